Context: an optimization exercise on an open-source flow, tuned for small area. The choices shown serve that exercise and are no tape-out recipe. RTL that was checked went through simulation tests only; none was proved equivalent to the original. Order is by start time. A run may have started before the one above it ended, and the first run may already hold edits. The series may have gaps, and a smaller design here may also do less where the tests do not look. Function not checked in runs 3 to 5, 8 and 9: the RTL went through the layout flow alone. Power is estimated from default activity; no workload was simulated.

File: flow/design.v
module SimpleFIFO16(
	input clk,
	input rst_n,
	input read,
	input write,
	input [15:0] d_in,
	output [15:0] d_out,
	output full,  
	output empty,  
	output reg wr_ack,  
	output reg wr_err,  
	output reg rd_ack,  
	output reg rd_err,  
	output reg [4:0] data_count  
);
	localparam [2:0] INIT = 3'b000; 
	localparam [2:0] NO_OP = 3'b001;
	localparam [2:0] READ = 3'b010;
	localparam [2:0] RD_ERROR = 3'b011;
	localparam [2:0] WRITE = 3'b100;
	localparam [2:0] WR_ERROR = 3'b101;
	reg [2:0] state;
	reg [2:0] next_state;
	reg [4:0] next_data_count;
	reg [3:0] head, tail;
	reg [3:0] next_head, next_tail;
	reg [15:0] BUFFER[0:15]; 
	reg [15:0] next_data;
	assign full = (data_count == 5'd16)?1'b1:1'b0;
	assign empty = (data_count == 5'd0)?1'b1:1'b0;
	assign d_out = BUFFER[head];
	always @(posedge clk, negedge rst_n) begin
		if(~rst_n) {state, data_count, head, tail} <= 13'b000; 
		else begin 
			state <= next_state;
			data_count <= next_data_count;
			head <= next_head;
			tail <= next_tail;
			BUFFER[tail] <= next_data;
		end
	end
	always @(read, write, data_count, state) begin
		case ({read, write})
			2'b00: 
				next_state <= NO_OP;
			2'b10: 
				if(data_count > 0) next_state <= READ;
				else next_state <= RD_ERROR;
			2'b01: 
				if(data_count < 16) next_state <= WRITE;
				else next_state <= WR_ERROR;
			2'b11: 
				next_state <= NO_OP;
			default:
				next_state <= 3'bxxx;
		endcase
	end
	always @(read, write, data_count, head, tail, d_in) begin
		if({write, read} == 2'b00 || {write, read} == 2'b11) begin 
				next_head <= head;
				next_tail <= tail;
				next_data_count <= data_count;
				next_data <= BUFFER[tail];
		end
		else if(write == 1'b1) begin 
			if(data_count == 16) begin 
				next_head <= head;
				next_tail <= tail;
				next_data_count <= data_count;
				next_data <= BUFFER[tail];
			end
			else begin 
				next_head <= head;
				next_tail <= tail + 1'b1;
				next_data_count <= data_count + 1'b1;
				next_data <= d_in;
			end
		end
		else if(read == 1'b1) begin
			if(data_count == 0) begin 
				next_head <= head;
				next_tail <= tail;
				next_data_count <= data_count;
				next_data <= BUFFER[tail];
			end
			else begin 
				next_head <= head + 1'b1;
				next_tail <= tail;
				next_data_count <= data_count - 1'b1;
				next_data <= BUFFER[tail];
			end
		end
		else begin 
			{next_head, next_tail, next_data_count} = 13'bxxxx_xxxx_xxxx;
			next_data <= 16'dx;
		end
	end	
	always @(state) begin
		case(state)
			INIT:
				{wr_ack, wr_err, rd_ack, rd_err} = 4'b0000;
			NO_OP:
				{wr_ack, wr_err, rd_ack, rd_err} = 4'b0000;
			READ:
				{wr_ack, wr_err, rd_ack, rd_err} = 4'b0010;
			RD_ERROR: 
				{wr_ack, wr_err, rd_ack, rd_err} = 4'b0001;
			WRITE:
				{wr_ack, wr_err, rd_ack, rd_err} = 4'b1000;
			WR_ERROR:
				{wr_ack, wr_err, rd_ack, rd_err} = 4'b0100;
			default: 
				{wr_ack, wr_err, rd_ack, rd_err} <= 4'bx;
		endcase
	end
endmodule
module SimpleFIFO32to16(
	input clk,
	input rst_n,
	input read,
	input write,
	input [31:0] d_in,
	output [15:0] d_out,
	output full,  
	output empty,  
	output reg wr_ack,  
	output reg wr_err,  
	output reg rd_ack,  
	output reg rd_err,  
	output reg [4:0] data_count  
);
	localparam [2:0] INIT = 3'b000; 
	localparam [2:0] NO_OP = 3'b001;
	localparam [2:0] READ = 3'b010;
	localparam [2:0] RD_ERROR = 3'b011;
	localparam [2:0] WRITE = 3'b100;
	localparam [2:0] WR_ERROR = 3'b101;
	reg [2:0] state;
	reg [2:0] next_state;
	reg [4:0] next_data_count;
	reg [3:0] head, tail;
	reg [3:0] next_head, next_tail;
	reg [15:0] BUFFER[0:15]; 
	reg [31:0] next_data;
	assign full = (data_count == 5'd16)?1'b1:1'b0;
	assign empty = (data_count == 5'd0)?1'b1:1'b0;
	assign d_out = BUFFER[head];
	always @(posedge clk, negedge rst_n) begin
		if(~rst_n) {state, data_count, head, tail} <= 13'b000; 
		else begin 
			state <= next_state;
			data_count <= next_data_count;
			head <= next_head;
			tail <= next_tail;
			{BUFFER[tail], BUFFER[tail+1]} <= next_data;
		end
	end
	always @(read, write, data_count, state) begin
		case ({read, write})
			2'b00: 
				next_state <= NO_OP;
			2'b10: 
				if(data_count > 0) next_state <= READ;
				else next_state <= RD_ERROR;
			2'b01: 
				if(data_count < 16) next_state <= WRITE;
				else next_state <= WR_ERROR;
			2'b11: 
				next_state <= NO_OP;
			default:
				next_state <= 3'bxxx;
		endcase
	end
	always @(read, write, data_count, head, tail, d_in) begin
		if({write, read} == 2'b00 || {write, read} == 2'b11) begin 
				next_head <= head;
				next_tail <= tail;
				next_data_count <= data_count;
				next_data <= {BUFFER[tail], BUFFER[tail+1]};
		end
		else if(write == 1'b1) begin 
			if(data_count > 15) begin 
				next_head <= head;
				next_tail <= tail;
				next_data_count <= data_count;
				next_data <= {BUFFER[tail], BUFFER[tail+1]};
			end
			else begin 
				next_head <= head;
				next_tail <= tail + 2'd2;
				next_data_count <= data_count + 2'd2;
				next_data <= d_in;
			end
		end
		else if(read == 1'b1) begin
			if(data_count == 0) begin 
				next_head <= head;
				next_tail <= tail;
				next_data_count <= data_count;
				next_data <= {BUFFER[tail], BUFFER[tail+1]};
			end
			else begin 
				next_head <= head + 1'b1;
				next_tail <= tail;
				next_data_count <= data_count - 1'b1;
				next_data <= {BUFFER[tail], BUFFER[tail+1]};
			end
		end
		else begin 
			{next_head, next_tail, next_data_count} = 15'bxxxx_xxxx_xxxx;
			next_data <= 32'dx;
		end
	end	
	always @(state) begin
		case(state)
			INIT:
				{wr_ack, wr_err, rd_ack, rd_err} = 4'b0000;
			NO_OP:
				{wr_ack, wr_err, rd_ack, rd_err} = 4'b0000;
			READ:
				{wr_ack, wr_err, rd_ack, rd_err} = 4'b0010;
			RD_ERROR: 
				{wr_ack, wr_err, rd_ack, rd_err} = 4'b0001;
			WRITE:
				{wr_ack, wr_err, rd_ack, rd_err} = 4'b1000;
			WR_ERROR:
				{wr_ack, wr_err, rd_ack, rd_err} = 4'b0100;
			default: 
				{wr_ack, wr_err, rd_ack, rd_err} <= 4'bx;
		endcase
	end
endmodule
module HammingWeight(
    input clk,
    input rst_n,
    input op_start,
    input [15:0] din,
    output hw_vld,
    output [4:0] hamW 
);
    reg [2:0] state, next_state;
    reg [15:0] t0, next_t0;
    localparam STA_IDLE = 3'd0;
    localparam STA_C1 = 3'd1;
    localparam STA_C2 = 3'd2;
    localparam STA_C3 = 3'd3;
    localparam STA_C4 = 3'd4;
    localparam M1 = 16'h5555;
    localparam M2 = 16'h3333;
    localparam M4 = 16'h0f0f;
    localparam M8 = 16'h00ff;
    assign hw_vld = (state == STA_IDLE); 
    assign hamW = t0[4:0]; 
    always @(posedge clk, negedge rst_n) begin
        if(~rst_n) begin
            state <= 3'd0;
            t0 <= 16'd0;
        end
        else begin
            state <= next_state;
            t0 <= next_t0;
        end
    end
    always @(state, op_start, t0, M1, M2, M4, M8, din) begin
        case(state)
            STA_IDLE: begin
                next_t0 <= t0;
                if(op_start) next_state <= STA_C1;
                else next_state <= STA_IDLE;
            end
            STA_C1: begin
                next_t0 <= (din & M1) + ((din >> 1) & M1);
                next_state <= STA_C2;
            end
            STA_C2: begin
                next_t0 <= (t0 & M2) + ((t0 >> 2) & M2);
                next_state <= STA_C3;
            end
            STA_C3: begin
                next_t0 <= (t0 & M4) + ((t0 >> 4) & M4);
                next_state <= STA_C4;
            end
            STA_C4: begin
                next_t0 <= (t0 & M8) + ((t0 >> 8) & M8);
                next_state <= STA_IDLE;
            end
            default: begin
                next_t0 <= 16'dx;
                next_state <= 3'dx;
            end
        endcase
    end
endmodule
module IDPManager(
	input clk,
	input rst_n,
	output reg MEM_REQ,
	output [31:0]MEM_ADDR,
	output reg   [3:0]MEM_CMD,
	input      [31:0]MEM_DIN,
	input      MEM_VLD,
    input      MEM_FIN,
	input      MEM_IDP_SEL,
	input pxMem_WR_RDY,
    output pxMem_WR_VLD,
	input pxMem_GRANT,
	output reg pxMem_WR_REQ,
	output [19:0] pxMem_Addr,
	output [3:0] pxMem_burst, 
	output [15:0] pxMem_out,
    output [19:0] track_din,
	output reg track_write,
    input IDP_START,
    output IDP_STATUS,
    input [31:0] CFG_READ_START_ADDR, 
    input [8:0] CFG_WIDTH,
	input [8:0] CFG_HEIGHT,
    input [9:0] CFG_NUM_FMAP
);
    localparam STA_IDLE = 5'd0;
    localparam STA_LOAD_CFG = 5'd1; 
    localparam STA_LD_SM_GRANT_REQ = 5'd2;
    localparam STA_LD_SM_CMD = 5'd3;
    localparam STA_LD_SM_WAIT = 5'd4;
    localparam STA_LD_SM_WRT_BUFFER = 5'd5;
    localparam STA_REQ_HAM_WEIGHT = 5'd6; 
    localparam STA_WAIT_HAM_WEIGHT = 5'd7; 
    localparam STA_LD_PX_DETERM_READ = 5'd8; 
    localparam STA_LD_PX_GRANT_REQ = 5'd9;
    localparam STA_LD_PX_CMD = 5'd10;
    localparam STA_LD_PX_WAIT = 5'd11;
    localparam STA_LD_PX_WRT_BUFFER = 5'd12; 
    localparam STA_MOVE_EMPTY = 5'd13;
    localparam STA_DEC_NONEMPTY = 5'd14; 
    localparam STA_CPY_PX_GRANT_REQ = 5'd15; 
    localparam STA_CPY_PX_CMD = 5'd16; 
    localparam STA_CPY_PX_BURST = 5'd17; 
    localparam STA_PX_CALC_COLUMN_POSITION = 5'd18; 
    localparam STA_PX_CHECK_ROW_FINISH = 5'd19;
    localparam STA_SET_ROW_TRACK_ADDR = 5'd20; 
    localparam STA_CHECK_NEXT_ITERATION = 5'd21; 
    localparam STA_FINISH = 5'd22; 
    reg [4:0] state, next_state;
    reg [9:0] cur_idx, next_idx;
    reg [8:0] cur_col, next_col;
    reg [8:0] cur_row, next_row;
    reg [20:0] cur_pxm_addr, next_pxm_addr;
    reg [31:0] cur_ext_mem_read_addr, next_ext_mem_read_addr;
    reg [3:0] cur_burst, next_burst;
    reg [15:0] cur_SM, next_SM;
    reg [4:0] px_cnt, next_px_cnt;
    reg memBufRead, memBufWrite;
    wire [15:0] memBufout; wire [4:0] memBufcnt;
    SimpleFIFO32to16 memRdBuffer(clk, rst_n, memBufRead, memBufWrite, MEM_DIN, memBufout, , , , , , , memBufcnt);
	reg decBufread, decBwrite;
    wire [15:0] decBufin;
	wire [15:0] decBufout; wire [4:0] decBufcnt;
    assign decBufin = (state == STA_MOVE_EMPTY)?16'd0:memBufout;
	SimpleFIFO16 decodeBuf(clk, rst_n, decBufread, decBwrite, decBufin, decBufout, , , , , , , decBufcnt); 
    wire [4:0] hamW;
    wire ham_vld;
    wire ham_start;
    assign ham_start = (state == STA_REQ_HAM_WEIGHT);
    HammingWeight hamCalc(clk, rst_n, ham_start, cur_SM, ham_vld, hamW);
    assign MEM_ADDR = cur_ext_mem_read_addr;
    assign IDP_STATUS = (state != STA_IDLE);
    assign pxMem_burst = 4'd15;
    assign pxMem_out = decBufout;
    assign track_din = cur_pxm_addr - CFG_NUM_FMAP * 16 * (((CFG_WIDTH - 1) / 16) + 1);
    assign pxMem_WR_VLD = (state == STA_CPY_PX_BURST);
    assign pxMem_Addr = cur_pxm_addr;
    always @(posedge clk, negedge rst_n) begin
        if(~rst_n) begin
            state <= 5'd0;
            cur_idx <= 10'd0;
            cur_col <= 9'd0;
            cur_row <= 9'd0;
            cur_pxm_addr <= 20'd0;
            cur_ext_mem_read_addr <= 32'd0;
            cur_burst <= 4'd0;
            cur_SM <= 16'd0;
            px_cnt <= 5'd0;
        end
        else begin
            state <= next_state;
            cur_idx <= next_idx;
            cur_col <= next_col;
            cur_row <= next_row;
            cur_pxm_addr <= next_pxm_addr;
            cur_ext_mem_read_addr <= next_ext_mem_read_addr;
            cur_burst <= next_burst;
            cur_SM <= next_SM;
            px_cnt <= next_px_cnt;
        end
    end
    always @(*) begin
        case(state)
            STA_IDLE: begin
                if(IDP_START) next_state <= STA_LOAD_CFG;
                else next_state <= STA_IDLE;
            end
            STA_LOAD_CFG: next_state <= STA_LD_SM_GRANT_REQ;
            STA_LD_SM_GRANT_REQ: begin
                if(MEM_IDP_SEL) next_state <= STA_LD_SM_CMD;
                else next_state <= STA_LD_SM_GRANT_REQ;
            end
            STA_LD_SM_CMD: next_state <= STA_LD_SM_WAIT;
            STA_LD_SM_WAIT: begin
                if(MEM_VLD) next_state <= STA_LD_SM_WRT_BUFFER;
                else next_state <= STA_LD_SM_WAIT;
            end
            STA_LD_SM_WRT_BUFFER: begin
                if(MEM_FIN) next_state <= STA_REQ_HAM_WEIGHT;
                else next_state <= STA_LD_SM_WRT_BUFFER;
            end
            STA_REQ_HAM_WEIGHT: next_state <= STA_WAIT_HAM_WEIGHT;
            STA_WAIT_HAM_WEIGHT: begin
                if(ham_vld) next_state <= STA_LD_PX_DETERM_READ;
                else next_state <= STA_WAIT_HAM_WEIGHT;
            end
            STA_LD_PX_DETERM_READ: begin
                if(hamW == 5'd0) next_state <= STA_MOVE_EMPTY;
                next_state <= STA_LD_PX_GRANT_REQ;
            end
            STA_LD_PX_GRANT_REQ: begin
                if(MEM_IDP_SEL) next_state <= STA_LD_PX_CMD;
                else next_state <= STA_LD_PX_GRANT_REQ;
            end
            STA_LD_PX_CMD: next_state <= STA_LD_PX_WAIT;
            STA_LD_PX_WAIT: begin
                if(MEM_VLD) next_state <= STA_LD_PX_WRT_BUFFER;
                else next_state <= STA_LD_PX_WAIT;
            end
            STA_LD_PX_WRT_BUFFER: begin
                if(MEM_FIN) begin
                    if(cur_SM[15]) next_state <= STA_DEC_NONEMPTY;
                    else next_state <= STA_MOVE_EMPTY;
                end
                else next_state <= STA_LD_PX_WRT_BUFFER;
            end
            STA_MOVE_EMPTY: begin
                if(cur_SM[15]) next_state <= STA_DEC_NONEMPTY;
                else if(px_cnt == 5'd1) next_state <= STA_CPY_PX_GRANT_REQ;
				else next_state <= STA_MOVE_EMPTY;
            end
            STA_DEC_NONEMPTY: begin
				if(px_cnt == 5'd1) next_state <= STA_CPY_PX_GRANT_REQ;
				else if(~cur_SM[14]) next_state <= STA_MOVE_EMPTY; 
				else next_state <= STA_DEC_NONEMPTY;
            end
            STA_CPY_PX_GRANT_REQ: begin
                if(pxMem_GRANT) next_state <= STA_CPY_PX_CMD;
                else next_state <= STA_CPY_PX_GRANT_REQ;
            end
            STA_CPY_PX_CMD: next_state <= STA_CPY_PX_BURST;
            STA_CPY_PX_BURST: begin
                if(decBufcnt == 4'd1) next_state <= STA_PX_CALC_COLUMN_POSITION;
                else next_state <= STA_CPY_PX_BURST;
            end
            STA_PX_CALC_COLUMN_POSITION: next_state <= STA_PX_CHECK_ROW_FINISH;
            STA_PX_CHECK_ROW_FINISH: begin
                if(CFG_NUM_FMAP == cur_idx) next_state <= STA_SET_ROW_TRACK_ADDR;
                else next_state <= STA_CHECK_NEXT_ITERATION;
            end
            STA_SET_ROW_TRACK_ADDR: next_state <= STA_CHECK_NEXT_ITERATION;
            STA_CHECK_NEXT_ITERATION: begin
                if(CFG_HEIGHT == cur_row) next_state <= STA_FINISH;
                else begin
                    if(memBufcnt) next_state <= STA_REQ_HAM_WEIGHT;
                    else next_state <= STA_LD_SM_GRANT_REQ;
                end
            end
            STA_FINISH: next_state <= STA_IDLE;
            default: next_state <= 4'dx;
        endcase
    end
    wire [4:0]aab = hamW;
    always @(*) begin
        case(state)
            STA_IDLE: begin
                next_idx <= cur_idx;
                next_col <= cur_col;
                next_row <= cur_row;
                next_pxm_addr <= cur_pxm_addr;
                next_ext_mem_read_addr <= cur_ext_mem_read_addr;
                next_burst <= cur_burst;
                next_SM <= cur_SM;
                next_px_cnt <= px_cnt;
                MEM_REQ <= 1'd0;
                MEM_CMD <= 4'd0;
                pxMem_WR_REQ <= 1'd0;
                track_write <= 1'd0;
                memBufRead <= 1'd0;
                memBufWrite <= 1'd0;
                decBufread <= 1'd0;
                decBwrite <= 1'd0;
            end
            STA_LOAD_CFG: begin
                next_idx <= 10'd0;
                next_col <= 9'd0;
                next_row <= 9'd0;
                next_pxm_addr <= 20'd0;
                next_ext_mem_read_addr <= CFG_READ_START_ADDR;
                next_burst <= cur_burst;
                next_SM <= cur_SM;
                next_px_cnt <= px_cnt;
                MEM_REQ <= 1'd0;
                MEM_CMD <= 4'd0;
                pxMem_WR_REQ <= 1'd0;
                track_write <= 1'd0;
                memBufRead <= 1'd0;
                memBufWrite <= 1'd0;
                decBufread <= 1'd0;
                decBwrite <= 1'd0;
            end
            STA_LD_SM_GRANT_REQ: begin
                next_idx <= cur_idx;
                next_col <= cur_col;
                next_row <= cur_row;
                next_pxm_addr <= cur_pxm_addr;
                next_ext_mem_read_addr <= cur_ext_mem_read_addr;
                next_burst <= cur_burst;
                next_SM <= cur_SM;
                next_px_cnt <= px_cnt;
                MEM_REQ <= 1'd1;
                MEM_CMD <= 4'd0;
                pxMem_WR_REQ <= 1'd0;
                track_write <= 1'd0;
                memBufRead <= 1'd0;
                memBufWrite <= 1'd0;
                decBufread <= 1'd0;
                decBwrite <= 1'd0;
            end
            STA_LD_SM_CMD: begin
                next_idx <= cur_idx;
                next_col <= cur_col;
                next_row <= cur_row;
                next_pxm_addr <= cur_pxm_addr;
                next_ext_mem_read_addr <= cur_ext_mem_read_addr;
                next_burst <= cur_burst;
                next_SM <= cur_SM;
                next_px_cnt <= px_cnt;
                MEM_REQ <= 1'd1;
                MEM_CMD <= 4'd0;
                pxMem_WR_REQ <= 1'd0;
                track_write <= 1'd0;
                memBufRead <= 1'd0;
                memBufWrite <= 1'd0;
                decBufread <= 1'd0;
                decBwrite <= 1'd0;
            end
            STA_LD_SM_WAIT: begin
                next_idx <= cur_idx;
                next_col <= cur_col;
                next_row <= cur_row;
                next_pxm_addr <= cur_pxm_addr;
                next_ext_mem_read_addr <= cur_ext_mem_read_addr;
                next_burst <= cur_burst;
                next_SM <= cur_SM;
                next_px_cnt <= px_cnt;
                MEM_REQ <= 1'd0;
                MEM_CMD <= 4'd0;
                pxMem_WR_REQ <= 1'd0;
                track_write <= 1'd0;
                memBufRead <= 1'd0;
                memBufWrite <= 1'd0;
                decBufread <= 1'd0;
                decBwrite <= 1'd0;
            end
            STA_LD_SM_WRT_BUFFER: begin
                next_idx <= cur_idx;
                next_col <= cur_col;
                next_row <= cur_row;
                next_pxm_addr <= cur_pxm_addr;
                next_ext_mem_read_addr <= cur_ext_mem_read_addr + 2;
                next_burst <= cur_burst;
                next_SM <= MEM_DIN[31:16];
                next_px_cnt <= px_cnt;
                MEM_REQ <= 1'd0;
                MEM_CMD <= 4'd0;
                pxMem_WR_REQ <= 1'd0;
                track_write <= 1'd0;
                memBufRead <= 1'd0;
                memBufWrite <= 1'd0;
                decBufread <= 1'd0;
                decBwrite <= 1'd0;
            end
            STA_REQ_HAM_WEIGHT: begin
                next_idx <= cur_idx;
                next_col <= cur_col;
                next_row <= cur_row;
                next_pxm_addr <= cur_pxm_addr;
                next_ext_mem_read_addr <= cur_ext_mem_read_addr;
                next_burst <= cur_burst;
                next_SM <= cur_SM;
                next_px_cnt <= px_cnt;
                MEM_REQ <= 1'd0;
                MEM_CMD <= 4'd0;
                pxMem_WR_REQ <= 1'd0;
                track_write <= 1'd0;
                memBufRead <= 1'd0;
                memBufWrite <= 1'd0;
                decBufread <= 1'd0;
                decBwrite <= 1'd0;
            end
            STA_WAIT_HAM_WEIGHT: begin
                next_idx <= cur_idx;
                next_col <= cur_col;
                next_row <= cur_row;
                next_pxm_addr <= cur_pxm_addr;
                next_ext_mem_read_addr <= cur_ext_mem_read_addr;
                next_burst <= cur_burst;
                next_SM <= cur_SM;
                next_px_cnt <= px_cnt;
                MEM_REQ <= 1'd0;
                MEM_CMD <= 4'd0;
                pxMem_WR_REQ <= 1'd0;
                track_write <= 1'd0;
                memBufRead <= 1'd0;
                memBufWrite <= 1'd0;
                decBufread <= 1'd0;
                decBwrite <= 1'd0;
            end
            STA_LD_PX_DETERM_READ: begin
                next_idx <= cur_idx;
                next_col <= cur_col;
                next_row <= cur_row;
                next_pxm_addr <= cur_pxm_addr;
                next_ext_mem_read_addr <= cur_ext_mem_read_addr;
                next_burst <= cur_burst;
                next_SM <= cur_SM;
                next_px_cnt <= 5'd16;
                MEM_REQ <= 1'd0;
                MEM_CMD <= 4'd0;
                pxMem_WR_REQ <= 1'd0;
                track_write <= 1'd0;
                memBufRead <= 1'd0;
                memBufWrite <= 1'd0;
                decBufread <= 1'd0;
                decBwrite <= 1'd0;
            end
            STA_LD_PX_GRANT_REQ: begin
                next_idx <= cur_idx;
                next_col <= cur_col;
                next_row <= cur_row;
                next_pxm_addr <= cur_pxm_addr;
                next_ext_mem_read_addr <= cur_ext_mem_read_addr;
                next_burst <= cur_burst;
                next_SM <= cur_SM;
                next_px_cnt <= px_cnt;
                MEM_REQ <= 1'd1;
                MEM_CMD <= {1'd0, aab[3:1]}; 
                pxMem_WR_REQ <= 1'd0;
                track_write <= 1'd0;
                memBufRead <= 1'd0;
                memBufWrite <= 1'd0;
                decBufread <= 1'd0;
                decBwrite <= 1'd0;
            end
            STA_LD_PX_CMD: begin
                next_idx <= cur_idx;
                next_col <= cur_col;
                next_row <= cur_row;
                next_pxm_addr <= cur_pxm_addr;
                next_ext_mem_read_addr <= cur_ext_mem_read_addr + aab[3:1] * 4 + 4;
                next_burst <= cur_burst;
                next_SM <= cur_SM;
                next_px_cnt <= px_cnt;
                MEM_REQ <= 1'd1;
                MEM_CMD <= {1'd0, aab[3:1]}; 
                pxMem_WR_REQ <= 1'd0;
                track_write <= 1'd0;
                memBufRead <= 1'd0;
                memBufWrite <= 1'd0;
                decBufread <= 1'd0;
                decBwrite <= 1'd0;
            end
            STA_LD_PX_WAIT: begin
                next_idx <= cur_idx;
                next_col <= cur_col;
                next_row <= cur_row;
                next_pxm_addr <= cur_pxm_addr;
                next_ext_mem_read_addr <= cur_ext_mem_read_addr;
                next_burst <= cur_burst;
                next_SM <= cur_SM;
                next_px_cnt <= px_cnt;
                MEM_REQ <= 1'd1;
                MEM_CMD <= 4'd0;
                pxMem_WR_REQ <= 1'd0;
                track_write <= 1'd0;
                memBufRead <= 1'd0;
                memBufWrite <= 1'd0;
                decBufread <= 1'd0;
                decBwrite <= 1'd0;
            end
            STA_LD_PX_WRT_BUFFER: begin
                next_idx <= cur_idx;
                next_col <= cur_col;
                next_row <= cur_row;
                next_pxm_addr <= cur_pxm_addr;
                next_ext_mem_read_addr <= cur_ext_mem_read_addr;
                next_burst <= cur_burst;
                next_SM <= cur_SM;
                next_px_cnt <= px_cnt;
                MEM_REQ <= 1'd0;
                MEM_CMD <= 4'd0;
                pxMem_WR_REQ <= 1'd0;
                track_write <= 1'd0;
                memBufRead <= 1'd0;
                memBufWrite <= 1'd1;
                decBufread <= 1'd0;
                decBwrite <= 1'd0;
            end
            STA_MOVE_EMPTY: begin
                next_idx <= cur_idx;
                next_col <= cur_col;
                next_row <= cur_row;
                next_pxm_addr <= cur_pxm_addr;
                next_ext_mem_read_addr <= cur_ext_mem_read_addr;
                next_burst <= cur_burst;
                MEM_REQ <= 1'd0;
                MEM_CMD <= 4'd0;
                pxMem_WR_REQ <= 1'd0;
                track_write <= 1'd0;
                memBufRead <= 1'd0;
                memBufWrite <= 1'd0;
                decBufread <= 1'd0;
                if(cur_SM[15]) begin
                    next_SM <= cur_SM;
                    next_px_cnt <= px_cnt;
                    decBwrite <= 1'd0;
                end
                else begin
                    next_SM <= {cur_SM[14:0], 1'd0};
                    next_px_cnt <= px_cnt - 1'd1;
                    decBwrite <= 1'd1;
                end
            end
            STA_DEC_NONEMPTY: begin
                next_idx <= cur_idx;
                next_col <= cur_col;
                next_row <= cur_row;
                next_pxm_addr <= cur_pxm_addr;
                next_ext_mem_read_addr <= cur_ext_mem_read_addr;
                next_burst <= cur_burst;
                next_SM <= {cur_SM[14:0], 1'd0};
                MEM_REQ <= 1'd0;
                MEM_CMD <= 4'd0;
                pxMem_WR_REQ <= 1'd0;
                track_write <= 1'd0;
                memBufRead <= 1'd1;
                memBufWrite <= 1'd0;
                decBufread <= 1'd0;
                next_px_cnt <= px_cnt - 1'd1;
                decBwrite <= 1'd1;
            end
            STA_CPY_PX_GRANT_REQ: begin
                next_idx <= cur_idx;
                next_col <= cur_col;
                next_row <= cur_row;
                next_pxm_addr <= cur_pxm_addr;
                next_ext_mem_read_addr <= cur_ext_mem_read_addr;
                next_burst <= 4'd15;
                next_SM <= cur_SM;
                next_px_cnt <= px_cnt;
                MEM_REQ <= 1'd0;
                MEM_CMD <= 4'd0;
                pxMem_WR_REQ <= 1'd1;
                track_write <= 1'd0;
                memBufRead <= 1'd0;
                memBufWrite <= 1'd0;
                decBufread <= 1'd0;
                decBwrite <= 1'd0;
            end
            STA_CPY_PX_CMD: begin
                next_idx <= cur_idx;
                next_col <= cur_col;
                next_row <= cur_row;
                next_pxm_addr <= cur_pxm_addr;
                next_ext_mem_read_addr <= cur_ext_mem_read_addr;
                next_burst <= cur_burst;
                next_SM <= cur_SM;
                next_px_cnt <= px_cnt;
                MEM_REQ <= 1'd0;
                MEM_CMD <= 4'd0;
                pxMem_WR_REQ <= 1'd1;
                track_write <= 1'd0;
                memBufRead <= 1'd0;
                memBufWrite <= 1'd0;
                decBufread <= 1'd0;
                decBwrite <= 1'd0;
            end
            STA_CPY_PX_BURST: begin
                next_idx <= cur_idx;
                next_col <= cur_col;
                next_row <= cur_row;
                next_pxm_addr <= cur_pxm_addr + 1;
                next_ext_mem_read_addr <= cur_ext_mem_read_addr;
                next_burst <= cur_burst;
                next_SM <= cur_SM;
                next_px_cnt <= px_cnt;
                MEM_REQ <= 1'd0;
                MEM_CMD <= 4'd0;
                pxMem_WR_REQ <= 1'd1;
                track_write <= 1'd0;
                memBufRead <= 1'd0;
                memBufWrite <= 1'd0;
                decBufread <= 1'd1;
                decBwrite <= 1'd0;
            end
            STA_PX_CALC_COLUMN_POSITION: begin
                if(cur_col + 16 >= CFG_WIDTH) begin
                    next_idx <= cur_idx + 1;
                    next_col <= 0;
                end
                else begin
                    next_idx <= cur_idx;
                    next_col <= cur_col + 16;
                end
                next_row <= cur_row;
                next_pxm_addr <= cur_pxm_addr;
                next_ext_mem_read_addr <= cur_ext_mem_read_addr;
                next_burst <= cur_burst;
                next_SM <= cur_SM;
                next_px_cnt <= px_cnt;
                MEM_REQ <= 1'd0;
                MEM_CMD <= 4'd0;
                pxMem_WR_REQ <= 1'd0;
                track_write <= 1'd0;
                memBufRead <= 1'd0;
                memBufWrite <= 1'd0;
                decBufread <= 1'd0;
                decBwrite <= 1'd0;
            end
            STA_PX_CHECK_ROW_FINISH: begin
                next_idx <= cur_idx;
                next_col <= cur_col;
                next_row <= cur_row;
                next_pxm_addr <= cur_pxm_addr;
                next_ext_mem_read_addr <= cur_ext_mem_read_addr;
                next_burst <= cur_burst;
                next_SM <= cur_SM;
                next_px_cnt <= px_cnt;
                MEM_REQ <= 1'd0;
                MEM_CMD <= 4'd0;
                pxMem_WR_REQ <= 1'd0;
                track_write <= 1'd0;
                memBufRead <= 1'd0;
                memBufWrite <= 1'd0;
                decBufread <= 1'd0;
                decBwrite <= 1'd0;
            end
            STA_SET_ROW_TRACK_ADDR: begin
                next_idx <= 10'd0;
                next_col <= cur_col;
                next_row <= cur_row + 1;
                next_pxm_addr <= cur_pxm_addr;
                next_ext_mem_read_addr <= cur_ext_mem_read_addr;
                next_burst <= cur_burst;
                next_SM <= cur_SM;
                next_px_cnt <= px_cnt;
                MEM_REQ <= 1'd0;
                MEM_CMD <= 4'd0;
                pxMem_WR_REQ <= 1'd0;
                track_write <= 1'd1;
                memBufRead <= 1'd0;
                memBufWrite <= 1'd0;
                decBufread <= 1'd0;
                decBwrite <= 1'd0;
            end
            STA_CHECK_NEXT_ITERATION: begin
                next_idx <= cur_idx;
                next_col <= cur_col;
                next_row <= cur_row;
                next_pxm_addr <= cur_pxm_addr;
                next_ext_mem_read_addr <= cur_ext_mem_read_addr;
                next_burst <= cur_burst;
                next_px_cnt <= px_cnt;
                MEM_REQ <= 1'd0;
                MEM_CMD <= 4'd0;
                pxMem_WR_REQ <= 1'd0;
                track_write <= 1'd0;
                memBufWrite <= 1'd0;
                decBufread <= 1'd0;
                decBwrite <= 1'd0;
                if(memBufcnt) begin
                    memBufRead <= 1'd1;
                    next_SM <= memBufout;
                end
                else begin
                    memBufRead <= 1'd0;
                    next_SM <= cur_SM;
                end
            end
            STA_FINISH: begin
                next_idx <= cur_idx;
                next_col <= cur_col;
                next_row <= cur_row;
                next_pxm_addr <= cur_pxm_addr;
                next_ext_mem_read_addr <= cur_ext_mem_read_addr;
                next_burst <= cur_burst;
                next_SM <= cur_SM;
                next_px_cnt <= px_cnt;
                MEM_REQ <= 1'd0;
                MEM_CMD <= 4'd0;
                pxMem_WR_REQ <= 1'd0;
                track_write <= 1'd0;
                memBufRead <= 1'd0;
                memBufWrite <= 1'd0;
                decBufread <= 1'd0;
                decBwrite <= 1'd0;
            end
            default: begin
                next_idx <= 10'dx;
                next_col <= 9'dx;
                next_row <= 9'dx;
                next_pxm_addr <= 20'dx;
                next_ext_mem_read_addr <= 32'dx;
                next_burst <= 32'dx;
                next_SM <= 32'dx;
                next_px_cnt <= 32'dx;
                MEM_REQ <= 1'dx;
                MEM_CMD <= 1'dx;
                pxMem_WR_REQ <= 1'dx;
                track_write <= 1'dx;
                memBufRead <= 1'dx;
                memBufWrite <= 1'dx;
                decBufread <= 1'dx;
                decBwrite <= 1'dx;
            end
        endcase
    end
endmodule
File: flow/run.sh
#!/bin/bash
# synth_recipe.tcl (not shown) runs the flow's synth.tcl, then flattens the netlist and writes it again
# the make line also repeats each setting of config.mk as NAME=value (left out here)
make -C /OpenROAD-flow-scripts/flow DESIGN_CONFIG=/design/flow/config.mk WORK_HOME=/design/flow/orfs CLKGATE_MAP_FILE= SYNTH_SCRIPT=/design/flow/synth_recipe.tcl finish
File: flow/config.mk
export PLATFORM = sky130hd
export DESIGN_NAME = IDPManager
export DESIGN_NICKNAME = IDPManager
export VERILOG_FILES = /design/flow/design.v
export SDC_FILE = /design/flow/constraint.sdc
export NUM_CORES = 4
export LEC_CHECK = 0
export CAP_MARGIN = 20
export CORE_MARGIN = 2
export CORE_UTILIZATION = 40
export SLEW_MARGIN = 20
File: flow/constraint.sdc
create_clock -name core_clock -period 16.0 [get_ports {clk}]
set_input_delay 3.2000 -clock core_clock [delete_from_list [all_inputs] [get_ports {clk}]]
set_output_delay 3.2000 -clock core_clock [all_outputs]
set_load 0.01 [all_outputs]
==> flow_summary.json, run 1 <==
{
  "synth.top_cells.by_area": "sky130_fd_sc_hd__edfxtp_1, sky130_fd_sc_hd__dfrtp_1, sky130_fd_sc_hd__a22oi_1, sky130_fd_sc_hd__fa_1, sky130_fd_sc_hd__ha_1",
  "final_min_period_over_clock_period": 0.947,
  "synth_sequential_area_ratio": 0.500,
  "port_buffers": 194,
  "r2r_start": "state[4]$_DFF_PN0_",
  "post_synth_num_cell_types": 78,
  "worst_ep_arrival_time_ps": 11950,
  "net-switching-power_uw": 3960,
  "cts_sinks": 658,
  "layout.cells.most_common": "sky130_fd_sc_hd__edfxtp_1",
  "asyncSetResetFlopFracSynth": 0.222,
  "grt_first_pass_wirelength_um": 193000,
  "final-seq-area_mm2": 0.0190,
  "power_frac_comb": 0.482,
  "slowest_delay_ps": 680,
  "synth-edff-count": 512,
  "hold_fix_buffers_at_cts": 0,
  "clock_tree_from_tritoncts": "yes",
  "grt.total_usage": 0.262,
  "power.share.sequential": 0.333,
  "drt_drc_violations_left": 0,
  "fp.dieW_um": 312,
  "mostFrequentLayoutCells": "sky130_fd_sc_hd__edfxtp_1, sky130_fd_sc_hd__nand2_1, sky130_fd_sc_hd__nor2_1",
  "dpl.cell_count": 4874,
  "vdd_drop_max_v": 0.000116,
  "max_freq_mhz": 66.0,
  "vias": 31319,
  "routabilityCongestion": 0.885,
  "post_layout_instance_area_mm2": 0.0440,
  "synth.avg_cell_area_um2": 10.7,
  "cell_type_group_with_the_largest_total_delay_on_the_critical_path": "adder cells",
  "worst_hold_path.endpoint": "cur_ext_mem_read_addr[0]$_DFFE_PN0P_",
  "relative_contribution_of_the_clock_network_to_total_power": 0.184,
  "timing_hold_violations_final": 0,
  "finish.cell_count_without_fillers": 5017,
  "clockBufferDepth": 3,
  "cellPowerDensity_mw_per_mm2": 212,
  "clk_root_buffer_cell": "sky130_fd_sc_hd__clkbuf_16",
  "num_rows": 113,
  "drive_gt1_frac": 0.0766,
  "endpoint_kind": "output pin",
  "rr_endpoint": "memRdBuffer.BUFFER[3][7]$_DFFE_PP_",
  "synth.ff_latch_count": 658,
  "max-cap-violations": 0,
  "fin_hold_ws_ps": 508,
  "run_status": "timing/DRC/antenna clean",
  "timing.setup.critical_path_class": "primary input to output pin",
  "grt_max_degree": 78,
  "total_leakage_power_uw": 0.0161,
  "worst_clk_skew_ps": 47.8,
  "grt_pass1_vias": 30110,
  "yosys_warnings": 6,
  "critPathSlowestCell": "sky130_fd_sc_hd__xnor2_1",
  "crit_path_max_fo": 10,
  "reg2regPathDepth": 11,
  "dominantRegCellSynth": "sky130_fd_sc_hd__edfxtp_1",
  "area_growth_pct": 15.6,
  "rrSetupSlack_ps": 10790,
  "detail_route.iter0.violations": 4723,
  "place_worst_setup_slack_ps": 797,
  "routed_via_density": 6.24,
  "clock_insertion_delay_worst_skew_ps": 660,
  "fillCellCount": 8738,
  "worst_hold_path_type": "register to register",
  "number_of_antenna_violations_at_the_first_check_in_global_routing": 2,
  "grt_overflow_total": 0,
  "total_of_endpoints_with_negative_setup_slack_in_the_final_report": 0,
  "critical_path_required_ps": 12800,
  "cp_num_buf_inv": 5,
  "cts.clk_slew.worst_paths_ps": 50,
  "finalWirelength_um": 131000,
  "final.min_clock_period_ps": 15150,
  "totalNegativeSetupSlack_ps": 0,
  "dp_hpwl_um": 80100,
  "swShare": 0.424,
  "relSlewSlack": 0.134,
  "multi_input_area_mm2": 0.0175,
  "ant_nets": 0,
  "route.detailed.wl_per_inst_um": 26.2,
  "die_h_um": 312,
  "final.setup.worst_slack_ps": 852,
  "drt-pass1-iter-count": 10,
  "timing.hold.worst_path_depth": 1,
  "postSynthCellCount": 3561,
  "die-area_mm2": 0.0976,
  "synth_largest_area_cell": "sky130_fd_sc_hd__edfxtp_1",
  "floorplan.initialDensity": 0.402,
  "floorplan.core_area_mm2": 0.0946,
  "post_cts_setup_buffer_count": 0,
  "min-delay-start": "cur_ext_mem_read_addr[0]$_DFFE_PN0P_",
  "cp_common_cell": "sky130_fd_sc_hd__ha_1",
  "io_pins": 201,
  "p_int_uw": 5380,
  "cts_htree_levels": 3,
  "cts_repair_resize_count": 0,
  "fin_nets": 3994,
  "cts_buffers": 76,
  "timing_max_transition_violations_final": 0,
  "rsz0062_at_grt": "no",
  "synth_top_area_frac": 0.404,
  "post_synth_instance_area_mm2": 0.0381,
  "critical_path.startpoint_type": "primary input",
  "instance_area_after_placement_mm2": 0.0415,
  "tightestPinTransition_ps": 1300
}
## per-layer routing
layer / track usage / vias up / wire (um)
met2: 0.389 / 2001 / 56400
met5: 0 / - / 0
met3: 0.0636 / 368 / 16300
li1: - / 13755 / -
met1: 0.367 / 15195 / 53200
met4: 0.106 / 0 / 5480
## power by group through the flow
stage | clock network, uW | registers [uW] | logic [uW]
after floorplan | 0 | 3020 | 2850
final | 1720 | 3110 | 4510
after global placement | 0 | 3130 | 4350
after global routing | 1810 | 3160 | 4900
after CTS | 1740 | 3100 | 4420
after detailed placement | 0 | 3140 | 4410
## Yosys cell counts, types with 86 or more instances
master,instances
sky130_fd_sc_hd__a22oi_1,216
sky130_fd_sc_hd__edfxtp_1,512
sky130_fd_sc_hd__o21ai_0,177
sky130_fd_sc_hd__inv_1,163
sky130_fd_sc_hd__nand3_1,86
sky130_fd_sc_hd__a221oi_1,88
sky130_fd_sc_hd__nor2_1,262
sky130_fd_sc_hd__clkbuf_1,229
sky130_fd_sc_hd__a222oi_1,96
sky130_fd_sc_hd__a21oi_1,201
sky130_fd_sc_hd__ha_1,125
sky130_fd_sc_hd__nand2_1,303
sky130_fd_sc_hd__dfrtp_1,146
## stage by stage
stage,power [uW],util
finish,9340,0.465
global route,9870,0.465
CTS,9270,0.464
detailed placement,7540,0.438
global placement,7480,0.438
floorplan,5870,-
## flip-flops by register name, summed over array words and instances, names as in the netlist, 9 cells and up
signal / cells
cur_idx: 10
hamCalc.t0: 16
decodeBuf.BUFFER: 256
cur_row: 9
cur_pxm_addr: 20
memRdBuffer.BUFFER: 256
cur_ext_mem_read_addr: 32
cur_SM: 16
## worst reg2reg max path, delay by kind of cell (launching register included)
family | cells | cell delay, ps
DFF | 1 | 600
AOI/OAI and AO/OA | 2 | 890
and+or+nand+nor | 2 | 480
adders and majority gates | 1 | 410
buffers and inverters | 6 | 2530
## worst max path at each step
stage                       from  slack [ps]            end  depth (start not counted)
floorplan           CFG_WIDTH[3]        2510  track_din[18]                         31
global placement    CFG_WIDTH[3]         830  track_din[18]                         32
detailed placement  CFG_WIDTH[3]         800  track_din[18]                         31
CTS                 CFG_WIDTH[3]         780  track_din[18]                         31
global route        CFG_WIDTH[3]         400  track_din[18]                         31
finish              CFG_WIDTH[3]         850  track_din[18]                         31
## area by class of cell
cell class,count,area share
clock buffers,101,0.0463
multi-input cells,2486,0.398
repair buffers,302,0.0635
inverters,166,0.0142
flip-flops and latches,658,0.433
diodes,3,0.000171
well taps,1265,0.0360
clock inverters,36,0.00939
## cells by family (layout without fill, tap and decap cells)
group | after synthesis | in the layout | share of synthesized area
compound gates | 1038 | 1038 | 0.193
xor+xnor | 125 | 125 | 0.0288
fa+ha+maj | 204 | 204 | 0.0827
buf+inv | 426 | 605 | 0.0432
flops | 658 | 658 | 0.500
mux | 79 | 79 | 0.0217
other cells | 2 | 14 | 0.000197
simple gates | 1029 | 1029 | 0.131
==> run 2, diff against run 1 <==
==> flow/design.v (replaced) <==
module rca #(parameter W = 8) (
    input  [W-1:0] a,
    input  [W-1:0] b,
    input          ci,
    output [W-1:0] s
);
    wire [W:0] c;
    assign c[0] = ci;
    genvar i;
    generate
        for (i = 0; i < W; i = i + 1) begin : g
            assign s[i]   = a[i] ^ b[i] ^ c[i];
            assign c[i+1] = (a[i] & b[i]) | (c[i] & (a[i] ^ b[i]));
        end
    endgenerate
endmodule
module inc #(parameter W = 8) (
    input  [W-1:0] a,
    input          ci,
    output [W-1:0] s
);
    wire [W:0] c;
    assign c[0] = ci;
    genvar i;
    generate
        for (i = 0; i < W; i = i + 1) begin : g
            assign s[i]   = a[i] ^ c[i];
            assign c[i+1] = a[i] & c[i];
        end
    endgenerate
endmodule
module csa #(parameter W = 8) (
    input  [W-1:0] a,
    input  [W-1:0] b,
    input  [W-1:0] c,
    output [W-1:0] s,
    output [W-1:0] y
);
    wire [W-1:0] m = (a & b) | (a & c) | (b & c);
    assign s = a ^ b ^ c;
    assign y = {m[W-2:0], 1'b0};
endmodule
module pop16half (
    input  [15:0] x,
    output [2:0]  h
);
    wire [4:0] s1, c1;
    genvar i;
    generate
        for (i = 0; i < 5; i = i + 1) begin : g
            assign s1[i] = x[3*i] ^ x[3*i+1] ^ x[3*i+2];
            assign c1[i] = (x[3*i] & x[3*i+1]) | (x[3*i] & x[3*i+2]) | (x[3*i+1] & x[3*i+2]);
        end
    endgenerate
    wire a0 = s1[0] ^ s1[1] ^ s1[2];
    wire a1 = (s1[0] & s1[1]) | (s1[0] & s1[2]) | (s1[1] & s1[2]);
    wire b0 = s1[3] ^ s1[4] ^ x[15];
    wire b1 = (s1[3] & s1[4]) | (s1[3] & x[15]) | (s1[4] & x[15]);
    wire w1c = a0 & b0;                  
    wire d0 = c1[0] ^ c1[1] ^ c1[2];
    wire d1 = (c1[0] & c1[1]) | (c1[0] & c1[2]) | (c1[1] & c1[2]);
    wire e0 = c1[3] ^ c1[4] ^ a1;
    wire e1 = (c1[3] & c1[4]) | (c1[3] & a1) | (c1[4] & a1);
    wire f0 = b1 ^ w1c ^ d0;
    wire f1 = (b1 & w1c) | (b1 & d0) | (w1c & d0);
    wire g0 = e0 ^ f0;
    wire g1 = e0 & f0;
    wire k0 = d1 ^ e1 ^ f1;
    wire k1 = (d1 & e1) | (d1 & f1) | (e1 & f1);
    assign h[0] = g0;
    assign h[1] = k0 ^ g1;
    assign h[2] = k1 ^ (k0 & g1);
endmodule
module IDPManager(
    input clk,
    input rst_n,
    output MEM_REQ,
    output [31:0] MEM_ADDR,
    output [3:0] MEM_CMD,
    input  [31:0] MEM_DIN,
    input  MEM_VLD,
    input  MEM_FIN,
    input  MEM_IDP_SEL,
    input  pxMem_WR_RDY,
    output pxMem_WR_VLD,
    input  pxMem_GRANT,
    output pxMem_WR_REQ,
    output [19:0] pxMem_Addr,
    output [3:0] pxMem_burst,
    output [15:0] pxMem_out,
    output [19:0] track_din,
    output track_write,
    input  IDP_START,
    output IDP_STATUS,
    input  [31:0] CFG_READ_START_ADDR,
    input  [8:0] CFG_WIDTH,
    input  [8:0] CFG_HEIGHT,
    input  [9:0] CFG_NUM_FMAP
);
    localparam S_IDLE      = 5'd0;
    localparam S_LOAD_CFG  = 5'd1;
    localparam S_SM_GNT    = 5'd2;
    localparam S_SM_CMD    = 5'd3;
    localparam S_SM_WAIT   = 5'd4;
    localparam S_SM_WRT    = 5'd5;
    localparam S_HAM       = 5'd6;    
    localparam S_PX_GNT    = 5'd9;
    localparam S_PX_CMD    = 5'd10;
    localparam S_PX_WAIT   = 5'd11;
    localparam S_PX_WRT    = 5'd12;
    localparam S_MOVE      = 5'd13;
    localparam S_DEC       = 5'd14;
    localparam S_CPY_GNT   = 5'd15;
    localparam S_CPY_CMD   = 5'd16;
    localparam S_BURST     = 5'd17;
    localparam S_CALC_COL  = 5'd18;
    localparam S_CHK_ROW   = 5'd19;
    localparam S_SET_ROW   = 5'd20;
    localparam S_CHK_NEXT  = 5'd21;
    localparam S_FINISH    = 5'd22;
    reg [4:0] state, next_state;
    reg [31:0] ext_addr;
    reg [19:0] pxm_addr;
    reg [9:0]  cur_idx;
    reg [4:0]  cur_col;     
    reg [8:0]  cur_row;
    reg [15:0] cur_SM;
    reg [3:0]  cnt;
    reg [15:0] BUFFER [0:15];
    reg [3:0]  head;
    reg [2:0]  tail;        
    reg [4:0]  bcnt;
    wire [15:0] bout = BUFFER[head];
    wire bempty = (bcnt == 5'd0);
    wire bfull  = (bcnt[4] == 1'b1);      
    wire st_burst = (state == S_BURST);
    wire bwrite = (state == S_PX_WRT) & ~bfull;
    wire bread  = ((st_burst & cur_SM[15]) | (state == S_CHK_NEXT)) & ~bempty;
    always @(posedge clk) begin
        if (bwrite) begin
            BUFFER[{tail, 1'b0}] <= MEM_DIN[31:16];
            BUFFER[{tail, 1'b1}] <= MEM_DIN[15:0];
        end
    end
    always @(posedge clk, negedge rst_n) begin
        if (~rst_n) begin
            head <= 4'd0;
            tail <= 3'd0;
            bcnt <= 5'd0;
        end else begin
            if (bwrite) begin
                tail <= tail + 1'b1;
                bcnt <= bcnt + 5'd2;
            end else if (bread) begin
                head <= head + 1'b1;
                bcnt <= bcnt - 1'b1;
            end
        end
    end
    wire [2:0] half;
    pop16half u_pop (.x(cur_SM), .h(half));
    assign IDP_STATUS   = (state != S_IDLE);
    assign MEM_REQ      = (state == S_SM_GNT) | (state == S_SM_CMD) | (state == S_PX_GNT) |
                          (state == S_PX_CMD) | (state == S_PX_WAIT);
    assign MEM_CMD      = {1'b0, ((state == S_PX_GNT) | (state == S_PX_CMD)) ? half : 3'd0};
    assign MEM_ADDR     = ext_addr;
    assign pxMem_WR_REQ = (state == S_CPY_GNT) | (state == S_CPY_CMD) | st_burst;
    assign pxMem_WR_VLD = st_burst;
    assign pxMem_Addr   = pxm_addr;
    assign pxMem_burst  = 4'd15;
    assign pxMem_out    = cur_SM[15] ? bout : 16'd0;
    assign track_write  = (state == S_SET_ROW);
    wire [5:0]  nseg;
    inc #(6) u_nseg (.a({1'b0, CFG_WIDTH[8:4]}), .ci(CFG_WIDTH[3:0] != 4'd0), .s(nseg));
    wire [15:0] N16 = {6'd0, CFG_NUM_FMAP};
    wire [15:0] r0 = ~pxm_addr[19:4];
    wire [15:0] r1 = N16 & {16{nseg[0]}};
    wire [15:0] r2 = (N16 << 1) & {16{nseg[1]}};
    wire [15:0] r3 = (N16 << 2) & {16{nseg[2]}};
    wire [15:0] r4 = (N16 << 3) & {16{nseg[3]}};
    wire [15:0] r5 = ((N16 << 4) & {16{nseg[4]}}) | ((N16 << 5) & {16{nseg[5]}});
    wire [15:0] s1a, y1a, s1b, y1b, s2, y2, s3, y3, tsum;
    csa #(16) u_c1a (.a(r0), .b(r1), .c(r2), .s(s1a), .y(y1a));
    csa #(16) u_c1b (.a(r3), .b(r4), .c(r5), .s(s1b), .y(y1b));
    csa #(16) u_c2  (.a(s1a), .b(y1a), .c(s1b), .s(s2), .y(y2));
    csa #(16) u_c3  (.a(s2), .b(y2), .c(y1b), .s(s3), .y(y3));
    rca #(16) u_tr  (.a(s3), .b(y3), .ci(1'b0), .s(tsum));
    assign track_din = {~tsum, pxm_addr[3:0]};
    wire [4:0] col_inc;
    inc #(5) u_col (.a(cur_col), .ci(1'b1), .s(col_inc));
    wire col_wrap = ({(cur_col == 5'd31), col_inc} >= nseg);
    always @(*) begin
        next_state = state;
        case (state)
            S_IDLE:     if (IDP_START) next_state = S_LOAD_CFG;
            S_LOAD_CFG: next_state = S_SM_GNT;
            S_SM_GNT:   if (MEM_IDP_SEL) next_state = S_SM_CMD;
            S_SM_CMD:   next_state = S_SM_WAIT;
            S_SM_WAIT:  if (MEM_VLD) next_state = S_SM_WRT;
            S_SM_WRT:   if (MEM_FIN) next_state = S_HAM;
            S_HAM:      if (cnt == 4'd15) next_state = S_PX_GNT;
            S_PX_GNT:   if (MEM_IDP_SEL) next_state = S_PX_CMD;
            S_PX_CMD:   next_state = S_PX_WAIT;
            S_PX_WAIT:  if (MEM_VLD) next_state = S_PX_WRT;
            S_PX_WRT:   if (MEM_FIN) next_state = cur_SM[15] ? S_DEC : S_MOVE;
            S_MOVE: begin
                if (cur_SM[15]) next_state = S_DEC;
                else if (cnt == 4'd15) next_state = S_CPY_GNT;
            end
            S_DEC: begin
                if (cnt == 4'd15) next_state = S_CPY_GNT;
                else if (~cur_SM[14]) next_state = S_MOVE;
            end
            S_CPY_GNT:  if (pxMem_GRANT) next_state = S_CPY_CMD;
            S_CPY_CMD:  next_state = S_BURST;
            S_BURST:    if (pxm_addr[3:0] == 4'd15) next_state = S_CALC_COL;
            S_CALC_COL: next_state = S_CHK_ROW;
            S_CHK_ROW:  next_state = (CFG_NUM_FMAP == cur_idx) ? S_SET_ROW : S_CHK_NEXT;
            S_SET_ROW:  next_state = S_CHK_NEXT;
            S_CHK_NEXT: begin
                if (CFG_HEIGHT == cur_row) next_state = S_FINISH;
                else if (~bempty) next_state = S_HAM;
                else next_state = S_SM_GNT;
            end
            S_FINISH:   next_state = S_IDLE;
            default:    next_state = 5'bxxxxx;
        endcase
    end
    wire st_smwrt = (state == S_SM_WRT);
    wire st_pxcmd = (state == S_PX_CMD);
    wire [31:0] ext_next;
    assign ext_next[0] = ext_addr[0];
    assign ext_next[1] = ext_addr[1] ^ st_smwrt;
    wire c2 = (st_smwrt & ext_addr[1]) | st_pxcmd;
    wire [2:0] f = half & {3{st_pxcmd}};
    wire [3:0] lo_sum;
    rca #(3) u_elo (.a(ext_addr[4:2]), .b(f), .ci(c2), .s(lo_sum[2:0]));
    assign lo_sum[3] = (ext_addr[4] & f[2]) | ((ext_addr[4] ^ f[2]) &
                       ((ext_addr[3] & f[1]) | ((ext_addr[3] ^ f[1]) &
                       ((ext_addr[2] & f[0]) | ((ext_addr[2] ^ f[0]) & c2)))));
    assign ext_next[4:2] = lo_sum[2:0];
    inc #(27) u_ehi (.a(ext_addr[31:5]), .ci(lo_sum[3]), .s(ext_next[31:5]));
    wire [19:0] pxm_next;
    inc #(20) u_pxm (.a(pxm_addr), .ci(st_burst), .s(pxm_next));
    wire rot = st_burst | (state == S_DEC) | ((state == S_MOVE) & ~cur_SM[15]);
    always @(posedge clk, negedge rst_n) begin
        if (~rst_n) begin
            state    <= S_IDLE;
            ext_addr <= 32'd0;
            pxm_addr <= 20'd0;
        end else begin
            state <= next_state;
            ext_addr <= (state == S_LOAD_CFG) ? CFG_READ_START_ADDR : ext_next;
            pxm_addr <= (state == S_LOAD_CFG) ? 20'd0 : pxm_next;
        end
    end
    wire [9:0] idx_inc;
    wire [8:0] row_inc;
    wire [3:0] cnt_inc;
    inc #(10) u_idx (.a(cur_idx), .ci(1'b1), .s(idx_inc));
    inc #(9)  u_row (.a(cur_row), .ci(1'b1), .s(row_inc));
    inc #(4)  u_cnt (.a(cnt), .ci(1'b1), .s(cnt_inc));
    always @(posedge clk) begin
        if (state == S_LOAD_CFG) begin
            cur_idx <= 10'd0;
            cur_col <= 5'd0;
            cur_row <= 9'd0;
        end else if (state == S_CALC_COL) begin
            if (col_wrap) begin
                cur_idx <= idx_inc;
                cur_col <= 5'd0;
            end else
                cur_col <= col_inc;
        end else if (state == S_SET_ROW) begin
            cur_idx <= 10'd0;
            cur_row <= row_inc;
        end
        if (state == S_SM_WRT) cur_SM <= MEM_DIN[31:16];
        else if ((state == S_CHK_NEXT) & ~bempty) cur_SM <= bout;
        else if (rot) cur_SM <= {cur_SM[14:0], cur_SM[15]};
        if ((state == S_SM_WRT) | (state == S_CHK_NEXT)) cnt <= 4'd9;
        else if ((state == S_HAM) | (state == S_DEC) | ((state == S_MOVE) & ~cur_SM[15]))
            cnt <= cnt_inc;
    end
endmodule
==> flow_summary.json, run 2 <==
{
  "grt_pass1_vias": 11471,
  "multi_input_area_mm2": 0.00738,
  "asyncSetResetFlopFracSynth": 0.187,
  "dominantRegCellSynth": "sky130_fd_sc_hd__edfxtp_1",
  "ant_nets": 0,
  "routed_via_density": 5.19,
  "post_cts_setup_buffer_count": 0,
  "timing_max_transition_violations_final": 0,
  "mostFrequentLayoutCells": "sky130_fd_sc_hd__edfxtp_1, sky130_fd_sc_hd__nand2_1, sky130_fd_sc_hd__clkdlybuf4s50_1",
  "regMostFlops": "BUFFER",
  "dp_hpwl_um": 27500,
  "drive_gt1_frac": 0.131,
  "yosys_warnings": 1,
  "die_h_um": 219,
  "worst_clk_skew_ps": 30.3,
  "crit_path_cells": "clkdlybuf4s50_1 -> or4_1 -> ha_1 -> ha_1 -> ha_1 -> ha_1 -> ha_1 -> and2_1 -> fa_1 -> fa_1 -> fa_1 -> fa_1 -> fa_1 -> fa_1 -> fa_1 -> fa_1 -> fa_1 -> fa_1 -> fa_1 -> fa_1 -> fa_1 -> inv_1 -> fa_1 -> clkdlybuf4s50_1",
  "die-area_mm2": 0.0481,
  "port_buffers": 194,
  "max_freq_mhz": 64.1,
  "cp_common_cell": "sky130_fd_sc_hd__fa_1",
  "critical_path.startpoint_type": "primary input",
  "clockBufferDepth": 3,
  "grt_first_pass_wirelength_um": 66200,
  "cts_htree_levels": 2,
  "worst_ep_arrival_time_ps": 12410,
  "cts.clk_slew.worst_paths_ps": 50,
  "endpoint_kind": "output pin",
  "route.detailed.wl_per_inst_um": 19.9,
  "number_of_flip_flops_in_the_largest_register": 256,
  "grt_overflow_total": 0,
  "synth.cells.most_frequent": "sky130_fd_sc_hd__edfxtp_1, sky130_fd_sc_hd__nand2_1, sky130_fd_sc_hd__ha_1, sky130_fd_sc_hd__inv_1, sky130_fd_sc_hd__dfrtp_1",
  "tightestPinTransition_ps": 1030,
  "clk_root_buffer_cell": "sky130_fd_sc_hd__clkbuf_16",
  "io_pins": 201,
  "synth.ff_latch_count": 369,
  "slowest_delay_ps": 570,
  "synth_top_area_frac": 0.441,
  "totalNegativeSetupSlack_ps": 0,
  "timing.setup.critical_path_class": "primary input to output pin",
  "relSlewSlack": 0.315,
  "postSynthCellCount": 1348,
  "timing_hold_violations_final": 0,
  "fp.dieW_um": 219,
  "fillCellCount": 4019,
  "rsz0062_at_grt": "no",
  "floorplan.core_area_mm2": 0.0456,
  "synth_sequential_area_ratio": 0.564,
  "post-synth-top-count-cell": "sky130_fd_sc_hd__edfxtp_1",
  "grt.total_usage": 0.182,
  "clock_tree_from_tritoncts": "yes",
  "synth.top_cells.by_area": "sky130_fd_sc_hd__edfxtp_1, sky130_fd_sc_hd__dfrtp_1, sky130_fd_sc_hd__mux4_2, sky130_fd_sc_hd__fa_1, sky130_fd_sc_hd__ha_1",
  "vdd_drop_max_v": 0.0000957,
  "synth.avg_cell_area_um2": 13.8,
  "worst_hold_path_type": "register to register",
  "floorplan.initialDensity": 0.407,
  "critPathSlowestCell": "sky130_fd_sc_hd__fa_1",
  "post_synth_instance_area_mm2": 0.0185,
  "regs_by_ff_count": "BUFFER: 256 flops, ext_addr: 32 flops, pxm_addr: 20 flops",
  "cts_sinks": 369,
  "critical_path_required_ps": 12800,
  "cellPowerDensity_mw_per_mm2": 138,
  "layout.cells.most_common": "sky130_fd_sc_hd__edfxtp_1",
  "routabilityCongestion": 0.794,
  "post_synth_num_cell_types": 74,
  "final.min_clock_period_ps": 15610,
  "drt-pass1-iter-count": 5,
  "total_leakage_power_uw": 0.00870,
  "number_of_antenna_violations_at_the_first_check_in_global_routing": 1,
  "cts_repair_resize_count": 0,
  "crit_path_max_fo": 2,
  "detail_route.iter0.violations": 671,
  "max-cap-violations": 0,
  "clock_insertion_delay_worst_skew_ps": 570,
  "final-seq-area_mm2": 0.0105,
  "total_of_endpoints_with_negative_setup_slack_in_the_final_report": 0,
  "synth-edff-count": 272,
  "drt_drc_violations_left": 0,
  "synth_largest_area_cell": "sky130_fd_sc_hd__edfxtp_1",
  "finalWirelength_um": 42900,
  "area_growth_pct": 20.7,
  "run_status": "timing/DRC/antenna clean",
  "grt_max_degree": 70,
  "fin_hold_ws_ps": 468,
  "vias": 11227,
  "hold_fix_buffers_at_cts": 0,
  "final_min_period_over_clock_period": 0.976,
  "num_rows": 78,
  "cts_buffers": 42,
  "layout.core_utilization": 0.491,
  "fin_nets": 1787
}
## run 2: logic make-up after synthesis
family	synth area share
buf+inv	0.0422
other cells	0.000405
xor+xnor	0.0175
flops	0.564
fa+ha+maj	0.132
compound gates	0.0533
simple gates	0.0899
mux	0.100
## run 2: final cells by class
type                            instances  area share
Sequential cell                       369       0.467
Clock inverter                         29      0.0120
Timing Repair Buffer                  214      0.0935
Inverter                               90      0.0151
Clock buffer                           47      0.0487
Antenna cell                            2    0.000224
Tap cell                              600      0.0335
Multi-Input combinational cell        811       0.330
## run 2: final timing paths
check                                         from                      end  slack (ps)  cells after the start
setup / recovery                      CFG_WIDTH[3]            track_din[18]         390                     24
hold / removal             cur_col[1]$_SDFFE_PP0P_  cur_col[1]$_SDFFE_PP0P_         470                      2
setup reg to reg              state[3]$_DFFE_PN0P_   ext_addr[31]$_DFF_PN0_        7010                     38
hold reg to reg            cur_col[1]$_SDFFE_PP0P_  cur_col[1]$_SDFFE_PP0P_         470                      2
max in group asynchronous                    rst_n      head[2]$_DFFE_PN0P_       12490                      1
min in group asynchronous                    rst_n   ext_addr[30]$_DFF_PN0_        2790                      1
## run 2: worst max-delay path, delay by kind of cell
| family | cells | cell delay, ps |
|---|---|---|
| buffers and inverters | 3 | 960 |
| adder cells (fa/ha/maj) | 19 | 7530 |
| AND/OR/NAND/NOR | 2 | 710 |
## run 2: stage by stage
stage / setup slack (ps) / cell area, um^2 / total power (uW) / cells
2_1_floorplan: 1230 / 18500 / 1760 / 1351
3_3_place_gp: 202 / 21000 / 2150 / 2084
3_5_place_dp: 161 / 21000 / 2160 / 2084
4_1_cts: 159 / 22400 / 3130 / 2160
5_1_grt: 68.4 / 22400 / 3280 / 2161
6_report: 392 / 22400 / 3090 / 2162
## run 2: layer usage
metal,GRT usage,routed length [um],vias up
li1,-,-,5193
met1,0.249,19100,5674
met2,0.296,20800,301
met3,0.0261,2090,59
met4,0.0637,996,0
met5,0,0,-
## run 2: report_power, final
part	switching (uW)	leakage, uW	internal [uW]	total [uW]
combinational	485	0.00447	456	941
clock	384	0.000667	570	955
sequential	80.9	0.00357	1110	1190
==> run 3, diff against run 2 <==
--- a/flow/design.v
+++ b/flow/design.v
@@ -127,10 +127,15 @@
     reg [15:0] cur_SM;
     reg [3:0]  cnt;
     reg [15:0] BUFFER [0:15];
-    reg [3:0]  head;
     reg [2:0]  tail;        
     reg [4:0]  bcnt;
-    wire [15:0] bout = BUFFER[head];
+    reg [15:0] hoh;         
+    reg [15:0] bout;
+    integer k;
+    always @(*) begin
+        bout = 16'd0;
+        for (k = 0; k < 16; k = k + 1) bout = bout | (BUFFER[k] & {16{hoh[k]}});
+    end
     wire bempty = (bcnt == 5'd0);
     wire bfull  = (bcnt[4] == 1'b1);      
     wire st_burst = (state == S_BURST);
@@ -144,7 +149,7 @@
     end
     always @(posedge clk, negedge rst_n) begin
         if (~rst_n) begin
-            head <= 4'd0;
+            hoh <= 16'd1;
             tail <= 3'd0;
             bcnt <= 5'd0;
         end else begin
@@ -152,7 +157,7 @@
                 tail <= tail + 1'b1;
                 bcnt <= bcnt + 5'd2;
             end else if (bread) begin
-                head <= head + 1'b1;
+                hoh <= {hoh[14:0], hoh[15]};
                 bcnt <= bcnt - 1'b1;
             end
         end
==> flow/flow/run.sh (new file) <==
#!/bin/bash
# The standard layout (standard synthesis, floorplan, power grid, placement,
# CTS, routing), with two changes: port buffers use the smallest buffer cell,
# and CTS uses small clock buffers without dummy loads.
set -euo pipefail
bash standard.sh \
  "BUFFER_PORTS_ARGS=-buffer_cell sky130_fd_sc_hd__buf_1" \
  "CTS_ARGS=-sink_clustering_enable -repair_clock_nets -buf_list {sky130_fd_sc_hd__clkbuf_4} -dont_use_dummy_load" \
  finish > flow_make.log 2>&1
==> flow/standard.sh (new file) <==
#!/bin/bash
# synth_recipe.tcl (not shown) runs the flow's synth.tcl, then flattens the netlist and writes it again
# the make line also repeats each setting of config.mk as NAME=value (left out here)
make -C /OpenROAD-flow-scripts/flow DESIGN_CONFIG=/design/flow/config.mk WORK_HOME=/design/flow/orfs CLKGATE_MAP_FILE= SYNTH_SCRIPT=/design/flow/synth_recipe.tcl "${@:-finish}"
removed: flow/run.sh
==> flow_summary.json, run 3 <==
{
  "timing.setup.critical_path_class": "primary input to output pin",
  "crit_path_max_fo": 11,
  "final.setup.worst_slack_ps": 820,
  "critPathSlowestCell": "sky130_fd_sc_hd__fa_1",
  "clock_insertion_delay_worst_skew_ps": 840,
  "ant_nets": 0,
  "port_buffers": 194,
  "power.share.sequential": 0.467,
  "die_h_um": 217,
  "floorplan.core_area_mm2": 0.0444,
  "layout.cells.most_common": "sky130_fd_sc_hd__edfxtp_1",
  "met2WireLength_um": 21900,
  "area_growth_pct": 11.2,
  "asyncSetResetFlopFracSynth": 0.213,
  "number_of_antenna_violations_at_the_first_check_in_global_routing": 5,
  "synth.avg_cell_area_um2": 13.1,
  "total_of_endpoints_with_negative_setup_slack_in_the_final_report": 0,
  "slowest_delay_ps": 570,
  "synth.ff_latch_count": 381,
  "cts_htree_levels": 3,
  "die-area_mm2": 0.0470,
  "cts_sinks": 381,
  "synth.top_cells.by_area": "sky130_fd_sc_hd__edfxtp_1, sky130_fd_sc_hd__dfrtp_1, sky130_fd_sc_hd__fa_1, sky130_fd_sc_hd__ha_1, sky130_fd_sc_hd__nand2_1",
  "tightestPinTransition_ps": 1190,
  "route.detailed.wl_per_inst_um": 20.9,
  "post_synth_instance_area_mm2": 0.0181,
  "synth-edff-count": 272,
  "worst_hold_path_type": "register to register",
  "dominantRegCellSynth": "sky130_fd_sc_hd__edfxtp_1",
  "final_min_period_over_clock_period": 0.949,
  "cell_type_group_with_the_largest_total_delay_on_the_critical_path": "adder cells",
  "timing_hold_violations_final": 0,
  "detail_route.iter0.violations": 893,
  "routed_via_density": 5.41,
  "uppermost_layer_routed": "met5",
  "critical_path_required_ps": 12800,
  "max_freq_mhz": 65.9,
  "grt_pass1_vias": 12097,
  "endpoint_kind": "output pin",
  "drt-pass1-iter-count": 5,
  "grt_first_pass_wirelength_um": 70200,
  "clock_tree_from_tritoncts": "yes",
  "final.min_clock_period_ps": 15180,
  "power_frac_comb": 0.288,
  "cellPowerDensity_mw_per_mm2": 125,
  "post_synth_num_cell_types": 64,
  "rsz0062_at_grt": "no",
  "p_int_uw": 1670,
  "synth_largest_area_cell": "sky130_fd_sc_hd__edfxtp_1",
  "synth_top_area_frac": 0.451,
  "relSlewSlack": 0.205,
  "relative_contribution_of_the_clock_network_to_total_power": 0.245,
  "drt_drc_violations_left": 0,
  "grt_max_degree": 70,
  "number_of_flip_flops_in_the_largest_register": 256,
  "hold_fix_buffers_at_cts": 0,
  "routabilityCongestion": 0.810,
  "swShare": 0.338,
  "timing_max_transition_violations_final": 0,
  "postSynthCellCount": 1384,
  "cp_common_cell": "sky130_fd_sc_hd__fa_1",
  "finalWirelength_um": 45900,
  "drive_gt1_frac": 0.0978,
  "fp.dieW_um": 217,
  "clockBufferDepth": 3,
  "num_rows": 77,
  "cts.clk_slew.worst_paths_ps": 60,
  "dp_hpwl_um": 28400,
  "grt_overflow_total": 0,
  "vdd_drop_max_v": 0.000121,
  "regMostFlops": "BUFFER",
  "totalNegativeSetupSlack_ps": 0,
  "run_status": "timing/DRC/antenna clean",
  "total_leakage_power_uw": 0.00779,
  "place_worst_setup_slack_ps": 762,
  "mostFrequentLayoutCells": "sky130_fd_sc_hd__edfxtp_1, sky130_fd_sc_hd__buf_1, sky130_fd_sc_hd__nand2_1",
  "io_pins": 201,
  "worst_ep_arrival_time_ps": 11980,
  "clk_root_buffer_cell": "sky130_fd_sc_hd__clkbuf_4",
  "net-switching-power_uw": 854,
  "yosys_warnings": 1,
  "cts_repair_resize_count": 0,
  "synth_sequential_area_ratio": 0.594,
  "fillCellCount": 4099,
  "critical_path.startpoint_type": "primary input",
  "met3_wirelength_um": 3160,
  "post_cts_setup_buffer_count": 0,
  "met1_length_um": 19900,
  "worst_clk_skew_ps": 144,
  "post-synth-top-count-cell": "sky130_fd_sc_hd__edfxtp_1",
  "grt.total_usage": 0.197,
  "cts_buffers": 98,
  "fin_nets": 1866,
  "vias": 11916,
  "regs_by_ff_count": "BUFFER: 256 flops, ext_addr: 32 flops, pxm_addr: 20 flops",
  "cp_num_buf_inv": 3,
  "finalPower_uw": 2520,
  "synth.cells.most_frequent": "sky130_fd_sc_hd__edfxtp_1, sky130_fd_sc_hd__nand2_1, sky130_fd_sc_hd__ha_1, sky130_fd_sc_hd__inv_1, sky130_fd_sc_hd__dfrtp_1",
  "max-cap-violations": 0,
  "floorplan.initialDensity": 0.408
}
run 3: metrics by stage:
stage,utilization,instances,hold slack [ps],area [um^2]
final,0.453,2202,480,20100
after CTS,0.453,2198,482,20100
after detailed placement,0.436,2100,468,19400
after global routing,0.453,2201,498,20100
after floorplan,-,1387,446,18100
after global placement,0.436,2099,461,19400
run 3: logic make-up (layout without fill, tap and decap cells):
family | Yosys count | count (layout) | share of synthesized area
flops | 381 | 381 | 0.594
simple gates | 364 | 364 | 0.0974
compound gates | 242 | 242 | 0.101
buf+inv | 182 | 401 | 0.0428
fa+ha+maj | 158 | 158 | 0.135
xor+xnor | 35 | 35 | 0.0169
mux | 20 | 20 | 0.0122
other cells | 2 | 9 | 0.000415
run 3: area by class of cell:
class                           count  area (um^2)  share of cell area
Timing Repair Buffer              212          887              0.0441
Clock buffer                       98          736              0.0365
Tap cell                          592          741              0.0368
Multi-Input combinational cell    824         6660               0.331
Inverter                           91          344              0.0171
Antenna cell                        4         10.0            0.000497
Sequential cell                   381        10800               0.534
run 3: power by group through the flow:
stage                     clock network, uW  logic (uW)  registers [uW]
after floorplan                           0         476            1200
after global placement                    0         720            1200
after detailed placement                  0         735            1200
after CTS                               643         739            1180
after global routing                    690         830            1190
final                                   619         726            1180
run 3: path summary, 6_finish.rpt:
path | start | to | slack, ps | cells past startpoint
worst max-delay path | CFG_WIDTH[3] | track_din[19] | 820 | 26
worst min-delay path | cur_col[1]$_SDFFE_PP0P_ | cur_col[1]$_SDFFE_PP0P_ | 480 | 1
worst max register to register | cur_SM[12]$_DFFE_PP_ | ext_addr[31]$_DFF_PN0_ | 6740 | 39
worst min register to register | cur_col[1]$_SDFFE_PP0P_ | cur_col[1]$_SDFFE_PP0P_ | 480 | 1
max in group asynchronous | rst_n | ext_addr[4]$_DFF_PN0_ | 12460 | 2
min in group asynchronous | rst_n | pxm_addr[16]$_DFF_PN0_ | 2300 | 1
run 3: per-layer routing:
metal / vias up / GRT usage
met4: 4 / 0.0603
met3: 78 / 0.0482
li1: 5462 / -
met2: 406 / 0.321
met5: - / 0
met1: 5966 / 0.261
==> run 4, diff against run 3 <==
--- a/flow/flow/run.sh
+++ b/flow/flow/run.sh
@@ -5,5 +5,5 @@
 set -euo pipefail
 bash standard.sh \
   "BUFFER_PORTS_ARGS=-buffer_cell sky130_fd_sc_hd__buf_1" \
-  "CTS_ARGS=-sink_clustering_enable -repair_clock_nets -buf_list {sky130_fd_sc_hd__clkbuf_4} -dont_use_dummy_load" \
+  "CTS_ARGS=-sink_clustering_enable -repair_clock_nets -buf_list {sky130_fd_sc_hd__clkbuf_8} -sink_clustering_size 16 -sink_clustering_max_diameter 50 -dont_use_dummy_load" \
   finish > flow_make.log 2>&1
==> flow_summary.json, run 4 <==
{
  "run_status": "timing/DRC/antenna clean",
  "synth.ff_latch_count": 381,
  "cts_sinks": 381,
  "synth.avg_cell_area_um2": 13.1,
  "synth_top_area_frac": 0.451,
  "post_synth_instance_area_mm2": 0.0181,
  "drt-pass1-iter-count": 5,
  "ant_nets": 0,
  "io_pins": 201,
  "floorplan.core_area_mm2": 0.0444,
  "number_of_antenna_violations_at_the_first_check_in_global_routing": 3,
  "timing_hold_violations_final": 0,
  "cts_htree_levels": 2,
  "synth.cells.most_frequent": "sky130_fd_sc_hd__edfxtp_1, sky130_fd_sc_hd__nand2_1, sky130_fd_sc_hd__ha_1, sky130_fd_sc_hd__inv_1, sky130_fd_sc_hd__dfrtp_1",
  "floorplan.initialDensity": 0.408,
  "relSlewSlack": 0.225,
  "grt_max_degree": 70,
  "clock_insertion_delay_worst_skew_ps": 660,
  "crit_path_max_fo": 11,
  "final_min_period_over_clock_period": 0.949,
  "postSynthCellCount": 1384,
  "regs_by_ff_count": "BUFFER: 256 flops, ext_addr: 32 flops, pxm_addr: 20 flops",
  "dp_hpwl_um": 28400,
  "totalNegativeSetupSlack_ps": 0,
  "asyncSetResetFlopFracSynth": 0.213,
  "grt_first_pass_wirelength_um": 68800,
  "synth.top_cells.by_area": "sky130_fd_sc_hd__edfxtp_1, sky130_fd_sc_hd__dfrtp_1, sky130_fd_sc_hd__fa_1, sky130_fd_sc_hd__ha_1, sky130_fd_sc_hd__nand2_1",
  "timing.setup.critical_path_class": "primary input to output pin",
  "timing_max_transition_violations_final": 0,
  "detail_route.iter0.violations": 975,
  "grt.total_usage": 0.193,
  "max_freq_mhz": 65.9,
  "post_cts_setup_buffer_count": 0,
  "grt_overflow_total": 0,
  "fin_nets": 1809,
  "fin_hold_ws_ps": 482,
  "mostFrequentLayoutCells": "sky130_fd_sc_hd__edfxtp_1, sky130_fd_sc_hd__buf_1, sky130_fd_sc_hd__nand2_1",
  "drt_drc_violations_left": 0,
  "clock_tree_from_tritoncts": "yes",
  "yosys_warnings": 1,
  "cts_repair_resize_count": 0,
  "synth-edff-count": 272,
  "finalWirelength_um": 45500,
  "synth_sequential_area_ratio": 0.594,
  "layout.cells.most_common": "sky130_fd_sc_hd__edfxtp_1",
  "vias": 11546,
  "regMostFlops": "BUFFER",
  "synth_largest_area_cell": "sky130_fd_sc_hd__edfxtp_1",
  "cts.clk_slew.worst_paths_ps": 70,
  "rsz0062_at_grt": "no",
  "num_rows": 77,
  "die-area_mm2": 0.0470,
  "route.detailed.wl_per_inst_um": 21.2,
  "clk_root_buffer_cell": "sky130_fd_sc_hd__clkbuf_8",
  "worst_clk_skew_ps": 138,
  "clockBufferDepth": 3,
  "post_synth_num_cell_types": 64,
  "max-cap-violations": 0,
  "layout.core_utilization": 0.449,
  "port_buffers": 194,
  "grt_pass1_vias": 11559,
  "dominantRegCellSynth": "sky130_fd_sc_hd__edfxtp_1",
  "vdd_drop_max_v": 0.000121,
  "post-synth-top-count-cell": "sky130_fd_sc_hd__edfxtp_1",
  "total_of_endpoints_with_negative_setup_slack_in_the_final_report": 0,
  "area_growth_pct": 10.2,
  "critical_path.startpoint_type": "primary input",
  "fp.dieW_um": 217,
  "tightestPinTransition_ps": 1160,
  "hold_fix_buffers_at_cts": 0,
  "worst_ep_arrival_time_ps": 11980,
  "worst_hold_path_type": "register to register",
  "cellPowerDensity_mw_per_mm2": 123,
  "total_leakage_power_uw": 0.00763,
  "drive_gt1_frac": 0.0646,
  "critical_path_required_ps": 12800,
  "cts_buffers": 41,
  "final.min_clock_period_ps": 15180,
  "number_of_flip_flops_in_the_largest_register": 256,
  "endpoint_kind": "output pin",
  "routabilityCongestion": 0.810,
  "routed_via_density": 5.39,
  "die_h_um": 217
}
==> run 4: cell counts after synthesis <==
Identical to the previous run, type by type.
==> run 4: through the flow <==
| step | worst slack, ps | cell area, um^2 | power (uW) | cells |
|---|---|---|---|---|
| 6_report | 821 | 20000 | 2450 | 2142 |
| 4_1_cts | 760 | 19900 | 2480 | 2141 |
| 3_5_place_dp | 762 | 19400 | 1930 | 2100 |
| 5_1_grt | 444 | 20000 | 2610 | 2141 |
| 2_1_floorplan | 1230 | 18100 | 1680 | 1387 |
| 3_3_place_gp | 825 | 19400 | 1920 | 2099 |
==> run 4: cell families after synthesis <==
family | synth area share
flops | 0.594
buf+inv | 0.0428
other cells | 0.000415
mux | 0.0122
simple gates | 0.0974
compound gates | 0.101
xor+xnor | 0.0169
fa+ha+maj | 0.135
==> run 4: layer usage <==
layer  part of all wire  track usage
met2               0.47        0.317
met1               0.44        0.260
met4              0.022       0.0514
met5            0.00059            0
met3              0.068       0.0405
==> run 4: critical path: stages <==
cell,delay [ps]
sky130_fd_sc_hd__buf_1,70
sky130_fd_sc_hd__or4_1,540
sky130_fd_sc_hd__ha_1,210
sky130_fd_sc_hd__ha_1,180
sky130_fd_sc_hd__ha_1,180
sky130_fd_sc_hd__ha_1,190
sky130_fd_sc_hd__ha_1,430
sky130_fd_sc_hd__and2_1,240
sky130_fd_sc_hd__fa_1,510
sky130_fd_sc_hd__fa_1,570
sky130_fd_sc_hd__fa_1,430
sky130_fd_sc_hd__fa_1,410
sky130_fd_sc_hd__fa_1,470
sky130_fd_sc_hd__fa_1,480
sky130_fd_sc_hd__fa_1,460
sky130_fd_sc_hd__fa_1,460
sky130_fd_sc_hd__fa_1,460
sky130_fd_sc_hd__fa_1,460
sky130_fd_sc_hd__fa_1,460
sky130_fd_sc_hd__fa_1,460
sky130_fd_sc_hd__fa_1,420
sky130_fd_sc_hd__inv_1,90
sky130_fd_sc_hd__fa_1,180
sky130_fd_sc_hd__xnor2_1,130
sky130_fd_sc_hd__xnor2_1,140
sky130_fd_sc_hd__buf_1,160
==> run 4: area by class of cell <==
class                           instances  area (um^2)
Antenna cell                            1         2.50
Clock buffer                           41          564
Fill cell                            4071        24500
Inverter                               91          344
Multi-Input combinational cell        824         6660
Sequential cell                       381        10800
Tap cell                              592          741
Timing Repair Buffer                  212          887
==> run 4: power by group <==
group	total, uW	switching, uW	internal [uW]
clock	545	318	227
sequential	1180	49.1	1130
combinational	723	459	264
==> run 4: final timing paths <==
path / start / end / slack (ps) / cells after the start
worst max-delay path: CFG_WIDTH[3] / track_din[19] / 820 / 26
worst min-delay path: cur_col[1]$_SDFFE_PP0P_ / cur_col[1]$_SDFFE_PP0P_ / 480 / 1
worst max register to register: cur_SM[14]$_DFFE_PP_ / ext_addr[31]$_DFF_PN0_ / 6820 / 39
worst min register to register: cur_col[1]$_SDFFE_PP0P_ / cur_col[1]$_SDFFE_PP0P_ / 480 / 1
max in group asynchronous: rst_n / ext_addr[6]$_DFF_PN0_ / 12320 / 2
min in group asynchronous: rst_n / pxm_addr[16]$_DFF_PN0_ / 2500 / 1
==> run 5, diff against run 4 <==
==> flow/flow/run.sh (replaced) <==
#!/bin/bash
# The standard layout (standard synthesis, floorplan, power grid, placement,
# CTS, routing), with two changes: port buffers use the smallest buffer cell,
# and CTS uses small clock buffers without dummy loads.
set -euo pipefail
bash standard.sh \
  "BUFFER_PORTS_ARGS=-buffer_cell sky130_fd_sc_hd__buf_1" \
  "CTS_ARGS=-sink_clustering_enable -repair_clock_nets -buf_list {sky130_fd_sc_hd__clkbuf_4} -sink_clustering_size 10 -sink_clustering_max_diameter 40 -dont_use_dummy_load" \
  finish > flow_make.log 2>&1
==> flow_summary.json, run 5 <==
{
  "run_status": "timing/DRC/antenna clean",
  "floorplan.initialDensity": 0.408,
  "dp_hpwl_um": 28400,
  "max_freq_mhz": 65.9,
  "io_pins": 201,
  "total_of_endpoints_with_negative_setup_slack_in_the_final_report": 0,
  "port_buffers": 194,
  "die_h_um": 217,
  "synth.top_cells.by_area": "sky130_fd_sc_hd__edfxtp_1, sky130_fd_sc_hd__dfrtp_1, sky130_fd_sc_hd__fa_1, sky130_fd_sc_hd__ha_1, sky130_fd_sc_hd__nand2_1",
  "critical_path.startpoint_type": "primary input",
  "finalWirelength_um": 45500,
  "yosys_warnings": 1,
  "detail_route.iter0.violations": 955,
  "hold_fix_buffers_at_cts": 0,
  "cts_sinks": 381,
  "cts_htree_levels": 2,
  "cp_common_cell": "sky130_fd_sc_hd__fa_1",
  "cts.clk_slew.worst_paths_ps": 50,
  "number_of_flip_flops_in_the_largest_register": 256,
  "rsz0062_at_grt": "no",
  "clk_root_buffer_cell": "sky130_fd_sc_hd__clkbuf_4",
  "slowest_delay_ps": 570,
  "synth_sequential_area_ratio": 0.594,
  "post-synth-top-count-cell": "sky130_fd_sc_hd__edfxtp_1",
  "tightestPinTransition_ps": 1200,
  "synth_largest_area_cell": "sky130_fd_sc_hd__edfxtp_1",
  "worst_hold_path_type": "register to register",
  "post_synth_instance_area_mm2": 0.0181,
  "clock_tree_from_tritoncts": "yes",
  "synth_top_area_frac": 0.451,
  "mostFrequentLayoutCells": "sky130_fd_sc_hd__edfxtp_1, sky130_fd_sc_hd__buf_1, sky130_fd_sc_hd__nand2_1",
  "timing_max_transition_violations_final": 0,
  "final.min_clock_period_ps": 15180,
  "grt_first_pass_wirelength_um": 69200,
  "total_leakage_power_uw": 0.00760,
  "synth.cells.most_frequent": "sky130_fd_sc_hd__edfxtp_1, sky130_fd_sc_hd__nand2_1, sky130_fd_sc_hd__ha_1, sky130_fd_sc_hd__inv_1, sky130_fd_sc_hd__dfrtp_1",
  "clockBufferDepth": 3,
  "vdd_drop_max_v": 0.000120,
  "area_growth_pct": 9.49,
  "routed_via_density": 5.40,
  "route.detailed.wl_per_inst_um": 21.0,
  "synth.ff_latch_count": 381,
  "die-area_mm2": 0.0470,
  "totalNegativeSetupSlack_ps": 0,
  "clock_insertion_delay_worst_skew_ps": 850,
  "dominantRegCellSynth": "sky130_fd_sc_hd__edfxtp_1",
  "ant_nets": 0,
  "floorplan.core_area_mm2": 0.0444,
  "cts_buffers": 57,
  "fin_nets": 1825,
  "final_min_period_over_clock_period": 0.949,
  "worst_ep_arrival_time_ps": 11980,
  "routabilityCongestion": 0.810,
  "regs_by_ff_count": "BUFFER: 256 flops, ext_addr: 32 flops, pxm_addr: 20 flops",
  "critPathSlowestCell": "sky130_fd_sc_hd__fa_1",
  "grt_pass1_vias": 11721,
  "regMostFlops": "BUFFER",
  "relSlewSlack": 0.199,
  "grt_max_degree": 70,
  "postSynthCellCount": 1384,
  "grt_overflow_total": 0,
  "layout.cells.most_common": "sky130_fd_sc_hd__edfxtp_1",
  "max-cap-violations": 0,
  "timing_hold_violations_final": 0,
  "fp.dieW_um": 217,
  "vias": 11683,
  "drt_drc_violations_left": 0,
  "endpoint_kind": "output pin",
  "grt.total_usage": 0.194,
  "cellPowerDensity_mw_per_mm2": 120,
  "num_rows": 77,
  "number_of_antenna_violations_at_the_first_check_in_global_routing": 5,
  "finalPower_uw": 2380,
  "worst_clk_skew_ps": 139,
  "fillCellCount": 4102,
  "cell_type_group_with_the_largest_total_delay_on_the_critical_path": "adder cells",
  "critical_path_required_ps": 12800,
  "drt-pass1-iter-count": 5,
  "timing.setup.critical_path_class": "primary input to output pin",
  "drive_gt1_frac": 0.0741,
  "asyncSetResetFlopFracSynth": 0.213,
  "cts_repair_resize_count": 0,
  "synth.avg_cell_area_um2": 13.1,
  "crit_path_max_fo": 11,
  "synth-edff-count": 272,
  "cp_num_buf_inv": 3,
  "post_synth_num_cell_types": 64,
  "post_cts_setup_buffer_count": 0
}
-- run 5: cell counts after synthesis --
Identical to the previous run, type by type.
-- run 5: routing by layer --
metal  track usage  vias to the layer above  wire, um
li1              -                     5351         -
met1         0.262                     5823     19700
met2         0.318                      416     21500
met3        0.0393                       89      3190
met4        0.0527                        4      1060
met5             0                        -        27
-- run 5: final cells by class --
cell class	instances	area, um^2	share of cell area
sequential	381	10800	0.543
tap	592	741	0.0374
inverter	91	344	0.0174
multi-input combinational	824	6660	0.336
clock buffer	57	428	0.0216
antenna	5	12.5	0.000631
timing repair buffer	212	887	0.0447
-- run 5: metrics by stage --
step | setup WS (ps) | hold WS, ps | instance area [um^2] | utilization | std cells
5_1_grt | 444 | 494 | 19800 | 0.446 | 2161
2_1_floorplan | 1230 | 446 | 18100 | - | 1387
3_3_place_gp | 825 | 461 | 19400 | 0.436 | 2099
6_report | 820 | 477 | 19800 | 0.446 | 2162
4_1_cts | 760 | 480 | 19800 | 0.446 | 2157
3_5_place_dp | 762 | 468 | 19400 | 0.436 | 2100
-- run 5: power breakdown --
part | switching (uW) | internal [uW] | leakage, uW
clock | 315 | 162 | 0.000262
sequential | 49.1 | 1130 | 0.00374
combinational | 457 | 264 | 0.00359
-- run 5: kinds of logic (layout without fill, tap and decap cells) --
family	Yosys count	after routing	synth area share
and+or+nand+nor	364	364	0.0974
buffers and inverters	182	360	0.0428
muxes	20	20	0.0122
other	2	10	0.000415
xor gates and xnor gates	35	35	0.0169
DFF	381	381	0.594
AOI/OAI and AO/OA	242	242	0.101
adders and majority gates	158	158	0.135
-- run 5: path summary, 6_finish.rpt --
kind	start	to	slack [ps]	depth (start not counted)
setup / recovery	CFG_WIDTH[3]	track_din[19]	820	26
hold reg to reg	cur_col[1]$_SDFFE_PP0P_	cur_col[1]$_SDFFE_PP0P_	480	1
max in group asynchronous	rst_n	tail[0]$_DFFE_PN0P_	12480	2
min in group asynchronous	rst_n	pxm_addr[15]$_DFF_PN0_	2290	1
hold / removal	cur_col[1]$_SDFFE_PP0P_	cur_col[1]$_SDFFE_PP0P_	480	1
setup reg to reg	cur_SM[14]$_DFFE_PP_	ext_addr[31]$_DFF_PN0_	6850	39
==> run 6, diff against run 5 <==
--- a/flow/design.v
+++ b/flow/design.v
@@ -71,6 +71,36 @@
     assign h[1] = k0 ^ g1;
     assign h[2] = k1 ^ (k0 & g1);
 endmodule
+module dec #(parameter W = 8) (
+    input  [W-1:0] a,
+    input          bi,
+    output [W-1:0] s
+);
+    wire [W:0] b;
+    assign b[0] = bi;
+    genvar i;
+    generate
+        for (i = 0; i < W; i = i + 1) begin : g
+            assign s[i]   = a[i] ^ b[i];
+            assign b[i+1] = ~a[i] & b[i];
+        end
+    endgenerate
+endmodule
+module geq #(parameter W = 8) (
+    input  [W-1:0] a,
+    input  [W-1:0] b,
+    output         ge
+);
+    wire [W:0] c;
+    assign c[0] = 1'b1;
+    genvar i;
+    generate
+        for (i = 0; i < W; i = i + 1) begin : g
+            assign c[i+1] = (a[i] & ~b[i]) | (c[i] & (a[i] | ~b[i]));
+        end
+    endgenerate
+    assign ge = c[W];
+endmodule
 module IDPManager(
     input clk,
     input rst_n,
@@ -121,9 +151,9 @@
     reg [4:0] state, next_state;
     reg [31:0] ext_addr;
     reg [19:0] pxm_addr;
-    reg [9:0]  cur_idx;
+    reg [9:0]  cur_idx;     
     reg [4:0]  cur_col;     
-    reg [8:0]  cur_row;
+    reg [8:0]  cur_row;     
     reg [15:0] cur_SM;
     reg [3:0]  cnt;
     reg [15:0] BUFFER [0:15];
@@ -141,6 +171,12 @@
     wire st_burst = (state == S_BURST);
     wire bwrite = (state == S_PX_WRT) & ~bfull;
     wire bread  = ((st_burst & cur_SM[15]) | (state == S_CHK_NEXT)) & ~bempty;
+    wire [2:0] tail_inc;
+    wire [3:0] bcnt_up;
+    wire [4:0] bcnt_dn;
+    inc #(3) u_tail (.a(tail), .ci(1'b1), .s(tail_inc));
+    inc #(4) u_bup (.a(bcnt[4:1]), .ci(1'b1), .s(bcnt_up));
+    dec #(5) u_bdn (.a(bcnt), .bi(1'b1), .s(bcnt_dn));
     always @(posedge clk) begin
         if (bwrite) begin
             BUFFER[{tail, 1'b0}] <= MEM_DIN[31:16];
@@ -154,11 +190,11 @@
             bcnt <= 5'd0;
         end else begin
             if (bwrite) begin
-                tail <= tail + 1'b1;
-                bcnt <= bcnt + 5'd2;
+                tail <= tail_inc;
+                bcnt <= {bcnt_up, bcnt[0]};
             end else if (bread) begin
                 hoh <= {hoh[14:0], hoh[15]};
-                bcnt <= bcnt - 1'b1;
+                bcnt <= bcnt_dn;
             end
         end
     end
@@ -193,7 +229,9 @@
     assign track_din = {~tsum, pxm_addr[3:0]};
     wire [4:0] col_inc;
     inc #(5) u_col (.a(cur_col), .ci(1'b1), .s(col_inc));
-    wire col_wrap = ({(cur_col == 5'd31), col_inc} >= nseg);
+    wire col_ge;
+    geq #(5) u_colge (.a(cur_col), .b(CFG_WIDTH[8:4]), .ge(col_ge));
+    wire col_wrap = col_ge | ((col_inc == CFG_WIDTH[8:4]) & (CFG_WIDTH[3:0] == 4'd0));
     always @(*) begin
         next_state = state;
         case (state)
@@ -220,10 +258,10 @@
             S_CPY_CMD:  next_state = S_BURST;
             S_BURST:    if (pxm_addr[3:0] == 4'd15) next_state = S_CALC_COL;
             S_CALC_COL: next_state = S_CHK_ROW;
-            S_CHK_ROW:  next_state = (CFG_NUM_FMAP == cur_idx) ? S_SET_ROW : S_CHK_NEXT;
+            S_CHK_ROW:  next_state = (&cur_idx) ? S_SET_ROW : S_CHK_NEXT;
             S_SET_ROW:  next_state = S_CHK_NEXT;
             S_CHK_NEXT: begin
-                if (CFG_HEIGHT == cur_row) next_state = S_FINISH;
+                if (&cur_row) next_state = S_FINISH;
                 else if (~bempty) next_state = S_HAM;
                 else next_state = S_SM_GNT;
             end
@@ -267,9 +305,9 @@
     inc #(4)  u_cnt (.a(cnt), .ci(1'b1), .s(cnt_inc));
     always @(posedge clk) begin
         if (state == S_LOAD_CFG) begin
-            cur_idx <= 10'd0;
+            cur_idx <= ~CFG_NUM_FMAP;
             cur_col <= 5'd0;
-            cur_row <= 9'd0;
+            cur_row <= ~CFG_HEIGHT;
         end else if (state == S_CALC_COL) begin
             if (col_wrap) begin
                 cur_idx <= idx_inc;
@@ -277,7 +315,7 @@
             end else
                 cur_col <= col_inc;
         end else if (state == S_SET_ROW) begin
-            cur_idx <= 10'd0;
+            cur_idx <= ~CFG_NUM_FMAP;
             cur_row <= row_inc;
         end
         if (state == S_SM_WRT) cur_SM <= MEM_DIN[31:16];
==> flow_summary.json, run 6 <==
{
  "number_of_flip_flops_in_the_largest_register": 256,
  "yosys_warnings": 1,
  "critical_path.startpoint_type": "primary input",
  "route.detailed.wl_per_inst_um": 21.9,
  "synth_sequential_area_ratio": 0.606,
  "grt_max_degree": 75,
  "finish.cell_count_without_fillers": 2055,
  "worst_clk_skew_ps": 138,
  "cts_htree_levels": 2,
  "net-switching-power_uw": 1010,
  "postSynthCellCount": 1261,
  "synth.avg_cell_area_um2": 14.3,
  "vias": 11292,
  "critical_path_required_ps": 12800,
  "final_min_period_over_clock_period": 0.940,
  "die-area_mm2": 0.0469,
  "fp.dieW_um": 216,
  "asyncSetResetFlopFracSynth": 0.213,
  "synth.cells.most_frequent": "sky130_fd_sc_hd__edfxtp_1, sky130_fd_sc_hd__ha_1, sky130_fd_sc_hd__inv_1, sky130_fd_sc_hd__dfrtp_1, sky130_fd_sc_hd__a22o_1",
  "worst_ep_arrival_time_ps": 11850,
  "cts_sinks": 381,
  "crit_path_max_fo": 10,
  "total_of_endpoints_with_negative_setup_slack_in_the_final_report": 0,
  "tightestPinTransition_ps": 1170,
  "grt_pass1_vias": 11473,
  "drt-pass1-iter-count": 5,
  "synth.ff_latch_count": 381,
  "vdd_drop_max_v": 0.000154,
  "number_of_antenna_violations_at_the_first_check_in_global_routing": 2,
  "num_rows": 77,
  "relSlewSlack": 0.221,
  "synth.top_cells.by_area": "sky130_fd_sc_hd__edfxtp_1, sky130_fd_sc_hd__dfrtp_1, sky130_fd_sc_hd__fa_1, sky130_fd_sc_hd__ha_1, sky130_fd_sc_hd__a22o_1",
  "floorplan.initialDensity": 0.407,
  "detail_route.iter0.violations": 781,
  "synth_largest_area_cell": "sky130_fd_sc_hd__edfxtp_1",
  "p_int_uw": 1790,
  "clock_insertion_delay_worst_skew_ps": 850,
  "routabilityCongestion": 0.801,
  "post_synth_instance_area_mm2": 0.0181,
  "floorplan.core_area_mm2": 0.0444,
  "fillCellCount": 4083,
  "timing_max_transition_violations_final": 0,
  "worst_hold_path_type": "register to register",
  "post_synth_num_cell_types": 71,
  "io_pins": 201,
  "final.min_clock_period_ps": 15050,
  "dominantRegCellSynth": "sky130_fd_sc_hd__edfxtp_1",
  "cts.clk_slew.worst_paths_ps": 80,
  "fin_nets": 1718,
  "timing.setup.critical_path_class": "primary input to output pin",
  "regMostFlops": "BUFFER",
  "run_status": "timing/DRC/antenna clean",
  "post-synth-top-count-cell": "sky130_fd_sc_hd__edfxtp_1",
  "power_frac_comb": 0.370,
  "grt_overflow_total": 0,
  "total_leakage_power_uw": 0.00749,
  "die_h_um": 216,
  "grt.total_usage": 0.192,
  "clockBufferDepth": 3,
  "dp_hpwl_um": 27700,
  "drt_drc_violations_left": 0,
  "port_buffers": 194,
  "post_cts_setup_buffer_count": 0,
  "max_freq_mhz": 66.5,
  "dpl.cell_count": 1993,
  "cellPowerDensity_mw_per_mm2": 141,
  "regs_by_ff_count": "BUFFER: 256 flops, ext_addr: 32 flops, pxm_addr: 20 flops",
  "synth_top_area_frac": 0.484,
  "layout.cells.most_common": "sky130_fd_sc_hd__edfxtp_1",
  "hold_fix_buffers_at_cts": 0,
  "timing_hold_violations_final": 0,
  "power.share.sequential": 0.456,
  "mostFrequentLayoutCells": "sky130_fd_sc_hd__edfxtp_1, sky130_fd_sc_hd__buf_1, sky130_fd_sc_hd__ha_1",
  "cts_buffers": 61,
  "rrSetupSlack_ps": 6890,
  "totalNegativeSetupSlack_ps": 0,
  "area_growth_pct": 10.0,
  "cts_repair_resize_count": 0,
  "clock_tree_from_tritoncts": "yes",
  "rsz0062_at_grt": "no",
  "relative_contribution_of_the_clock_network_to_total_power": 0.174,
  "finalWirelength_um": 44900,
  "drive_gt1_frac": 0.102,
  "ant_nets": 0,
  "max-cap-violations": 0,
  "grt_first_pass_wirelength_um": 68400,
  "clk_root_buffer_cell": "sky130_fd_sc_hd__clkbuf_4",
  "endpoint_kind": "output pin",
  "synth-edff-count": 291,
  "routed_via_density": 5.49,
  "swShare": 0.362
}
-- run 6: changes by cell type after synthesis, sizes merged, moves of 11 or more --
cell	before	now
a211oi	0	17
a21o	0	18
a21oi	41	23
clkbuf	57	46
dfxtp	28	9
edfxtp	272	291
mux2	17	47
nand2	189	59
nand3	19	7
o21ai	37	13
-- run 6: path summary, 6_finish.rpt --
| path | from | to | cells past startpoint |
|---|---|---|---|
| max | CFG_WIDTH[3] | track_din[19] | 27 |
| min | cnt[0]$_SDFFE_PP1P_ | cnt[0]$_SDFFE_PP1P_ | 2 |
| max reg2reg | cur_SM[3]$_DFFE_PP_ | ext_addr[30]$_DFF_PN0_ | 40 |
| min reg2reg | cnt[0]$_SDFFE_PP1P_ | cnt[0]$_SDFFE_PP1P_ | 2 |
| max in group asynchronous | rst_n | bcnt[0]$_DFFE_PN0P_ | 2 |
| min in group asynchronous | rst_n | pxm_addr[6]$_DFF_PN0_ | 1 |
-- run 6: cell type report --
| cell class | instances | area (um^2) | share of cell area |
|---|---|---|---|
| inverters | 91 | 342 | 0.0172 |
| flip-flops and latches | 381 | 10900 | 0.551 |
| clock buffers | 61 | 458 | 0.0231 |
| well taps | 592 | 741 | 0.0373 |
| repair buffers | 215 | 890 | 0.0448 |
| multi-input cells | 714 | 6490 | 0.326 |
| diodes | 1 | 2.50 | 0.000126 |
-- run 6: logic make-up after synthesis --
group	synth area share
flip-flops	0.606
AO/OA/AOI/OAI	0.107
AND/OR/NAND/NOR	0.0734
buffers and inverters	0.0391
adder cells (fa/ha/maj)	0.132
multiplexers	0.0326
XOR/XNOR	0.00873
other	0.000416
-- run 6: metrics by stage --
step                      setup WS, ps   util  hold WS, ps  area (um^2)  total power (uW)
final                              953  0.447          503        19900              2810
after global routing               492  0.447          533        19900              3010
after CTS                          854  0.447          509        19900              2850
after detailed placement           870  0.437          489        19400              2360
after global placement             964  0.437          481        19400              2320
after floorplan                   1400      -          466        18100              1980
-- run 6: routing by layer --
metal  global-route usage  up-vias  share of wire
met4               0.0605        2          0.023
met5                    0        -        0.00029
met1                0.262     5681           0.44
met2                0.313      421           0.48
li1                     -     5114              -
met3               0.0347       74          0.063
-- run 6: power groups by stage --
stage	clock, uW	combinational [uW]	sequential (uW)
after floorplan	0	679	1300
after global placement	0	1030	1300
after detailed placement	0	1050	1300
after CTS	511	1060	1280
after global routing	547	1160	1300
final	488	1040	1280
-- run 6: critical path, stage by stage --
cell and delay (ps):
sky130_fd_sc_hd__buf_1 70, sky130_fd_sc_hd__nor4_1 370, sky130_fd_sc_hd__inv_1 90, sky130_fd_sc_hd__ha_1 190, sky130_fd_sc_hd__ha_1 180, sky130_fd_sc_hd__ha_1 180
sky130_fd_sc_hd__ha_1 190, sky130_fd_sc_hd__ha_1 400, sky130_fd_sc_hd__and2_1 230, sky130_fd_sc_hd__fa_1 500, sky130_fd_sc_hd__fa_1 560, sky130_fd_sc_hd__fa_1 430
sky130_fd_sc_hd__fa_1 420, sky130_fd_sc_hd__fa_1 480, sky130_fd_sc_hd__fa_1 460, sky130_fd_sc_hd__fa_1 470, sky130_fd_sc_hd__fa_1 460, sky130_fd_sc_hd__fa_1 460
sky130_fd_sc_hd__fa_1 460, sky130_fd_sc_hd__fa_1 460, sky130_fd_sc_hd__fa_1 460, sky130_fd_sc_hd__fa_1 420, sky130_fd_sc_hd__inv_1 90, sky130_fd_sc_hd__fa_1 190
sky130_fd_sc_hd__xnor2_1 130, sky130_fd_sc_hd__xnor2_1 140, sky130_fd_sc_hd__buf_1 170
==> run 7, diff against run 6 <==
==> flow/flow/run.sh (replaced) <==
#!/bin/bash
# The standard layout (standard synthesis, floorplan, power grid, placement,
# CTS, routing), with two changes: port buffers use the smallest buffer cell,
# and CTS uses small clock buffers without dummy loads.
set -euo pipefail
bash standard.sh \
  "BUFFER_PORTS_ARGS=-buffer_cell sky130_fd_sc_hd__buf_1" \
  "CTS_ARGS=-sink_clustering_enable -repair_clock_nets -buf_list {sky130_fd_sc_hd__clkbuf_2 sky130_fd_sc_hd__clkbuf_4} -sink_clustering_size 12 -sink_clustering_max_diameter 45 -dont_use_dummy_load" \
  finish > flow_make.log 2>&1
==> flow_summary.json, run 7 <==
{
  "synth_area_in_simple_gates": 0.0734,
  "grt_overflow_total": 0,
  "post-synth-top-count-cell": "sky130_fd_sc_hd__edfxtp_1",
  "cp_common_cell": "sky130_fd_sc_hd__fa_1",
  "synth-edff-count": 291,
  "fillCellCount": 4089,
  "finalPower_uw": 2780,
  "swShare": 0.364,
  "drt-pass1-iter-count": 7,
  "net-switching-power_uw": 1010,
  "xor_and_xnor_area_share_after_synthesis": 0.00873,
  "area_growth_pct": 9.62,
  "rsz0062_at_grt": "no",
  "port_buffers": 194,
  "totalNegativeSetupSlack_ps": 0,
  "synth_top_area_frac": 0.484,
  "clock_insertion_delay_worst_skew_ps": 860,
  "post_synth_instance_area_mm2": 0.0181,
  "timing.setup.critical_path_class": "primary input to output pin",
  "synth_largest_area_cell": "sky130_fd_sc_hd__edfxtp_1",
  "timing_max_transition_violations_final": 0,
  "critPathSlowestCell": "sky130_fd_sc_hd__fa_1",
  "synth_compound_gate_area_share": 0.107,
  "slowest_delay_ps": 560,
  "clockBufferDepth": 3,
  "adder_and_majority_cell_fraction_of_the_synthesized_area": 0.132,
  "tightestPinTransition_ps": 1150,
  "final-seq-area_mm2": 0.0109,
  "postSynthCellCount": 1261,
  "synth_sequential_area_ratio": 0.606,
  "cts.clk_slew.worst_paths_ps": 80,
  "synth_top_family_by_area": "adder cells",
  "vdd_drop_max_v": 0.000155,
  "dp_hpwl_um": 27700,
  "regs_by_ff_count": "BUFFER: 256 flops, ext_addr: 32 flops, pxm_addr: 20 flops",
  "grt_pass1_vias": 11423,
  "final.min_clock_period_ps": 15050,
  "cts_sinks": 381,
  "final_min_period_over_clock_period": 0.941,
  "finish.cell_count_without_fillers": 2047,
  "number_of_antenna_violations_at_the_first_check_in_global_routing": 3,
  "routed_via_density": 5.50,
  "grt_first_pass_wirelength_um": 68400,
  "grt.total_usage": 0.192,
  "relative_contribution_of_the_clock_network_to_total_power": 0.164,
  "cts_repair_resize_count": 0,
  "number_of_flip_flops_in_the_largest_register": 256,
  "worst_clk_skew_ps": 204,
  "p_int_uw": 1770,
  "floorplan.initialDensity": 0.407,
  "endpoint_kind": "output pin",
  "timing_hold_violations_final": 0,
  "fp.dieW_um": 216,
  "run_status": "timing/DRC/antenna clean",
  "worst_ep_arrival_time_ps": 11850,
  "grt_max_degree": 75,
  "crit_path_max_fo": 10,
  "route.detailed.wl_per_inst_um": 21.9,
  "synth.area.mux_share": 0.0326,
  "regMostFlops": "BUFFER",
  "die-area_mm2": 0.0469,
  "drive_gt1_frac": 0.0957,
  "floorplan.core_area_mm2": 0.0444,
  "multi_input_area_mm2": 0.00649,
  "fin_nets": 1708,
  "critical_path.startpoint_type": "primary input",
  "power_frac_comb": 0.375,
  "yosys_warnings": 1,
  "clock_tree_from_tritoncts": "yes",
  "clk_root_buffer_cell": "sky130_fd_sc_hd__clkbuf_4",
  "max_freq_mhz": 66.4,
  "cellPowerDensity_mw_per_mm2": 140,
  "synth.top_cells.by_area": "sky130_fd_sc_hd__edfxtp_1, sky130_fd_sc_hd__dfrtp_1, sky130_fd_sc_hd__fa_1, sky130_fd_sc_hd__ha_1, sky130_fd_sc_hd__a22o_1",
  "post_synth_num_cell_types": 71,
  "cts_buffers": 51,
  "num_rows": 77,
  "max-cap-violations": 0,
  "cts_htree_levels": 2,
  "vias": 11261,
  "layout.cells.most_common": "sky130_fd_sc_hd__edfxtp_1",
  "critical_path_required_ps": 12800,
  "routabilityCongestion": 0.801,
  "total_of_endpoints_with_negative_setup_slack_in_the_final_report": 0,
  "asyncSetResetFlopFracSynth": 0.213,
  "dpl.cell_count": 1993,
  "finalWirelength_um": 44800,
  "worst_hold_path_type": "register to register",
  "mostFrequentLayoutCells": "sky130_fd_sc_hd__edfxtp_1, sky130_fd_sc_hd__buf_1, sky130_fd_sc_hd__ha_1",
  "detail_route.iter0.violations": 726,
  "die_h_um": 216,
  "io_pins": 201,
  "synth.avg_cell_area_um2": 14.3,
  "layout.core_utilization": 0.446,
  "cp_num_buf_inv": 4,
  "power.share.sequential": 0.461,
  "ant_nets": 0,
  "cell_type_group_with_the_largest_total_delay_on_the_critical_path": "adder cells",
  "drt_drc_violations_left": 0,
  "synth.cells.most_frequent": "sky130_fd_sc_hd__edfxtp_1, sky130_fd_sc_hd__ha_1, sky130_fd_sc_hd__inv_1, sky130_fd_sc_hd__dfrtp_1, sky130_fd_sc_hd__a22o_1",
  "total_leakage_power_uw": 0.00745,
  "post_cts_setup_buffer_count": 0,
  "hold_fix_buffers_at_cts": 0,
  "synth.ff_latch_count": 381,
  "dominantRegCellSynth": "sky130_fd_sc_hd__edfxtp_1",
  "relSlewSlack": 0.232
}
## run 7: cell count changes in the layout (fill, tap and decap cells not counted), sizes merged
| cell | before | now |
|---|---|---|
| diode | 1 | 3 |
| clkbuf | 62 | 52 |
## run 7: final timing paths
kind | startpoint | end | slack [ps] | depth (start not counted)
min | cnt[0]$_SDFFE_PP1P_ | cnt[0]$_SDFFE_PP1P_ | 500 | 2
max in group asynchronous | rst_n | tail[0]$_DFFE_PN0P_ | 12410 | 2
min in group asynchronous | rst_n | pxm_addr[5]$_DFF_PN0_ | 2340 | 1
min reg2reg | cnt[0]$_SDFFE_PP1P_ | cnt[0]$_SDFFE_PP1P_ | 500 | 2
max reg2reg | cur_SM[3]$_DFFE_PP_ | ext_addr[30]$_DFF_PN0_ | 6870 | 40
max | CFG_WIDTH[3] | track_din[19] | 950 | 27
## run 7: area by class of cell
class | instances | area share
flip-flops and latches | 381 | 0.553
multi-input cells | 714 | 0.328
repair buffers | 215 | 0.0449
well taps | 592 | 0.0374
clock buffers | 51 | 0.0193
inverters | 91 | 0.0173
diodes | 3 | 0.000379
## run 7: worst register-to-register path, delay by kind of cell (launching register included)
kind          cells  cell delay (ps)
buf+inv           4              280
mux               1              260
fa+ha+maj        33             7700
simple gates      2              310
flops             1              390
## run 7: power by group through the flow
stage	clock, uW	combinational (uW)	sequential [uW]
finish	456	1040	1280
detailed placement	0	1050	1300
CTS	478	1060	1280
global placement	0	1030	1300
floorplan	0	679	1300
global route	514	1160	1300
## run 7: cell families after synthesis
| logic type | count (synthesis) |
|---|---|
| flip-flops | 381 |
| other | 2 |
| buffers and inverters | 169 |
| multiplexers | 53 |
| XOR/XNOR | 18 |
| AO/OA/AOI/OAI | 242 |
| adder cells (fa/ha/maj) | 154 |
| AND/OR/NAND/NOR | 242 |
## run 7: per-stage QoR
step                setup slack, ps  hold slack, ps  area, um^2
finish                          946             500       19800
global route                    492             537       19800
CTS                             854             509       19800
detailed placement              870             489       19400
global placement                964             481       19400
floorplan                      1400             466       18100
## run 7: per-layer routing
| layer | up-vias | global-route usage | part of all wire |
|---|---|---|---|
| met1 | 5668 | 0.262 | 0.43 |
| met2 | 414 | 0.313 | 0.48 |
| met5 | - | 0 | 0.00029 |
| li1 | 5084 | - | - |
| met4 | 2 | 0.0564 | 0.025 |
| met3 | 93 | 0.0378 | 0.067 |
==> run 8, diff against run 7 <==
--- a/flow/design.v
+++ b/flow/design.v
@@ -127,27 +127,27 @@
     input  [8:0] CFG_HEIGHT,
     input  [9:0] CFG_NUM_FMAP
 );
-    localparam S_IDLE      = 5'd0;
-    localparam S_LOAD_CFG  = 5'd1;
-    localparam S_SM_GNT    = 5'd2;
-    localparam S_SM_CMD    = 5'd3;
-    localparam S_SM_WAIT   = 5'd4;
-    localparam S_SM_WRT    = 5'd5;
-    localparam S_HAM       = 5'd6;    
-    localparam S_PX_GNT    = 5'd9;
-    localparam S_PX_CMD    = 5'd10;
-    localparam S_PX_WAIT   = 5'd11;
-    localparam S_PX_WRT    = 5'd12;
-    localparam S_MOVE      = 5'd13;
-    localparam S_DEC       = 5'd14;
-    localparam S_CPY_GNT   = 5'd15;
-    localparam S_CPY_CMD   = 5'd16;
-    localparam S_BURST     = 5'd17;
-    localparam S_CALC_COL  = 5'd18;
-    localparam S_CHK_ROW   = 5'd19;
-    localparam S_SET_ROW   = 5'd20;
-    localparam S_CHK_NEXT  = 5'd21;
-    localparam S_FINISH    = 5'd22;
+    localparam S_IDLE = 5'd0;
+    localparam S_LOAD_CFG = 5'd1;
+    localparam S_SM_GNT = 5'd4;
+    localparam S_SM_CMD = 5'd5;
+    localparam S_SM_WAIT = 5'd6;
+    localparam S_SM_WRT = 5'd7;
+    localparam S_HAM = 5'd3;    
+    localparam S_PX_GNT = 5'd8;
+    localparam S_PX_CMD = 5'd9;
+    localparam S_PX_WAIT = 5'd10;
+    localparam S_PX_WRT = 5'd11;
+    localparam S_MOVE = 5'd12;
+    localparam S_DEC = 5'd13;
+    localparam S_CPY_GNT = 5'd16;
+    localparam S_CPY_CMD = 5'd17;
+    localparam S_BURST = 5'd18;
+    localparam S_CALC_COL = 5'd20;
+    localparam S_CHK_ROW = 5'd21;
+    localparam S_SET_ROW = 5'd22;
+    localparam S_CHK_NEXT = 5'd23;
+    localparam S_FINISH = 5'd2;
     reg [4:0] state, next_state;
     reg [31:0] ext_addr;
     reg [19:0] pxm_addr;
@@ -285,7 +285,9 @@
     inc #(27) u_ehi (.a(ext_addr[31:5]), .ci(lo_sum[3]), .s(ext_next[31:5]));
     wire [19:0] pxm_next;
     inc #(20) u_pxm (.a(pxm_addr), .ci(st_burst), .s(pxm_next));
-    wire rot = st_burst | (state == S_DEC) | ((state == S_MOVE) & ~cur_SM[15]);
+    wire rot = st_burst | (state == S_DEC) | ((state == S_MOVE) & ~cur_SM[15]) |
+               (state == S_CALC_COL) | (state == S_CHK_ROW) | (state == S_SET_ROW) |
+               (state == S_IDLE) | (state == S_LOAD_CFG) | (state == S_FINISH);
     always @(posedge clk, negedge rst_n) begin
         if (~rst_n) begin
             state    <= S_IDLE;
@@ -318,10 +320,10 @@
             cur_idx <= ~CFG_NUM_FMAP;
             cur_row <= row_inc;
         end
-        if (state == S_SM_WRT) cur_SM <= MEM_DIN[31:16];
-        else if ((state == S_CHK_NEXT) & ~bempty) cur_SM <= bout;
+        if (state[4:2] == 3'b001) cur_SM <= MEM_DIN[31:16];
+        else if (state == S_CHK_NEXT) cur_SM <= bout;
         else if (rot) cur_SM <= {cur_SM[14:0], cur_SM[15]};
-        if ((state == S_SM_WRT) | (state == S_CHK_NEXT)) cnt <= 4'd9;
+        if ((state[4:2] == 3'b001) | (state == S_CHK_NEXT)) cnt <= 4'd9;
         else if ((state == S_HAM) | (state == S_DEC) | ((state == S_MOVE) & ~cur_SM[15]))
             cnt <= cnt_inc;
     end
==> flow/flow/run.sh (replaced) <==
#!/bin/bash
# The standard layout (standard synthesis, floorplan, power grid, placement,
# CTS, routing), with two changes: port buffers use the smallest buffer cell,
# and CTS uses small clock buffers without dummy loads.
set -euo pipefail
bash standard.sh \
  "BUFFER_PORTS_ARGS=-buffer_cell sky130_fd_sc_hd__buf_1" \
  "CTS_ARGS=-sink_clustering_enable -repair_clock_nets -buf_list {sky130_fd_sc_hd__clkbuf_4} -sink_clustering_size 10 -sink_clustering_max_diameter 40 -dont_use_dummy_load" \
  finish > flow_make.log 2>&1
==> flow_summary.json, run 8 <==
{
  "run_status": "timing/DRC/antenna clean",
  "post_layout_instance_area_mm2": 0.0197,
  "cts_repair_resize_count": 0,
  "floorplan.initialDensity": 0.406,
  "grt_pass1_vias": 11541,
  "cts.clk_slew.worst_paths_ps": 60,
  "synth.top_cells.by_area": "sky130_fd_sc_hd__edfxtp_1, sky130_fd_sc_hd__dfrtp_1, sky130_fd_sc_hd__fa_1, sky130_fd_sc_hd__ha_1, sky130_fd_sc_hd__a22oi_1",
  "power_frac_comb": 0.375,
  "die-area_mm2": 0.0467,
  "asyncSetResetFlopFracSynth": 0.213,
  "slowest_delay_ps": 570,
  "dominantRegCellSynth": "sky130_fd_sc_hd__edfxtp_1",
  "fp.dieW_um": 216,
  "port_buffers": 194,
  "number_of_flip_flops_in_the_largest_register": 256,
  "relative_contribution_of_the_clock_network_to_total_power": 0.163,
  "synth.cells.most_frequent": "sky130_fd_sc_hd__edfxtp_1, sky130_fd_sc_hd__nand2_1, sky130_fd_sc_hd__ha_1, sky130_fd_sc_hd__inv_1, sky130_fd_sc_hd__a22oi_1",
  "timing.setup.critical_path_class": "primary input to output pin",
  "max-cap-violations": 0,
  "synth.ff_latch_count": 381,
  "relSlewSlack": 0.208,
  "clock_insertion_delay_worst_skew_ps": 780,
  "rsz0062_at_grt": "no",
  "detail_route.iter0.violations": 912,
  "tightestPinTransition_ps": 1190,
  "finalPower_uw": 2710,
  "totalNegativeSetupSlack_ps": 0,
  "clk_root_buffer_cell": "sky130_fd_sc_hd__clkbuf_4",
  "vdd_drop_max_v": 0.000194,
  "layout.cells.most_common": "sky130_fd_sc_hd__edfxtp_1",
  "post_cts_setup_buffer_count": 0,
  "critical_path.startpoint_type": "primary input",
  "synth.avg_cell_area_um2": 13.4,
  "synth-edff-count": 291,
  "grt.total_usage": 0.197,
  "crit_path_max_fo": 10,
  "grt_first_pass_wirelength_um": 69900,
  "critPathSlowestCell": "sky130_fd_sc_hd__fa_1",
  "io_pins": 201,
  "finalWirelength_um": 45900,
  "post_synth_instance_area_mm2": 0.0180,
  "grt_overflow_total": 0,
  "die_h_um": 216,
  "dp_hpwl_um": 28600,
  "cts_buffers": 49,
  "net-switching-power_uw": 1010,
  "cp_common_cell": "sky130_fd_sc_hd__fa_1",
  "endpoint_kind": "output pin",
  "route.detailed.wl_per_inst_um": 21.7,
  "routabilityCongestion": 0.810,
  "hold_fix_buffers_at_cts": 0,
  "regMostFlops": "BUFFER",
  "regs_by_ff_count": "BUFFER: 256 flops, ext_addr: 32 flops, pxm_addr: 20 flops",
  "grt_max_degree": 82,
  "final_min_period_over_clock_period": 0.950,
  "critical_path_required_ps": 12800,
  "synth_sequential_area_ratio": 0.609,
  "post_synth_num_cell_types": 73,
  "worst_hold_path_type": "register to register",
  "floorplan.core_area_mm2": 0.0443,
  "final.min_clock_period_ps": 15210,
  "swShare": 0.372,
  "routed_via_density": 5.42,
  "number_of_antenna_violations_at_the_first_check_in_global_routing": 1,
  "cts_sinks": 381,
  "timing_max_transition_violations_final": 0,
  "clockBufferDepth": 3,
  "post-synth-top-count-cell": "sky130_fd_sc_hd__edfxtp_1",
  "cp_num_buf_inv": 3,
  "clock_tree_from_tritoncts": "yes",
  "cell_type_group_with_the_largest_total_delay_on_the_critical_path": "adder cells",
  "worst_clk_skew_ps": 143,
  "drt-pass1-iter-count": 5,
  "ant_nets": 0,
  "synth_top_area_frac": 0.486,
  "area_growth_pct": 9.40,
  "cellPowerDensity_mw_per_mm2": 138,
  "p_int_uw": 1710,
  "cts_htree_levels": 2,
  "worst_ep_arrival_time_ps": 12010,
  "synth_largest_area_cell": "sky130_fd_sc_hd__edfxtp_1",
  "mostFrequentLayoutCells": "sky130_fd_sc_hd__edfxtp_1, sky130_fd_sc_hd__buf_1, sky130_fd_sc_hd__nand2_1",
  "instance_area_after_placement_mm2": 0.0193,
  "postSynthCellCount": 1341,
  "total_leakage_power_uw": 0.00762,
  "fillCellCount": 4083,
  "drt_drc_violations_left": 0,
  "max_freq_mhz": 65.8,
  "total_of_endpoints_with_negative_setup_slack_in_the_final_report": 0,
  "yosys_warnings": 1,
  "timing_hold_violations_final": 0,
  "fin_nets": 1781,
  "num_rows": 77,
  "drive_gt1_frac": 0.0754,
  "power.share.sequential": 0.462,
  "vias": 11472
}
==> run 8: changes by cell type after synthesis, moves of 17 or more <==
cell,previous run,this run
sky130_fd_sc_hd__a22oi_1,7,87
sky130_fd_sc_hd__nand2_1,59,151
sky130_fd_sc_hd__a221oi_1,65,32
sky130_fd_sc_hd__a22o_1,69,38
sky130_fd_sc_hd__nand3_1,7,39
sky130_fd_sc_hd__mux2_2,44,17
sky130_fd_sc_hd__a21o_1,18,1
==> run 8: final timing paths <==
check / from / to / slack, ps / depth (start not counted)
max in group asynchronous: rst_n / hoh[3]$_DFFE_PN0P_ / 12720 / 2
worst min register to register: ext_addr[0]$_DFFE_PN0P_ / ext_addr[0]$_DFFE_PN0P_ / 470 / 2
worst min-delay path: ext_addr[0]$_DFFE_PN0P_ / ext_addr[0]$_DFFE_PN0P_ / 470 / 2
worst max register to register: cur_SM[6]$_DFFE_PP_ / ext_addr[31]$_DFF_PN0_ / 7090 / 40
min in group asynchronous: rst_n / pxm_addr[18]$_DFF_PN0_ / 2620 / 2
worst max-delay path: CFG_WIDTH[3] / track_din[19] / 790 / 26
==> run 8: worst reg2reg max path: cells and delay by family, from the launching register on <==
family / cells / cell delay, ps
adders and majority gates: 33 / 7620
buffers and inverters: 3 / 230
AOI/OAI and AO/OA: 1 / 80
and+or+nand+nor: 2 / 220
xor gates and xnor gates: 1 / 150
DFF: 1 / 440
==> run 8: power by group through the flow <==
stage               Combinational (uW)  Clock, uW  Sequential, uW
finish                            1020        442            1250
global route                      1170        496            1270
CTS                               1050        462            1250
detailed placement                1050          0            1280
global placement                  1030          0            1270
floorplan                          686          0            1270
==> run 8: cell families after synthesis <==
logic type / synth area share
flops: 0.609
simple gates: 0.0911
compound gates: 0.104
buf+inv: 0.0393
fa+ha+maj: 0.133
mux: 0.0141
xor+xnor: 0.00877
other cells: 0.000418
==> run 8: area by class of cell <==
class | count | area [um^2] | area share
multi-input cells | 793 | 6400 | 0.325
well taps | 592 | 741 | 0.0377
flip-flops and latches | 381 | 11000 | 0.557
inverters | 90 | 338 | 0.0172
diodes | 1 | 2.50 | 0.000127
clock buffers | 49 | 368 | 0.0187
repair buffers | 212 | 871 | 0.0443
==> run 8: metal layers <==
layer,track usage,vias up,share of wire
met1,0.265,5772,0.42
met2,0.329,380,0.49
met3,0.0319,77,0.063
met4,0.0603,0,0.027
met5,0,-,0
li1,-,5243,-
==> run 8: stage by stage <==
stage,hold slack [ps],setup slack [ps],utilization,cells
2_1_floorplan,452,1240,-,1344
3_3_place_gp,456,818,0.435,2068
3_5_place_dp,461,736,0.435,2068
4_1_cts,477,743,0.444,2117
5_1_grt,528,425,0.444,2118
6_report,473,795,0.444,2118
==> run 9, diff against run 8 <==
==> flow/design.v (replaced) <==
module fa (
    input  a,
    input  b,
    input  c,
    output s,
    output co
);
    assign s  = a ^ b ^ c;
    assign co = (a & b) | (a & c) | (b & c);
endmodule
module IDPManager(
    input clk,
    input rst_n,
    output MEM_REQ,
    output [31:0] MEM_ADDR,
    output [3:0] MEM_CMD,
    input  [31:0] MEM_DIN,
    input  MEM_VLD,
    input  MEM_FIN,
    input  MEM_IDP_SEL,
    input  pxMem_WR_RDY,
    output pxMem_WR_VLD,
    input  pxMem_GRANT,
    output pxMem_WR_REQ,
    output [19:0] pxMem_Addr,
    output [3:0] pxMem_burst,
    output [15:0] pxMem_out,
    output [19:0] track_din,
    output track_write,
    input  IDP_START,
    output IDP_STATUS,
    input  [31:0] CFG_READ_START_ADDR,
    input  [8:0] CFG_WIDTH,
    input  [8:0] CFG_HEIGHT,
    input  [9:0] CFG_NUM_FMAP
);
    localparam S_IDLE      = 5'd0;
    localparam S_LOAD_CFG  = 5'd1;
    localparam S_SM_GNT    = 5'd2;
    localparam S_SM_CMD    = 5'd3;
    localparam S_SM_WAIT   = 5'd4;
    localparam S_SM_WRT    = 5'd5;
    localparam S_HAM       = 5'd6;    
    localparam S_PX_GNT    = 5'd9;
    localparam S_PX_CMD    = 5'd10;
    localparam S_PX_WAIT   = 5'd11;
    localparam S_PX_WRT    = 5'd12;
    localparam S_MOVE      = 5'd13;
    localparam S_DEC       = 5'd14;
    localparam S_CPY_GNT   = 5'd15;
    localparam S_CPY_CMD   = 5'd16;
    localparam S_BURST     = 5'd17;
    localparam S_CALC_COL  = 5'd18;
    localparam S_CHK_ROW   = 5'd19;
    localparam S_SET_ROW   = 5'd20;
    localparam S_CHK_NEXT  = 5'd21;
    localparam S_FINISH    = 5'd22;
    reg [4:0] state, next_state;
    function [31:0] f_inc;             
        input [31:0] a;
        input        ci;
        integer j;
        reg c;
        begin
            c = ci;
            for (j = 0; j < 32; j = j + 1) begin
                f_inc[j] = a[j] ^ c;
                c = a[j] & c;
            end
        end
    endfunction
    function [31:0] f_dec;             
        input [31:0] a;
        input        bi;
        integer j;
        reg b;
        begin
            b = bi;
            for (j = 0; j < 32; j = j + 1) begin
                f_dec[j] = a[j] ^ b;
                b = ~a[j] & b;
            end
        end
    endfunction
    reg [31:0] ext_addr;
    reg [19:0] pxm_addr;
    reg [9:0]  cur_idx;     
    reg [4:0]  cur_col;     
    reg [8:0]  cur_row;     
    reg [15:0] cur_SM;
    reg [3:0]  cnt;
    reg [15:0] BUFFER [0:15];
    reg [2:0]  tail;        
    reg [4:0]  bcnt;
    reg [15:0] hoh;         
    reg [15:0] bout;
    integer k;
    always @(*) begin
        bout = 16'd0;
        for (k = 0; k < 16; k = k + 1) bout = bout | (BUFFER[k] & {16{hoh[k]}});
    end
    wire bempty = (bcnt == 5'd0);
    wire bfull  = (bcnt[4] == 1'b1);      
    wire st_burst = (state == S_BURST);
    wire bwrite = (state == S_PX_WRT) & ~bfull;
    wire bread  = ((st_burst & cur_SM[15]) | (state == S_CHK_NEXT)) & ~bempty;
    wire [2:0] tail_inc;
    wire [3:0] bcnt_up;
    wire [4:0] bcnt_dn;
    assign tail_inc = f_inc(tail, 1'b1);
    assign bcnt_up = f_inc(bcnt[4:1], 1'b1);
    assign bcnt_dn = f_dec(bcnt, 1'b1);
    always @(posedge clk) begin
        if (bwrite) begin
            BUFFER[{tail, 1'b0}] <= MEM_DIN[31:16];
            BUFFER[{tail, 1'b1}] <= MEM_DIN[15:0];
        end
    end
    always @(posedge clk, negedge rst_n) begin
        if (~rst_n) begin
            hoh <= 16'd1;
            tail <= 3'd0;
            bcnt <= 5'd0;
        end else begin
            if (bwrite) begin
                tail <= tail_inc;
                bcnt <= {bcnt_up, bcnt[0]};
            end else if (bread) begin
                hoh <= {hoh[14:0], hoh[15]};
                bcnt <= bcnt_dn;
            end
        end
    end
    wire [2:0] half;
    wire [4:0] ps1, pc1;
    genvar gi;
    generate
        for (gi = 0; gi < 5; gi = gi + 1) begin : g_pop
            fa u_p (.a(cur_SM[3*gi]), .b(cur_SM[3*gi+1]), .c(cur_SM[3*gi+2]), .s(ps1[gi]), .co(pc1[gi]));
        end
    endgenerate
    wire pa0, pa1, pb0, pb1, pd0, pd1, pe0, pe1, pf0, pf1, pk0, pk1;
    fa u_pa (.a(ps1[0]), .b(ps1[1]), .c(ps1[2]), .s(pa0), .co(pa1));
    fa u_pb (.a(ps1[3]), .b(ps1[4]), .c(cur_SM[15]), .s(pb0), .co(pb1));
    wire pw1c = pa0 & pb0;
    fa u_pd (.a(pc1[0]), .b(pc1[1]), .c(pc1[2]), .s(pd0), .co(pd1));
    fa u_pe (.a(pc1[3]), .b(pc1[4]), .c(pa1), .s(pe0), .co(pe1));
    fa u_pf (.a(pb1), .b(pw1c), .c(pd0), .s(pf0), .co(pf1));
    wire pg1 = pe0 & pf0;
    fa u_pk (.a(pd1), .b(pe1), .c(pf1), .s(pk0), .co(pk1));
    assign half[0] = pe0 ^ pf0;
    assign half[1] = pk0 ^ pg1;
    assign half[2] = pk1 ^ (pk0 & pg1);
    assign IDP_STATUS   = (state != S_IDLE);
    assign MEM_REQ      = (state == S_SM_GNT) | (state == S_SM_CMD) | (state == S_PX_GNT) |
                          (state == S_PX_CMD) | (state == S_PX_WAIT);
    assign MEM_CMD      = {1'b0, ((state == S_PX_GNT) | (state == S_PX_CMD)) ? half : 3'd0};
    assign MEM_ADDR     = ext_addr;
    assign pxMem_WR_REQ = (state == S_CPY_GNT) | (state == S_CPY_CMD) | st_burst;
    assign pxMem_WR_VLD = st_burst;
    assign pxMem_Addr   = pxm_addr;
    assign pxMem_burst  = 4'd15;
    assign pxMem_out    = cur_SM[15] ? bout : 16'd0;
    assign track_write  = (state == S_SET_ROW);
    wire [5:0]  nseg;
    assign nseg = f_inc({1'b0, CFG_WIDTH[8:4]}, CFG_WIDTH[3:0] != 4'd0);
    wire [15:0] npx = ~pxm_addr[19:4];
    wire [9:0]  pp0 = CFG_NUM_FMAP & {10{nseg[0]}};
    wire [9:0]  pp1 = CFG_NUM_FMAP & {10{nseg[1]}};
    wire [9:0]  pp2 = CFG_NUM_FMAP & {10{nseg[2]}};
    wire [9:0]  pp3 = CFG_NUM_FMAP & {10{nseg[3]}};
    wire [10:0] pp4 = ({1'b0, CFG_NUM_FMAP} & {11{nseg[4]}}) | ({CFG_NUM_FMAP, 1'b0} & {11{nseg[5]}});
    wire [15:0] tsum;
    wire tk_1 = npx[3] ^ pp0[3];
    wire tk_2 = npx[3] & pp0[3];
    wire tk_3, tk_4;
    fa u_tk_3 (.a(npx[4]), .b(pp0[4]), .c(pp1[3]), .s(tk_3), .co(tk_4));
    wire tk_5 = pp2[2] ^ pp3[1];
    wire tk_6 = pp2[2] & pp3[1];
    wire tk_7, tk_8;
    fa u_tk_7 (.a(npx[5]), .b(pp0[5]), .c(pp1[4]), .s(tk_7), .co(tk_8));
    wire tk_9, tk_10;
    fa u_tk_9 (.a(pp2[3]), .b(pp3[2]), .c(pp4[1]), .s(tk_9), .co(tk_10));
    wire tk_11, tk_12;
    fa u_tk_11 (.a(npx[6]), .b(pp0[6]), .c(pp1[5]), .s(tk_11), .co(tk_12));
    wire tk_13, tk_14;
    fa u_tk_13 (.a(pp2[4]), .b(pp3[3]), .c(pp4[2]), .s(tk_13), .co(tk_14));
    wire tk_15, tk_16;
    fa u_tk_15 (.a(npx[7]), .b(pp0[7]), .c(pp1[6]), .s(tk_15), .co(tk_16));
    wire tk_17, tk_18;
    fa u_tk_17 (.a(pp2[5]), .b(pp3[4]), .c(pp4[3]), .s(tk_17), .co(tk_18));
    wire tk_19, tk_20;
    fa u_tk_19 (.a(npx[8]), .b(pp0[8]), .c(pp1[7]), .s(tk_19), .co(tk_20));
    wire tk_21, tk_22;
    fa u_tk_21 (.a(pp2[6]), .b(pp3[5]), .c(pp4[4]), .s(tk_21), .co(tk_22));
    wire tk_23, tk_24;
    fa u_tk_23 (.a(npx[9]), .b(pp0[9]), .c(pp1[8]), .s(tk_23), .co(tk_24));
    wire tk_25, tk_26;
    fa u_tk_25 (.a(pp2[7]), .b(pp3[6]), .c(pp4[5]), .s(tk_25), .co(tk_26));
    wire tk_27, tk_28;
    fa u_tk_27 (.a(npx[10]), .b(pp1[9]), .c(pp2[8]), .s(tk_27), .co(tk_28));
    wire tk_29 = pp3[7] ^ pp4[6];
    wire tk_30 = pp3[7] & pp4[6];
    wire tk_31, tk_32;
    fa u_tk_31 (.a(npx[11]), .b(pp2[9]), .c(pp3[8]), .s(tk_31), .co(tk_32));
    wire tk_33 = npx[2] ^ pp0[2];
    wire tk_34 = npx[2] & pp0[2];
    wire tk_35, tk_36;
    fa u_tk_35 (.a(pp1[2]), .b(pp2[1]), .c(pp3[0]), .s(tk_35), .co(tk_36));
    wire tk_37, tk_38;
    fa u_tk_37 (.a(pp4[0]), .b(tk_3), .c(tk_5), .s(tk_37), .co(tk_38));
    wire tk_39, tk_40;
    fa u_tk_39 (.a(tk_7), .b(tk_9), .c(tk_4), .s(tk_39), .co(tk_40));
    wire tk_41, tk_42;
    fa u_tk_41 (.a(tk_11), .b(tk_13), .c(tk_8), .s(tk_41), .co(tk_42));
    wire tk_43, tk_44;
    fa u_tk_43 (.a(tk_15), .b(tk_17), .c(tk_12), .s(tk_43), .co(tk_44));
    wire tk_45, tk_46;
    fa u_tk_45 (.a(tk_19), .b(tk_21), .c(tk_16), .s(tk_45), .co(tk_46));
    wire tk_47, tk_48;
    fa u_tk_47 (.a(tk_23), .b(tk_25), .c(tk_20), .s(tk_47), .co(tk_48));
    wire tk_49, tk_50;
    fa u_tk_49 (.a(tk_27), .b(tk_29), .c(tk_24), .s(tk_49), .co(tk_50));
    wire tk_51, tk_52;
    fa u_tk_51 (.a(pp4[7]), .b(tk_31), .c(tk_28), .s(tk_51), .co(tk_52));
    wire tk_53, tk_54;
    fa u_tk_53 (.a(npx[12]), .b(pp3[9]), .c(pp4[8]), .s(tk_53), .co(tk_54));
    wire tk_55 = npx[1] ^ pp0[1];
    wire tk_56 = npx[1] & pp0[1];
    wire tk_57, tk_58;
    fa u_tk_57 (.a(pp1[1]), .b(pp2[0]), .c(tk_33), .s(tk_57), .co(tk_58));
    wire tk_59, tk_60;
    fa u_tk_59 (.a(tk_1), .b(tk_35), .c(tk_34), .s(tk_59), .co(tk_60));
    wire tk_61, tk_62;
    fa u_tk_61 (.a(tk_2), .b(tk_37), .c(tk_36), .s(tk_61), .co(tk_62));
    wire tk_63, tk_64;
    fa u_tk_63 (.a(tk_6), .b(tk_39), .c(tk_38), .s(tk_63), .co(tk_64));
    wire tk_65, tk_66;
    fa u_tk_65 (.a(tk_10), .b(tk_41), .c(tk_40), .s(tk_65), .co(tk_66));
    wire tk_67, tk_68;
    fa u_tk_67 (.a(tk_14), .b(tk_43), .c(tk_42), .s(tk_67), .co(tk_68));
    wire tk_69, tk_70;
    fa u_tk_69 (.a(tk_18), .b(tk_45), .c(tk_44), .s(tk_69), .co(tk_70));
    wire tk_71, tk_72;
    fa u_tk_71 (.a(tk_22), .b(tk_47), .c(tk_46), .s(tk_71), .co(tk_72));
    wire tk_73, tk_74;
    fa u_tk_73 (.a(tk_26), .b(tk_49), .c(tk_48), .s(tk_73), .co(tk_74));
    wire tk_75, tk_76;
    fa u_tk_75 (.a(tk_30), .b(tk_51), .c(tk_50), .s(tk_75), .co(tk_76));
    wire tk_77, tk_78;
    fa u_tk_77 (.a(tk_32), .b(tk_53), .c(tk_52), .s(tk_77), .co(tk_78));
    wire tk_79, tk_80;
    fa u_tk_79 (.a(npx[13]), .b(pp4[9]), .c(tk_54), .s(tk_79), .co(tk_80));
    wire tk_81 = npx[14] ^ pp4[10];
    wire tk_82 = npx[14] & pp4[10];
    wire tk_83 = npx[0] ^ pp0[0];
    wire tk_84 = npx[0] & pp0[0];
    wire tk_85, tk_86;
    fa u_tk_85 (.a(pp1[0]), .b(tk_55), .c(tk_84), .s(tk_85), .co(tk_86));
    wire tk_87, tk_88;
    fa u_tk_87 (.a(tk_57), .b(tk_56), .c(tk_86), .s(tk_87), .co(tk_88));
    wire tk_89, tk_90;
    fa u_tk_89 (.a(tk_59), .b(tk_58), .c(tk_88), .s(tk_89), .co(tk_90));
    wire tk_91, tk_92;
    fa u_tk_91 (.a(tk_61), .b(tk_60), .c(tk_90), .s(tk_91), .co(tk_92));
    wire tk_93, tk_94;
    fa u_tk_93 (.a(tk_63), .b(tk_62), .c(tk_92), .s(tk_93), .co(tk_94));
    wire tk_95, tk_96;
    fa u_tk_95 (.a(tk_65), .b(tk_64), .c(tk_94), .s(tk_95), .co(tk_96));
    wire tk_97, tk_98;
    fa u_tk_97 (.a(tk_67), .b(tk_66), .c(tk_96), .s(tk_97), .co(tk_98));
    wire tk_99, tk_100;
    fa u_tk_99 (.a(tk_69), .b(tk_68), .c(tk_98), .s(tk_99), .co(tk_100));
    wire tk_101, tk_102;
    fa u_tk_101 (.a(tk_71), .b(tk_70), .c(tk_100), .s(tk_101), .co(tk_102));
    wire tk_103, tk_104;
    fa u_tk_103 (.a(tk_73), .b(tk_72), .c(tk_102), .s(tk_103), .co(tk_104));
    wire tk_105, tk_106;
    fa u_tk_105 (.a(tk_75), .b(tk_74), .c(tk_104), .s(tk_105), .co(tk_106));
    wire tk_107, tk_108;
    fa u_tk_107 (.a(tk_77), .b(tk_76), .c(tk_106), .s(tk_107), .co(tk_108));
    wire tk_109, tk_110;
    fa u_tk_109 (.a(tk_79), .b(tk_78), .c(tk_108), .s(tk_109), .co(tk_110));
    wire tk_111, tk_112;
    fa u_tk_111 (.a(tk_81), .b(tk_80), .c(tk_110), .s(tk_111), .co(tk_112));
    wire tk_113, tk_114;
    fa u_tk_113 (.a(npx[15]), .b(tk_82), .c(tk_112), .s(tk_113), .co(tk_114));
    assign tsum = {tk_113, tk_111, tk_109, tk_107, tk_105, tk_103, tk_101, tk_99, tk_97, tk_95, tk_93, tk_91, tk_89, tk_87, tk_85, tk_83};
    assign track_din = {~tsum, pxm_addr[3:0]};
    wire [4:0] col_inc;
    assign col_inc = f_inc(cur_col, 1'b1);
    wire col_ge;
    reg cge;
    integer gj;
    always @(*) begin
        cge = 1'b1;
        for (gj = 0; gj < 5; gj = gj + 1)
            cge = (cur_col[gj] & ~CFG_WIDTH[4+gj]) | (cge & (cur_col[gj] | ~CFG_WIDTH[4+gj]));
    end
    assign col_ge = cge;
    wire col_wrap = col_ge | ((col_inc == CFG_WIDTH[8:4]) & (CFG_WIDTH[3:0] == 4'd0));
    always @(*) begin
        next_state = state;
        case (state)
            S_IDLE:     if (IDP_START) next_state = S_LOAD_CFG;
            S_LOAD_CFG: next_state = S_SM_GNT;
            S_SM_GNT:   if (MEM_IDP_SEL) next_state = S_SM_CMD;
            S_SM_CMD:   next_state = S_SM_WAIT;
            S_SM_WAIT:  if (MEM_VLD) next_state = S_SM_WRT;
            S_SM_WRT:   if (MEM_FIN) next_state = S_HAM;
            S_HAM:      if (cnt == 4'd15) next_state = S_PX_GNT;
            S_PX_GNT:   if (MEM_IDP_SEL) next_state = S_PX_CMD;
            S_PX_CMD:   next_state = S_PX_WAIT;
            S_PX_WAIT:  if (MEM_VLD) next_state = S_PX_WRT;
            S_PX_WRT:   if (MEM_FIN) next_state = cur_SM[15] ? S_DEC : S_MOVE;
            S_MOVE: begin
                if (cur_SM[15]) next_state = S_DEC;
                else if (cnt == 4'd15) next_state = S_CPY_GNT;
            end
            S_DEC: begin
                if (cnt == 4'd15) next_state = S_CPY_GNT;
                else if (~cur_SM[14]) next_state = S_MOVE;
            end
            S_CPY_GNT:  if (pxMem_GRANT) next_state = S_CPY_CMD;
            S_CPY_CMD:  next_state = S_BURST;
            S_BURST:    if (pxm_addr[3:0] == 4'd15) next_state = S_CALC_COL;
            S_CALC_COL: next_state = S_CHK_ROW;
            S_CHK_ROW:  next_state = (&cur_idx) ? S_SET_ROW : S_CHK_NEXT;
            S_SET_ROW:  next_state = S_CHK_NEXT;
            S_CHK_NEXT: begin
                if (&cur_row) next_state = S_FINISH;
                else if (~bempty) next_state = S_HAM;
                else next_state = S_SM_GNT;
            end
            S_FINISH:   next_state = S_IDLE;
            default:    next_state = 5'bxxxxx;
        endcase
    end
    wire st_smwrt = (state == S_SM_WRT);
    wire st_pxcmd = (state == S_PX_CMD);
    wire [31:0] ext_next;
    assign ext_next[0] = ext_addr[0];
    assign ext_next[1] = ext_addr[1] ^ st_smwrt;
    wire c2 = (st_smwrt & ext_addr[1]) | st_pxcmd;
    wire [2:0] f = half & {3{st_pxcmd}};
    wire [3:0] lo_sum;
    wire ec3, ec4;
    fa u_e2 (.a(ext_addr[2]), .b(f[0]), .c(c2),  .s(lo_sum[0]), .co(ec3));
    fa u_e3 (.a(ext_addr[3]), .b(f[1]), .c(ec3), .s(lo_sum[1]), .co(ec4));
    fa u_e4 (.a(ext_addr[4]), .b(f[2]), .c(ec4), .s(lo_sum[2]), .co(lo_sum[3]));
    assign ext_next[4:2] = lo_sum[2:0];
    assign ext_next[31:5] = f_inc(ext_addr[31:5], lo_sum[3]);
    wire [19:0] pxm_next;
    assign pxm_next = f_inc(pxm_addr, st_burst);
    wire rot = st_burst | (state == S_DEC) | ((state == S_MOVE) & ~cur_SM[15]);
    always @(posedge clk, negedge rst_n) begin
        if (~rst_n) begin
            state    <= S_IDLE;
            ext_addr <= 32'd0;
            pxm_addr <= 20'd0;
        end else begin
            state <= next_state;
            ext_addr <= (state == S_LOAD_CFG) ? CFG_READ_START_ADDR : ext_next;
            pxm_addr <= (state == S_LOAD_CFG) ? 20'd0 : pxm_next;
        end
    end
    wire [9:0] idx_inc;
    wire [8:0] row_inc;
    wire [3:0] cnt_inc;
    assign idx_inc = f_inc(cur_idx, 1'b1);
    assign row_inc = f_inc(cur_row, 1'b1);
    assign cnt_inc = f_inc(cnt, 1'b1);
    always @(posedge clk) begin
        if (state == S_LOAD_CFG) begin
            cur_idx <= ~CFG_NUM_FMAP;
            cur_col <= 5'd0;
            cur_row <= ~CFG_HEIGHT;
        end else if (state == S_CALC_COL) begin
            if (col_wrap) begin
                cur_idx <= idx_inc;
                cur_col <= 5'd0;
            end else
                cur_col <= col_inc;
        end else if (state == S_SET_ROW) begin
            cur_idx <= ~CFG_NUM_FMAP;
            cur_row <= row_inc;
        end
        if (state == S_SM_WRT) cur_SM <= MEM_DIN[31:16];
        else if ((state == S_CHK_NEXT) & ~bempty) cur_SM <= bout;
        else if (rot) cur_SM <= {cur_SM[14:0], cur_SM[15]};
        if ((state == S_SM_WRT) | (state == S_CHK_NEXT)) cnt <= 4'd9;
        else if ((state == S_HAM) | (state == S_DEC) | ((state == S_MOVE) & ~cur_SM[15]))
            cnt <= cnt_inc;
    end
endmodule
==> flow_summary.json, run 9 <==
{
  "routed_via_density": 5.49,
  "final.min_clock_period_ps": 14540,
  "grt.total_usage": 0.197,
  "num_rows": 77,
  "fillCellCount": 4075,
  "clock_insertion_delay_worst_skew_ps": 840,
  "synth.avg_cell_area_um2": 13.3,
  "detail_route.iter0.violations": 1011,
  "final.setup.worst_slack_ps": 1460,
  "timing.setup.critical_path_class": "primary input to output pin",
  "critical_path_required_ps": 12800,
  "rsz0062_at_grt": "no",
  "area_growth_pct": 9.75,
  "max-cap-violations": 0,
  "number_of_flip_flops_in_the_largest_register": 256,
  "place_worst_setup_slack_ps": 1460,
  "clk_root_buffer_cell": "sky130_fd_sc_hd__clkbuf_4",
  "crit_path_max_fo": 10,
  "timing_hold_violations_final": 0,
  "endpoint_kind": "output pin",
  "run_status": "timing/DRC/antenna clean",
  "critical_path.startpoint_type": "primary input",
  "total_of_endpoints_with_negative_setup_slack_in_the_final_report": 0,
  "synth-edff-count": 291,
  "grt_max_degree": 77,
  "cp_common_cell": "sky130_fd_sc_hd__fa_1",
  "post-synth-top-count-cell": "sky130_fd_sc_hd__edfxtp_1",
  "post_cts_setup_buffer_count": 0,
  "fp.dieW_um": 217,
  "relSlewSlack": 0.208,
  "worst_hold_path_type": "register to register",
  "hold_fix_buffers_at_cts": 0,
  "die-area_mm2": 0.0469,
  "finalWirelength_um": 46000,
  "critPathSlowestCell": "sky130_fd_sc_hd__or4_4",
  "dominantRegCellSynth": "sky130_fd_sc_hd__edfxtp_1",
  "synth.cells.most_frequent": "sky130_fd_sc_hd__edfxtp_1, sky130_fd_sc_hd__nand2_1, sky130_fd_sc_hd__inv_1, sky130_fd_sc_hd__ha_1, sky130_fd_sc_hd__dfrtp_1",
  "regMostFlops": "BUFFER",
  "finish.cell_count_without_fillers": 2138,
  "floorplan.initialDensity": 0.407,
  "multi_input_area_mm2": 0.00649,
  "synth.ff_latch_count": 381,
  "dpl.cell_count": 2076,
  "asyncSetResetFlopFracSynth": 0.213,
  "grt_pass1_vias": 11645,
  "cellPowerDensity_mw_per_mm2": 139,
  "synth.top_cells.by_area": "sky130_fd_sc_hd__edfxtp_1, sky130_fd_sc_hd__dfrtp_1, sky130_fd_sc_hd__fa_1, sky130_fd_sc_hd__ha_1, sky130_fd_sc_hd__a22o_1",
  "cts_htree_levels": 2,
  "vdd_drop_max_v": 0.000124,
  "die_h_um": 217,
  "final_min_period_over_clock_period": 0.909,
  "cp_num_buf_inv": 4,
  "mostFrequentLayoutCells": "sky130_fd_sc_hd__edfxtp_1, sky130_fd_sc_hd__buf_1, sky130_fd_sc_hd__nand2_1",
  "slowest_delay_ps": 530,
  "number_of_antenna_violations_at_the_first_check_in_global_routing": 3,
  "total_leakage_power_uw": 0.00751,
  "port_buffers": 194,
  "cts_repair_resize_count": 0,
  "cts_buffers": 59,
  "postSynthCellCount": 1358,
  "cell_type_group_with_the_largest_total_delay_on_the_critical_path": "adder cells",
  "floorplan.core_area_mm2": 0.0444,
  "synth_largest_area_cell": "sky130_fd_sc_hd__edfxtp_1",
  "timing_max_transition_violations_final": 0,
  "worst_ep_arrival_time_ps": 11340,
  "ant_nets": 0,
  "cts_sinks": 381,
  "drt_drc_violations_left": 0,
  "grt_overflow_total": 0,
  "final-seq-area_mm2": 0.0109,
  "totalNegativeSetupSlack_ps": 0,
  "routabilityCongestion": 0.830,
  "cts.clk_slew.worst_paths_ps": 70,
  "regs_by_ff_count": "BUFFER: 256 flops, ext_addr: 32 flops, pxm_addr: 20 flops",
  "layout.cells.most_common": "sky130_fd_sc_hd__edfxtp_1",
  "post_synth_num_cell_types": 62,
  "worst_clk_skew_ps": 173,
  "min-delay-start": "cur_col[1]$_SDFFE_PP0P_",
  "io_pins": 201,
  "post_synth_instance_area_mm2": 0.0181,
  "dp_hpwl_um": 28500,
  "fin_nets": 1795,
  "drive_gt1_frac": 0.0797,
  "clockBufferDepth": 3,
  "crit_path_start": "CFG_WIDTH[3]",
  "route.detailed.wl_per_inst_um": 21.5,
  "drt-pass1-iter-count": 5,
  "vias": 11732,
  "r2r_start": "cur_SM[14]$_DFFE_PP_",
  "max_freq_mhz": 68.8,
  "grt_first_pass_wirelength_um": 69600,
  "synth_sequential_area_ratio": 0.605,
  "tightestPinTransition_ps": 1190,
  "clock_tree_from_tritoncts": "yes",
  "synth_top_area_frac": 0.483,
  "yosys_warnings": 1
}
## run 9: cell types whose count changed in the layout (fill, tap and decap cells not counted), sizes merged, moves of 17 or more
cell    change
a22oi      -82
and4       +17
a221oi     +33
nand3      -34
a22o       +33
a21oi      +22
## run 9: cell type report
| class | count | area share |
|---|---|---|
| sequential | 381 | 0.552 |
| multi-input combinational | 801 | 0.327 |
| timing repair buffer | 212 | 0.0439 |
| tap | 592 | 0.0373 |
| clock buffer | 59 | 0.0223 |
| inverter | 90 | 0.0170 |
| antenna | 3 | 0.000378 |
## run 9: per-layer routing
layer	vias up	part of all wire	GRT usage
met4	0	0.026	0.0710
li1	5315	-	-
met1	5890	0.43	0.265
met3	77	0.073	0.0392
met5	-	0	0
met2	450	0.47	0.317
## run 9: tightest hold or removal path: stages (launching register included)
cell and delay, ps:
sky130_fd_sc_hd__dfxtp_1 330, sky130_fd_sc_hd__nand2_1 60, sky130_fd_sc_hd__nand2_1 40
## run 9: path summary, 6_finish.rpt
kind / slack [ps] / endpoint / cells past startpoint
min in group asynchronous: 2330 / ext_addr[14]$_DFF_PN0_ / 1
setup reg to reg: 6980 / ext_addr[31]$_DFF_PN0_ / 39
setup / recovery: 1460 / track_din[19] / 26
max in group asynchronous: 12710 / hoh[1]$_DFFE_PN0P_ / 2
hold reg to reg: 470 / cur_col[1]$_SDFFE_PP0P_ / 2
hold / removal: 470 / cur_col[1]$_SDFFE_PP0P_ / 2
## run 9: report_power, final
part | switching, uW | total, uW | internal [uW]
logic | 625 | 992 | 367
registers | 86.7 | 1280 | 1200
clock network | 312 | 479 | 167
total | 1020 | 2750 | 1730
## run 9: logic make-up (layout without fill, tap and decap cells)
family	after synthesis	after routing	share of synthesized area
muxes	21	21	0.0128
buffers and inverters	179	361	0.0400
other	2	8	0.000415
DFF	381	381	0.605
xor gates and xnor gates	17	17	0.00823
and+or+nand+nor	371	371	0.104
adders and majority gates	150	150	0.130
AOI/OAI and AO/OA	237	237	0.100
## run 9: through the flow
stage | power (uW) | cell area, um^2 | hold WS, ps | utilization
3_5_place_dp | 2300 | 19400 | 462 | 0.437
5_1_grt | 2960 | 19800 | 491 | 0.447
2_1_floorplan | 1940 | 18100 | 440 | -
4_1_cts | 2780 | 19800 | 471 | 0.446
3_3_place_gp | 2270 | 19400 | 455 | 0.436
6_report | 2750 | 19800 | 467 | 0.447
==> run 10, diff against run 9 <==
==> flow/design.v (replaced) <==
module rca #(parameter W = 8) (
    input  [W-1:0] a,
    input  [W-1:0] b,
    input          ci,
    output [W-1:0] s
);
    wire [W:0] c;
    assign c[0] = ci;
    genvar i;
    generate
        for (i = 0; i < W; i = i + 1) begin : g
            assign s[i]   = a[i] ^ b[i] ^ c[i];
            assign c[i+1] = (a[i] & b[i]) | (c[i] & (a[i] ^ b[i]));
        end
    endgenerate
endmodule
module inc #(parameter W = 8) (
    input  [W-1:0] a,
    input          ci,
    output [W-1:0] s
);
    wire [W:0] c;
    assign c[0] = ci;
    genvar i;
    generate
        for (i = 0; i < W; i = i + 1) begin : g
            assign s[i]   = a[i] ^ c[i];
            assign c[i+1] = a[i] & c[i];
        end
    endgenerate
endmodule
module csa #(parameter W = 8) (
    input  [W-1:0] a,
    input  [W-1:0] b,
    input  [W-1:0] c,
    output [W-1:0] s,
    output [W-1:0] y
);
    wire [W-1:0] m = (a & b) | (a & c) | (b & c);
    assign s = a ^ b ^ c;
    assign y = {m[W-2:0], 1'b0};
endmodule
module pop16half (
    input  [15:0] x,
    output [2:0]  h
);
    wire [4:0] s1, c1;
    genvar i;
    generate
        for (i = 0; i < 5; i = i + 1) begin : g
            assign s1[i] = x[3*i] ^ x[3*i+1] ^ x[3*i+2];
            assign c1[i] = (x[3*i] & x[3*i+1]) | (x[3*i] & x[3*i+2]) | (x[3*i+1] & x[3*i+2]);
        end
    endgenerate
    wire a0 = s1[0] ^ s1[1] ^ s1[2];
    wire a1 = (s1[0] & s1[1]) | (s1[0] & s1[2]) | (s1[1] & s1[2]);
    wire b0 = s1[3] ^ s1[4] ^ x[15];
    wire b1 = (s1[3] & s1[4]) | (s1[3] & x[15]) | (s1[4] & x[15]);
    wire w1c = a0 & b0;                  
    wire d0 = c1[0] ^ c1[1] ^ c1[2];
    wire d1 = (c1[0] & c1[1]) | (c1[0] & c1[2]) | (c1[1] & c1[2]);
    wire e0 = c1[3] ^ c1[4] ^ a1;
    wire e1 = (c1[3] & c1[4]) | (c1[3] & a1) | (c1[4] & a1);
    wire f0 = b1 ^ w1c ^ d0;
    wire f1 = (b1 & w1c) | (b1 & d0) | (w1c & d0);
    wire g0 = e0 ^ f0;
    wire g1 = e0 & f0;
    wire k0 = d1 ^ e1 ^ f1;
    wire k1 = (d1 & e1) | (d1 & f1) | (e1 & f1);
    assign h[0] = g0;
    assign h[1] = k0 ^ g1;
    assign h[2] = k1 ^ (k0 & g1);
endmodule
module dec #(parameter W = 8) (
    input  [W-1:0] a,
    input          bi,
    output [W-1:0] s
);
    wire [W:0] b;
    assign b[0] = bi;
    genvar i;
    generate
        for (i = 0; i < W; i = i + 1) begin : g
            assign s[i]   = a[i] ^ b[i];
            assign b[i+1] = ~a[i] & b[i];
        end
    endgenerate
endmodule
module geq #(parameter W = 8) (
    input  [W-1:0] a,
    input  [W-1:0] b,
    output         ge
);
    wire [W:0] c;
    assign c[0] = 1'b1;
    genvar i;
    generate
        for (i = 0; i < W; i = i + 1) begin : g
            assign c[i+1] = (a[i] & ~b[i]) | (c[i] & (a[i] | ~b[i]));
        end
    endgenerate
    assign ge = c[W];
endmodule
module IDPManager(
    input clk,
    input rst_n,
    output MEM_REQ,
    output [31:0] MEM_ADDR,
    output [3:0] MEM_CMD,
    input  [31:0] MEM_DIN,
    input  MEM_VLD,
    input  MEM_FIN,
    input  MEM_IDP_SEL,
    input  pxMem_WR_RDY,
    output pxMem_WR_VLD,
    input  pxMem_GRANT,
    output pxMem_WR_REQ,
    output [19:0] pxMem_Addr,
    output [3:0] pxMem_burst,
    output [15:0] pxMem_out,
    output [19:0] track_din,
    output track_write,
    input  IDP_START,
    output IDP_STATUS,
    input  [31:0] CFG_READ_START_ADDR,
    input  [8:0] CFG_WIDTH,
    input  [8:0] CFG_HEIGHT,
    input  [9:0] CFG_NUM_FMAP
);
    localparam S_IDLE = 5'd0;
    localparam S_LOAD_CFG = 5'd1;
    localparam S_SM_GNT = 5'd4;
    localparam S_SM_CMD = 5'd5;
    localparam S_SM_WAIT = 5'd6;
    localparam S_SM_WRT = 5'd7;
    localparam S_HAM = 5'd3;    
    localparam S_PX_GNT = 5'd8;
    localparam S_PX_CMD = 5'd9;
    localparam S_PX_WAIT = 5'd10;
    localparam S_PX_WRT = 5'd11;
    localparam S_MOVE = 5'd12;
    localparam S_DEC = 5'd13;
    localparam S_CPY_GNT = 5'd16;
    localparam S_CPY_CMD = 5'd17;
    localparam S_BURST = 5'd18;
    localparam S_CALC_COL = 5'd20;
    localparam S_CHK_ROW = 5'd21;
    localparam S_SET_ROW = 5'd22;
    localparam S_CHK_NEXT = 5'd23;
    localparam S_FINISH = 5'd2;
    reg [4:0] state, next_state;
    reg [31:0] ext_addr;
    reg [19:0] pxm_addr;
    reg [9:0]  cur_idx;     
    reg [4:0]  cur_col;     
    reg [8:0]  cur_row;     
    reg [15:0] cur_SM;
    reg [3:0]  cnt;
    reg [15:0] BUFFER [0:15];
    reg [2:0]  tail;        
    reg [4:0]  bcnt;
    reg [3:0]  hlo, hhi;    
    wire [15:0] hoh = {{4{hhi[3]}} & hlo, {4{hhi[2]}} & hlo, {4{hhi[1]}} & hlo, {4{hhi[0]}} & hlo};
    reg [15:0] bout;
    integer k;
    always @(*) begin
        bout = 16'd0;
        for (k = 0; k < 16; k = k + 1) bout = bout | (BUFFER[k] & {16{hoh[k]}});
    end
    wire bempty = (bcnt == 5'd0);
    wire bfull  = (bcnt[4] == 1'b1);      
    wire st_burst = (state == S_BURST);
    wire bwrite = (state == S_PX_WRT) & ~bfull;
    wire bread  = ((st_burst & cur_SM[15]) | (state == S_CHK_NEXT)) & ~bempty;
    wire [2:0] tail_inc;
    wire [3:0] bcnt_up;
    wire [4:0] bcnt_dn;
    inc #(3) u_tail (.a(tail), .ci(1'b1), .s(tail_inc));
    inc #(4) u_bup (.a(bcnt[4:1]), .ci(1'b1), .s(bcnt_up));
    dec #(5) u_bdn (.a(bcnt), .bi(1'b1), .s(bcnt_dn));
    always @(posedge clk) begin
        if (bwrite) begin
            BUFFER[{tail, 1'b0}] <= MEM_DIN[31:16];
            BUFFER[{tail, 1'b1}] <= MEM_DIN[15:0];
        end
    end
    always @(posedge clk, negedge rst_n) begin
        if (~rst_n) begin
            hlo <= 4'd1;
            hhi <= 4'd1;
            tail <= 3'd0;
            bcnt <= 5'd0;
        end else begin
            if (bwrite) begin
                tail <= tail_inc;
                bcnt <= {bcnt_up, bcnt[0]};
            end else if (bread) begin
                hlo <= {hlo[2:0], hlo[3]};
                if (hlo[3]) hhi <= {hhi[2:0], hhi[3]};
                bcnt <= bcnt_dn;
            end
        end
    end
    wire [2:0] half;
    pop16half u_pop (.x(cur_SM), .h(half));
    assign IDP_STATUS   = (state != S_IDLE);
    assign MEM_REQ      = (state == S_SM_GNT) | (state == S_SM_CMD) | (state == S_PX_GNT) |
                          (state == S_PX_CMD) | (state == S_PX_WAIT);
    assign MEM_CMD      = {1'b0, ((state == S_PX_GNT) | (state == S_PX_CMD)) ? half : 3'd0};
    assign MEM_ADDR     = ext_addr;
    assign pxMem_WR_REQ = (state == S_CPY_GNT) | (state == S_CPY_CMD) | st_burst;
    assign pxMem_WR_VLD = st_burst;
    assign pxMem_Addr   = pxm_addr;
    assign pxMem_burst  = 4'd15;
    assign pxMem_out    = cur_SM[15] ? bout : 16'd0;
    assign track_write  = (state == S_SET_ROW);
    wire [5:0]  nseg;
    inc #(6) u_nseg (.a({1'b0, CFG_WIDTH[8:4]}), .ci(CFG_WIDTH[3:0] != 4'd0), .s(nseg));
    wire [15:0] N16 = {6'd0, CFG_NUM_FMAP};
    wire [15:0] r0 = ~pxm_addr[19:4];
    wire [15:0] r1 = N16 & {16{nseg[0]}};
    wire [15:0] r2 = (N16 << 1) & {16{nseg[1]}};
    wire [15:0] r3 = (N16 << 2) & {16{nseg[2]}};
    wire [15:0] r4 = (N16 << 3) & {16{nseg[3]}};
    wire [15:0] r5 = ((N16 << 4) & {16{nseg[4]}}) | ((N16 << 5) & {16{nseg[5]}});
    wire [15:0] s1a, y1a, s1b, y1b, s2, y2, s3, y3, tsum;
    csa #(16) u_c1a (.a(r0), .b(r1), .c(r2), .s(s1a), .y(y1a));
    csa #(16) u_c1b (.a(r3), .b(r4), .c(r5), .s(s1b), .y(y1b));
    csa #(16) u_c2  (.a(s1a), .b(y1a), .c(s1b), .s(s2), .y(y2));
    csa #(16) u_c3  (.a(s2), .b(y2), .c(y1b), .s(s3), .y(y3));
    rca #(16) u_tr  (.a(s3), .b(y3), .ci(1'b0), .s(tsum));
    assign track_din = {~tsum, pxm_addr[3:0]};
    wire [4:0] col_inc;
    inc #(5) u_col (.a(cur_col), .ci(1'b1), .s(col_inc));
    wire col_ge;
    geq #(5) u_colge (.a(cur_col), .b(CFG_WIDTH[8:4]), .ge(col_ge));
    wire col_wrap = col_ge | ((col_inc == CFG_WIDTH[8:4]) & (CFG_WIDTH[3:0] == 4'd0));
    always @(*) begin
        next_state = state;
        case (state)
            S_IDLE:     if (IDP_START) next_state = S_LOAD_CFG;
            S_LOAD_CFG: next_state = S_SM_GNT;
            S_SM_GNT:   if (MEM_IDP_SEL) next_state = S_SM_CMD;
            S_SM_CMD:   next_state = S_SM_WAIT;
            S_SM_WAIT:  if (MEM_VLD) next_state = S_SM_WRT;
            S_SM_WRT:   if (MEM_FIN) next_state = S_HAM;
            S_HAM:      if (cnt == 4'd15) next_state = S_PX_GNT;
            S_PX_GNT:   if (MEM_IDP_SEL) next_state = S_PX_CMD;
            S_PX_CMD:   next_state = S_PX_WAIT;
            S_PX_WAIT:  if (MEM_VLD) next_state = S_PX_WRT;
            S_PX_WRT:   if (MEM_FIN) next_state = cur_SM[15] ? S_DEC : S_MOVE;
            S_MOVE: begin
                if (cur_SM[15]) next_state = S_DEC;
                else if (cnt == 4'd15) next_state = S_CPY_GNT;
            end
            S_DEC: begin
                if (cnt == 4'd15) next_state = S_CPY_GNT;
                else if (~cur_SM[14]) next_state = S_MOVE;
            end
            S_CPY_GNT:  if (pxMem_GRANT) next_state = S_CPY_CMD;
            S_CPY_CMD:  next_state = S_BURST;
            S_BURST:    if (pxm_addr[3:0] == 4'd15) next_state = S_CALC_COL;
            S_CALC_COL: next_state = S_CHK_ROW;
            S_CHK_ROW:  next_state = (&cur_idx) ? S_SET_ROW : S_CHK_NEXT;
            S_SET_ROW:  next_state = S_CHK_NEXT;
            S_CHK_NEXT: begin
                if (&cur_row) next_state = S_FINISH;
                else if (~bempty) next_state = S_HAM;
                else next_state = S_SM_GNT;
            end
            S_FINISH:   next_state = S_IDLE;
            default:    next_state = 5'bxxxxx;
        endcase
    end
    wire st_smwrt = (state == S_SM_WRT);
    wire st_pxcmd = (state == S_PX_CMD);
    wire [31:0] ext_next;
    assign ext_next[0] = ext_addr[0];
    assign ext_next[1] = ext_addr[1] ^ st_smwrt;
    wire c2 = (st_smwrt & ext_addr[1]) | st_pxcmd;
    wire [2:0] f = half & {3{st_pxcmd}};
    wire [3:0] lo_sum;
    rca #(3) u_elo (.a(ext_addr[4:2]), .b(f), .ci(c2), .s(lo_sum[2:0]));
    assign lo_sum[3] = (ext_addr[4] & f[2]) | ((ext_addr[4] ^ f[2]) &
                       ((ext_addr[3] & f[1]) | ((ext_addr[3] ^ f[1]) &
                       ((ext_addr[2] & f[0]) | ((ext_addr[2] ^ f[0]) & c2)))));
    assign ext_next[4:2] = lo_sum[2:0];
    inc #(27) u_ehi (.a(ext_addr[31:5]), .ci(lo_sum[3]), .s(ext_next[31:5]));
    wire [19:0] pxm_next;
    inc #(20) u_pxm (.a(pxm_addr), .ci(st_burst), .s(pxm_next));
    wire rot = st_burst | (state == S_DEC) | ((state == S_MOVE) & ~cur_SM[15]) |
               (state == S_CALC_COL) | (state == S_CHK_ROW) | (state == S_SET_ROW) |
               (state == S_IDLE) | (state == S_LOAD_CFG) | (state == S_FINISH);
    always @(posedge clk, negedge rst_n) begin
        if (~rst_n) begin
            state    <= S_IDLE;
            ext_addr <= 32'd0;
            pxm_addr <= 20'd0;
        end else begin
            state <= next_state;
            ext_addr <= (state == S_LOAD_CFG) ? CFG_READ_START_ADDR : ext_next;
            pxm_addr <= (state == S_LOAD_CFG) ? 20'd0 : pxm_next;
        end
    end
    wire [9:0] idx_inc;
    wire [8:0] row_inc;
    wire [3:0] cnt_inc;
    inc #(10) u_idx (.a(cur_idx), .ci(1'b1), .s(idx_inc));
    inc #(9)  u_row (.a(cur_row), .ci(1'b1), .s(row_inc));
    inc #(4)  u_cnt (.a(cnt), .ci(1'b1), .s(cnt_inc));
    always @(posedge clk) begin
        if (state == S_LOAD_CFG) begin
            cur_idx <= ~CFG_NUM_FMAP;
            cur_col <= 5'd0;
            cur_row <= ~CFG_HEIGHT;
        end else if (state == S_CALC_COL) begin
            if (col_wrap) begin
                cur_idx <= idx_inc;
                cur_col <= 5'd0;
            end else
                cur_col <= col_inc;
        end else if (state == S_SET_ROW) begin
            cur_idx <= ~CFG_NUM_FMAP;
            cur_row <= row_inc;
        end
        if (state[4:2] == 3'b001) cur_SM <= MEM_DIN[31:16];
        else if (state == S_CHK_NEXT) cur_SM <= bout;
        else if (rot) cur_SM <= {cur_SM[14:0], cur_SM[15]};
        if ((state[4:2] == 3'b001) | (state == S_CHK_NEXT)) cnt <= 4'd9;
        else if ((state == S_HAM) | (state == S_DEC) | ((state == S_MOVE) & ~cur_SM[15]))
            cnt <= cnt_inc;
    end
endmodule
==> flow_summary.json, run 10 <==
{
  "worst_ep_arrival_time_ps": 12030,
  "fin_nets": 1810,
  "post-synth-top-count-cell": "sky130_fd_sc_hd__edfxtp_1",
  "ant_nets": 0,
  "total_of_endpoints_with_negative_setup_slack_in_the_final_report": 0,
  "rsz0062_at_grt": "no",
  "post_cts_setup_buffer_count": 0,
  "timing_max_transition_violations_final": 0,
  "reg2regPathDepth": 38,
  "post_synth_num_cell_types": 68,
  "synth_top_area_frac": 0.492,
  "route.detailed.wl_per_inst_um": 20.6,
  "io_pins": 201,
  "finish.cell_count_without_fillers": 2148,
  "routed_via_density": 5.46,
  "relative_contribution_of_the_clock_network_to_total_power": 0.158,
  "synth_sequential_area_ratio": 0.605,
  "worst_hold_path.endpoint": "cur_col[0]$_SDFFE_PP0P_",
  "cp_common_cell": "sky130_fd_sc_hd__fa_1",
  "grt_util_met3": 0.0317,
  "regs_by_ff_count": "BUFFER: 256 flops, ext_addr: 32 flops, pxm_addr: 20 flops",
  "clockBufferDepth": 3,
  "rrSetupSlack_ps": 7000,
  "routabilityCongestion": 0.854,
  "layer_carrying_the_most_global_route_usage": "met2",
  "min-delay-start": "cur_col[0]$_SDFFE_PP0P_",
  "fillCellCount": 4157,
  "final_min_period_over_clock_period": 0.952,
  "use_met2": 0.321,
  "worst_clk_skew_ps": 114,
  "grt_pass1_vias": 11844,
  "net-switching-power_uw": 1040,
  "max-cap-violations": 0,
  "asyncSetResetFlopFracSynth": 0.196,
  "synth_largest_area_cell": "sky130_fd_sc_hd__edfxtp_1",
  "grt_util_met1": 0.264,
  "clock_tree_from_tritoncts": "yes",
  "drt-pass1-iter-count": 10,
  "final.min_clock_period_ps": 15230,
  "floorplan.core_area_mm2": 0.0440,
  "final-seq-area_mm2": 0.0107,
  "critical_path.startpoint_type": "primary input",
  "clock_insertion_delay_worst_skew_ps": 750,
  "synth.top_cells.by_area": "sky130_fd_sc_hd__edfxtp_1, sky130_fd_sc_hd__dfrtp_1, sky130_fd_sc_hd__fa_1, sky130_fd_sc_hd__ha_1, sky130_fd_sc_hd__nand2_1",
  "yosys_warnings": 1,
  "grt_first_pass_wirelength_um": 69300,
  "swShare": 0.377,
  "detail_route.iter0.violations": 1119,
  "clk_root_buffer_cell": "sky130_fd_sc_hd__clkbuf_4",
  "synth.cells.most_frequent": "sky130_fd_sc_hd__edfxtp_1, sky130_fd_sc_hd__nand2_1, sky130_fd_sc_hd__inv_1, sky130_fd_sc_hd__ha_1, sky130_fd_sc_hd__dfrtp_1",
  "hold_fix_buffers_at_cts": 0,
  "cts_htree_levels": 2,
  "dp_hpwl_um": 28000,
  "synth.avg_cell_area_um2": 13.0,
  "regMostFlops": "BUFFER",
  "total_leakage_power_uw": 0.00727,
  "run_status": "timing/DRC/antenna clean",
  "die_h_um": 215,
  "vias": 11738,
  "endpoint_kind": "output pin",
  "cts_sinks": 373,
  "number_of_antenna_violations_at_the_first_check_in_global_routing": 2,
  "vdd_drop_max_v": 0.000120,
  "p_int_uw": 1730,
  "grt.total_usage": 0.194,
  "timing.hold.worst_path_depth": 2,
  "post_synth_instance_area_mm2": 0.0178,
  "crit_path_max_fo": 3,
  "fp.dieW_um": 215,
  "cts_repair_resize_count": 0,
  "postSynthCellCount": 1368,
  "cts_buffers": 49,
  "floorplan.initialDensity": 0.404,
  "grt_overflow_total": 0,
  "finalWirelength_um": 44400,
  "num_rows": 77,
  "relSlewSlack": 0.316,
  "max_freq_mhz": 65.7,
  "grt_max_degree": 74,
  "synth.ff_latch_count": 373,
  "slowest_delay_ps": 640,
  "critPathSlowestCell": "sky130_fd_sc_hd__nor4_1",
  "r2r_start": "cur_SM[15]$_DFFE_PP_",
  "cts.clk_slew.worst_paths_ps": 80,
  "rr_endpoint": "ext_addr[31]$_DFF_PN0_",
  "critical_path_required_ps": 12800,
  "timing_hold_violations_final": 0,
  "drt_drc_violations_left": 0,
  "tightestPinTransition_ps": 1020,
  "port_buffers": 194,
  "layout.cells.most_common": "sky130_fd_sc_hd__edfxtp_1",
  "totalNegativeSetupSlack_ps": 0,
  "dominantRegCellSynth": "sky130_fd_sc_hd__edfxtp_1",
  "multi_input_area_mm2": 0.00638,
  "dpl.cell_count": 2097,
  "number_of_flip_flops_in_the_largest_register": 256,
  "timing.setup.critical_path_class": "primary input to output pin",
  "die-area_mm2": 0.0461,
  "area_growth_pct": 9.74,
  "worst_hold_path_type": "register to register",
  "cellPowerDensity_mw_per_mm2": 142,
  "power.share.sequential": 0.468,
  "power_frac_comb": 0.374,
  "mostFrequentLayoutCells": "sky130_fd_sc_hd__edfxtp_1, sky130_fd_sc_hd__buf_1, sky130_fd_sc_hd__nand2_1",
  "synth-edff-count": 291,
  "drive_gt1_frac": 0.0611
}
run 10: changes by cell type in the layout (fill, tap and decap cells not counted), moves of 9 or more:
cell / before / now
sky130_fd_sc_hd__a21oi_1: 39 / 52
sky130_fd_sc_hd__a221oi_1: 65 / 2
sky130_fd_sc_hd__a222oi_1: 0 / 34
sky130_fd_sc_hd__a22o_1: 71 / 15
sky130_fd_sc_hd__a22oi_1: 4 / 68
sky130_fd_sc_hd__and2_1: 48 / 38
sky130_fd_sc_hd__and4_1: 17 / 1
sky130_fd_sc_hd__clkbuf_4: 60 / 49
sky130_fd_sc_hd__mux2_2: 17 / 2
sky130_fd_sc_hd__nand2_1: 161 / 171
sky130_fd_sc_hd__nand3_1: 4 / 21
sky130_fd_sc_hd__nor2b_1: 24 / 15
sky130_fd_sc_hd__o22ai_1: 0 / 33
run 10: worst max-delay path: cells and delay by family:
kind | cells | cell delay, ps
xor+xnor | 2 | 290
fa+ha+maj | 19 | 7330
buf+inv | 4 | 410
simple gates | 2 | 830
run 10: final cells by class:
type	count	area share
Tap cell	592	0.0380
Timing Repair Buffer	217	0.0464
Inverter	95	0.0183
Multi-Input combinational cell	820	0.327
Antenna cell	2	0.000257
Clock buffer	49	0.0189
Sequential cell	373	0.551
run 10: worst max-delay path by stage:
stage / start / to / slack (ps)
3_5_place_dp: CFG_WIDTH[3] / track_din[19] / 720
6_report: CFG_WIDTH[3] / track_din[19] / 770
4_1_cts: CFG_WIDTH[3] / track_din[19] / 700
5_1_grt: CFG_WIDTH[3] / track_din[19] / 400
2_1_floorplan: CFG_WIDTH[3] / track_din[19] / 1350
3_3_place_gp: CFG_WIDTH[3] / track_din[19] / 800
run 10: kinds of logic after synthesis:
group,share of synthesized area
fa+ha+maj,0.135
simple gates,0.0966
buf+inv,0.0405
compound gates,0.108
mux,0.00535
other cells,0.000423
xor+xnor,0.00887
flops,0.605
run 10: power by group through the flow:
stage / combinational, uW / clock [uW] / sequential (uW)
CTS: 1070 / 453 / 1300
floorplan: 697 / 0 / 1280
global placement: 1040 / 0 / 1310
global route: 1200 / 492 / 1320
detailed placement: 1070 / 0 / 1320
finish: 1030 / 437 / 1300
run 10: metrics by stage:
stage / total power, uW / instance area (um^2) / worst slack, ps / util / hold slack, ps
2_1_floorplan: 1980 / 17800 / 1350 / - / 449
3_3_place_gp: 2350 / 19100 / 797 / 0.434 / 457
3_5_place_dp: 2390 / 19100 / 716 / 0.435 / 468
4_1_cts: 2820 / 19500 / 701 / 0.443 / 482
5_1_grt: 3000 / 19500 / 402 / 0.443 / 523
6_report: 2770 / 19500 / 773 / 0.443 / 487
run 10: layer usage:
layer,routed length [um],vias up
li1,-,5376
met1,18900,5872
met2,21400,417
met3,3100,73
met4,1050,0
met5,0,-
==> run 11, diff against run 10 <==
--- a/flow/config.mk
+++ b/flow/config.mk
@@ -7,5 +7,6 @@
 export LEC_CHECK = 0
 export CAP_MARGIN = 20
 export CORE_MARGIN = 2
-export CORE_UTILIZATION = 40
+export CORE_UTILIZATION = 60
+export PLACE_DENSITY = 0.7
 export SLEW_MARGIN = 20
==> flow_summary.json, run 11 <==
{
  "net-switching-power_uw": 1010,
  "floorplan.initialDensity": 0.604,
  "grt_overflow_total": 0,
  "regMostFlops": "BUFFER",
  "timing.setup.critical_path_class": "primary input to output pin",
  "final.setup.worst_slack_ps": 932,
  "synth_top_area_frac": 0.492,
  "final_min_period_over_clock_period": 0.942,
  "grt_max_degree": 74,
  "postSynthCellCount": 1368,
  "synth_sequential_area_ratio": 0.605,
  "fin_nets": 1809,
  "ant_nets": 0,
  "dominantRegCellSynth": "sky130_fd_sc_hd__edfxtp_1",
  "grt.total_usage": 0.276,
  "worst_hold_path_type": "register to register",
  "synth-edff-count": 291,
  "rsz0062_at_grt": "no",
  "port_buffers": 194,
  "drive_gt1_frac": 0.0618,
  "asyncSetResetFlopFracSynth": 0.196,
  "post_cts_setup_buffer_count": 0,
  "hold_fix_buffers_at_cts": 0,
  "yosys_warnings": 1,
  "worst_ep_arrival_time_ps": 11870,
  "drt-pass1-iter-count": 6,
  "floorplan.core_area_mm2": 0.0294,
  "critical_path.startpoint_type": "primary input",
  "final.min_clock_period_ps": 15070,
  "clock_insertion_delay_worst_skew_ps": 740,
  "relSlewSlack": 0.329,
  "totalNegativeSetupSlack_ps": 0,
  "max-cap-violations": 0,
  "route.detailed.wl_per_inst_um": 21.6,
  "cts_buffers": 52,
  "timing_max_transition_violations_final": 0,
  "instance_area_after_placement_mm2": 0.0188,
  "final-seq-area_mm2": 0.0108,
  "grt_pass1_vias": 12021,
  "multi_input_area_mm2": 0.00638,
  "die_h_um": 176,
  "p_int_uw": 1730,
  "vdd_drop_max_v": 0.000141,
  "cts.clk_slew.worst_paths_ps": 90,
  "cts_sinks": 373,
  "synth.top_cells.by_area": "sky130_fd_sc_hd__edfxtp_1, sky130_fd_sc_hd__dfrtp_1, sky130_fd_sc_hd__fa_1, sky130_fd_sc_hd__ha_1, sky130_fd_sc_hd__nand2_1",
  "clock_tree_from_tritoncts": "yes",
  "regs_by_ff_count": "BUFFER: 256 flops, ext_addr: 32 flops, pxm_addr: 20 flops",
  "number_of_flip_flops_in_the_largest_register": 256,
  "post_layout_instance_area_mm2": 0.0192,
  "total_leakage_power_uw": 0.00727,
  "number_of_antenna_violations_at_the_first_check_in_global_routing": 1,
  "detail_route.iter0.violations": 1326,
  "synth.ff_latch_count": 373,
  "run_status": "timing/DRC/antenna clean",
  "dp_hpwl_um": 25700,
  "layout.cells.most_common": "sky130_fd_sc_hd__edfxtp_1",
  "grt_first_pass_wirelength_um": 65800,
  "die-area_mm2": 0.0310,
  "tightestPinTransition_ps": 1010,
  "finalWirelength_um": 42000,
  "max_freq_mhz": 66.4,
  "cellPowerDensity_mw_per_mm2": 142,
  "worst_clk_skew_ps": 87.3,
  "synth.cells.most_frequent": "sky130_fd_sc_hd__edfxtp_1, sky130_fd_sc_hd__nand2_1, sky130_fd_sc_hd__inv_1, sky130_fd_sc_hd__ha_1, sky130_fd_sc_hd__dfrtp_1",
  "clk_root_buffer_cell": "sky130_fd_sc_hd__clkbuf_4",
  "drt_drc_violations_left": 0,
  "area_growth_pct": 8.27,
  "mostFrequentLayoutCells": "sky130_fd_sc_hd__edfxtp_1, sky130_fd_sc_hd__buf_1, sky130_fd_sc_hd__nand2_1",
  "timing_hold_violations_final": 0,
  "routabilityCongestion": 0.818,
  "relative_contribution_of_the_clock_network_to_total_power": 0.163,
  "fillCellCount": 2320,
  "synth_largest_area_cell": "sky130_fd_sc_hd__edfxtp_1",
  "critical_path_required_ps": 12800,
  "routed_via_density": 6.10,
  "clockBufferDepth": 3,
  "num_rows": 63,
  "io_pins": 201,
  "cts_htree_levels": 2,
  "fp.dieW_um": 176,
  "cts_repair_resize_count": 0,
  "post_synth_num_cell_types": 68,
  "power_frac_comb": 0.363,
  "crit_path_max_fo": 10,
  "synth.avg_cell_area_um2": 13.0,
  "post_synth_instance_area_mm2": 0.0178,
  "power.share.sequential": 0.474,
  "total_of_endpoints_with_negative_setup_slack_in_the_final_report": 0,
  "swShare": 0.369,
  "endpoint_kind": "output pin",
  "vias": 11862,
  "place_worst_setup_slack_ps": 833,
  "post-synth-top-count-cell": "sky130_fd_sc_hd__edfxtp_1"
}
==> run 11: cell families (layout without fill, tap and decap cells) <==
kind of cell	count (synthesis)	after routing	synth area share
adders and majority gates	155	155	0.135
other	2	6	0.000423
buffers and inverters	178	360	0.0405
DFF	373	373	0.605
AOI/OAI and AO/OA	270	270	0.108
and+or+nand+nor	363	363	0.0966
xor gates and xnor gates	18	18	0.00887
muxes	9	9	0.00535
==> run 11: final timing paths <==
path,startpoint,to,depth (start not counted),slack [ps]
min in group asynchronous,rst_n,ext_addr[11]$_DFF_PN0_,2,2660
min reg2reg,ext_addr[0]$_DFFE_PN0P_,ext_addr[0]$_DFFE_PN0P_,2,480
min,ext_addr[0]$_DFFE_PN0P_,ext_addr[0]$_DFFE_PN0P_,2,480
max in group asynchronous,rst_n,pxm_addr[5]$_DFF_PN0_,2,12800
max reg2reg,cur_SM[9]$_DFFE_PP_,ext_addr[31]$_DFF_PN0_,41,7020
max,CFG_WIDTH[3],track_din[19],27,930
==> run 11: cell type report <==
| type | instances | area share |
|---|---|---|
| well taps | 390 | 0.0254 |
| diodes | 1 | 0.000130 |
| inverters | 95 | 0.0185 |
| clock buffers | 52 | 0.0203 |
| flip-flops and latches | 373 | 0.559 |
| multi-input cells | 820 | 0.331 |
| repair buffers | 213 | 0.0456 |
==> run 11: per-stage QoR <==
step	total power [uW]	std cells	hold WS, ps	utilization
after floorplan	1980	1371	449	-
after global placement	2280	1891	458	0.641
after detailed placement	2320	1891	460	0.641
after CTS	2760	1943	482	0.654
after global routing	2950	1944	530	0.654
final	2740	1944	484	0.654
==> run 11: worst max-delay path, cell delays in order <==
cell	delay, ps
sky130_fd_sc_hd__buf_1	70
sky130_fd_sc_hd__nor4_1	440
sky130_fd_sc_hd__inv_1	90
sky130_fd_sc_hd__ha_1	200
sky130_fd_sc_hd__ha_1	180
sky130_fd_sc_hd__ha_1	180
sky130_fd_sc_hd__ha_1	180
sky130_fd_sc_hd__ha_1	400
sky130_fd_sc_hd__and2_1	230
sky130_fd_sc_hd__fa_1	500
sky130_fd_sc_hd__fa_1	560
sky130_fd_sc_hd__fa_1	430
sky130_fd_sc_hd__fa_1	400
sky130_fd_sc_hd__fa_1	460
sky130_fd_sc_hd__fa_1	470
sky130_fd_sc_hd__fa_1	460
sky130_fd_sc_hd__fa_1	470
sky130_fd_sc_hd__fa_1	460
sky130_fd_sc_hd__fa_1	460
sky130_fd_sc_hd__fa_1	460
sky130_fd_sc_hd__fa_1	460
sky130_fd_sc_hd__fa_1	420
sky130_fd_sc_hd__inv_1	80
sky130_fd_sc_hd__fa_1	180
sky130_fd_sc_hd__xnor2_1	130
sky130_fd_sc_hd__xnor2_1	140
sky130_fd_sc_hd__buf_1	160
==> run 11: per-layer routing <==
metal | wire length (um) | global-route usage | vias to the layer above
li1 | - | - | 5372
met4 | 1020 | 0.0768 | 0
met2 | 19600 | 0.443 | 612
met1 | 17100 | 0.398 | 5787
met5 | 0 | 0 | -
met3 | 4230 | 0.0437 | 91
==> run 11: power groups by stage <==
stage | Sequential (uW) | Clock, uW | Combinational [uW]
final | 1300 | 445 | 994
after global routing | 1310 | 492 | 1150
after CTS | 1300 | 457 | 1010
after detailed placement | 1320 | 0 | 1000
after global placement | 1310 | 0 | 968
after floorplan | 1280 | 0 | 697
==> run 12, diff against run 11 <==
--- a/flow/config.mk
+++ b/flow/config.mk
@@ -5,8 +5,8 @@
 export SDC_FILE = /design/flow/constraint.sdc
 export NUM_CORES = 4
 export LEC_CHECK = 0
-export CAP_MARGIN = 20
+export CAP_MARGIN = 0
 export CORE_MARGIN = 2
 export CORE_UTILIZATION = 60
 export PLACE_DENSITY = 0.7
-export SLEW_MARGIN = 20
+export SLEW_MARGIN = 0
==> flow_summary.json, run 12 <==
{
  "post_synth_instance_area_mm2": 0.0178,
  "endpoint_kind": "output pin",
  "relSlewSlack": 0.259,
  "crit_path_max_fo": 10,
  "mostFrequentLayoutCells": "sky130_fd_sc_hd__edfxtp_1, sky130_fd_sc_hd__buf_1, sky130_fd_sc_hd__nand2_1",
  "totalNegativeSetupSlack_ps": 0,
  "io_pins": 201,
  "postSynthCellCount": 1368,
  "clk_root_buffer_cell": "sky130_fd_sc_hd__clkbuf_4",
  "final_min_period_over_clock_period": 0.942,
  "worst_ep_arrival_time_ps": 11870,
  "synth_top_family_by_area": "adder cells",
  "dp_hpwl_um": 25700,
  "cts_htree_levels": 2,
  "num_rows": 63,
  "total_of_endpoints_with_negative_setup_slack_in_the_final_report": 0,
  "dominantRegCellSynth": "sky130_fd_sc_hd__edfxtp_1",
  "regMostFlops": "BUFFER",
  "net-switching-power_uw": 1010,
  "worst_hold_path_type": "register to register",
  "asyncSetResetFlopFracSynth": 0.196,
  "clock_tree_from_tritoncts": "yes",
  "synth.top_cells.by_area": "sky130_fd_sc_hd__edfxtp_1, sky130_fd_sc_hd__dfrtp_1, sky130_fd_sc_hd__fa_1, sky130_fd_sc_hd__ha_1, sky130_fd_sc_hd__nand2_1",
  "dpl.cell_count": 1891,
  "detail_route.iter0.violations": 1320,
  "finish.cell_count_without_fillers": 1944,
  "critPathSlowestCell": "sky130_fd_sc_hd__fa_1",
  "cts_buffers": 52,
  "fillCellCount": 2322,
  "clockBufferDepth": 3,
  "area_growth_pct": 8.22,
  "routed_via_density": 6.10,
  "drt_drc_violations_left": 0,
  "post-synth-top-count-cell": "sky130_fd_sc_hd__edfxtp_1",
  "port_buffers": 194,
  "timing_max_transition_violations_final": 0,
  "total_leakage_power_uw": 0.00726,
  "max-cap-violations": 0,
  "cp_num_buf_inv": 4,
  "synth_largest_area_cell": "sky130_fd_sc_hd__edfxtp_1",
  "synth-edff-count": 291,
  "critical_path.startpoint_type": "primary input",
  "max_freq_mhz": 66.4,
  "synth_area_in_simple_gates": 0.0966,
  "grt_first_pass_wirelength_um": 65800,
  "slowest_delay_ps": 560,
  "synth.cells.most_frequent": "sky130_fd_sc_hd__edfxtp_1, sky130_fd_sc_hd__nand2_1, sky130_fd_sc_hd__inv_1, sky130_fd_sc_hd__ha_1, sky130_fd_sc_hd__dfrtp_1",
  "cts.clk_slew.worst_paths_ps": 90,
  "cellPowerDensity_mw_per_mm2": 142,
  "number_of_flip_flops_in_the_largest_register": 256,
  "timing_hold_violations_final": 0,
  "rsz0062_at_grt": "no",
  "power_frac_comb": 0.363,
  "cts_sinks": 373,
  "xor_and_xnor_area_share_after_synthesis": 0.00887,
  "synth.avg_cell_area_um2": 13.0,
  "instance_area_after_placement_mm2": 0.0188,
  "floorplan.core_area_mm2": 0.0294,
  "timing.setup.critical_path_class": "primary input to output pin",
  "synth_top_area_frac": 0.492,
  "clock_insertion_delay_worst_skew_ps": 740,
  "hold_fix_buffers_at_cts": 0,
  "relative_contribution_of_the_clock_network_to_total_power": 0.163,
  "post_cts_setup_buffer_count": 0,
  "floorplan.initialDensity": 0.604,
  "drt-pass1-iter-count": 7,
  "p_int_uw": 1730,
  "worst_clk_skew_ps": 88.1,
  "vdd_drop_max_v": 0.000141,
  "finalWirelength_um": 42000,
  "grt_overflow_total": 0,
  "die-area_mm2": 0.0310,
  "route.detailed.wl_per_inst_um": 21.6,
  "die_h_um": 176,
  "critical_path_required_ps": 12800,
  "post_synth_num_cell_types": 68,
  "multi_input_area_mm2": 0.00637,
  "grt_pass1_vias": 12021,
  "vias": 11868,
  "final-seq-area_mm2": 0.0108,
  "final.min_clock_period_ps": 15070,
  "fp.dieW_um": 176,
  "run_status": "timing/DRC/antenna clean",
  "ant_nets": 0,
  "cell_type_group_with_the_largest_total_delay_on_the_critical_path": "adder cells",
  "drive_gt1_frac": 0.0612,
  "fin_nets": 1809,
  "synth.ff_latch_count": 373,
  "regs_by_ff_count": "BUFFER: 256 flops, ext_addr: 32 flops, pxm_addr: 20 flops",
  "grt_max_degree": 74,
  "synth_sequential_area_ratio": 0.605,
  "cts_repair_resize_count": 0,
  "layout.cells.most_common": "sky130_fd_sc_hd__edfxtp_1",
  "grt.total_usage": 0.276,
  "adder_and_majority_cell_fraction_of_the_synthesized_area": 0.135,
  "routabilityCongestion": 0.818,
  "synth.area.mux_share": 0.00535,
  "yosys_warnings": 1,
  "swShare": 0.369,
  "post_layout_instance_area_mm2": 0.0192,
  "tightestPinTransition_ps": 1100,
  "power.share.sequential": 0.474,
  "cp_common_cell": "sky130_fd_sc_hd__fa_1",
  "synth_compound_gate_area_share": 0.108,
  "number_of_antenna_violations_at_the_first_check_in_global_routing": 1
}
[run 12: cell types whose count changed in the layout (fill, tap and decap cells not counted)]
| cell | change |
|---|---|
| sky130_fd_sc_hd__buf_4 | +1 |
| sky130_fd_sc_hd__buf_6 | -1 |
| sky130_fd_sc_hd__nor3_1 | +1 |
| sky130_fd_sc_hd__nor3_2 | -1 |
[run 12: power groups by stage]
stage	Combinational (uW)	Sequential [uW]	Clock, uW
CTS	1010	1300	457
floorplan	697	1280	0
global route	1150	1310	492
global placement	968	1310	0
detailed placement	1000	1320	0
finish	991	1300	445
[run 12: path summary, 6_finish.rpt]
check | start | end | slack, ps | depth (start not counted)
min | ext_addr[0]$_DFFE_PN0P_ | ext_addr[0]$_DFFE_PN0P_ | 480 | 2
min in group asynchronous | rst_n | ext_addr[11]$_DFF_PN0_ | 2780 | 2
min reg2reg | ext_addr[0]$_DFFE_PN0P_ | ext_addr[0]$_DFFE_PN0P_ | 480 | 2
max in group asynchronous | rst_n | hhi[1]$_DFFE_PN0P_ | 12510 | 2
max | CFG_WIDTH[3] | track_din[19] | 930 | 27
max reg2reg | cur_SM[9]$_DFFE_PP_ | ext_addr[31]$_DFF_PN0_ | 7010 | 41
[run 12: final cells by class]
cell class	instances	area share
multi-input cells	820	0.331
well taps	390	0.0254
inverters	95	0.0185
clock buffers	52	0.0203
flip-flops and latches	373	0.559
diodes	1	0.000130
repair buffers	213	0.0455
[run 12: worst min-delay path, cell delays in order, from the launching register on]
cell and delay, ps:
sky130_fd_sc_hd__dfrtp_1 350, sky130_fd_sc_hd__nand2_1 50, sky130_fd_sc_hd__nand2_1 60
[run 12: routing by layer]
metal | routed length, um | global-route usage
met1 | 17500 | 0.398
met2 | 19700 | 0.443
met3 | 3760 | 0.0437
met5 | 0 | 0
met4 | 1010 | 0.0768
[run 12: kinds of logic after synthesis]
kind of cell             Yosys count
AND/OR/NAND/NOR                  363
AO/OA/AOI/OAI                    270
buffers and inverters            178
XOR/XNOR                          18
flip-flops                       373
multiplexers                       9
other                              2
adder cells (fa/ha/maj)          155
[run 12: stage by stage]
stage / utilization / setup WS, ps / power (uW) / hold WS [ps]
detailed placement: 0.641 / 833 / 2320 / 460
global route: 0.654 / 389 / 2950 / 537
finish: 0.654 / 929 / 2730 / 480
global placement: 0.641 / 878 / 2280 / 458
floorplan: - / 1350 / 1980 / 449
CTS: 0.654 / 851 / 2760 / 482
==> run 13, diff against run 12 <==
--- a/flow/config.mk
+++ b/flow/config.mk
@@ -5,8 +5,10 @@
 export SDC_FILE = /design/flow/constraint.sdc
 export NUM_CORES = 4
 export LEC_CHECK = 0
-export CAP_MARGIN = 0
+export CAP_MARGIN = 20
 export CORE_MARGIN = 2
 export CORE_UTILIZATION = 60
+export GPL_ROUTABILITY_DRIVEN = 0
+export GPL_TIMING_DRIVEN = 0
 export PLACE_DENSITY = 0.7
-export SLEW_MARGIN = 0
+export SLEW_MARGIN = 20
==> flow_summary.json, run 13 <==
{
  "run_status": "timing/DRC/antenna clean",
  "synth.ff_latch_count": 373,
  "detail_route.iter0.violations": 1517,
  "die_h_um": 176,
  "timing_max_transition_violations_final": 0,
  "tightestPinTransition_ps": 1210,
  "ant_nets": 0,
  "crit_path_max_fo": 10,
  "cts.clk_slew.worst_paths_ps": 80,
  "hold_fix_buffers_at_cts": 0,
  "yosys_warnings": 1,
  "cts_repair_resize_count": 0,
  "fin_hold_ws_ps": 482,
  "die-area_mm2": 0.0310,
  "num_rows": 63,
  "cts_htree_levels": 2,
  "fp.dieW_um": 176,
  "synth_sequential_area_ratio": 0.605,
  "final.min_clock_period_ps": 15360,
  "rrSetupSlack_ps": 7170,
  "synth.top_cells.by_area": "sky130_fd_sc_hd__edfxtp_1, sky130_fd_sc_hd__dfrtp_1, sky130_fd_sc_hd__fa_1, sky130_fd_sc_hd__ha_1, sky130_fd_sc_hd__nand2_1",
  "synth_top_area_frac": 0.492,
  "clockBufferDepth": 3,
  "cts_buffers": 51,
  "crit_path_start": "CFG_WIDTH[3]",
  "total_of_endpoints_with_negative_setup_slack_in_the_final_report": 0,
  "critical_path_required_ps": 12800,
  "totalNegativeSetupSlack_ps": 0,
  "total_leakage_power_uw": 0.00760,
  "reg2regPathDepth": 41,
  "port_buffers": 194,
  "synth_largest_area_cell": "sky130_fd_sc_hd__edfxtp_1",
  "grt_max_degree": 31,
  "synth-edff-count": 291,
  "rsz0062_at_grt": "no",
  "post_cts_setup_buffer_count": 0,
  "fillCellCount": 2289,
  "max-cap-violations": 0,
  "postSynthCellCount": 1368,
  "drt_drc_violations_left": 0,
  "worst_ep_arrival_time_ps": 12160,
  "dpl.cell_count": 1999,
  "regs_by_ff_count": "BUFFER: 256 flops, ext_addr: 32 flops, pxm_addr: 20 flops",
  "dp_hpwl_um": 32700,
  "drt-pass1-iter-count": 6,
  "routed_via_density": 6.10,
  "layout.cells.most_common": "sky130_fd_sc_hd__edfxtp_1",
  "instance_area_after_placement_mm2": 0.0195,
  "dominantRegCellSynth": "sky130_fd_sc_hd__edfxtp_1",
  "worst_clk_skew_ps": 144,
  "clk_root_buffer_cell": "sky130_fd_sc_hd__clkbuf_4",
  "timing_hold_violations_final": 0,
  "timing.setup.critical_path_class": "primary input to output pin",
  "clock_tree_from_tritoncts": "yes",
  "cellPowerDensity_mw_per_mm2": 138,
  "synth.cells.most_frequent": "sky130_fd_sc_hd__edfxtp_1, sky130_fd_sc_hd__nand2_1, sky130_fd_sc_hd__inv_1, sky130_fd_sc_hd__ha_1, sky130_fd_sc_hd__dfrtp_1",
  "vdd_drop_max_v": 0.000147,
  "clock_insertion_delay_worst_skew_ps": 750,
  "route.detailed.wl_per_inst_um": 22.2,
  "relSlewSlack": 0.169,
  "layout.core_utilization": 0.676,
  "number_of_antenna_violations_at_the_first_check_in_global_routing": 1,
  "post_synth_num_cell_types": 68,
  "post-synth-top-count-cell": "sky130_fd_sc_hd__edfxtp_1",
  "grt_overflow_total": 0,
  "fin_nets": 1916,
  "grt_pass1_vias": 12404,
  "drive_gt1_frac": 0.0819,
  "floorplan.core_area_mm2": 0.0294,
  "post_synth_instance_area_mm2": 0.0178,
  "r2r_start": "cur_SM[9]$_DFFE_PP_",
  "worst_hold_path_type": "register to register",
  "asyncSetResetFlopFracSynth": 0.196,
  "number_of_flip_flops_in_the_largest_register": 256,
  "critical_path.endpoint": "track_din[19]",
  "floorplan.initialDensity": 0.604,
  "vias": 12517,
  "max_freq_mhz": 65.1,
  "post_layout_instance_area_mm2": 0.0199,
  "cts_sinks": 373,
  "finish.cell_count_without_fillers": 2052,
  "grt.total_usage": 0.296,
  "io_pins": 201,
  "grt_first_pass_wirelength_um": 69500,
  "mostFrequentLayoutCells": "sky130_fd_sc_hd__edfxtp_1, sky130_fd_sc_hd__buf_1, sky130_fd_sc_hd__nand2_1",
  "synth.avg_cell_area_um2": 13.0,
  "rr_endpoint": "ext_addr[31]$_DFF_PN0_",
  "final_min_period_over_clock_period": 0.960,
  "area_growth_pct": 11.8,
  "finalWirelength_um": 45500,
  "regMostFlops": "BUFFER",
  "endpoint_kind": "output pin",
  "critical_path.startpoint_type": "primary input"
}
[run 13: cell counts after synthesis]
Identical to the previous run, type by type.
[run 13: layout make-up]
cell class,count,area [um^2],area share
buffer,83,364,0.0183
tap,390,488,0.0246
multi-input combinational,820,6390,0.321
sequential,373,10700,0.541
antenna,2,5.00,0.000252
inverter,95,357,0.0179
clock buffer,51,383,0.0193
timing repair buffer,238,1140,0.0572
[run 13: power by group]
| group | switching [uW] | leakage [uW] | internal (uW) |
|---|---|---|---|
| combinational | 630 | 0.00372 | 403 |
| sequential | 78.1 | 0.00364 | 1180 |
| clock | 300 | 0.000235 | 146 |
| total | 1010 | 0.00760 | 1730 |
[run 13: routing by layer]
| layer | vias up | GRT usage | part of all wire |
|---|---|---|---|
| li1 | 5604 | - | - |
| met4 | 0 | 0.111 | 0.036 |
| met3 | 113 | 0.0650 | 0.11 |
| met1 | 6060 | 0.422 | 0.40 |
| met5 | - | 0 | 0 |
| met2 | 740 | 0.452 | 0.45 |
[run 13: worst max-delay path, stage by stage]
cell	delay [ps]
sky130_fd_sc_hd__buf_1	70
sky130_fd_sc_hd__nor4_1	520
sky130_fd_sc_hd__inv_1	90
sky130_fd_sc_hd__ha_1	200
sky130_fd_sc_hd__ha_1	180
sky130_fd_sc_hd__ha_1	180
sky130_fd_sc_hd__ha_1	180
sky130_fd_sc_hd__ha_1	260
sky130_fd_sc_hd__clkbuf_1	350
sky130_fd_sc_hd__and2_1	220
sky130_fd_sc_hd__fa_1	420
sky130_fd_sc_hd__fa_1	570
sky130_fd_sc_hd__fa_1	440
sky130_fd_sc_hd__fa_1	410
sky130_fd_sc_hd__fa_1	460
sky130_fd_sc_hd__fa_1	470
sky130_fd_sc_hd__fa_1	470
sky130_fd_sc_hd__fa_1	470
sky130_fd_sc_hd__fa_1	460
sky130_fd_sc_hd__fa_1	470
sky130_fd_sc_hd__fa_1	480
sky130_fd_sc_hd__fa_1	470
sky130_fd_sc_hd__fa_1	420
sky130_fd_sc_hd__inv_1	90
sky130_fd_sc_hd__fa_1	180
sky130_fd_sc_hd__xnor2_1	130
sky130_fd_sc_hd__xnor2_1	130
sky130_fd_sc_hd__buf_1	170
[run 13: cell families (layout without fill, tap and decap cells)]
logic type	after synthesis	in the layout	share of synthesized area
flip-flops	373	373	0.605
buffers and inverters	178	467	0.0405
other	2	7	0.000423
AO/OA/AOI/OAI	270	270	0.108
multiplexers	9	9	0.00535
XOR/XNOR	18	18	0.00887
AND/OR/NAND/NOR	363	363	0.0966
adder cells (fa/ha/maj)	155	155	0.135
[run 13: worst min path at each step]
stage,start,end,slack (ps),depth (start not counted)
floorplan,cur_col[0]$_SDFFE_PP0P_,cur_col[0]$_SDFFE_PP0P_,450,2
finish,cur_col[0]$_SDFFE_PP0P_,cur_col[0]$_SDFFE_PP0P_,480,2
global placement,cur_col[0]$_SDFFE_PP0P_,cur_col[0]$_SDFFE_PP0P_,460,2
global route,cur_col[0]$_SDFFE_PP0P_,cur_col[0]$_SDFFE_PP0P_,500,2
detailed placement,cur_col[0]$_SDFFE_PP0P_,cur_col[0]$_SDFFE_PP0P_,470,2
CTS,cur_col[0]$_SDFFE_PP0P_,cur_col[0]$_SDFFE_PP0P_,480,2
[run 13: stage by stage]
stage	total power (uW)	worst slack (ps)
3_3_place_gp	2280	703
5_1_grt	2960	165
2_1_floorplan	1980	1350
6_report	2740	638
3_5_place_dp	2310	578
4_1_cts	2750	576

## re-timing with driven ports
Ports are ideal in the flow. The routed layouts listed here were re-timed in OpenROAD. Step 1, drivers: a clkbuf_16 drives clk and a buf_2 each remaining input, both assumed. Step 2 times the ports against the registers' clock, not the clock port: input delays grow and output delays shrink by t, the midpoint of the rising clock arrivals with the driver on. Slacks: ideal / step 1 / step 2; pairs: ideal / step 1.
run	t, ns	setup WS [ns]	worst register clock-pin slew, ns	worst slew at a driven data input, ns
run 1	0.697	0.852 / 0.832 / 0.832	0.06 / 0.06	0.10
run 2	0.611	0.392 / 0.368 / 0.368	0.06 / 0.06	0.09
run 3	0.822	0.820 / 0.798 / 0.798	0.07 / 0.07	0.07
run 4	0.642	0.821 / 0.799 / 0.799	0.10 / 0.10	0.08
run 5	0.831	0.820 / 0.798 / 0.798	0.11 / 0.11	0.08
run 6	0.834	0.953 / 0.932 / 0.932	0.11 / 0.11	0.07
run 7	0.815	0.946 / 0.925 / 0.925	0.12 / 0.12	0.06
run 8	0.748	0.795 / 0.774 / 0.774	0.11 / 0.11	0.08
run 9	0.817	1.462 / 1.441 / 1.441	0.11 / 0.11	0.09
run 10	0.750	0.773 / 0.751 / 0.751	0.11 / 0.11	0.08
run 11	0.738	0.932 / 0.912 / 0.912	0.11 / 0.11	0.07
run 12	0.741	0.929 / 0.909 / 0.909	0.11 / 0.11	0.07
run 13	0.735	0.638 / 0.617 / 0.617	0.12 / 0.12	0.08
After both steps setup and hold are still met in every run listed. The setup slack of run 2, which loses most, moves by -0.024 ns with the drivers and by -0.024 ns with both steps.
